This design comes from an exercise in tuning for small area on the open sky130 flow, not from production work.
The RTL was checked by simulation tests, not by an equivalence proof against the original design.
The runs stand in the order in which they began. Some may have run side by side, so a run need not build on the results above it, and the first need not be the original design.
The series may have gaps, and a smaller design here may also do less where the tests do not look.
Power figures rest on the tool's default switching activity, not on a simulated workload.

==> flow/config.mk <==
export PLATFORM = sky130hd
export DESIGN_NAME = ITAGelu
export DESIGN_NICKNAME = ITAGelu
export VERILOG_FILES = /design/flow/design.v
export SDC_FILE = /design/flow/constraint.sdc
export NUM_CORES = 4
export LEC_CHECK = 0
export CAP_MARGIN = 20
export CORE_MARGIN = 2
export CORE_UTILIZATION = 40
export SLEW_MARGIN = 20
==> flow/constraint.sdc <==
create_clock -name core_clock -period 16.0 [get_ports {io_clk}]
set_input_delay 3.2000 -clock core_clock [delete_from_list [all_inputs] [get_ports {io_clk}]]
set_output_delay 3.2000 -clock core_clock [all_outputs]
set_load 0.01 [all_outputs]
==> flow/design.v <==
`timescale 1ns/1ps
module ITAGelu (
  input  wire          io_clk,
  input  wire          io_rst_ni,
  input  wire [15:0]   io_b_i,
  input  wire [15:0]   io_c_i,
  input  wire          io_calc_en_i,
  input  wire          io_calc_en_q_i,
  input  wire [7:0]    io_data_i,
  output wire [25:0]   io_data_o
);
  wire       [15:0]   _zz_coreArea_erf_abs;
  wire       [15:0]   _zz_coreArea_erf_clipped;
  wire       [15:0]   _zz_coreArea_erf_clipped_1;
  wire       [25:0]   _zz_coreArea_poly_sq_d;
  wire       [31:0]   _zz_coreArea_poly_sq_d_1;
  wire       [25:0]   _zz_coreArea_erf_L_q1;
  wire       [25:0]   _zz_coreArea_gelu_erf_q1;
  wire       [25:0]   _zz_coreArea_gelu_sum_q1;
  wire       [25:0]   _zz_coreArea_gelu_out_q1;
  wire       [33:0]   _zz_coreArea_gelu_out_q1_1;
  reg        [15:0]   coreArea_c_q1;
  reg        [7:0]    coreArea_data_q1;
  reg                 coreArea_erf_sgn_q1;
  reg        [25:0]   coreArea_poly_sq_q1;
  reg        [25:0]   coreArea_gelu_out_q2;
  wire       [15:0]   coreArea_data_sign_ext;
  wire                coreArea_erf_sgn_d;
  wire       [15:0]   coreArea_erf_abs;
  wire       [15:0]   coreArea_erf_clipped;
  wire       [15:0]   coreArea_poly_d;
  wire       [25:0]   coreArea_poly_sq_d;
  wire       [25:0]   coreArea_erf_L_q1;
  wire       [25:0]   coreArea_gelu_erf_q1;
  wire       [25:0]   coreArea_gelu_sum_q1;
  wire       [25:0]   coreArea_gelu_out_q1;
  assign _zz_coreArea_erf_abs = (- coreArea_data_sign_ext);
  assign _zz_coreArea_erf_clipped = (- io_b_i);
  assign _zz_coreArea_erf_clipped_1 = (- io_b_i);
  assign _zz_coreArea_poly_sq_d_1 = ($signed(coreArea_poly_d) * $signed(coreArea_poly_d));
  assign _zz_coreArea_poly_sq_d = _zz_coreArea_poly_sq_d_1[25:0];
  assign _zz_coreArea_erf_L_q1 = {{10{coreArea_c_q1[15]}}, coreArea_c_q1};
  assign _zz_coreArea_gelu_erf_q1 = (- coreArea_erf_L_q1);
  assign _zz_coreArea_gelu_sum_q1 = {{10{coreArea_c_q1[15]}}, coreArea_c_q1};
  assign _zz_coreArea_gelu_out_q1_1 = ($signed(coreArea_data_q1) * $signed(coreArea_gelu_sum_q1));
  assign _zz_coreArea_gelu_out_q1 = _zz_coreArea_gelu_out_q1_1[25:0];
  assign coreArea_data_sign_ext = {{8{io_data_i[7]}}, io_data_i};
  assign coreArea_erf_sgn_d = ($signed(io_data_i) < $signed(8'h0));
  assign coreArea_erf_abs = (coreArea_erf_sgn_d ? _zz_coreArea_erf_abs : coreArea_data_sign_ext);
  assign coreArea_erf_clipped = (($signed(_zz_coreArea_erf_clipped) < $signed(coreArea_erf_abs)) ? _zz_coreArea_erf_clipped_1 : coreArea_erf_abs);
  assign coreArea_poly_d = ($signed(coreArea_erf_clipped) + $signed(io_b_i));
  assign coreArea_poly_sq_d = (io_calc_en_i ? _zz_coreArea_poly_sq_d : coreArea_poly_sq_q1);
  assign coreArea_erf_L_q1 = ($signed(coreArea_poly_sq_q1) + $signed(_zz_coreArea_erf_L_q1));
  assign coreArea_gelu_erf_q1 = (coreArea_erf_sgn_q1 ? _zz_coreArea_gelu_erf_q1 : coreArea_erf_L_q1);
  assign coreArea_gelu_sum_q1 = ($signed(coreArea_gelu_erf_q1) + $signed(_zz_coreArea_gelu_sum_q1));
  assign coreArea_gelu_out_q1 = (io_calc_en_q_i ? _zz_coreArea_gelu_out_q1 : coreArea_gelu_out_q2);
  assign io_data_o = coreArea_gelu_out_q2;
  always @(posedge io_clk or negedge io_rst_ni) begin
    if(!io_rst_ni) begin
      coreArea_c_q1 <= 16'h0;
      coreArea_data_q1 <= 8'h0;
      coreArea_erf_sgn_q1 <= 1'b0;
      coreArea_poly_sq_q1 <= 26'h0;
      coreArea_gelu_out_q2 <= 26'h0;
    end else begin
      coreArea_c_q1 <= io_c_i;
      coreArea_data_q1 <= io_data_i;
      coreArea_erf_sgn_q1 <= coreArea_erf_sgn_d;
      coreArea_poly_sq_q1 <= coreArea_poly_sq_d;
      coreArea_gelu_out_q2 <= coreArea_gelu_out_q1;
    end
  end
endmodule
==> flow/run.sh <==
#!/bin/bash
# synth_recipe.tcl (not shown) runs the flow's synth.tcl, then flattens the netlist and writes it again
# the make line also repeats each setting of config.mk as NAME=value (left out here)
make -C /OpenROAD-flow-scripts/flow DESIGN_CONFIG=/design/flow/config.mk WORK_HOME=/design/flow/orfs CLKGATE_MAP_FILE= SYNTH_SCRIPT=/design/flow/synth_recipe.tcl finish
==> summary.md, run 1 <==
| Metric | Value |
|---|---|
| Register bit count reported by yosys | 75 |
| Top Ports | 70 |
| Top library cells by usage in the layout, fill and taps aside | inv_1, fa_1, ha_1 |
| Number of DRC markers after the initial detailed-route iteration | 620 |
| Largest family of logic cells by synthesized area | adder cells |
| Worst r2r src | coreArea_c_q1[2] |
| Clk buf depth | 2 |
| Largest stage delay on the critical path | 0.66 ns |
| Final wirelength | roughly 44000 µm |
| Xor and xnor fraction of the mapped netlist area | between 7 and 8% |
| Avg Inst Size Synth | between 8 and 9 µm² |
| Clock network latency to the later pin of the worst-skew pair | roughly 0.38 ns |
| Clock H-tree levels | 3 |
| Register-to-Register Path Depth | 33 |
| Post-placement worst setup slack | between 0.2 and 0.3 ns |
| Total global routing track utilization | 18.7% |
| Final worst-path cycle share | 93.4% |
| Crit Path Max Fanout | 9 |
| Class of the tightest hold or removal check | flip-flop to flip-flop |
| Sink count of the clock tree | 75 |
| Via count of the first global-routing pass | 15.9k |
| Sequential cell area fraction in the yosys report | 9.58% |
| CTS clock-pin slew for the worst setup and hold paths | 0.06 ns |
| Hold Slack | 0.502 ns |
| Post-synthesis share of cell area spent on and, or, nand and nor gates | ~15% |
| Synth Cell Area | between 15000 and 20000 µm² |
| Length of the first detailed-routing pass in iterations | 5 |
| Slew headroom | around 36% |
| Final setup TNS | 0 ns |
| Antenna violations before repair | 0 |
| Hold Violations, Final | 0 |
| EDFF count, synth | 0 |
| Leading cell type in the layout, fill and taps excluded | inv_1 |
| Per-cell routed wire length | around 15 µm |
| X dimension of the die | 225 µm |
| Net total in the final layout | 2830 |
| Hpwl dp | 37000 µm |
| Max Clock Skew | 0.00547 ns |
| Placed cell count | 2874 |
| Count of vias placed by the detailed router | 14.6k |
| Critical setup path kind | primary input to flip-flop |
| Area fraction in compound gates after synthesis | 9.54% |
| Unrepaired setup endpoints after global routing | no |
| Adder-Cell Fraction of Synth Area | 45.2% |
| Critical path launch point type | primary input |
| Most used flip-flop cell after synthesis | dfrtp_1 |
| DRC violation count after routing | 0 |
| Layout cells sized above 1 | 4.36% |
| Data arrival time of the worst path | between 15 and 20 ns |
| Startpoint of the most critical hold path | coreArea_poly_sq_q1[16] |
| Required time of the critical path | 16.26 ns |
| Dominant cell type by count on the critical path | fa_1 |
| Count of input and output buffers | between 60 and 70 |
| Worst setup slack for register-to-register paths | 6.04 ns |
| Library cell contributing the largest single delay on the critical path | or4b_1 |
| Die boundary height | 225 µm |
| Highest clock frequency the design can meet | ~0.067 GHz |
| CP endpoint kind | flip-flop |
| Global route total overflow | 0 |
| Starting density of the core | 40.3% |
| Run status | timing/DRC/antenna clean |
| Inserted Clock Buffers | 9 |
| Fraction of synthesized area in multiplexers | 2.58% |
| Min setup slack post-route | ~1.1 ns |
| Routability-driven placement congestion ratio | 0.862 |
| End point of the worst hold path | coreArea_poly_sq_q1[16] |
| Growth of design area from synthesis to finish | 9.23% |
| Number of vias per cell after detailed routing | 5.06 |
| Distinct cells, synth | 78 |
| Crit path time final | 14.94 ns |
| Root cell of the clock tree | clkbuf_16 |
| Count of final max-slew check failures | 0 |
| CTS hold repair buffers | 0 |
| Hold Path Cell Cnt | 1 |
| Crit Reg-Reg Endpoint | coreArea_gelu_out_q2[25] |
| Yosys warnings | 1 |
| Die area | about 50000 µm² |
| Remaining antenna violation count after routing | 0 |
| Mapped Cells | 2205 |
| Final setup violation count | 0 |
| Global-route wire length before repair | approximately 76000 µm |
| Area of the core region | 48600 µm² |
| Max cap viols | 0 |
| Largest net degree at the start of global routing | 76 |
| Post-route insts no fill | about 2.9k |
| Worst Max-Slew Pin Slew | about 0.96 ns |
| Number of placement rows | 81 |
| TritonCTS clock tree | yes |
| Fraction of registers with async set/reset | 100% |
## final cells by class
class / count / area (µm²)
Multi-Input combinational cell: 1611 / 15800
Tap cell: 622 / 778
Sequential cell: 75 / 1880
Clock inverter: 7 / 87.6
Antenna cell: 1 / 2.50
Clock buffer: 9 / 225
Fill cell: 4755 / 27200
Timing Repair Buffer: 88 / 835
Inverter: 479 / 1800
## worst max-delay path: cells and delay by family
| family | cells | cell delay, ns |
|---|---|---|
| AOI/OAI and AO/OA | 17 | 3.73 |
| xor gates and xnor gates | 3 | 0.59 |
| adders and majority gates | 10 | 3.91 |
| buffers and inverters | 7 | 1.00 |
| muxes | 1 | 0.26 |
| and+or+nand+nor | 12 | 2.53 |
## per-layer routing
metal	wire length, µm	global-route usage, %	vias up
met5	0	0	-
met4	778	4.83	0
met3	1410	2.45	46
met2	22900	35.0	250
met1	18800	22.4	7315
li1	-	-	7029
## Yosys cell counts, types with 3 or more instances
cell type	number	area, µm²
a21oi_1	70	350
o41ai_1	3	26.3
xor2_1	46	403
nand2_1	173	649
dfrtp_1	75	1880
nor2b_1	35	219
o22ai_1	3	18.8
and3_1	11	68.8
nand4_1	7	43.8
a21boi_0	5	37.5
nand3b_1	3	22.5
mux2_2	40	450
nor4_1	5	31.3
clkbuf_1	45	169
xnor3_1	4	90.1
o211ai_1	5	37.5
a2111oi_0	6	52.6
fa_1	309	6190
o21ai_1	10	50.1
o21ai_0	58	290
a211oi_1	12	90.1
or2_2	6	37.5
o21a_1	12	90.1
a31oi_1	15	93.8
and4_1	3	26.3
mux2i_1	4	40.0
nor3_1	23	115
a21o_1	41	308
nand3_1	16	80.1
nor2_1	101	379
ha_1	213	2670
and2_1	114	713
o21bai_1	11	82.6
xnor2_1	118	1030
nand2b_1	54	338
o31ai_1	7	52.6
nand4b_1	3	26.3
inv_1	477	1790
or3_1	11	68.8
## sequential cells by signal, summed over array words and instances (netlist names)
register,cells
coreArea_poly_sq_q1,25
coreArea_c_q1,16
coreArea_gelu_out_q2,26
coreArea_data_q1,8
## cells by family (layout without fill, tap and decap cells)
group | count (synthesis) | after routing
and+or+nand+nor | 582 | 582
muxes | 45 | 45
xor gates and xnor gates | 168 | 168
other | 1 | 9
adders and majority gates | 522 | 522
buffers and inverters | 526 | 583
DFF | 75 | 75
AOI/OAI and AO/OA | 286 | 286
## per-stage QoR
step	cell area, µm²	utilization [%]
4_1_cts	21400	43.9
3_5_place_dp	21100	43.3
3_3_place_gp	21100	43.3
5_1_grt	21400	44.0
6_report	21400	44.0
2_1_floorplan	19600	-
## what timing repair did
action	in CTS	in global routing
setup endpoints to repair	0	7
endpoints found under the hold margin	0	0
setup buffers	0	1
gates resized for setup	0	4
## how the worst max path moves through the flow
| stage | slack, ns | cells past startpoint | end | start |
|---|---|---|---|---|
| finish | 1.06 | 50 | coreArea_poly_sq_q1[24] | io_b_i[2] |
| floorplan | 1.97 | 49 | coreArea_poly_sq_q1[24] | io_b_i[2] |
| global route | 0.06 | 50 | coreArea_poly_sq_q1[24] | io_b_i[2] |
| CTS | 0.67 | 50 | coreArea_poly_sq_q1[24] | io_b_i[2] |
| global placement | 0.64 | 50 | coreArea_poly_sq_q1[24] | io_b_i[2] |
| detailed placement | 0.30 | 50 | coreArea_poly_sq_q1[24] | io_b_i[2] |
Power of run 1 is left out: the tool's default activity adds up to more than one toggle a clock period on the data nets, which glitch-free logic cannot reach.
==> inputs of run 2 (changes only) <==
==> flow/design.v (replaced) <==
`timescale 1ns/1ps
module ITAGelu (
  input  wire          io_clk,
  input  wire          io_rst_ni,
  input  wire [15:0]   io_b_i,
  input  wire [15:0]   io_c_i,
  input  wire          io_calc_en_i,
  input  wire          io_calc_en_q_i,
  input  wire [7:0]    io_data_i,
  output wire [25:0]   io_data_o
);
  reg  [14:0] q_q1;      
  reg  [15:0] cg_q1;     
  reg  [7:0]  x_q1;      
  reg  [25:0] out_q2;
  wire [25:0] prod;
  wire nb1;
  wire nb2;
  wire nb3;
  wire nb4;
  wire nb5;
  wire nb6;
  wire nb7;
  wire nb8;
  wire nb9;
  wire nb10;
  wire nb11;
  wire nb12;
  wire nb13;
  wire nb14;
  wire nb15;
  wire nb16;
  wire z17;
  wire z18;
  wire z19;
  wire z20;
  wire z21;
  wire z22;
  wire z23;
  wire ns24;
  wire s25;
  wire k26;
  wire s27;
  wire k28;
  wire s29;
  wire k30;
  wire s31;
  wire k32;
  wire s33;
  wire k34;
  wire s35;
  wire k36;
  wire s37;
  wire k38;
  wire s39;
  wire k40;
  wire s41;
  wire k42;
  wire s43;
  wire k44;
  wire s45;
  wire k46;
  wire s47;
  wire k48;
  wire s49;
  wire k50;
  wire s51;
  wire k52;
  wire s53;
  wire k54;
  wire s55;
  wire k56;
  wire s57;
  wire k58;
  wire s59;
  wire k60;
  wire s61;
  wire k62;
  wire s63;
  wire k64;
  wire s65;
  wire k66;
  wire s67;
  wire k68;
  wire s69;
  wire k70;
  wire s71;
  wire k72;
  wire s73;
  wire k74;
  wire s75;
  wire k76;
  wire s77;
  wire k78;
  wire s79;
  wire k80;
  wire s81;
  wire k82;
  wire s83;
  wire k84;
  wire s85;
  wire k86;
  wire s87;
  wire k88;
  wire s89;
  wire k90;
  wire p91;
  wire p92;
  wire p93;
  wire p94;
  wire p95;
  wire p96;
  wire p97;
  wire p98;
  wire p99;
  wire p100;
  wire p101;
  wire p102;
  wire p103;
  wire p104;
  wire p105;
  wire p106;
  wire p107;
  wire p108;
  wire p109;
  wire p110;
  wire p111;
  wire p112;
  wire p113;
  wire p114;
  wire p115;
  wire p116;
  wire p117;
  wire p118;
  wire p119;
  wire p120;
  wire p121;
  wire p122;
  wire p123;
  wire p124;
  wire p125;
  wire p126;
  wire p127;
  wire p128;
  wire p129;
  wire p130;
  wire p131;
  wire p132;
  wire p133;
  wire p134;
  wire p135;
  wire p136;
  wire p137;
  wire p138;
  wire p139;
  wire p140;
  wire p141;
  wire p142;
  wire p143;
  wire p144;
  wire p145;
  wire p146;
  wire p147;
  wire p148;
  wire p149;
  wire p150;
  wire p151;
  wire p152;
  wire p153;
  wire p154;
  wire p155;
  wire p156;
  wire p157;
  wire p158;
  wire p159;
  wire p160;
  wire p161;
  wire p162;
  wire p163;
  wire p164;
  wire p165;
  wire p166;
  wire p167;
  wire p168;
  wire p169;
  wire p170;
  wire p171;
  wire p172;
  wire p173;
  wire p174;
  wire p175;
  wire p176;
  wire p177;
  wire p178;
  wire p179;
  wire p180;
  wire p181;
  wire p182;
  wire p183;
  wire p184;
  wire p185;
  wire p186;
  wire p187;
  wire p188;
  wire p189;
  wire p190;
  wire p191;
  wire p192;
  wire p193;
  wire p194;
  wire p195;
  wire p196;
  wire p197;
  wire p198;
  wire p199;
  wire p200;
  wire p201;
  wire p202;
  wire p203;
  wire s204;
  wire k205;
  wire s206;
  wire k207;
  wire s208;
  wire k209;
  wire s210;
  wire k211;
  wire s212;
  wire k213;
  wire s214;
  wire k215;
  wire s216;
  wire k217;
  wire s218;
  wire k219;
  wire s220;
  wire k221;
  wire s222;
  wire k223;
  wire s224;
  wire k225;
  wire s226;
  wire k227;
  wire s228;
  wire k229;
  wire s230;
  wire k231;
  wire s232;
  wire k233;
  wire s234;
  wire k235;
  wire s236;
  wire k237;
  wire s238;
  wire k239;
  wire s240;
  wire k241;
  wire s242;
  wire k243;
  wire s244;
  wire k245;
  wire s246;
  wire k247;
  wire s248;
  wire k249;
  wire s250;
  wire k251;
  wire s252;
  wire k253;
  wire s254;
  wire k255;
  wire s256;
  wire k257;
  wire s258;
  wire k259;
  wire s260;
  wire k261;
  wire s262;
  wire k263;
  wire s264;
  wire k265;
  wire s266;
  wire k267;
  wire s268;
  wire k269;
  wire s270;
  wire k271;
  wire s272;
  wire k273;
  wire s274;
  wire k275;
  wire s276;
  wire k277;
  wire s278;
  wire k279;
  wire s280;
  wire k281;
  wire s282;
  wire k283;
  wire s284;
  wire k285;
  wire s286;
  wire k287;
  wire s288;
  wire k289;
  wire s290;
  wire k291;
  wire s292;
  wire k293;
  wire s294;
  wire k295;
  wire s296;
  wire k297;
  wire s298;
  wire k299;
  wire s300;
  wire k301;
  wire s302;
  wire k303;
  wire s304;
  wire k305;
  wire s306;
  wire k307;
  wire s308;
  wire k309;
  wire s310;
  wire k311;
  wire s312;
  wire k313;
  wire s314;
  wire k315;
  wire s316;
  wire k317;
  wire s318;
  wire k319;
  wire s320;
  wire k321;
  wire s322;
  wire k323;
  wire s324;
  wire k325;
  wire s326;
  wire k327;
  wire s328;
  wire k329;
  wire s330;
  wire k331;
  wire s332;
  wire k333;
  wire s334;
  wire k335;
  wire s336;
  wire k337;
  wire s338;
  wire k339;
  wire s340;
  wire k341;
  wire s342;
  wire k343;
  wire s344;
  wire k345;
  wire s346;
  wire k347;
  wire s348;
  wire k349;
  wire s350;
  wire k351;
  wire s352;
  wire k353;
  wire s354;
  wire k355;
  wire s356;
  wire k357;
  wire s358;
  wire k359;
  wire s360;
  wire k361;
  wire s362;
  wire k363;
  wire s364;
  wire k365;
  wire s366;
  wire k367;
  wire s368;
  wire k369;
  wire s370;
  wire k371;
  wire s372;
  wire k373;
  wire s374;
  wire k375;
  wire s376;
  wire k377;
  wire s378;
  wire k379;
  wire s380;
  wire k381;
  wire s382;
  wire k383;
  wire s384;
  wire k385;
  wire s386;
  wire k387;
  wire s388;
  wire k389;
  wire s390;
  wire k391;
  wire s392;
  wire k393;
  wire s394;
  wire k395;
  wire s396;
  wire k397;
  wire s398;
  wire k399;
  wire s400;
  wire k401;
  wire s402;
  wire k403;
  wire s404;
  wire k405;
  wire s406;
  wire k407;
  wire s408;
  wire k409;
  wire s410;
  wire k411;
  wire s412;
  wire k413;
  wire s414;
  wire k415;
  wire s416;
  wire k417;
  wire s418;
  wire k419;
  wire s420;
  wire k421;
  wire s422;
  wire k423;
  wire s424;
  wire k425;
  wire s426;
  wire k427;
  wire s428;
  wire k429;
  wire s430;
  wire k431;
  wire s432;
  wire k433;
  wire s434;
  wire k435;
  wire s436;
  wire k437;
  wire s438;
  wire k439;
  wire s440;
  wire k441;
  wire s442;
  wire k443;
  wire s444;
  wire k445;
  wire s446;
  wire k447;
  wire s448;
  wire k449;
  wire b1_450;
  wire b2_451;
  wire bn_452;
  wire p453;
  wire p454;
  wire p455;
  wire p456;
  wire p457;
  wire p458;
  wire p459;
  wire p460;
  wire p461;
  wire p462;
  wire p463;
  wire p464;
  wire p465;
  wire p466;
  wire p467;
  wire p468;
  wire p469;
  wire p470;
  wire p471;
  wire p472;
  wire p473;
  wire p474;
  wire p475;
  wire p476;
  wire p477;
  wire p478;
  wire p479;
  wire b1_480;
  wire b2_481;
  wire bn_482;
  wire p483;
  wire p484;
  wire p485;
  wire p486;
  wire p487;
  wire p488;
  wire p489;
  wire p490;
  wire p491;
  wire p492;
  wire p493;
  wire p494;
  wire p495;
  wire p496;
  wire p497;
  wire p498;
  wire p499;
  wire p500;
  wire p501;
  wire p502;
  wire p503;
  wire p504;
  wire p505;
  wire p506;
  wire p507;
  wire b1_508;
  wire b2_509;
  wire bn_510;
  wire p511;
  wire p512;
  wire p513;
  wire p514;
  wire p515;
  wire p516;
  wire p517;
  wire p518;
  wire p519;
  wire p520;
  wire p521;
  wire p522;
  wire p523;
  wire p524;
  wire p525;
  wire p526;
  wire p527;
  wire p528;
  wire p529;
  wire p530;
  wire p531;
  wire p532;
  wire p533;
  wire b1_534;
  wire b2_535;
  wire p536;
  wire p537;
  wire p538;
  wire p539;
  wire p540;
  wire p541;
  wire p542;
  wire p543;
  wire p544;
  wire p545;
  wire p546;
  wire p547;
  wire p548;
  wire p549;
  wire p550;
  wire p551;
  wire p552;
  wire p553;
  wire p554;
  wire p555;
  wire s556;
  wire k557;
  wire s558;
  wire k559;
  wire s560;
  wire k561;
  wire s562;
  wire k563;
  wire s564;
  wire k565;
  wire s566;
  wire k567;
  wire s568;
  wire k569;
  wire s570;
  wire k571;
  wire s572;
  wire k573;
  wire s574;
  wire k575;
  wire s576;
  wire k577;
  wire s578;
  wire k579;
  wire s580;
  wire k581;
  wire s582;
  wire k583;
  wire s584;
  wire k585;
  wire s586;
  wire k587;
  wire s588;
  wire k589;
  wire s590;
  wire k591;
  wire s592;
  wire k593;
  wire s594;
  wire k595;
  wire s596;
  wire k597;
  wire s598;
  wire k599;
  wire s600;
  wire k601;
  wire s602;
  wire k603;
  wire s604;
  wire k605;
  wire s606;
  wire k607;
  wire s608;
  wire k609;
  wire s610;
  wire k611;
  wire s612;
  wire k613;
  wire s614;
  wire k615;
  wire s616;
  wire k617;
  wire s618;
  wire k619;
  wire s620;
  wire k621;
  wire s622;
  wire k623;
  wire s624;
  wire k625;
  wire s626;
  wire k627;
  wire s628;
  wire k629;
  wire s630;
  wire k631;
  wire s632;
  wire k633;
  wire s634;
  wire k635;
  wire s636;
  wire k637;
  wire s638;
  wire k639;
  wire s640;
  wire k641;
  wire s642;
  wire k643;
  wire s644;
  wire k645;
  wire s646;
  wire k647;
  wire s648;
  wire k649;
  wire s650;
  wire k651;
  wire s652;
  wire k653;
  wire s654;
  wire k655;
  wire s656;
  wire k657;
  wire s658;
  wire k659;
  wire s660;
  wire k661;
  wire s662;
  wire k663;
  wire s664;
  wire k665;
  wire s666;
  wire k667;
  wire s668;
  wire k669;
  wire s670;
  wire k671;
  wire s672;
  wire k673;
  wire s674;
  wire k675;
  wire s676;
  wire k677;
  wire s678;
  wire k679;
  wire s680;
  wire k681;
  wire s682;
  wire k683;
  wire s684;
  wire k685;
  wire s686;
  wire k687;
  wire s688;
  wire k689;
  wire s690;
  wire k691;
  wire s692;
  wire k693;
  assign nb1 = ~io_b_i[0];
  assign nb2 = ~io_b_i[1];
  assign nb3 = ~io_b_i[2];
  assign nb4 = ~io_b_i[3];
  assign nb5 = ~io_b_i[4];
  assign nb6 = ~io_b_i[5];
  assign nb7 = ~io_b_i[6];
  assign nb8 = ~io_b_i[7];
  assign nb9 = ~io_b_i[8];
  assign nb10 = ~io_b_i[9];
  assign nb11 = ~io_b_i[10];
  assign nb12 = ~io_b_i[11];
  assign nb13 = ~io_b_i[12];
  assign nb14 = ~io_b_i[13];
  assign nb15 = ~io_b_i[14];
  assign nb16 = ~io_b_i[15];
  assign z17 = io_data_i[0] ^ ~io_data_i[7];
  assign z18 = io_data_i[1] ^ ~io_data_i[7];
  assign z19 = io_data_i[2] ^ ~io_data_i[7];
  assign z20 = io_data_i[3] ^ ~io_data_i[7];
  assign z21 = io_data_i[4] ^ ~io_data_i[7];
  assign z22 = io_data_i[5] ^ ~io_data_i[7];
  assign z23 = io_data_i[6] ^ ~io_data_i[7];
  assign ns24 = ~io_data_i[7];
  gelu_fa u_s25 (.a(io_data_i[7]), .b(nb1), .c(z17), .s(s25), .co(k26));
  gelu_fa u_s27 (.a(nb2), .b(ns24), .c(z18), .s(s27), .co(k28));
  gelu_ha u_s29 (.a(k26), .b(s27), .s(s29), .co(k30));
  gelu_fa u_s31 (.a(nb3), .b(z19), .c(k28), .s(s31), .co(k32));
  gelu_ha u_s33 (.a(k30), .b(s31), .s(s33), .co(k34));
  gelu_fa u_s35 (.a(nb4), .b(z20), .c(k32), .s(s35), .co(k36));
  gelu_ha u_s37 (.a(k34), .b(s35), .s(s37), .co(k38));
  gelu_fa u_s39 (.a(nb5), .b(z21), .c(k36), .s(s39), .co(k40));
  gelu_ha u_s41 (.a(k38), .b(s39), .s(s41), .co(k42));
  gelu_fa u_s43 (.a(nb6), .b(z22), .c(k40), .s(s43), .co(k44));
  gelu_ha u_s45 (.a(k42), .b(s43), .s(s45), .co(k46));
  gelu_fa u_s47 (.a(nb7), .b(z23), .c(k44), .s(s47), .co(k48));
  gelu_ha u_s49 (.a(k46), .b(s47), .s(s49), .co(k50));
  assign s51 = ~(nb8 ^ k48);
  assign k52 = nb8 | k48;
  gelu_ha u_s53 (.a(k50), .b(s51), .s(s53), .co(k54));
  assign s55 = ~(nb9 ^ k52);
  assign k56 = nb9 | k52;
  gelu_ha u_s57 (.a(k54), .b(s55), .s(s57), .co(k58));
  assign s59 = ~(nb10 ^ k56);
  assign k60 = nb10 | k56;
  gelu_ha u_s61 (.a(k58), .b(s59), .s(s61), .co(k62));
  assign s63 = ~(nb11 ^ k60);
  assign k64 = nb11 | k60;
  gelu_ha u_s65 (.a(k62), .b(s63), .s(s65), .co(k66));
  assign s67 = ~(nb12 ^ k64);
  assign k68 = nb12 | k64;
  gelu_ha u_s69 (.a(k66), .b(s67), .s(s69), .co(k70));
  assign s71 = ~(nb13 ^ k68);
  assign k72 = nb13 | k68;
  gelu_ha u_s73 (.a(k70), .b(s71), .s(s73), .co(k74));
  assign s75 = ~(nb14 ^ k72);
  assign k76 = nb14 | k72;
  gelu_ha u_s77 (.a(k74), .b(s75), .s(s77), .co(k78));
  assign s79 = ~(nb15 ^ k76);
  assign k80 = nb15 | k76;
  gelu_ha u_s81 (.a(k78), .b(s79), .s(s81), .co(k82));
  assign s83 = ~(nb16 ^ k80);
  assign k84 = nb16 | k80;
  gelu_ha u_s85 (.a(k82), .b(s83), .s(s85), .co(k86));
  assign s87 = ~(nb16 ^ k84);
  assign k88 = nb16 | k84;
  gelu_ha u_s89 (.a(k86), .b(s87), .s(s89), .co(k90));
  wire [16:0] q = {s89, s85, s81, s77, s73, s69, s65, s61, s57, s53, s49, s45, s41, s37, s33, s29, s25};
  wire        bmin = io_b_i[15] & ~(|io_b_i[14:0]);
  wire        take = ~q[16] & ~bmin;
  assign p91 = q_q1[0] & q_q1[2];
  assign p92 = q_q1[0] & q_q1[3];
  assign p93 = q_q1[0] & q_q1[4];
  assign p94 = q_q1[0] & q_q1[5];
  assign p95 = q_q1[0] & q_q1[6];
  assign p96 = q_q1[0] & q_q1[7];
  assign p97 = q_q1[0] & q_q1[8];
  assign p98 = q_q1[0] & q_q1[9];
  assign p99 = q_q1[0] & q_q1[10];
  assign p100 = q_q1[0] & q_q1[11];
  assign p101 = q_q1[0] & q_q1[12];
  assign p102 = q_q1[0] & q_q1[13];
  assign p103 = q_q1[0] & q_q1[14];
  assign p104 = q_q1[1] & q_q1[3];
  assign p105 = q_q1[1] & q_q1[4];
  assign p106 = q_q1[1] & q_q1[5];
  assign p107 = q_q1[1] & q_q1[6];
  assign p108 = q_q1[1] & q_q1[7];
  assign p109 = q_q1[1] & q_q1[8];
  assign p110 = q_q1[1] & q_q1[9];
  assign p111 = q_q1[1] & q_q1[10];
  assign p112 = q_q1[1] & q_q1[11];
  assign p113 = q_q1[1] & q_q1[12];
  assign p114 = q_q1[1] & q_q1[13];
  assign p115 = q_q1[1] & q_q1[14];
  assign p116 = q_q1[2] & q_q1[4];
  assign p117 = q_q1[2] & q_q1[5];
  assign p118 = q_q1[2] & q_q1[6];
  assign p119 = q_q1[2] & q_q1[7];
  assign p120 = q_q1[2] & q_q1[8];
  assign p121 = q_q1[2] & q_q1[9];
  assign p122 = q_q1[2] & q_q1[10];
  assign p123 = q_q1[2] & q_q1[11];
  assign p124 = q_q1[2] & q_q1[12];
  assign p125 = q_q1[2] & q_q1[13];
  assign p126 = q_q1[2] & q_q1[14];
  assign p127 = q_q1[3] & q_q1[5];
  assign p128 = q_q1[3] & q_q1[6];
  assign p129 = q_q1[3] & q_q1[7];
  assign p130 = q_q1[3] & q_q1[8];
  assign p131 = q_q1[3] & q_q1[9];
  assign p132 = q_q1[3] & q_q1[10];
  assign p133 = q_q1[3] & q_q1[11];
  assign p134 = q_q1[3] & q_q1[12];
  assign p135 = q_q1[3] & q_q1[13];
  assign p136 = q_q1[3] & q_q1[14];
  assign p137 = q_q1[4] & q_q1[6];
  assign p138 = q_q1[4] & q_q1[7];
  assign p139 = q_q1[4] & q_q1[8];
  assign p140 = q_q1[4] & q_q1[9];
  assign p141 = q_q1[4] & q_q1[10];
  assign p142 = q_q1[4] & q_q1[11];
  assign p143 = q_q1[4] & q_q1[12];
  assign p144 = q_q1[4] & q_q1[13];
  assign p145 = q_q1[4] & q_q1[14];
  assign p146 = q_q1[5] & q_q1[7];
  assign p147 = q_q1[5] & q_q1[8];
  assign p148 = q_q1[5] & q_q1[9];
  assign p149 = q_q1[5] & q_q1[10];
  assign p150 = q_q1[5] & q_q1[11];
  assign p151 = q_q1[5] & q_q1[12];
  assign p152 = q_q1[5] & q_q1[13];
  assign p153 = q_q1[5] & q_q1[14];
  assign p154 = q_q1[6] & q_q1[8];
  assign p155 = q_q1[6] & q_q1[9];
  assign p156 = q_q1[6] & q_q1[10];
  assign p157 = q_q1[6] & q_q1[11];
  assign p158 = q_q1[6] & q_q1[12];
  assign p159 = q_q1[6] & q_q1[13];
  assign p160 = q_q1[6] & q_q1[14];
  assign p161 = q_q1[7] & q_q1[9];
  assign p162 = q_q1[7] & q_q1[10];
  assign p163 = q_q1[7] & q_q1[11];
  assign p164 = q_q1[7] & q_q1[12];
  assign p165 = q_q1[7] & q_q1[13];
  assign p166 = q_q1[7] & q_q1[14];
  assign p167 = q_q1[8] & q_q1[10];
  assign p168 = q_q1[8] & q_q1[11];
  assign p169 = q_q1[8] & q_q1[12];
  assign p170 = q_q1[8] & q_q1[13];
  assign p171 = q_q1[8] & q_q1[14];
  assign p172 = q_q1[9] & q_q1[11];
  assign p173 = q_q1[9] & q_q1[12];
  assign p174 = q_q1[9] & q_q1[13];
  assign p175 = q_q1[9] & q_q1[14];
  assign p176 = q_q1[10] & q_q1[12];
  assign p177 = q_q1[10] & q_q1[13];
  assign p178 = q_q1[10] & q_q1[14];
  assign p179 = q_q1[11] & q_q1[13];
  assign p180 = q_q1[1] & ~q_q1[0];
  assign p181 = q_q1[1] & q_q1[0];
  assign p182 = q_q1[2] & ~q_q1[1];
  assign p183 = q_q1[2] & q_q1[1];
  assign p184 = q_q1[3] & ~q_q1[2];
  assign p185 = q_q1[3] & q_q1[2];
  assign p186 = q_q1[4] & ~q_q1[3];
  assign p187 = q_q1[4] & q_q1[3];
  assign p188 = q_q1[5] & ~q_q1[4];
  assign p189 = q_q1[5] & q_q1[4];
  assign p190 = q_q1[6] & ~q_q1[5];
  assign p191 = q_q1[6] & q_q1[5];
  assign p192 = q_q1[7] & ~q_q1[6];
  assign p193 = q_q1[7] & q_q1[6];
  assign p194 = q_q1[8] & ~q_q1[7];
  assign p195 = q_q1[8] & q_q1[7];
  assign p196 = q_q1[9] & ~q_q1[8];
  assign p197 = q_q1[9] & q_q1[8];
  assign p198 = q_q1[10] & ~q_q1[9];
  assign p199 = q_q1[10] & q_q1[9];
  assign p200 = q_q1[11] & ~q_q1[10];
  assign p201 = q_q1[11] & q_q1[10];
  assign p202 = q_q1[12] & ~q_q1[11];
  assign p203 = q_q1[12] & q_q1[11];
  gelu_ha u_s204 (.a(p180), .b(cg_q1[1]), .s(s204), .co(k205));
  gelu_fa u_s206 (.a(cg_q1[2]), .b(p91), .c(p181), .s(s206), .co(k207));
  gelu_ha u_s208 (.a(k205), .b(s206), .s(s208), .co(k209));
  gelu_fa u_s210 (.a(cg_q1[3]), .b(p92), .c(p182), .s(s210), .co(k211));
  gelu_fa u_s212 (.a(k207), .b(s210), .c(k209), .s(s212), .co(k213));
  gelu_fa u_s214 (.a(cg_q1[4]), .b(p93), .c(p104), .s(s214), .co(k215));
  gelu_fa u_s216 (.a(p183), .b(k211), .c(s214), .s(s216), .co(k217));
  gelu_ha u_s218 (.a(k213), .b(s216), .s(s218), .co(k219));
  gelu_fa u_s220 (.a(cg_q1[5]), .b(p94), .c(p105), .s(s220), .co(k221));
  gelu_fa u_s222 (.a(p184), .b(k215), .c(s220), .s(s222), .co(k223));
  gelu_fa u_s224 (.a(k217), .b(s222), .c(k219), .s(s224), .co(k225));
  gelu_fa u_s226 (.a(cg_q1[6]), .b(p95), .c(p106), .s(s226), .co(k227));
  gelu_fa u_s228 (.a(p116), .b(p185), .c(k221), .s(s228), .co(k229));
  gelu_fa u_s230 (.a(s226), .b(k223), .c(s228), .s(s230), .co(k231));
  gelu_ha u_s232 (.a(k225), .b(s230), .s(s232), .co(k233));
  gelu_fa u_s234 (.a(cg_q1[7]), .b(p96), .c(p107), .s(s234), .co(k235));
  gelu_fa u_s236 (.a(p117), .b(p186), .c(k227), .s(s236), .co(k237));
  gelu_fa u_s238 (.a(s234), .b(k229), .c(s236), .s(s238), .co(k239));
  gelu_fa u_s240 (.a(k231), .b(s238), .c(k233), .s(s240), .co(k241));
  gelu_fa u_s242 (.a(cg_q1[8]), .b(p97), .c(p108), .s(s242), .co(k243));
  gelu_fa u_s244 (.a(p118), .b(p127), .c(p187), .s(s244), .co(k245));
  gelu_fa u_s246 (.a(k235), .b(s242), .c(s244), .s(s246), .co(k247));
  gelu_fa u_s248 (.a(k237), .b(s246), .c(k239), .s(s248), .co(k249));
  gelu_ha u_s250 (.a(k241), .b(s248), .s(s250), .co(k251));
  gelu_fa u_s252 (.a(cg_q1[9]), .b(p98), .c(p109), .s(s252), .co(k253));
  gelu_fa u_s254 (.a(p119), .b(p128), .c(p188), .s(s254), .co(k255));
  gelu_fa u_s256 (.a(k243), .b(k245), .c(s252), .s(s256), .co(k257));
  gelu_fa u_s258 (.a(s254), .b(k247), .c(s256), .s(s258), .co(k259));
  gelu_fa u_s260 (.a(s258), .b(k249), .c(k251), .s(s260), .co(k261));
  gelu_fa u_s262 (.a(cg_q1[10]), .b(p99), .c(p110), .s(s262), .co(k263));
  gelu_fa u_s264 (.a(p120), .b(p129), .c(p137), .s(s264), .co(k265));
  gelu_fa u_s266 (.a(p189), .b(k253), .c(k255), .s(s266), .co(k267));
  gelu_fa u_s268 (.a(s262), .b(s264), .c(k257), .s(s268), .co(k269));
  gelu_fa u_s270 (.a(s266), .b(k259), .c(s268), .s(s270), .co(k271));
  gelu_ha u_s272 (.a(k261), .b(s270), .s(s272), .co(k273));
  gelu_fa u_s274 (.a(cg_q1[11]), .b(p100), .c(p111), .s(s274), .co(k275));
  gelu_fa u_s276 (.a(p121), .b(p130), .c(p138), .s(s276), .co(k277));
  gelu_fa u_s278 (.a(p190), .b(k263), .c(k265), .s(s278), .co(k279));
  gelu_fa u_s280 (.a(s274), .b(s276), .c(k267), .s(s280), .co(k281));
  gelu_fa u_s282 (.a(s278), .b(s280), .c(k269), .s(s282), .co(k283));
  gelu_fa u_s284 (.a(k271), .b(s282), .c(k273), .s(s284), .co(k285));
  gelu_fa u_s286 (.a(cg_q1[12]), .b(p101), .c(p112), .s(s286), .co(k287));
  gelu_fa u_s288 (.a(p122), .b(p131), .c(p139), .s(s288), .co(k289));
  gelu_fa u_s290 (.a(p146), .b(p191), .c(k275), .s(s290), .co(k291));
  gelu_fa u_s292 (.a(k277), .b(s286), .c(s288), .s(s292), .co(k293));
  gelu_fa u_s294 (.a(k279), .b(s290), .c(s292), .s(s294), .co(k295));
  gelu_fa u_s296 (.a(k281), .b(s294), .c(k283), .s(s296), .co(k297));
  gelu_ha u_s298 (.a(k285), .b(s296), .s(s298), .co(k299));
  gelu_fa u_s300 (.a(cg_q1[13]), .b(p102), .c(p113), .s(s300), .co(k301));
  gelu_fa u_s302 (.a(p123), .b(p132), .c(p140), .s(s302), .co(k303));
  gelu_fa u_s304 (.a(p147), .b(p192), .c(k287), .s(s304), .co(k305));
  gelu_fa u_s306 (.a(k289), .b(s300), .c(s302), .s(s306), .co(k307));
  gelu_fa u_s308 (.a(k291), .b(k293), .c(s304), .s(s308), .co(k309));
  gelu_fa u_s310 (.a(s306), .b(k295), .c(s308), .s(s310), .co(k311));
  gelu_fa u_s312 (.a(s310), .b(k297), .c(k299), .s(s312), .co(k313));
  gelu_fa u_s314 (.a(cg_q1[14]), .b(p103), .c(p114), .s(s314), .co(k315));
  gelu_fa u_s316 (.a(p124), .b(p133), .c(p141), .s(s316), .co(k317));
  gelu_fa u_s318 (.a(p148), .b(p154), .c(p193), .s(s318), .co(k319));
  gelu_fa u_s320 (.a(k301), .b(k303), .c(s314), .s(s320), .co(k321));
  gelu_fa u_s322 (.a(s316), .b(s318), .c(k305), .s(s322), .co(k323));
  gelu_fa u_s324 (.a(k307), .b(s320), .c(s322), .s(s324), .co(k325));
  gelu_fa u_s326 (.a(k309), .b(k311), .c(s324), .s(s326), .co(k327));
  gelu_ha u_s328 (.a(k313), .b(s326), .s(s328), .co(k329));
  gelu_fa u_s330 (.a(cg_q1[15]), .b(p115), .c(p125), .s(s330), .co(k331));
  gelu_fa u_s332 (.a(p134), .b(p142), .c(p149), .s(s332), .co(k333));
  gelu_fa u_s334 (.a(p155), .b(p194), .c(k315), .s(s334), .co(k335));
  gelu_fa u_s336 (.a(k317), .b(k319), .c(s330), .s(s336), .co(k337));
  gelu_fa u_s338 (.a(s332), .b(k321), .c(s334), .s(s338), .co(k339));
  gelu_fa u_s340 (.a(s336), .b(k323), .c(s338), .s(s340), .co(k341));
  gelu_fa u_s342 (.a(k325), .b(s340), .c(k327), .s(s342), .co(k343));
  gelu_ha u_s344 (.a(k329), .b(s342), .s(s344), .co(k345));
  gelu_fa u_s346 (.a(cg_q1[15]), .b(p126), .c(p135), .s(s346), .co(k347));
  gelu_fa u_s348 (.a(p143), .b(p150), .c(p156), .s(s348), .co(k349));
  gelu_fa u_s350 (.a(p161), .b(p195), .c(k331), .s(s350), .co(k351));
  gelu_fa u_s352 (.a(k333), .b(s346), .c(s348), .s(s352), .co(k353));
  gelu_fa u_s354 (.a(k335), .b(k337), .c(s350), .s(s354), .co(k355));
  gelu_fa u_s356 (.a(s352), .b(k339), .c(s354), .s(s356), .co(k357));
  gelu_fa u_s358 (.a(k341), .b(s356), .c(k343), .s(s358), .co(k359));
  gelu_ha u_s360 (.a(k345), .b(s358), .s(s360), .co(k361));
  gelu_fa u_s362 (.a(cg_q1[15]), .b(p136), .c(p144), .s(s362), .co(k363));
  gelu_fa u_s364 (.a(p151), .b(p157), .c(p162), .s(s364), .co(k365));
  gelu_fa u_s366 (.a(p196), .b(k347), .c(k349), .s(s366), .co(k367));
  gelu_fa u_s368 (.a(s362), .b(s364), .c(k351), .s(s368), .co(k369));
  gelu_fa u_s370 (.a(k353), .b(s366), .c(s368), .s(s370), .co(k371));
  gelu_fa u_s372 (.a(k355), .b(k357), .c(s370), .s(s372), .co(k373));
  gelu_fa u_s374 (.a(s372), .b(k359), .c(k361), .s(s374), .co(k375));
  gelu_fa u_s376 (.a(cg_q1[15]), .b(p145), .c(p152), .s(s376), .co(k377));
  gelu_fa u_s378 (.a(p158), .b(p163), .c(p167), .s(s378), .co(k379));
  gelu_fa u_s380 (.a(p197), .b(k363), .c(k365), .s(s380), .co(k381));
  gelu_fa u_s382 (.a(s376), .b(s378), .c(k367), .s(s382), .co(k383));
  gelu_fa u_s384 (.a(s380), .b(k369), .c(s382), .s(s384), .co(k385));
  gelu_fa u_s386 (.a(k371), .b(s384), .c(k373), .s(s386), .co(k387));
  gelu_ha u_s388 (.a(k375), .b(s386), .s(s388), .co(k389));
  gelu_fa u_s390 (.a(cg_q1[15]), .b(p153), .c(p159), .s(s390), .co(k391));
  gelu_fa u_s392 (.a(p164), .b(p168), .c(p198), .s(s392), .co(k393));
  gelu_fa u_s394 (.a(k377), .b(k379), .c(s390), .s(s394), .co(k395));
  gelu_fa u_s396 (.a(s392), .b(k381), .c(s394), .s(s396), .co(k397));
  gelu_fa u_s398 (.a(k383), .b(s396), .c(k385), .s(s398), .co(k399));
  gelu_fa u_s400 (.a(s398), .b(k387), .c(k389), .s(s400), .co(k401));
  gelu_fa u_s402 (.a(cg_q1[15]), .b(p160), .c(p165), .s(s402), .co(k403));
  gelu_fa u_s404 (.a(p169), .b(p172), .c(p199), .s(s404), .co(k405));
  gelu_fa u_s406 (.a(k391), .b(k393), .c(s402), .s(s406), .co(k407));
  gelu_fa u_s408 (.a(s404), .b(k395), .c(s406), .s(s408), .co(k409));
  gelu_fa u_s410 (.a(k397), .b(s408), .c(k399), .s(s410), .co(k411));
  gelu_ha u_s412 (.a(k401), .b(s410), .s(s412), .co(k413));
  gelu_fa u_s414 (.a(cg_q1[15]), .b(p166), .c(p170), .s(s414), .co(k415));
  gelu_fa u_s416 (.a(p173), .b(p200), .c(k403), .s(s416), .co(k417));
  gelu_fa u_s418 (.a(k405), .b(s414), .c(k407), .s(s418), .co(k419));
  gelu_fa u_s420 (.a(s416), .b(k409), .c(s418), .s(s420), .co(k421));
  gelu_fa u_s422 (.a(s420), .b(k411), .c(k413), .s(s422), .co(k423));
  gelu_fa u_s424 (.a(cg_q1[15]), .b(p171), .c(p174), .s(s424), .co(k425));
  gelu_fa u_s426 (.a(p176), .b(p201), .c(k415), .s(s426), .co(k427));
  gelu_fa u_s428 (.a(s424), .b(k417), .c(s426), .s(s428), .co(k429));
  gelu_fa u_s430 (.a(k419), .b(s428), .c(k421), .s(s430), .co(k431));
  gelu_ha u_s432 (.a(k423), .b(s430), .s(s432), .co(k433));
  gelu_fa u_s434 (.a(cg_q1[15]), .b(p175), .c(p177), .s(s434), .co(k435));
  gelu_fa u_s436 (.a(p202), .b(k425), .c(s434), .s(s436), .co(k437));
  gelu_fa u_s438 (.a(k427), .b(s436), .c(k429), .s(s438), .co(k439));
  gelu_fa u_s440 (.a(s438), .b(k431), .c(k433), .s(s440), .co(k441));
  gelu_fa u_s442 (.a(cg_q1[15]), .b(p178), .c(p179), .s(s442), .co(k443));
  gelu_fa u_s444 (.a(p203), .b(k435), .c(s442), .s(s444), .co(k445));
  gelu_fa u_s446 (.a(k437), .b(s444), .c(k439), .s(s446), .co(k447));
  gelu_ha u_s448 (.a(k441), .b(s446), .s(s448), .co(k449));
  assign b1_450 = x_q1[0] ^ 1'b0;
  assign b2_451 = (x_q1[1] & ~x_q1[0] & ~1'b0) | (~x_q1[1] & x_q1[0] & 1'b0);
  assign bn_452 = x_q1[1] ^ x_q1[7];
  assign p453 = (b1_450 & q_q1[0]);
  assign p454 = bn_452 & ~p453;
  assign p455 = ((b1_450 & cg_q1[0]) | (b2_451 & q_q1[0])) ^ bn_452;
  assign p456 = ((b1_450 & s204) | (b2_451 & cg_q1[0])) ^ bn_452;
  assign p457 = ((b1_450 & s208) | (b2_451 & s204)) ^ bn_452;
  assign p458 = ((b1_450 & s212) | (b2_451 & s208)) ^ bn_452;
  assign p459 = ((b1_450 & s218) | (b2_451 & s212)) ^ bn_452;
  assign p460 = ((b1_450 & s224) | (b2_451 & s218)) ^ bn_452;
  assign p461 = ((b1_450 & s232) | (b2_451 & s224)) ^ bn_452;
  assign p462 = ((b1_450 & s240) | (b2_451 & s232)) ^ bn_452;
  assign p463 = ((b1_450 & s250) | (b2_451 & s240)) ^ bn_452;
  assign p464 = ((b1_450 & s260) | (b2_451 & s250)) ^ bn_452;
  assign p465 = ((b1_450 & s272) | (b2_451 & s260)) ^ bn_452;
  assign p466 = ((b1_450 & s284) | (b2_451 & s272)) ^ bn_452;
  assign p467 = ((b1_450 & s298) | (b2_451 & s284)) ^ bn_452;
  assign p468 = ((b1_450 & s312) | (b2_451 & s298)) ^ bn_452;
  assign p469 = ((b1_450 & s328) | (b2_451 & s312)) ^ bn_452;
  assign p470 = ((b1_450 & s344) | (b2_451 & s328)) ^ bn_452;
  assign p471 = ((b1_450 & s360) | (b2_451 & s344)) ^ bn_452;
  assign p472 = ((b1_450 & s374) | (b2_451 & s360)) ^ bn_452;
  assign p473 = ((b1_450 & s388) | (b2_451 & s374)) ^ bn_452;
  assign p474 = ((b1_450 & s400) | (b2_451 & s388)) ^ bn_452;
  assign p475 = ((b1_450 & s412) | (b2_451 & s400)) ^ bn_452;
  assign p476 = ((b1_450 & s422) | (b2_451 & s412)) ^ bn_452;
  assign p477 = ((b1_450 & s432) | (b2_451 & s422)) ^ bn_452;
  assign p478 = ((b1_450 & s440) | (b2_451 & s432)) ^ bn_452;
  assign p479 = ((b1_450 & s448) | (b2_451 & s440)) ^ bn_452;
  assign b1_480 = x_q1[2] ^ x_q1[1];
  assign b2_481 = (x_q1[3] & ~x_q1[2] & ~x_q1[1]) | (~x_q1[3] & x_q1[2] & x_q1[1]);
  assign bn_482 = x_q1[3] ^ x_q1[7];
  assign p483 = (b1_480 & q_q1[0]);
  assign p484 = bn_482 & ~p483;
  assign p485 = ((b1_480 & cg_q1[0]) | (b2_481 & q_q1[0])) ^ bn_482;
  assign p486 = ((b1_480 & s204) | (b2_481 & cg_q1[0])) ^ bn_482;
  assign p487 = ((b1_480 & s208) | (b2_481 & s204)) ^ bn_482;
  assign p488 = ((b1_480 & s212) | (b2_481 & s208)) ^ bn_482;
  assign p489 = ((b1_480 & s218) | (b2_481 & s212)) ^ bn_482;
  assign p490 = ((b1_480 & s224) | (b2_481 & s218)) ^ bn_482;
  assign p491 = ((b1_480 & s232) | (b2_481 & s224)) ^ bn_482;
  assign p492 = ((b1_480 & s240) | (b2_481 & s232)) ^ bn_482;
  assign p493 = ((b1_480 & s250) | (b2_481 & s240)) ^ bn_482;
  assign p494 = ((b1_480 & s260) | (b2_481 & s250)) ^ bn_482;
  assign p495 = ((b1_480 & s272) | (b2_481 & s260)) ^ bn_482;
  assign p496 = ((b1_480 & s284) | (b2_481 & s272)) ^ bn_482;
  assign p497 = ((b1_480 & s298) | (b2_481 & s284)) ^ bn_482;
  assign p498 = ((b1_480 & s312) | (b2_481 & s298)) ^ bn_482;
  assign p499 = ((b1_480 & s328) | (b2_481 & s312)) ^ bn_482;
  assign p500 = ((b1_480 & s344) | (b2_481 & s328)) ^ bn_482;
  assign p501 = ((b1_480 & s360) | (b2_481 & s344)) ^ bn_482;
  assign p502 = ((b1_480 & s374) | (b2_481 & s360)) ^ bn_482;
  assign p503 = ((b1_480 & s388) | (b2_481 & s374)) ^ bn_482;
  assign p504 = ((b1_480 & s400) | (b2_481 & s388)) ^ bn_482;
  assign p505 = ((b1_480 & s412) | (b2_481 & s400)) ^ bn_482;
  assign p506 = ((b1_480 & s422) | (b2_481 & s412)) ^ bn_482;
  assign p507 = ((b1_480 & s432) | (b2_481 & s422)) ^ bn_482;
  assign b1_508 = x_q1[4] ^ x_q1[3];
  assign b2_509 = (x_q1[5] & ~x_q1[4] & ~x_q1[3]) | (~x_q1[5] & x_q1[4] & x_q1[3]);
  assign bn_510 = x_q1[5] ^ x_q1[7];
  assign p511 = (b1_508 & q_q1[0]);
  assign p512 = bn_510 & ~p511;
  assign p513 = ((b1_508 & cg_q1[0]) | (b2_509 & q_q1[0])) ^ bn_510;
  assign p514 = ((b1_508 & s204) | (b2_509 & cg_q1[0])) ^ bn_510;
  assign p515 = ((b1_508 & s208) | (b2_509 & s204)) ^ bn_510;
  assign p516 = ((b1_508 & s212) | (b2_509 & s208)) ^ bn_510;
  assign p517 = ((b1_508 & s218) | (b2_509 & s212)) ^ bn_510;
  assign p518 = ((b1_508 & s224) | (b2_509 & s218)) ^ bn_510;
  assign p519 = ((b1_508 & s232) | (b2_509 & s224)) ^ bn_510;
  assign p520 = ((b1_508 & s240) | (b2_509 & s232)) ^ bn_510;
  assign p521 = ((b1_508 & s250) | (b2_509 & s240)) ^ bn_510;
  assign p522 = ((b1_508 & s260) | (b2_509 & s250)) ^ bn_510;
  assign p523 = ((b1_508 & s272) | (b2_509 & s260)) ^ bn_510;
  assign p524 = ((b1_508 & s284) | (b2_509 & s272)) ^ bn_510;
  assign p525 = ((b1_508 & s298) | (b2_509 & s284)) ^ bn_510;
  assign p526 = ((b1_508 & s312) | (b2_509 & s298)) ^ bn_510;
  assign p527 = ((b1_508 & s328) | (b2_509 & s312)) ^ bn_510;
  assign p528 = ((b1_508 & s344) | (b2_509 & s328)) ^ bn_510;
  assign p529 = ((b1_508 & s360) | (b2_509 & s344)) ^ bn_510;
  assign p530 = ((b1_508 & s374) | (b2_509 & s360)) ^ bn_510;
  assign p531 = ((b1_508 & s388) | (b2_509 & s374)) ^ bn_510;
  assign p532 = ((b1_508 & s400) | (b2_509 & s388)) ^ bn_510;
  assign p533 = ((b1_508 & s412) | (b2_509 & s400)) ^ bn_510;
  assign b1_534 = x_q1[6] ^ x_q1[5];
  assign b2_535 = (x_q1[7] & ~x_q1[6] & ~x_q1[5]) | (~x_q1[7] & x_q1[6] & x_q1[5]);
  assign p536 = (b1_534 & q_q1[0]);
  assign p537 = ((b1_534 & cg_q1[0]) | (b2_535 & q_q1[0]));
  assign p538 = ((b1_534 & s204) | (b2_535 & cg_q1[0]));
  assign p539 = ((b1_534 & s208) | (b2_535 & s204));
  assign p540 = ((b1_534 & s212) | (b2_535 & s208));
  assign p541 = ((b1_534 & s218) | (b2_535 & s212));
  assign p542 = ((b1_534 & s224) | (b2_535 & s218));
  assign p543 = ((b1_534 & s232) | (b2_535 & s224));
  assign p544 = ((b1_534 & s240) | (b2_535 & s232));
  assign p545 = ((b1_534 & s250) | (b2_535 & s240));
  assign p546 = ((b1_534 & s260) | (b2_535 & s250));
  assign p547 = ((b1_534 & s272) | (b2_535 & s260));
  assign p548 = ((b1_534 & s284) | (b2_535 & s272));
  assign p549 = ((b1_534 & s298) | (b2_535 & s284));
  assign p550 = ((b1_534 & s312) | (b2_535 & s298));
  assign p551 = ((b1_534 & s328) | (b2_535 & s312));
  assign p552 = ((b1_534 & s344) | (b2_535 & s328));
  assign p553 = ((b1_534 & s360) | (b2_535 & s344));
  assign p554 = ((b1_534 & s374) | (b2_535 & s360));
  assign p555 = ((b1_534 & s388) | (b2_535 & s374));
  gelu_ha u_s556 (.a(p454), .b(p455), .s(s556), .co(k557));
  gelu_fa u_s558 (.a(p483), .b(k557), .c(p456), .s(s558), .co(k559));
  gelu_fa u_s560 (.a(p484), .b(p485), .c(k559), .s(s560), .co(k561));
  gelu_ha u_s562 (.a(p457), .b(s560), .s(s562), .co(k563));
  gelu_fa u_s564 (.a(p511), .b(p486), .c(k561), .s(s564), .co(k565));
  gelu_fa u_s566 (.a(p458), .b(k563), .c(s564), .s(s566), .co(k567));
  gelu_fa u_s568 (.a(p512), .b(p513), .c(p487), .s(s568), .co(k569));
  gelu_fa u_s570 (.a(s568), .b(p459), .c(k565), .s(s570), .co(k571));
  gelu_ha u_s572 (.a(k567), .b(s570), .s(s572), .co(k573));
  gelu_fa u_s574 (.a(p536), .b(p514), .c(p488), .s(s574), .co(k575));
  gelu_fa u_s576 (.a(k569), .b(s574), .c(p460), .s(s576), .co(k577));
  gelu_fa u_s578 (.a(k571), .b(k573), .c(s576), .s(s578), .co(k579));
  gelu_fa u_s580 (.a(p537), .b(p515), .c(p489), .s(s580), .co(k581));
  gelu_fa u_s582 (.a(k575), .b(s580), .c(p461), .s(s582), .co(k583));
  gelu_fa u_s584 (.a(k577), .b(s582), .c(k579), .s(s584), .co(k585));
  gelu_fa u_s586 (.a(p538), .b(p516), .c(p490), .s(s586), .co(k587));
  gelu_fa u_s588 (.a(k581), .b(s586), .c(k583), .s(s588), .co(k589));
  gelu_fa u_s590 (.a(p462), .b(s588), .c(k585), .s(s590), .co(k591));
  gelu_fa u_s592 (.a(p539), .b(p517), .c(p491), .s(s592), .co(k593));
  gelu_fa u_s594 (.a(k587), .b(s592), .c(p463), .s(s594), .co(k595));
  gelu_fa u_s596 (.a(k589), .b(s594), .c(k591), .s(s596), .co(k597));
  gelu_fa u_s598 (.a(p540), .b(p518), .c(k593), .s(s598), .co(k599));
  gelu_fa u_s600 (.a(p492), .b(s598), .c(k595), .s(s600), .co(k601));
  gelu_fa u_s602 (.a(p464), .b(s600), .c(k597), .s(s602), .co(k603));
  gelu_fa u_s604 (.a(p541), .b(p519), .c(p493), .s(s604), .co(k605));
  gelu_fa u_s606 (.a(k599), .b(s604), .c(p465), .s(s606), .co(k607));
  gelu_fa u_s608 (.a(k601), .b(s606), .c(k603), .s(s608), .co(k609));
  gelu_fa u_s610 (.a(p542), .b(p520), .c(k605), .s(s610), .co(k611));
  gelu_fa u_s612 (.a(p494), .b(s610), .c(p466), .s(s612), .co(k613));
  gelu_fa u_s614 (.a(k607), .b(s612), .c(k609), .s(s614), .co(k615));
  gelu_fa u_s616 (.a(p543), .b(p521), .c(p495), .s(s616), .co(k617));
  gelu_fa u_s618 (.a(k611), .b(s616), .c(p467), .s(s618), .co(k619));
  gelu_fa u_s620 (.a(k613), .b(s618), .c(k615), .s(s620), .co(k621));
  gelu_fa u_s622 (.a(p544), .b(p522), .c(p496), .s(s622), .co(k623));
  gelu_fa u_s624 (.a(k617), .b(s622), .c(p468), .s(s624), .co(k625));
  gelu_fa u_s626 (.a(k619), .b(s624), .c(k621), .s(s626), .co(k627));
  gelu_fa u_s628 (.a(p545), .b(p523), .c(p497), .s(s628), .co(k629));
  gelu_fa u_s630 (.a(k623), .b(s628), .c(p469), .s(s630), .co(k631));
  gelu_fa u_s632 (.a(k625), .b(s630), .c(k627), .s(s632), .co(k633));
  gelu_fa u_s634 (.a(p546), .b(p524), .c(p498), .s(s634), .co(k635));
  gelu_fa u_s636 (.a(k629), .b(p470), .c(s634), .s(s636), .co(k637));
  gelu_fa u_s638 (.a(k631), .b(s636), .c(k633), .s(s638), .co(k639));
  gelu_fa u_s640 (.a(p547), .b(p525), .c(p499), .s(s640), .co(k641));
  gelu_fa u_s642 (.a(k635), .b(p471), .c(s640), .s(s642), .co(k643));
  gelu_fa u_s644 (.a(k637), .b(s642), .c(k639), .s(s644), .co(k645));
  gelu_fa u_s646 (.a(p548), .b(p526), .c(p500), .s(s646), .co(k647));
  gelu_fa u_s648 (.a(k641), .b(s646), .c(p472), .s(s648), .co(k649));
  gelu_fa u_s650 (.a(k643), .b(s648), .c(k645), .s(s650), .co(k651));
  gelu_fa u_s652 (.a(p549), .b(p527), .c(p501), .s(s652), .co(k653));
  gelu_fa u_s654 (.a(k647), .b(s652), .c(p473), .s(s654), .co(k655));
  gelu_fa u_s656 (.a(k649), .b(s654), .c(k651), .s(s656), .co(k657));
  gelu_fa u_s658 (.a(p550), .b(p528), .c(p502), .s(s658), .co(k659));
  gelu_fa u_s660 (.a(k653), .b(s658), .c(p474), .s(s660), .co(k661));
  gelu_fa u_s662 (.a(k655), .b(s660), .c(k657), .s(s662), .co(k663));
  gelu_fa u_s664 (.a(p551), .b(p529), .c(p503), .s(s664), .co(k665));
  gelu_fa u_s666 (.a(k659), .b(s664), .c(p475), .s(s666), .co(k667));
  gelu_fa u_s668 (.a(k661), .b(s666), .c(k663), .s(s668), .co(k669));
  gelu_fa u_s670 (.a(p552), .b(p530), .c(p504), .s(s670), .co(k671));
  gelu_fa u_s672 (.a(k665), .b(s670), .c(p476), .s(s672), .co(k673));
  gelu_fa u_s674 (.a(k667), .b(s672), .c(k669), .s(s674), .co(k675));
  gelu_fa u_s676 (.a(p553), .b(p531), .c(p505), .s(s676), .co(k677));
  gelu_fa u_s678 (.a(k671), .b(s676), .c(p477), .s(s678), .co(k679));
  gelu_fa u_s680 (.a(k673), .b(s678), .c(k675), .s(s680), .co(k681));
  gelu_fa u_s682 (.a(p554), .b(p532), .c(p506), .s(s682), .co(k683));
  gelu_fa u_s684 (.a(k677), .b(s682), .c(p478), .s(s684), .co(k685));
  gelu_fa u_s686 (.a(k679), .b(s684), .c(k681), .s(s686), .co(k687));
  gelu_fa u_s688 (.a(p555), .b(p533), .c(p507), .s(s688), .co(k689));
  gelu_fa u_s690 (.a(k683), .b(s688), .c(p479), .s(s690), .co(k691));
  gelu_fa u_s692 (.a(k685), .b(s690), .c(k687), .s(s692), .co(k693));
  assign prod = {s692, s686, s680, s674, s668, s662, s656, s650, s644, s638, s632, s626, s620, s614, s608, s602, s596, s590, s584, s578, s572, s566, s562, s558, s556, p453};
  assign io_data_o = out_q2;
  always @(posedge io_clk or negedge io_rst_ni) begin
    if (!io_rst_ni) begin
      q_q1   <= 15'd0;
      cg_q1  <= 16'd0;
      x_q1   <= 8'd0;
      out_q2 <= 26'd0;
    end else begin
      if (io_calc_en_i) q_q1 <= take ? q[14:0] : 15'd0;
      cg_q1  <= io_data_i[7] ? 16'd0 : io_c_i;
      x_q1   <= io_data_i;
      if (io_calc_en_q_i) out_q2 <= prod;
    end
  end
endmodule
module gelu_fa (input wire a, input wire b, input wire c, output wire s, output wire co);
  assign s  = a ^ b ^ c;
  assign co = (a & b) | (a & c) | (b & c);
endmodule
module gelu_ha (input wire a, input wire b, output wire s, output wire co);
  assign s  = a ^ b;
  assign co = a & b;
endmodule
--- a/flow/config.mk
+++ b/flow/config.mk
@@ -6,6 +6,9 @@
 export NUM_CORES = 4
 export LEC_CHECK = 0
+export ABC_AREA = 1
 export CAP_MARGIN = 20
 export CORE_MARGIN = 2
 export CORE_UTILIZATION = 40
 export SLEW_MARGIN = 20
+export SYNTH_HIERARCHICAL = 1
+export SYNTH_MINIMUM_KEEP_SIZE = 0
==> summary.md, run 2 <==
| Metric | Value |
|---|---|
| Layout cells sized above 1 | 4.49% (was 4.36%) |
| Slew headroom | 34.7% (was 36.0%) |
| Peak supply drop | 0.122 mV |
| Post-placement worst setup slack | 3.79 ns (was 0.298 ns) |
| Hold Slack | 0.504 ns (was 0.502 ns) |
| Reg with most FFs | out_q2 (was coreArea_gelu_out_q2) |
| Class of the tightest hold or removal check | flip-flop to flip-flop (unchanged) |
| Net total in the final layout | 1466 (was 2830) |
| Global-route wire length before repair | 38200 µm (was 76400 µm) |
| Dominant cell type by count on the critical path | fa_1 (unchanged) |
| Length of the first detailed-routing pass in iterations | 5 (unchanged) |
| Total global routing track utilization | 18.4% (was 18.7%) |
| Mapped Cells | 1180 (was 2205) |
| Number of placement rows | 57 (was 81) |
| Power per unit of standard cell area | 213 nW/µm² |
| Final core area utilization | 45.2% (was 44.0%) |
| Largest net degree at the start of global routing | 66 (was 76) |
| DRC violation count after routing | 0 (unchanged) |
| Buffers inserted by post-CTS timing repair | 0 (unchanged) |
| Hpwl dp | 17600 µm (was 37000 µm) |
| Global route total overflow | 0 (unchanged) |
| Per-cell routed wire length | 14.6 µm (was 15.2 µm) |
| Root cell of the clock tree | clkbuf_16 (unchanged) |
| Count of vias placed by the detailed router | 7438 (was 14.6k) |
| Flip-flop count of the largest register after layout | 26 (unchanged) |
| Distinct cells, synth | 25 (was 78) |
| Starting density of the core | 40.6% (was 40.3%) |
| Data arrival time of the worst path | 12.48 ns (was 15.20 ns) |
| Count of final max-slew check failures | 0 (unchanged) |
| Top library cells by usage in the layout, fill and taps aside | nand2_1, inv_1, fa_1 (was inv_1, fa_1, ha_1) |
| Number of vias per cell after detailed routing | 4.87 (was 5.06) |
| Sequential cell area fraction in the yosys report | 16.6% (was 9.58%) |
| Leading cell type in the layout, fill and taps excluded | nand2_1 (was inv_1) |
| Die area | 25800 µm² (was 50800 µm²) |
| Final wirelength | 22300 µm (was 43900 µm) |
| Library cell contributing the largest single delay on the critical path | nand2_1 (was or4b_1) |
| Register bit count reported by yosys | 65 (was 75) |
| Number of inserted diodes | 0 (was 1) |
| Clock H-tree levels | 3 (unchanged) |
| Most used flip-flop cell after synthesis | dfrtp_1 (unchanged) |
| Min setup slack post-route | 3.75 ns (was 1.06 ns) |
| CP endpoint kind | flip-flop (unchanged) |
| Number of instances resized during post-cts repair | 0 (unchanged) |
| Routability-driven placement congestion ratio | 0.841 (was 0.862) |
| Synth Cell Area | 9810 µm² (was 19600 µm²) |
| Area contributors post-synth | fa_1, dfrtp_1, nand2_1 (was fa_1, ha_1, dfrtp_1) |
| EDFF count, synth | 0 (unchanged) |
| Busiest layer in global routing | met2 (unchanged) |
| Count of input and output buffers | 69 (unchanged) |
| Inserted Clock Buffers | 9 (unchanged) |
| Unrepaired setup endpoints after global routing | no (unchanged) |
| Critical path launch point type | flip-flop (was primary input) |
| TritonCTS clock tree | yes (unchanged) |
| Avg Inst Size Synth | 8.31 µm² (was 8.89 µm²) |
| Final worst-path cycle share | 76.6% (was 93.4%) |
| Antenna violations before repair | 0 (unchanged) |
| Max cap viols | 0 (unchanged) |
| CP Buf/Inv Count | 1 (was 7) |
| Met3 track utilization from global routing | 2.87% (was 2.45%) |
| CTS clock-pin slew for the worst setup and hold paths | 0.07 ns (was 0.06 ns) |
| Share of Yosys cell area claimed by the top area cell type | 37.1% (was 31.6%) |
| Clk buf depth | 2 (unchanged) |
| Highest clock frequency the design can meet | 0.0816 GHz (was 0.0669 GHz) |
| Dominant delay contributor by cell family on the critical path | adder cells (unchanged) |
| Final setup violation count | 0 (unchanged) |
| CTS hold repair buffers | 0 (unchanged) |
| Reported leakage power | 0.00632 µW |
| Largest stage delay on the critical path | 0.58 ns (was 0.66 ns) |
| Most numerous cell in the Yosys netlist | nand2_1 (was inv_1) |
| Max Clock Skew | 0.0127 ns (was 0.00547 ns) |
| Yosys warnings | 7 (was 1) |
| Via count of the first global-routing pass | 7685 (was 15.9k) |
| Final setup TNS | 0 ns (unchanged) |
| Required time of the critical path | 16.23 ns (was 16.26 ns) |
| Post-synth top cells | nand2_1, inv_1, fa_1 (was inv_1, fa_1, ha_1) |
| Critical setup path kind | flip-flop to flip-flop (was primary input to flip-flop) |
| Remaining antenna violation count after routing | 0 (unchanged) |
| Hold Violations, Final | 0 (unchanged) |
| Cell type with the highest aggregate area in the netlist | fa_1 (unchanged) |
| Run status | timing/DRC/antenna clean (unchanged) |
| Clock network latency to the later pin of the worst-skew pair | 0.35 ns (was 0.38 ns) |
| Fraction of registers with async set/reset | 100% (unchanged) |
| Global routing met2 resource utilization | 31.0% (was 35.0%) |
| Crit Path Max Fanout | 25 (was 9) |
| Crit path time final | 12.25 ns (was 14.94 ns) |
| Growth of design area from synthesis to finish | 11.5% (was 9.23%) |
| Worst Max-Slew Pin Slew | 0.978 ns (was 0.960 ns) |
| Number of DRC markers after the initial detailed-route iteration | 666 (was 620) |
| X dimension of the die | 161 µm (was 225 µm) |
| Sink count of the clock tree | 65 (was 75) |
| Area of the core region | 24200 µm² (was 48600 µm²) |
| Die boundary height | 161 µm (was 225 µm) |
| Registers with the highest flip-flop counts | out_q2 (26), cg_q1 (16), q_q1 (15) (was coreArea_gelu_out_q2 (26), coreArea_poly_sq_q1 (25), coreArea_c_q1 (16)) |
| Top Ports | 70 (unchanged) |
| GR met1 Demand/Resource | 25.1% (was 22.4%) |
## run 2: cell types whose count changed after synthesis, moves of 54 or more
cell / before / now
nand2b_1: 54 / 0
a21oi_1: 70 / 1
fa_1: 309 / 182
inv_1: 477 / 201
nand2_1: 173 / 364
ha_1: 213 / 42
nand3_1: 16 / 104
and2_1: 114 / 1
nor2_1: 101 / 42
xnor2_1: 118 / 7
## run 2: stage by stage
step,cells,cell area [µm²],power (µW)
floorplan,1180,9810,1710
global placement,1511,10600,2100
detailed placement,1511,10600,2160
CTS,1527,10900,2380
global route,1527,10900,2680
finish,1527,10900,2330
## run 2: final cells by class
class                   count  area, µm²
fillers                  2385      13200
multi-input cells         843       7110
flip-flops and latches     65       1630
inverters                 204        766
repair buffers             75        731
well taps                 324        405
clock buffers               9        225
clock inverters             7       77.6
## run 2: worst register-to-register path: cells and delay by family, from the launching register on
family | cells | cell delay, ns
buffers and inverters | 1 | 0.33
XOR/XNOR | 1 | 0.11
multiplexers | 1 | 0.27
adder cells (fa/ha/maj) | 26 | 10.09
AND/OR/NAND/NOR | 1 | 0.59
flip-flops | 1 | 0.41
AO/OA/AOI/OAI | 1 | 0.34
## run 2: cell families (layout without fill, tap and decap cells)
family | count (synthesis) | in the layout | share of synthesized area (%)
adders and majority gates | 224 | 224 | 42.5
buffers and inverters | 272 | 295 | 11.0
DFF | 65 | 65 | 16.6
muxes | 25 | 25 | 2.87
AOI/OAI and AO/OA | 48 | 48 | 2.79
and+or+nand+nor | 512 | 512 | 21.0
xor gates and xnor gates | 34 | 34 | 3.30
## run 2: final timing paths
kind                             from          to  slack, ns  cells past startpoint
max                           x_q1[0]  out_q2[25]       3.75                     31
min reg2reg                out_q2[10]  out_q2[10]       0.50                      1
max reg2reg                   x_q1[0]  out_q2[25]       3.75                     31
min                        out_q2[10]  out_q2[10]       0.50                      1
min in group asynchronous   io_rst_ni   out_q2[7]       3.03                      2
max in group asynchronous   io_rst_ni     q_q1[8]      12.41                      2
## run 2: metal layers
metal / share of wire [%] / vias up
li1: - / 3568
met1: 47 / 3653
met2: 47 / 192
met3: 4.9 / 25
met4: 1.4 / 0
met5: 0 / -
## run 2: report_power, final
group / total [µW] / internal, µW / switching, µW
sequential: 280 / 232 / 48.9
combinational: 1840 / 909 / 935
clock: 203 / 122 / 81.0
total: 2330 / 1260 / 1070
## run 2: per-module statistics from Yosys, one instance, submodules excluded
module | copies in the design | flops+latches | cells | cell area [µm²]
gelu_ha | 33 | 0 | 1 | 12.5
gelu_fa | 182 | 0 | 1 | 20.0
ITAGelu | 1 | 65 | 965 | 5750
==> inputs of run 3 (changes only) <==
==> flow/design.v (replaced) <==
`timescale 1ns/1ps
module ITAGelu (
  input  wire          io_clk,
  input  wire          io_rst_ni,
  input  wire [15:0]   io_b_i,
  input  wire [15:0]   io_c_i,
  input  wire          io_calc_en_i,
  input  wire          io_calc_en_q_i,
  input  wire [7:0]    io_data_i,
  output wire [25:0]   io_data_o
);
  reg  [14:0] p_q1;
  reg  [15:0] cgx_q1;
  reg  [7:0]  x_q1;
  reg  [25:0] out_q2;
  wire n1;
  wire n2;
  wire n3;
  wire n4;
  wire n5;
  wire n6;
  wire n7;
  wire s8;
  wire k9;
  wire s10;
  wire k11;
  wire s12;
  wire k13;
  wire s14;
  wire k15;
  wire s16;
  wire k17;
  wire s18;
  wire k19;
  wire s20;
  wire k21;
  wire s22;
  wire k23;
  wire s24;
  wire k25;
  wire s26;
  wire k27;
  wire s28;
  wire k29;
  wire s30;
  wire k31;
  wire s32;
  wire k33;
  wire s34;
  wire k35;
  wire s36;
  wire k37;
  wire s38;
  wire k39;
  wire pd40;
  wire pd41;
  wire pd42;
  wire pd43;
  wire pd44;
  wire pd45;
  wire pd46;
  wire pd47;
  wire pd48;
  wire pd49;
  wire pd50;
  wire pd51;
  wire pd52;
  wire pd53;
  wire pd54;
  wire n55;
  wire cd56;
  wire cd57;
  wire cd58;
  wire cd59;
  wire cd60;
  wire cd61;
  wire cd62;
  wire cd63;
  wire cd64;
  wire cd65;
  wire cd66;
  wire cd67;
  wire cd68;
  wire cd69;
  wire cd70;
  wire cd71;
  wire n72;
  wire p73;
  wire p74;
  wire p75;
  wire p76;
  wire p77;
  wire p78;
  wire p79;
  wire p80;
  wire p81;
  wire p82;
  wire p83;
  wire p84;
  wire p85;
  wire p86;
  wire n87;
  wire p88;
  wire p89;
  wire p90;
  wire p91;
  wire p92;
  wire p93;
  wire p94;
  wire p95;
  wire p96;
  wire p97;
  wire p98;
  wire p99;
  wire p100;
  wire n101;
  wire p102;
  wire p103;
  wire p104;
  wire p105;
  wire p106;
  wire p107;
  wire p108;
  wire p109;
  wire p110;
  wire p111;
  wire p112;
  wire p113;
  wire n114;
  wire p115;
  wire p116;
  wire p117;
  wire p118;
  wire p119;
  wire p120;
  wire p121;
  wire p122;
  wire p123;
  wire p124;
  wire p125;
  wire n126;
  wire p127;
  wire p128;
  wire p129;
  wire p130;
  wire p131;
  wire p132;
  wire p133;
  wire p134;
  wire p135;
  wire p136;
  wire n137;
  wire p138;
  wire p139;
  wire p140;
  wire p141;
  wire p142;
  wire p143;
  wire p144;
  wire p145;
  wire p146;
  wire n147;
  wire p148;
  wire p149;
  wire p150;
  wire p151;
  wire p152;
  wire p153;
  wire p154;
  wire p155;
  wire n156;
  wire p157;
  wire p158;
  wire p159;
  wire p160;
  wire p161;
  wire p162;
  wire p163;
  wire n164;
  wire p165;
  wire p166;
  wire p167;
  wire p168;
  wire p169;
  wire p170;
  wire n171;
  wire p172;
  wire p173;
  wire p174;
  wire p175;
  wire p176;
  wire n177;
  wire p178;
  wire p179;
  wire p180;
  wire p181;
  wire n182;
  wire p183;
  wire p184;
  wire n185;
  wire s186;
  wire k187;
  wire s188;
  wire k189;
  wire s190;
  wire k191;
  wire s192;
  wire k193;
  wire s194;
  wire k195;
  wire s196;
  wire k197;
  wire s198;
  wire k199;
  wire s200;
  wire k201;
  wire s202;
  wire k203;
  wire s204;
  wire k205;
  wire s206;
  wire k207;
  wire s208;
  wire k209;
  wire s210;
  wire k211;
  wire s212;
  wire k213;
  wire s214;
  wire k215;
  wire s216;
  wire k217;
  wire s218;
  wire k219;
  wire s220;
  wire k221;
  wire s222;
  wire k223;
  wire s224;
  wire k225;
  wire s226;
  wire k227;
  wire s228;
  wire k229;
  wire s230;
  wire k231;
  wire s232;
  wire k233;
  wire s234;
  wire k235;
  wire s236;
  wire k237;
  wire s238;
  wire k239;
  wire s240;
  wire k241;
  wire s242;
  wire k243;
  wire s244;
  wire k245;
  wire s246;
  wire k247;
  wire s248;
  wire k249;
  wire s250;
  wire k251;
  wire s252;
  wire k253;
  wire s254;
  wire k255;
  wire s256;
  wire k257;
  wire s258;
  wire k259;
  wire s260;
  wire k261;
  wire s262;
  wire k263;
  wire s264;
  wire k265;
  wire s266;
  wire k267;
  wire s268;
  wire k269;
  wire s270;
  wire k271;
  wire s272;
  wire k273;
  wire s274;
  wire k275;
  wire s276;
  wire k277;
  wire s278;
  wire k279;
  wire s280;
  wire k281;
  wire s282;
  wire k283;
  wire s284;
  wire k285;
  wire s286;
  wire k287;
  wire s288;
  wire k289;
  wire s290;
  wire k291;
  wire s292;
  wire k293;
  wire s294;
  wire k295;
  wire s296;
  wire k297;
  wire s298;
  wire k299;
  wire s300;
  wire k301;
  wire s302;
  wire k303;
  wire s304;
  wire k305;
  wire s306;
  wire k307;
  wire s308;
  wire k309;
  wire s310;
  wire k311;
  wire s312;
  wire k313;
  wire s314;
  wire k315;
  wire s316;
  wire k317;
  wire s318;
  wire k319;
  wire s320;
  wire k321;
  wire s322;
  wire k323;
  wire s324;
  wire k325;
  wire s326;
  wire k327;
  wire s328;
  wire k329;
  wire s330;
  wire k331;
  wire s332;
  wire k333;
  wire s334;
  wire k335;
  wire s336;
  wire k337;
  wire s338;
  wire k339;
  wire s340;
  wire k341;
  wire s342;
  wire k343;
  wire s344;
  wire k345;
  wire s346;
  wire k347;
  wire s348;
  wire k349;
  wire s350;
  wire k351;
  wire s352;
  wire k353;
  wire s354;
  wire k355;
  wire s356;
  wire k357;
  wire s358;
  wire k359;
  wire s360;
  wire k361;
  wire s362;
  wire k363;
  wire s364;
  wire k365;
  wire s366;
  wire k367;
  wire s368;
  wire k369;
  wire s370;
  wire k371;
  wire s372;
  wire k373;
  wire s374;
  wire k375;
  wire s376;
  wire k377;
  wire s378;
  wire k379;
  wire s380;
  wire k381;
  wire s382;
  wire k383;
  wire s384;
  wire k385;
  wire s386;
  wire k387;
  wire s388;
  wire k389;
  wire s390;
  wire k391;
  wire s392;
  wire k393;
  wire s394;
  wire k395;
  wire s396;
  wire k397;
  wire s398;
  wire k399;
  wire s400;
  wire k401;
  wire n402;
  wire n403;
  wire n404;
  wire n405;
  wire n406;
  wire n407;
  wire m408;
  wire p409;
  wire m410;
  wire p411;
  wire m412;
  wire p413;
  wire m414;
  wire p415;
  wire m416;
  wire p417;
  wire m418;
  wire p419;
  wire m420;
  wire p421;
  wire m422;
  wire p423;
  wire m424;
  wire p425;
  wire m426;
  wire p427;
  wire m428;
  wire p429;
  wire m430;
  wire p431;
  wire m432;
  wire p433;
  wire m434;
  wire p435;
  wire m436;
  wire p437;
  wire m438;
  wire p439;
  wire m440;
  wire p441;
  wire m442;
  wire p443;
  wire m444;
  wire p445;
  wire m446;
  wire p447;
  wire m448;
  wire p449;
  wire m450;
  wire p451;
  wire m452;
  wire p453;
  wire m454;
  wire p455;
  wire m456;
  wire p457;
  wire m458;
  wire p459;
  wire m460;
  wire p461;
  wire m462;
  wire p463;
  wire m464;
  wire p465;
  wire m466;
  wire p467;
  wire m468;
  wire p469;
  wire m470;
  wire p471;
  wire m472;
  wire p473;
  wire m474;
  wire p475;
  wire m476;
  wire p477;
  wire m478;
  wire p479;
  wire m480;
  wire p481;
  wire m482;
  wire p483;
  wire m484;
  wire p485;
  wire m486;
  wire p487;
  wire m488;
  wire p489;
  wire m490;
  wire p491;
  wire m492;
  wire p493;
  wire m494;
  wire p495;
  wire m496;
  wire p497;
  wire m498;
  wire p499;
  wire m500;
  wire p501;
  wire m502;
  wire p503;
  wire m504;
  wire p505;
  wire m506;
  wire p507;
  wire m508;
  wire p509;
  wire m510;
  wire p511;
  wire m512;
  wire p513;
  wire m514;
  wire p515;
  wire m516;
  wire p517;
  wire m518;
  wire p519;
  wire m520;
  wire p521;
  wire m522;
  wire p523;
  wire m524;
  wire p525;
  wire m526;
  wire p527;
  wire m528;
  wire p529;
  wire m530;
  wire p531;
  wire m532;
  wire p533;
  wire m534;
  wire p535;
  wire m536;
  wire p537;
  wire m538;
  wire p539;
  wire m540;
  wire p541;
  wire m542;
  wire p543;
  wire m544;
  wire p545;
  wire m546;
  wire p547;
  wire m548;
  wire p549;
  wire m550;
  wire p551;
  wire m552;
  wire m553;
  wire m554;
  wire m555;
  wire m556;
  wire m557;
  wire m558;
  wire m559;
  wire m560;
  wire m561;
  wire m562;
  wire m563;
  wire m564;
  wire m565;
  wire m566;
  wire m567;
  wire m568;
  wire m569;
  wire m570;
  wire m571;
  wire s572;
  wire k573;
  wire s574;
  wire k575;
  wire s576;
  wire k577;
  wire s578;
  wire k579;
  wire s580;
  wire k581;
  wire s582;
  wire k583;
  wire s584;
  wire k585;
  wire s586;
  wire k587;
  wire s588;
  wire k589;
  wire s590;
  wire k591;
  wire s592;
  wire k593;
  wire s594;
  wire k595;
  wire s596;
  wire k597;
  wire s598;
  wire k599;
  wire s600;
  wire k601;
  wire s602;
  wire k603;
  wire s604;
  wire k605;
  wire s606;
  wire k607;
  wire s608;
  wire k609;
  wire s610;
  wire k611;
  wire s612;
  wire k613;
  wire s614;
  wire k615;
  wire s616;
  wire k617;
  wire s618;
  wire k619;
  wire s620;
  wire k621;
  wire s622;
  wire k623;
  wire s624;
  wire k625;
  wire s626;
  wire k627;
  wire s628;
  wire k629;
  wire s630;
  wire k631;
  wire s632;
  wire k633;
  wire s634;
  wire k635;
  wire s636;
  wire k637;
  wire s638;
  wire k639;
  wire s640;
  wire k641;
  wire s642;
  wire k643;
  wire s644;
  wire k645;
  wire s646;
  wire k647;
  wire s648;
  wire k649;
  wire s650;
  wire k651;
  wire s652;
  wire k653;
  wire s654;
  wire k655;
  wire s656;
  wire k657;
  wire s658;
  wire k659;
  wire s660;
  wire k661;
  wire s662;
  wire k663;
  wire s664;
  wire k665;
  wire s666;
  wire k667;
  wire s668;
  wire k669;
  wire s670;
  wire k671;
  wire s672;
  wire k673;
  wire s674;
  wire k675;
  wire s676;
  wire k677;
  wire s678;
  wire k679;
  wire s680;
  wire k681;
  wire s682;
  wire k683;
  wire s684;
  wire k685;
  wire s686;
  wire k687;
  wire s688;
  wire k689;
  wire s690;
  wire k691;
  wire s692;
  wire k693;
  wire s694;
  wire k695;
  wire s696;
  wire k697;
  wire s698;
  wire k699;
  wire s700;
  wire k701;
  wire s702;
  wire k703;
  wire n704;
  wire n705;
  wire n706;
  wire n707;
  wire n708;
  wire n709;
  wire od710;
  wire od711;
  wire od712;
  wire od713;
  wire od714;
  wire od715;
  wire od716;
  wire od717;
  wire od718;
  wire od719;
  wire od720;
  wire od721;
  wire od722;
  wire od723;
  wire od724;
  wire od725;
  wire od726;
  wire od727;
  wire od728;
  wire od729;
  wire od730;
  wire od731;
  wire od732;
  wire od733;
  wire od734;
  wire od735;
  gelu_xor2 u1 (.a(io_data_i[0]), .b(io_data_i[7]), .y(n1));
  gelu_xor2 u2 (.a(io_data_i[1]), .b(io_data_i[7]), .y(n2));
  gelu_xor2 u3 (.a(io_data_i[2]), .b(io_data_i[7]), .y(n3));
  gelu_xor2 u4 (.a(io_data_i[3]), .b(io_data_i[7]), .y(n4));
  gelu_xor2 u5 (.a(io_data_i[4]), .b(io_data_i[7]), .y(n5));
  gelu_xor2 u6 (.a(io_data_i[5]), .b(io_data_i[7]), .y(n6));
  gelu_xor2 u7 (.a(io_data_i[6]), .b(io_data_i[7]), .y(n7));
  gelu_fa u9 (.a(io_b_i[0]), .b(io_data_i[7]), .c(n1), .s(s8), .co(k9));
  gelu_fa u11 (.a(io_b_i[1]), .b(n2), .c(k9), .s(s10), .co(k11));
  gelu_fa u13 (.a(io_b_i[2]), .b(n3), .c(k11), .s(s12), .co(k13));
  gelu_fa u15 (.a(io_b_i[3]), .b(n4), .c(k13), .s(s14), .co(k15));
  gelu_fa u17 (.a(io_b_i[4]), .b(n5), .c(k15), .s(s16), .co(k17));
  gelu_fa u19 (.a(io_b_i[5]), .b(n6), .c(k17), .s(s18), .co(k19));
  gelu_fa u21 (.a(io_b_i[6]), .b(n7), .c(k19), .s(s20), .co(k21));
  gelu_ha u23 (.a(io_b_i[7]), .b(k21), .s(s22), .co(k23));
  gelu_ha u25 (.a(io_b_i[8]), .b(k23), .s(s24), .co(k25));
  gelu_ha u27 (.a(io_b_i[9]), .b(k25), .s(s26), .co(k27));
  gelu_ha u29 (.a(io_b_i[10]), .b(k27), .s(s28), .co(k29));
  gelu_ha u31 (.a(io_b_i[11]), .b(k29), .s(s30), .co(k31));
  gelu_ha u33 (.a(io_b_i[12]), .b(k31), .s(s32), .co(k33));
  gelu_ha u35 (.a(io_b_i[13]), .b(k33), .s(s34), .co(k35));
  gelu_ha u37 (.a(io_b_i[14]), .b(k35), .s(s36), .co(k37));
  gelu_ha u39 (.a(io_b_i[15]), .b(k37), .s(s38), .co(k39));
  wire ld = io_calc_en_i & io_b_i[15] & ~k39 & (|io_b_i[14:0]);
  wire nen1 = ~io_calc_en_i;
  gelu_a22o u40 (.a1(ld), .a2(s8), .b1(nen1), .b2(p_q1[0]), .y(pd40));
  gelu_a22o u41 (.a1(ld), .a2(s10), .b1(nen1), .b2(p_q1[1]), .y(pd41));
  gelu_a22o u42 (.a1(ld), .a2(s12), .b1(nen1), .b2(p_q1[2]), .y(pd42));
  gelu_a22o u43 (.a1(ld), .a2(s14), .b1(nen1), .b2(p_q1[3]), .y(pd43));
  gelu_a22o u44 (.a1(ld), .a2(s16), .b1(nen1), .b2(p_q1[4]), .y(pd44));
  gelu_a22o u45 (.a1(ld), .a2(s18), .b1(nen1), .b2(p_q1[5]), .y(pd45));
  gelu_a22o u46 (.a1(ld), .a2(s20), .b1(nen1), .b2(p_q1[6]), .y(pd46));
  gelu_a22o u47 (.a1(ld), .a2(s22), .b1(nen1), .b2(p_q1[7]), .y(pd47));
  gelu_a22o u48 (.a1(ld), .a2(s24), .b1(nen1), .b2(p_q1[8]), .y(pd48));
  gelu_a22o u49 (.a1(ld), .a2(s26), .b1(nen1), .b2(p_q1[9]), .y(pd49));
  gelu_a22o u50 (.a1(ld), .a2(s28), .b1(nen1), .b2(p_q1[10]), .y(pd50));
  gelu_a22o u51 (.a1(ld), .a2(s30), .b1(nen1), .b2(p_q1[11]), .y(pd51));
  gelu_a22o u52 (.a1(ld), .a2(s32), .b1(nen1), .b2(p_q1[12]), .y(pd52));
  gelu_a22o u53 (.a1(ld), .a2(s34), .b1(nen1), .b2(p_q1[13]), .y(pd53));
  gelu_a22o u54 (.a1(ld), .a2(s36), .b1(nen1), .b2(p_q1[14]), .y(pd54));
  gelu_inv u55 (.a(io_data_i[7]), .y(n55));
  gelu_nand2 u56 (.a(n55), .b(io_c_i[0]), .y(cd56));
  gelu_nand2 u57 (.a(n55), .b(io_c_i[1]), .y(cd57));
  gelu_nand2 u58 (.a(n55), .b(io_c_i[2]), .y(cd58));
  gelu_nand2 u59 (.a(n55), .b(io_c_i[3]), .y(cd59));
  gelu_nand2 u60 (.a(n55), .b(io_c_i[4]), .y(cd60));
  gelu_nand2 u61 (.a(n55), .b(io_c_i[5]), .y(cd61));
  gelu_nand2 u62 (.a(n55), .b(io_c_i[6]), .y(cd62));
  gelu_nand2 u63 (.a(n55), .b(io_c_i[7]), .y(cd63));
  gelu_nand2 u64 (.a(n55), .b(io_c_i[8]), .y(cd64));
  gelu_nand2 u65 (.a(n55), .b(io_c_i[9]), .y(cd65));
  gelu_nand2 u66 (.a(n55), .b(io_c_i[10]), .y(cd66));
  gelu_nand2 u67 (.a(n55), .b(io_c_i[11]), .y(cd67));
  gelu_nand2 u68 (.a(n55), .b(io_c_i[12]), .y(cd68));
  gelu_nand2 u69 (.a(n55), .b(io_c_i[13]), .y(cd69));
  gelu_nand2 u70 (.a(n55), .b(io_c_i[14]), .y(cd70));
  gelu_and2 u71 (.a(n55), .b(io_c_i[15]), .y(cd71));
  gelu_inv u72 (.a(p_q1[0]), .y(n72));
  gelu_nand2 u73 (.a(p_q1[0]), .b(p_q1[1]), .y(p73));
  gelu_nand2 u74 (.a(p_q1[0]), .b(p_q1[2]), .y(p74));
  gelu_nand2 u75 (.a(p_q1[0]), .b(p_q1[3]), .y(p75));
  gelu_nand2 u76 (.a(p_q1[0]), .b(p_q1[4]), .y(p76));
  gelu_nand2 u77 (.a(p_q1[0]), .b(p_q1[5]), .y(p77));
  gelu_nand2 u78 (.a(p_q1[0]), .b(p_q1[6]), .y(p78));
  gelu_nand2 u79 (.a(p_q1[0]), .b(p_q1[7]), .y(p79));
  gelu_nand2 u80 (.a(p_q1[0]), .b(p_q1[8]), .y(p80));
  gelu_nand2 u81 (.a(p_q1[0]), .b(p_q1[9]), .y(p81));
  gelu_nand2 u82 (.a(p_q1[0]), .b(p_q1[10]), .y(p82));
  gelu_nand2 u83 (.a(p_q1[0]), .b(p_q1[11]), .y(p83));
  gelu_nand2 u84 (.a(p_q1[0]), .b(p_q1[12]), .y(p84));
  gelu_nand2 u85 (.a(p_q1[0]), .b(p_q1[13]), .y(p85));
  gelu_nand2 u86 (.a(p_q1[0]), .b(p_q1[14]), .y(p86));
  gelu_inv u87 (.a(p_q1[1]), .y(n87));
  gelu_nand2 u88 (.a(p_q1[1]), .b(p_q1[2]), .y(p88));
  gelu_nand2 u89 (.a(p_q1[1]), .b(p_q1[3]), .y(p89));
  gelu_nand2 u90 (.a(p_q1[1]), .b(p_q1[4]), .y(p90));
  gelu_nand2 u91 (.a(p_q1[1]), .b(p_q1[5]), .y(p91));
  gelu_nand2 u92 (.a(p_q1[1]), .b(p_q1[6]), .y(p92));
  gelu_nand2 u93 (.a(p_q1[1]), .b(p_q1[7]), .y(p93));
  gelu_nand2 u94 (.a(p_q1[1]), .b(p_q1[8]), .y(p94));
  gelu_nand2 u95 (.a(p_q1[1]), .b(p_q1[9]), .y(p95));
  gelu_nand2 u96 (.a(p_q1[1]), .b(p_q1[10]), .y(p96));
  gelu_nand2 u97 (.a(p_q1[1]), .b(p_q1[11]), .y(p97));
  gelu_nand2 u98 (.a(p_q1[1]), .b(p_q1[12]), .y(p98));
  gelu_nand2 u99 (.a(p_q1[1]), .b(p_q1[13]), .y(p99));
  gelu_nand2 u100 (.a(p_q1[1]), .b(p_q1[14]), .y(p100));
  gelu_inv u101 (.a(p_q1[2]), .y(n101));
  gelu_nand2 u102 (.a(p_q1[2]), .b(p_q1[3]), .y(p102));
  gelu_nand2 u103 (.a(p_q1[2]), .b(p_q1[4]), .y(p103));
  gelu_nand2 u104 (.a(p_q1[2]), .b(p_q1[5]), .y(p104));
  gelu_nand2 u105 (.a(p_q1[2]), .b(p_q1[6]), .y(p105));
  gelu_nand2 u106 (.a(p_q1[2]), .b(p_q1[7]), .y(p106));
  gelu_nand2 u107 (.a(p_q1[2]), .b(p_q1[8]), .y(p107));
  gelu_nand2 u108 (.a(p_q1[2]), .b(p_q1[9]), .y(p108));
  gelu_nand2 u109 (.a(p_q1[2]), .b(p_q1[10]), .y(p109));
  gelu_nand2 u110 (.a(p_q1[2]), .b(p_q1[11]), .y(p110));
  gelu_nand2 u111 (.a(p_q1[2]), .b(p_q1[12]), .y(p111));
  gelu_nand2 u112 (.a(p_q1[2]), .b(p_q1[13]), .y(p112));
  gelu_nand2 u113 (.a(p_q1[2]), .b(p_q1[14]), .y(p113));
  gelu_inv u114 (.a(p_q1[3]), .y(n114));
  gelu_nand2 u115 (.a(p_q1[3]), .b(p_q1[4]), .y(p115));
  gelu_nand2 u116 (.a(p_q1[3]), .b(p_q1[5]), .y(p116));
  gelu_nand2 u117 (.a(p_q1[3]), .b(p_q1[6]), .y(p117));
  gelu_nand2 u118 (.a(p_q1[3]), .b(p_q1[7]), .y(p118));
  gelu_nand2 u119 (.a(p_q1[3]), .b(p_q1[8]), .y(p119));
  gelu_nand2 u120 (.a(p_q1[3]), .b(p_q1[9]), .y(p120));
  gelu_nand2 u121 (.a(p_q1[3]), .b(p_q1[10]), .y(p121));
  gelu_nand2 u122 (.a(p_q1[3]), .b(p_q1[11]), .y(p122));
  gelu_nand2 u123 (.a(p_q1[3]), .b(p_q1[12]), .y(p123));
  gelu_nand2 u124 (.a(p_q1[3]), .b(p_q1[13]), .y(p124));
  gelu_nand2 u125 (.a(p_q1[3]), .b(p_q1[14]), .y(p125));
  gelu_inv u126 (.a(p_q1[4]), .y(n126));
  gelu_nand2 u127 (.a(p_q1[4]), .b(p_q1[5]), .y(p127));
  gelu_nand2 u128 (.a(p_q1[4]), .b(p_q1[6]), .y(p128));
  gelu_nand2 u129 (.a(p_q1[4]), .b(p_q1[7]), .y(p129));
  gelu_nand2 u130 (.a(p_q1[4]), .b(p_q1[8]), .y(p130));
  gelu_nand2 u131 (.a(p_q1[4]), .b(p_q1[9]), .y(p131));
  gelu_nand2 u132 (.a(p_q1[4]), .b(p_q1[10]), .y(p132));
  gelu_nand2 u133 (.a(p_q1[4]), .b(p_q1[11]), .y(p133));
  gelu_nand2 u134 (.a(p_q1[4]), .b(p_q1[12]), .y(p134));
  gelu_nand2 u135 (.a(p_q1[4]), .b(p_q1[13]), .y(p135));
  gelu_nand2 u136 (.a(p_q1[4]), .b(p_q1[14]), .y(p136));
  gelu_inv u137 (.a(p_q1[5]), .y(n137));
  gelu_nand2 u138 (.a(p_q1[5]), .b(p_q1[6]), .y(p138));
  gelu_nand2 u139 (.a(p_q1[5]), .b(p_q1[7]), .y(p139));
  gelu_nand2 u140 (.a(p_q1[5]), .b(p_q1[8]), .y(p140));
  gelu_nand2 u141 (.a(p_q1[5]), .b(p_q1[9]), .y(p141));
  gelu_nand2 u142 (.a(p_q1[5]), .b(p_q1[10]), .y(p142));
  gelu_nand2 u143 (.a(p_q1[5]), .b(p_q1[11]), .y(p143));
  gelu_nand2 u144 (.a(p_q1[5]), .b(p_q1[12]), .y(p144));
  gelu_nand2 u145 (.a(p_q1[5]), .b(p_q1[13]), .y(p145));
  gelu_nand2 u146 (.a(p_q1[5]), .b(p_q1[14]), .y(p146));
  gelu_inv u147 (.a(p_q1[6]), .y(n147));
  gelu_nand2 u148 (.a(p_q1[6]), .b(p_q1[7]), .y(p148));
  gelu_nand2 u149 (.a(p_q1[6]), .b(p_q1[8]), .y(p149));
  gelu_nand2 u150 (.a(p_q1[6]), .b(p_q1[9]), .y(p150));
  gelu_nand2 u151 (.a(p_q1[6]), .b(p_q1[10]), .y(p151));
  gelu_nand2 u152 (.a(p_q1[6]), .b(p_q1[11]), .y(p152));
  gelu_nand2 u153 (.a(p_q1[6]), .b(p_q1[12]), .y(p153));
  gelu_nand2 u154 (.a(p_q1[6]), .b(p_q1[13]), .y(p154));
  gelu_nand2 u155 (.a(p_q1[6]), .b(p_q1[14]), .y(p155));
  gelu_inv u156 (.a(p_q1[7]), .y(n156));
  gelu_nand2 u157 (.a(p_q1[7]), .b(p_q1[8]), .y(p157));
  gelu_nand2 u158 (.a(p_q1[7]), .b(p_q1[9]), .y(p158));
  gelu_nand2 u159 (.a(p_q1[7]), .b(p_q1[10]), .y(p159));
  gelu_nand2 u160 (.a(p_q1[7]), .b(p_q1[11]), .y(p160));
  gelu_nand2 u161 (.a(p_q1[7]), .b(p_q1[12]), .y(p161));
  gelu_nand2 u162 (.a(p_q1[7]), .b(p_q1[13]), .y(p162));
  gelu_nand2 u163 (.a(p_q1[7]), .b(p_q1[14]), .y(p163));
  gelu_inv u164 (.a(p_q1[8]), .y(n164));
  gelu_nand2 u165 (.a(p_q1[8]), .b(p_q1[9]), .y(p165));
  gelu_nand2 u166 (.a(p_q1[8]), .b(p_q1[10]), .y(p166));
  gelu_nand2 u167 (.a(p_q1[8]), .b(p_q1[11]), .y(p167));
  gelu_nand2 u168 (.a(p_q1[8]), .b(p_q1[12]), .y(p168));
  gelu_nand2 u169 (.a(p_q1[8]), .b(p_q1[13]), .y(p169));
  gelu_nand2 u170 (.a(p_q1[8]), .b(p_q1[14]), .y(p170));
  gelu_inv u171 (.a(p_q1[9]), .y(n171));
  gelu_nand2 u172 (.a(p_q1[9]), .b(p_q1[10]), .y(p172));
  gelu_nand2 u173 (.a(p_q1[9]), .b(p_q1[11]), .y(p173));
  gelu_nand2 u174 (.a(p_q1[9]), .b(p_q1[12]), .y(p174));
  gelu_nand2 u175 (.a(p_q1[9]), .b(p_q1[13]), .y(p175));
  gelu_nand2 u176 (.a(p_q1[9]), .b(p_q1[14]), .y(p176));
  gelu_inv u177 (.a(p_q1[10]), .y(n177));
  gelu_nand2 u178 (.a(p_q1[10]), .b(p_q1[11]), .y(p178));
  gelu_nand2 u179 (.a(p_q1[10]), .b(p_q1[12]), .y(p179));
  gelu_nand2 u180 (.a(p_q1[10]), .b(p_q1[13]), .y(p180));
  gelu_nand2 u181 (.a(p_q1[10]), .b(p_q1[14]), .y(p181));
  gelu_inv u182 (.a(p_q1[11]), .y(n182));
  gelu_nand2 u183 (.a(p_q1[11]), .b(p_q1[12]), .y(p183));
  gelu_nand2 u184 (.a(p_q1[11]), .b(p_q1[13]), .y(p184));
  gelu_inv u185 (.a(p_q1[12]), .y(n185));
  gelu_fa u187 (.a(cgx_q1[1]), .b(n87), .c(p73), .s(s186), .co(k187));
  gelu_fa u189 (.a(cgx_q1[2]), .b(p74), .c(k187), .s(s188), .co(k189));
  gelu_fa u191 (.a(cgx_q1[3]), .b(n101), .c(p75), .s(s190), .co(k191));
  gelu_fa u193 (.a(p88), .b(s190), .c(k189), .s(s192), .co(k193));
  gelu_fa u195 (.a(cgx_q1[4]), .b(p76), .c(p89), .s(s194), .co(k195));
  gelu_fa u197 (.a(k191), .b(s194), .c(k193), .s(s196), .co(k197));
  gelu_fa u199 (.a(cgx_q1[5]), .b(n114), .c(p77), .s(s198), .co(k199));
  gelu_fa u201 (.a(p90), .b(p102), .c(k195), .s(s200), .co(k201));
  gelu_fa u203 (.a(s198), .b(s200), .c(k197), .s(s202), .co(k203));
  gelu_fa u205 (.a(cgx_q1[6]), .b(p78), .c(p91), .s(s204), .co(k205));
  gelu_fa u207 (.a(p103), .b(k199), .c(s204), .s(s206), .co(k207));
  gelu_fa u209 (.a(k201), .b(s206), .c(k203), .s(s208), .co(k209));
  gelu_fa u211 (.a(cgx_q1[7]), .b(n126), .c(p79), .s(s210), .co(k211));
  gelu_fa u213 (.a(p92), .b(p104), .c(p115), .s(s212), .co(k213));
  gelu_fa u215 (.a(k205), .b(s210), .c(s212), .s(s214), .co(k215));
  gelu_fa u217 (.a(k207), .b(s214), .c(k209), .s(s216), .co(k217));
  gelu_fa u219 (.a(cgx_q1[8]), .b(p80), .c(p93), .s(s218), .co(k219));
  gelu_fa u221 (.a(p105), .b(p116), .c(k211), .s(s220), .co(k221));
  gelu_fa u223 (.a(k213), .b(s218), .c(s220), .s(s222), .co(k223));
  gelu_fa u225 (.a(k215), .b(s222), .c(k217), .s(s224), .co(k225));
  gelu_fa u227 (.a(cgx_q1[9]), .b(n137), .c(p81), .s(s226), .co(k227));
  gelu_fa u229 (.a(p94), .b(p106), .c(p117), .s(s228), .co(k229));
  gelu_fa u231 (.a(p127), .b(k219), .c(s226), .s(s230), .co(k231));
  gelu_fa u233 (.a(s228), .b(k221), .c(s230), .s(s232), .co(k233));
  gelu_fa u235 (.a(k223), .b(s232), .c(k225), .s(s234), .co(k235));
  gelu_fa u237 (.a(cgx_q1[10]), .b(p82), .c(p95), .s(s236), .co(k237));
  gelu_fa u239 (.a(p107), .b(p118), .c(p128), .s(s238), .co(k239));
  gelu_fa u241 (.a(k227), .b(k229), .c(s236), .s(s240), .co(k241));
  gelu_fa u243 (.a(s238), .b(k231), .c(s240), .s(s242), .co(k243));
  gelu_fa u245 (.a(k233), .b(s242), .c(k235), .s(s244), .co(k245));
  gelu_fa u247 (.a(cgx_q1[11]), .b(n147), .c(p83), .s(s246), .co(k247));
  gelu_fa u249 (.a(p96), .b(p108), .c(p119), .s(s248), .co(k249));
  gelu_fa u251 (.a(p129), .b(p138), .c(k237), .s(s250), .co(k251));
  gelu_fa u253 (.a(k239), .b(s246), .c(s248), .s(s252), .co(k253));
  gelu_fa u255 (.a(s250), .b(k241), .c(s252), .s(s254), .co(k255));
  gelu_fa u257 (.a(k243), .b(s254), .c(k245), .s(s256), .co(k257));
  gelu_fa u259 (.a(cgx_q1[12]), .b(p84), .c(p97), .s(s258), .co(k259));
  gelu_fa u261 (.a(p109), .b(p120), .c(p130), .s(s260), .co(k261));
  gelu_fa u263 (.a(p139), .b(k247), .c(k249), .s(s262), .co(k263));
  gelu_fa u265 (.a(s258), .b(s260), .c(k251), .s(s264), .co(k265));
  gelu_fa u267 (.a(s262), .b(k253), .c(s264), .s(s266), .co(k267));
  gelu_fa u269 (.a(k255), .b(s266), .c(k257), .s(s268), .co(k269));
  gelu_fa u271 (.a(cgx_q1[13]), .b(n156), .c(p85), .s(s270), .co(k271));
  gelu_fa u273 (.a(p98), .b(p110), .c(p121), .s(s272), .co(k273));
  gelu_fa u275 (.a(p131), .b(p140), .c(p148), .s(s274), .co(k275));
  gelu_fa u277 (.a(k259), .b(k261), .c(s270), .s(s276), .co(k277));
  gelu_fa u279 (.a(s272), .b(s274), .c(k263), .s(s278), .co(k279));
  gelu_fa u281 (.a(s276), .b(k265), .c(s278), .s(s280), .co(k281));
  gelu_fa u283 (.a(k267), .b(s280), .c(k269), .s(s282), .co(k283));
  gelu_fa u285 (.a(cgx_q1[14]), .b(p86), .c(p99), .s(s284), .co(k285));
  gelu_fa u287 (.a(p111), .b(p122), .c(p132), .s(s286), .co(k287));
  gelu_fa u289 (.a(p141), .b(p149), .c(k271), .s(s288), .co(k289));
  gelu_fa u291 (.a(k273), .b(k275), .c(s284), .s(s290), .co(k291));
  gelu_fa u293 (.a(s286), .b(s288), .c(k277), .s(s292), .co(k293));
  gelu_fa u295 (.a(s290), .b(k279), .c(s292), .s(s294), .co(k295));
  gelu_fa u297 (.a(k281), .b(s294), .c(k283), .s(s296), .co(k297));
  gelu_fa u299 (.a(p_q1[0]), .b(cgx_q1[15]), .c(n164), .s(s298), .co(k299));
  gelu_fa u301 (.a(p100), .b(p112), .c(p123), .s(s300), .co(k301));
  gelu_fa u303 (.a(p133), .b(p142), .c(p150), .s(s302), .co(k303));
  gelu_fa u305 (.a(p157), .b(k285), .c(k287), .s(s304), .co(k305));
  gelu_fa u307 (.a(s298), .b(s300), .c(s302), .s(s306), .co(k307));
  gelu_fa u309 (.a(k289), .b(s304), .c(k291), .s(s308), .co(k309));
  gelu_fa u311 (.a(s306), .b(k293), .c(s308), .s(s310), .co(k311));
  gelu_fa u313 (.a(k295), .b(s310), .c(k297), .s(s312), .co(k313));
  gelu_fa u315 (.a(p_q1[1]), .b(p113), .c(p124), .s(s314), .co(k315));
  gelu_fa u317 (.a(p134), .b(p143), .c(p151), .s(s316), .co(k317));
  gelu_fa u319 (.a(p158), .b(k299), .c(k301), .s(s318), .co(k319));
  gelu_fa u321 (.a(k303), .b(s314), .c(s316), .s(s320), .co(k321));
  gelu_fa u323 (.a(k305), .b(s318), .c(k307), .s(s322), .co(k323));
  gelu_fa u325 (.a(s320), .b(k309), .c(s322), .s(s324), .co(k325));
  gelu_fa u327 (.a(k311), .b(s324), .c(k313), .s(s326), .co(k327));
  gelu_fa u329 (.a(p_q1[2]), .b(n171), .c(p125), .s(s328), .co(k329));
  gelu_fa u331 (.a(p135), .b(p144), .c(p152), .s(s330), .co(k331));
  gelu_fa u333 (.a(p159), .b(p165), .c(k315), .s(s332), .co(k333));
  gelu_fa u335 (.a(k317), .b(s328), .c(s330), .s(s334), .co(k335));
  gelu_fa u337 (.a(k319), .b(s332), .c(k321), .s(s336), .co(k337));
  gelu_fa u339 (.a(s334), .b(k323), .c(s336), .s(s338), .co(k339));
  gelu_fa u341 (.a(k325), .b(s338), .c(k327), .s(s340), .co(k341));
  gelu_fa u343 (.a(p_q1[3]), .b(p136), .c(p145), .s(s342), .co(k343));
  gelu_fa u345 (.a(p153), .b(p160), .c(p166), .s(s344), .co(k345));
  gelu_fa u347 (.a(k329), .b(k331), .c(s342), .s(s346), .co(k347));
  gelu_fa u349 (.a(s344), .b(k333), .c(k335), .s(s348), .co(k349));
  gelu_fa u351 (.a(s346), .b(k337), .c(s348), .s(s350), .co(k351));
  gelu_fa u353 (.a(k339), .b(s350), .c(k341), .s(s352), .co(k353));
  gelu_fa u355 (.a(p_q1[4]), .b(n177), .c(p146), .s(s354), .co(k355));
  gelu_fa u357 (.a(p154), .b(p161), .c(p167), .s(s356), .co(k357));
  gelu_fa u359 (.a(p172), .b(k343), .c(k345), .s(s358), .co(k359));
  gelu_fa u361 (.a(s354), .b(s356), .c(s358), .s(s360), .co(k361));
  gelu_fa u363 (.a(k347), .b(k349), .c(s360), .s(s362), .co(k363));
  gelu_fa u365 (.a(k351), .b(s362), .c(k353), .s(s364), .co(k365));
  gelu_fa u367 (.a(p_q1[5]), .b(p155), .c(p162), .s(s366), .co(k367));
  gelu_fa u369 (.a(p168), .b(p173), .c(k355), .s(s368), .co(k369));
  gelu_fa u371 (.a(k357), .b(s366), .c(k359), .s(s370), .co(k371));
  gelu_fa u373 (.a(s368), .b(k361), .c(s370), .s(s372), .co(k373));
  gelu_fa u375 (.a(k363), .b(s372), .c(k365), .s(s374), .co(k375));
  gelu_fa u377 (.a(p_q1[6]), .b(n182), .c(p163), .s(s376), .co(k377));
  gelu_fa u379 (.a(p169), .b(p174), .c(p178), .s(s378), .co(k379));
  gelu_fa u381 (.a(k367), .b(s376), .c(s378), .s(s380), .co(k381));
  gelu_fa u383 (.a(k369), .b(s380), .c(k371), .s(s382), .co(k383));
  gelu_fa u385 (.a(k373), .b(s382), .c(k375), .s(s384), .co(k385));
  gelu_fa u387 (.a(p_q1[7]), .b(p170), .c(p175), .s(s386), .co(k387));
  gelu_fa u389 (.a(p179), .b(k377), .c(k379), .s(s388), .co(k389));
  gelu_fa u391 (.a(s386), .b(s388), .c(k381), .s(s390), .co(k391));
  gelu_fa u393 (.a(s390), .b(k383), .c(k385), .s(s392), .co(k393));
  gelu_fa u395 (.a(p_q1[8]), .b(n185), .c(p176), .s(s394), .co(k395));
  gelu_fa u397 (.a(p180), .b(p183), .c(k387), .s(s396), .co(k397));
  gelu_fa u399 (.a(s394), .b(k389), .c(s396), .s(s398), .co(k399));
  gelu_fa u401 (.a(k391), .b(s398), .c(k393), .s(s400), .co(k401));
  gelu_xor2 u402 (.a(p_q1[9]), .b(p181), .y(n402));
  gelu_xor2 u403 (.a(p184), .b(n402), .y(n403));
  gelu_xor2 u404 (.a(k395), .b(n403), .y(n404));
  gelu_xor2 u405 (.a(n404), .b(k397), .y(n405));
  gelu_xor2 u406 (.a(n405), .b(k399), .y(n406));
  gelu_xor2 u407 (.a(n406), .b(k401), .y(n407));
  wire [3:0] none, ntwo, neg, nneg;
  assign none[0] = ~(x_q1[0] ^ 1'b0);
  assign ntwo[0] = ~((x_q1[1] & ~x_q1[0] & ~1'b0) | (~x_q1[1] & x_q1[0] & 1'b0));
  assign neg[0] = x_q1[1] ^ x_q1[7];
  assign nneg[0] = ~(x_q1[1] ^ x_q1[7]);
  assign none[1] = ~(x_q1[2] ^ x_q1[1]);
  assign ntwo[1] = ~((x_q1[3] & ~x_q1[2] & ~x_q1[1]) | (~x_q1[3] & x_q1[2] & x_q1[1]));
  assign neg[1] = x_q1[3] ^ x_q1[7];
  assign nneg[1] = ~(x_q1[3] ^ x_q1[7]);
  assign none[2] = ~(x_q1[4] ^ x_q1[3]);
  assign ntwo[2] = ~((x_q1[5] & ~x_q1[4] & ~x_q1[3]) | (~x_q1[5] & x_q1[4] & x_q1[3]));
  assign neg[2] = x_q1[5] ^ x_q1[7];
  assign nneg[2] = ~(x_q1[5] ^ x_q1[7]);
  assign none[3] = ~(x_q1[6] ^ x_q1[5]);
  assign ntwo[3] = ~((x_q1[7] & ~x_q1[6] & ~x_q1[5]) | (~x_q1[7] & x_q1[6] & x_q1[5]));
  assign neg[3] = x_q1[7] ^ x_q1[7];
  assign nneg[3] = ~(x_q1[7] ^ x_q1[7]);
  gelu_nor2 u408 (.a(none[0]), .b(n72), .y(m408));
  gelu_nor2 u409 (.a(m408), .b(nneg[0]), .y(p409));
  gelu_o22ai u410 (.a1(none[0]), .a2(cgx_q1[0]), .b1(ntwo[0]), .b2(n72), .y(m410));
  gelu_xor2 u411 (.a(m410), .b(neg[0]), .y(p411));
  gelu_o22ai u412 (.a1(none[0]), .a2(s186), .b1(ntwo[0]), .b2(cgx_q1[0]), .y(m412));
  gelu_xor2 u413 (.a(m412), .b(neg[0]), .y(p413));
  gelu_o22ai u414 (.a1(none[0]), .a2(s188), .b1(ntwo[0]), .b2(s186), .y(m414));
  gelu_xor2 u415 (.a(m414), .b(neg[0]), .y(p415));
  gelu_o22ai u416 (.a1(none[0]), .a2(s192), .b1(ntwo[0]), .b2(s188), .y(m416));
  gelu_xor2 u417 (.a(m416), .b(neg[0]), .y(p417));
  gelu_o22ai u418 (.a1(none[0]), .a2(s196), .b1(ntwo[0]), .b2(s192), .y(m418));
  gelu_xor2 u419 (.a(m418), .b(neg[0]), .y(p419));
  gelu_o22ai u420 (.a1(none[0]), .a2(s202), .b1(ntwo[0]), .b2(s196), .y(m420));
  gelu_xor2 u421 (.a(m420), .b(neg[0]), .y(p421));
  gelu_o22ai u422 (.a1(none[0]), .a2(s208), .b1(ntwo[0]), .b2(s202), .y(m422));
  gelu_xor2 u423 (.a(m422), .b(neg[0]), .y(p423));
  gelu_o22ai u424 (.a1(none[0]), .a2(s216), .b1(ntwo[0]), .b2(s208), .y(m424));
  gelu_xor2 u425 (.a(m424), .b(neg[0]), .y(p425));
  gelu_o22ai u426 (.a1(none[0]), .a2(s224), .b1(ntwo[0]), .b2(s216), .y(m426));
  gelu_xor2 u427 (.a(m426), .b(neg[0]), .y(p427));
  gelu_o22ai u428 (.a1(none[0]), .a2(s234), .b1(ntwo[0]), .b2(s224), .y(m428));
  gelu_xor2 u429 (.a(m428), .b(neg[0]), .y(p429));
  gelu_o22ai u430 (.a1(none[0]), .a2(s244), .b1(ntwo[0]), .b2(s234), .y(m430));
  gelu_xor2 u431 (.a(m430), .b(neg[0]), .y(p431));
  gelu_o22ai u432 (.a1(none[0]), .a2(s256), .b1(ntwo[0]), .b2(s244), .y(m432));
  gelu_xor2 u433 (.a(m432), .b(neg[0]), .y(p433));
  gelu_o22ai u434 (.a1(none[0]), .a2(s268), .b1(ntwo[0]), .b2(s256), .y(m434));
  gelu_xor2 u435 (.a(m434), .b(neg[0]), .y(p435));
  gelu_o22ai u436 (.a1(none[0]), .a2(s282), .b1(ntwo[0]), .b2(s268), .y(m436));
  gelu_xor2 u437 (.a(m436), .b(neg[0]), .y(p437));
  gelu_o22ai u438 (.a1(none[0]), .a2(s296), .b1(ntwo[0]), .b2(s282), .y(m438));
  gelu_xor2 u439 (.a(m438), .b(neg[0]), .y(p439));
  gelu_o22ai u440 (.a1(none[0]), .a2(s312), .b1(ntwo[0]), .b2(s296), .y(m440));
  gelu_xor2 u441 (.a(m440), .b(neg[0]), .y(p441));
  gelu_o22ai u442 (.a1(none[0]), .a2(s326), .b1(ntwo[0]), .b2(s312), .y(m442));
  gelu_xor2 u443 (.a(m442), .b(neg[0]), .y(p443));
  gelu_o22ai u444 (.a1(none[0]), .a2(s340), .b1(ntwo[0]), .b2(s326), .y(m444));
  gelu_xor2 u445 (.a(m444), .b(neg[0]), .y(p445));
  gelu_o22ai u446 (.a1(none[0]), .a2(s352), .b1(ntwo[0]), .b2(s340), .y(m446));
  gelu_xor2 u447 (.a(m446), .b(neg[0]), .y(p447));
  gelu_o22ai u448 (.a1(none[0]), .a2(s364), .b1(ntwo[0]), .b2(s352), .y(m448));
  gelu_xor2 u449 (.a(m448), .b(neg[0]), .y(p449));
  gelu_o22ai u450 (.a1(none[0]), .a2(s374), .b1(ntwo[0]), .b2(s364), .y(m450));
  gelu_xor2 u451 (.a(m450), .b(neg[0]), .y(p451));
  gelu_o22ai u452 (.a1(none[0]), .a2(s384), .b1(ntwo[0]), .b2(s374), .y(m452));
  gelu_xor2 u453 (.a(m452), .b(neg[0]), .y(p453));
  gelu_o22ai u454 (.a1(none[0]), .a2(s392), .b1(ntwo[0]), .b2(s384), .y(m454));
  gelu_xor2 u455 (.a(m454), .b(neg[0]), .y(p455));
  gelu_o22ai u456 (.a1(none[0]), .a2(s400), .b1(ntwo[0]), .b2(s392), .y(m456));
  gelu_xor2 u457 (.a(m456), .b(neg[0]), .y(p457));
  gelu_o22ai u458 (.a1(none[0]), .a2(n407), .b1(ntwo[0]), .b2(s400), .y(m458));
  gelu_xor2 u459 (.a(m458), .b(neg[0]), .y(p459));
  gelu_nor2 u460 (.a(none[1]), .b(n72), .y(m460));
  gelu_nor2 u461 (.a(m460), .b(nneg[1]), .y(p461));
  gelu_o22ai u462 (.a1(none[1]), .a2(cgx_q1[0]), .b1(ntwo[1]), .b2(n72), .y(m462));
  gelu_xor2 u463 (.a(m462), .b(neg[1]), .y(p463));
  gelu_o22ai u464 (.a1(none[1]), .a2(s186), .b1(ntwo[1]), .b2(cgx_q1[0]), .y(m464));
  gelu_xor2 u465 (.a(m464), .b(neg[1]), .y(p465));
  gelu_o22ai u466 (.a1(none[1]), .a2(s188), .b1(ntwo[1]), .b2(s186), .y(m466));
  gelu_xor2 u467 (.a(m466), .b(neg[1]), .y(p467));
  gelu_o22ai u468 (.a1(none[1]), .a2(s192), .b1(ntwo[1]), .b2(s188), .y(m468));
  gelu_xor2 u469 (.a(m468), .b(neg[1]), .y(p469));
  gelu_o22ai u470 (.a1(none[1]), .a2(s196), .b1(ntwo[1]), .b2(s192), .y(m470));
  gelu_xor2 u471 (.a(m470), .b(neg[1]), .y(p471));
  gelu_o22ai u472 (.a1(none[1]), .a2(s202), .b1(ntwo[1]), .b2(s196), .y(m472));
  gelu_xor2 u473 (.a(m472), .b(neg[1]), .y(p473));
  gelu_o22ai u474 (.a1(none[1]), .a2(s208), .b1(ntwo[1]), .b2(s202), .y(m474));
  gelu_xor2 u475 (.a(m474), .b(neg[1]), .y(p475));
  gelu_o22ai u476 (.a1(none[1]), .a2(s216), .b1(ntwo[1]), .b2(s208), .y(m476));
  gelu_xor2 u477 (.a(m476), .b(neg[1]), .y(p477));
  gelu_o22ai u478 (.a1(none[1]), .a2(s224), .b1(ntwo[1]), .b2(s216), .y(m478));
  gelu_xor2 u479 (.a(m478), .b(neg[1]), .y(p479));
  gelu_o22ai u480 (.a1(none[1]), .a2(s234), .b1(ntwo[1]), .b2(s224), .y(m480));
  gelu_xor2 u481 (.a(m480), .b(neg[1]), .y(p481));
  gelu_o22ai u482 (.a1(none[1]), .a2(s244), .b1(ntwo[1]), .b2(s234), .y(m482));
  gelu_xor2 u483 (.a(m482), .b(neg[1]), .y(p483));
  gelu_o22ai u484 (.a1(none[1]), .a2(s256), .b1(ntwo[1]), .b2(s244), .y(m484));
  gelu_xor2 u485 (.a(m484), .b(neg[1]), .y(p485));
  gelu_o22ai u486 (.a1(none[1]), .a2(s268), .b1(ntwo[1]), .b2(s256), .y(m486));
  gelu_xor2 u487 (.a(m486), .b(neg[1]), .y(p487));
  gelu_o22ai u488 (.a1(none[1]), .a2(s282), .b1(ntwo[1]), .b2(s268), .y(m488));
  gelu_xor2 u489 (.a(m488), .b(neg[1]), .y(p489));
  gelu_o22ai u490 (.a1(none[1]), .a2(s296), .b1(ntwo[1]), .b2(s282), .y(m490));
  gelu_xor2 u491 (.a(m490), .b(neg[1]), .y(p491));
  gelu_o22ai u492 (.a1(none[1]), .a2(s312), .b1(ntwo[1]), .b2(s296), .y(m492));
  gelu_xor2 u493 (.a(m492), .b(neg[1]), .y(p493));
  gelu_o22ai u494 (.a1(none[1]), .a2(s326), .b1(ntwo[1]), .b2(s312), .y(m494));
  gelu_xor2 u495 (.a(m494), .b(neg[1]), .y(p495));
  gelu_o22ai u496 (.a1(none[1]), .a2(s340), .b1(ntwo[1]), .b2(s326), .y(m496));
  gelu_xor2 u497 (.a(m496), .b(neg[1]), .y(p497));
  gelu_o22ai u498 (.a1(none[1]), .a2(s352), .b1(ntwo[1]), .b2(s340), .y(m498));
  gelu_xor2 u499 (.a(m498), .b(neg[1]), .y(p499));
  gelu_o22ai u500 (.a1(none[1]), .a2(s364), .b1(ntwo[1]), .b2(s352), .y(m500));
  gelu_xor2 u501 (.a(m500), .b(neg[1]), .y(p501));
  gelu_o22ai u502 (.a1(none[1]), .a2(s374), .b1(ntwo[1]), .b2(s364), .y(m502));
  gelu_xor2 u503 (.a(m502), .b(neg[1]), .y(p503));
  gelu_o22ai u504 (.a1(none[1]), .a2(s384), .b1(ntwo[1]), .b2(s374), .y(m504));
  gelu_xor2 u505 (.a(m504), .b(neg[1]), .y(p505));
  gelu_o22ai u506 (.a1(none[1]), .a2(s392), .b1(ntwo[1]), .b2(s384), .y(m506));
  gelu_xor2 u507 (.a(m506), .b(neg[1]), .y(p507));
  gelu_nor2 u508 (.a(none[2]), .b(n72), .y(m508));
  gelu_nor2 u509 (.a(m508), .b(nneg[2]), .y(p509));
  gelu_o22ai u510 (.a1(none[2]), .a2(cgx_q1[0]), .b1(ntwo[2]), .b2(n72), .y(m510));
  gelu_xor2 u511 (.a(m510), .b(neg[2]), .y(p511));
  gelu_o22ai u512 (.a1(none[2]), .a2(s186), .b1(ntwo[2]), .b2(cgx_q1[0]), .y(m512));
  gelu_xor2 u513 (.a(m512), .b(neg[2]), .y(p513));
  gelu_o22ai u514 (.a1(none[2]), .a2(s188), .b1(ntwo[2]), .b2(s186), .y(m514));
  gelu_xor2 u515 (.a(m514), .b(neg[2]), .y(p515));
  gelu_o22ai u516 (.a1(none[2]), .a2(s192), .b1(ntwo[2]), .b2(s188), .y(m516));
  gelu_xor2 u517 (.a(m516), .b(neg[2]), .y(p517));
  gelu_o22ai u518 (.a1(none[2]), .a2(s196), .b1(ntwo[2]), .b2(s192), .y(m518));
  gelu_xor2 u519 (.a(m518), .b(neg[2]), .y(p519));
  gelu_o22ai u520 (.a1(none[2]), .a2(s202), .b1(ntwo[2]), .b2(s196), .y(m520));
  gelu_xor2 u521 (.a(m520), .b(neg[2]), .y(p521));
  gelu_o22ai u522 (.a1(none[2]), .a2(s208), .b1(ntwo[2]), .b2(s202), .y(m522));
  gelu_xor2 u523 (.a(m522), .b(neg[2]), .y(p523));
  gelu_o22ai u524 (.a1(none[2]), .a2(s216), .b1(ntwo[2]), .b2(s208), .y(m524));
  gelu_xor2 u525 (.a(m524), .b(neg[2]), .y(p525));
  gelu_o22ai u526 (.a1(none[2]), .a2(s224), .b1(ntwo[2]), .b2(s216), .y(m526));
  gelu_xor2 u527 (.a(m526), .b(neg[2]), .y(p527));
  gelu_o22ai u528 (.a1(none[2]), .a2(s234), .b1(ntwo[2]), .b2(s224), .y(m528));
  gelu_xor2 u529 (.a(m528), .b(neg[2]), .y(p529));
  gelu_o22ai u530 (.a1(none[2]), .a2(s244), .b1(ntwo[2]), .b2(s234), .y(m530));
  gelu_xor2 u531 (.a(m530), .b(neg[2]), .y(p531));
  gelu_o22ai u532 (.a1(none[2]), .a2(s256), .b1(ntwo[2]), .b2(s244), .y(m532));
  gelu_xor2 u533 (.a(m532), .b(neg[2]), .y(p533));
  gelu_o22ai u534 (.a1(none[2]), .a2(s268), .b1(ntwo[2]), .b2(s256), .y(m534));
  gelu_xor2 u535 (.a(m534), .b(neg[2]), .y(p535));
  gelu_o22ai u536 (.a1(none[2]), .a2(s282), .b1(ntwo[2]), .b2(s268), .y(m536));
  gelu_xor2 u537 (.a(m536), .b(neg[2]), .y(p537));
  gelu_o22ai u538 (.a1(none[2]), .a2(s296), .b1(ntwo[2]), .b2(s282), .y(m538));
  gelu_xor2 u539 (.a(m538), .b(neg[2]), .y(p539));
  gelu_o22ai u540 (.a1(none[2]), .a2(s312), .b1(ntwo[2]), .b2(s296), .y(m540));
  gelu_xor2 u541 (.a(m540), .b(neg[2]), .y(p541));
  gelu_o22ai u542 (.a1(none[2]), .a2(s326), .b1(ntwo[2]), .b2(s312), .y(m542));
  gelu_xor2 u543 (.a(m542), .b(neg[2]), .y(p543));
  gelu_o22ai u544 (.a1(none[2]), .a2(s340), .b1(ntwo[2]), .b2(s326), .y(m544));
  gelu_xor2 u545 (.a(m544), .b(neg[2]), .y(p545));
  gelu_o22ai u546 (.a1(none[2]), .a2(s352), .b1(ntwo[2]), .b2(s340), .y(m546));
  gelu_xor2 u547 (.a(m546), .b(neg[2]), .y(p547));
  gelu_o22ai u548 (.a1(none[2]), .a2(s364), .b1(ntwo[2]), .b2(s352), .y(m548));
  gelu_xor2 u549 (.a(m548), .b(neg[2]), .y(p549));
  gelu_o22ai u550 (.a1(none[2]), .a2(s374), .b1(ntwo[2]), .b2(s364), .y(m550));
  gelu_xor2 u551 (.a(m550), .b(neg[2]), .y(p551));
  gelu_nor2 u552 (.a(none[3]), .b(n72), .y(m552));
  gelu_o22ai u553 (.a1(none[3]), .a2(cgx_q1[0]), .b1(ntwo[3]), .b2(n72), .y(m553));
  gelu_o22ai u554 (.a1(none[3]), .a2(s186), .b1(ntwo[3]), .b2(cgx_q1[0]), .y(m554));
  gelu_o22ai u555 (.a1(none[3]), .a2(s188), .b1(ntwo[3]), .b2(s186), .y(m555));
  gelu_o22ai u556 (.a1(none[3]), .a2(s192), .b1(ntwo[3]), .b2(s188), .y(m556));
  gelu_o22ai u557 (.a1(none[3]), .a2(s196), .b1(ntwo[3]), .b2(s192), .y(m557));
  gelu_o22ai u558 (.a1(none[3]), .a2(s202), .b1(ntwo[3]), .b2(s196), .y(m558));
  gelu_o22ai u559 (.a1(none[3]), .a2(s208), .b1(ntwo[3]), .b2(s202), .y(m559));
  gelu_o22ai u560 (.a1(none[3]), .a2(s216), .b1(ntwo[3]), .b2(s208), .y(m560));
  gelu_o22ai u561 (.a1(none[3]), .a2(s224), .b1(ntwo[3]), .b2(s216), .y(m561));
  gelu_o22ai u562 (.a1(none[3]), .a2(s234), .b1(ntwo[3]), .b2(s224), .y(m562));
  gelu_o22ai u563 (.a1(none[3]), .a2(s244), .b1(ntwo[3]), .b2(s234), .y(m563));
  gelu_o22ai u564 (.a1(none[3]), .a2(s256), .b1(ntwo[3]), .b2(s244), .y(m564));
  gelu_o22ai u565 (.a1(none[3]), .a2(s268), .b1(ntwo[3]), .b2(s256), .y(m565));
  gelu_o22ai u566 (.a1(none[3]), .a2(s282), .b1(ntwo[3]), .b2(s268), .y(m566));
  gelu_o22ai u567 (.a1(none[3]), .a2(s296), .b1(ntwo[3]), .b2(s282), .y(m567));
  gelu_o22ai u568 (.a1(none[3]), .a2(s312), .b1(ntwo[3]), .b2(s296), .y(m568));
  gelu_o22ai u569 (.a1(none[3]), .a2(s326), .b1(ntwo[3]), .b2(s312), .y(m569));
  gelu_o22ai u570 (.a1(none[3]), .a2(s340), .b1(ntwo[3]), .b2(s326), .y(m570));
  gelu_o22ai u571 (.a1(none[3]), .a2(s352), .b1(ntwo[3]), .b2(s340), .y(m571));
  gelu_ha u573 (.a(p409), .b(p411), .s(s572), .co(k573));
  gelu_fa u575 (.a(m460), .b(p413), .c(k573), .s(s574), .co(k575));
  gelu_fa u577 (.a(p461), .b(p463), .c(p415), .s(s576), .co(k577));
  gelu_ha u579 (.a(k575), .b(s576), .s(s578), .co(k579));
  gelu_fa u581 (.a(m508), .b(p465), .c(p417), .s(s580), .co(k581));
  gelu_fa u583 (.a(k577), .b(k579), .c(s580), .s(s582), .co(k583));
  gelu_fa u585 (.a(p509), .b(p511), .c(p467), .s(s584), .co(k585));
  gelu_fa u587 (.a(s584), .b(p419), .c(k581), .s(s586), .co(k587));
  gelu_ha u589 (.a(k583), .b(s586), .s(s588), .co(k589));
  gelu_fa u591 (.a(m552), .b(p513), .c(p469), .s(s590), .co(k591));
  gelu_fa u593 (.a(k585), .b(s590), .c(k587), .s(s592), .co(k593));
  gelu_fa u595 (.a(p421), .b(k589), .c(s592), .s(s594), .co(k595));
  gelu_fa u597 (.a(m553), .b(p515), .c(p471), .s(s596), .co(k597));
  gelu_fa u599 (.a(k591), .b(s596), .c(k593), .s(s598), .co(k599));
  gelu_fa u601 (.a(p423), .b(k595), .c(s598), .s(s600), .co(k601));
  gelu_fa u603 (.a(m554), .b(p517), .c(k597), .s(s602), .co(k603));
  gelu_fa u605 (.a(p473), .b(s602), .c(k599), .s(s604), .co(k605));
  gelu_fa u607 (.a(p425), .b(k601), .c(s604), .s(s606), .co(k607));
  gelu_fa u609 (.a(m555), .b(p519), .c(k603), .s(s608), .co(k609));
  gelu_fa u611 (.a(p475), .b(s608), .c(k605), .s(s610), .co(k611));
  gelu_fa u613 (.a(p427), .b(s610), .c(k607), .s(s612), .co(k613));
  gelu_fa u615 (.a(m556), .b(p521), .c(k609), .s(s614), .co(k615));
  gelu_fa u617 (.a(p477), .b(s614), .c(k611), .s(s616), .co(k617));
  gelu_fa u619 (.a(p429), .b(s616), .c(k613), .s(s618), .co(k619));
  gelu_fa u621 (.a(m557), .b(p523), .c(k615), .s(s620), .co(k621));
  gelu_fa u623 (.a(p479), .b(s620), .c(p431), .s(s622), .co(k623));
  gelu_fa u625 (.a(k617), .b(s622), .c(k619), .s(s624), .co(k625));
  gelu_fa u627 (.a(m558), .b(p525), .c(k621), .s(s626), .co(k627));
  gelu_fa u629 (.a(p481), .b(s626), .c(p433), .s(s628), .co(k629));
  gelu_fa u631 (.a(k623), .b(s628), .c(k625), .s(s630), .co(k631));
  gelu_fa u633 (.a(m559), .b(p527), .c(p483), .s(s632), .co(k633));
  gelu_fa u635 (.a(k627), .b(s632), .c(p435), .s(s634), .co(k635));
  gelu_fa u637 (.a(k629), .b(s634), .c(k631), .s(s636), .co(k637));
  gelu_fa u639 (.a(m560), .b(p529), .c(p485), .s(s638), .co(k639));
  gelu_fa u641 (.a(k633), .b(s638), .c(p437), .s(s640), .co(k641));
  gelu_fa u643 (.a(k635), .b(s640), .c(k637), .s(s642), .co(k643));
  gelu_fa u645 (.a(m561), .b(p531), .c(p487), .s(s644), .co(k645));
  gelu_fa u647 (.a(k639), .b(s644), .c(p439), .s(s646), .co(k647));
  gelu_fa u649 (.a(k641), .b(s646), .c(k643), .s(s648), .co(k649));
  gelu_fa u651 (.a(m562), .b(p533), .c(p489), .s(s650), .co(k651));
  gelu_fa u653 (.a(k645), .b(s650), .c(p441), .s(s652), .co(k653));
  gelu_fa u655 (.a(k647), .b(s652), .c(k649), .s(s654), .co(k655));
  gelu_fa u657 (.a(m563), .b(p535), .c(p491), .s(s656), .co(k657));
  gelu_fa u659 (.a(k651), .b(s656), .c(p443), .s(s658), .co(k659));
  gelu_fa u661 (.a(k653), .b(s658), .c(k655), .s(s660), .co(k661));
  gelu_fa u663 (.a(m564), .b(p537), .c(p493), .s(s662), .co(k663));
  gelu_fa u665 (.a(k657), .b(s662), .c(p445), .s(s664), .co(k665));
  gelu_fa u667 (.a(k659), .b(s664), .c(k661), .s(s666), .co(k667));
  gelu_fa u669 (.a(m565), .b(p539), .c(p495), .s(s668), .co(k669));
  gelu_fa u671 (.a(k663), .b(s668), .c(p447), .s(s670), .co(k671));
  gelu_fa u673 (.a(k665), .b(k667), .c(s670), .s(s672), .co(k673));
  gelu_fa u675 (.a(m566), .b(p541), .c(p497), .s(s674), .co(k675));
  gelu_fa u677 (.a(k669), .b(s674), .c(p449), .s(s676), .co(k677));
  gelu_fa u679 (.a(k671), .b(s676), .c(k673), .s(s678), .co(k679));
  gelu_fa u681 (.a(m567), .b(p543), .c(p499), .s(s680), .co(k681));
  gelu_fa u683 (.a(k675), .b(s680), .c(p451), .s(s682), .co(k683));
  gelu_fa u685 (.a(k677), .b(s682), .c(k679), .s(s684), .co(k685));
  gelu_fa u687 (.a(m568), .b(p545), .c(p501), .s(s686), .co(k687));
  gelu_fa u689 (.a(k681), .b(s686), .c(p453), .s(s688), .co(k689));
  gelu_fa u691 (.a(k683), .b(s688), .c(k685), .s(s690), .co(k691));
  gelu_fa u693 (.a(m569), .b(p547), .c(p503), .s(s692), .co(k693));
  gelu_fa u695 (.a(k687), .b(s692), .c(p455), .s(s694), .co(k695));
  gelu_fa u697 (.a(k689), .b(s694), .c(k691), .s(s696), .co(k697));
  gelu_fa u699 (.a(m570), .b(p549), .c(p505), .s(s698), .co(k699));
  gelu_fa u701 (.a(k693), .b(s698), .c(p457), .s(s700), .co(k701));
  gelu_fa u703 (.a(k695), .b(s700), .c(k697), .s(s702), .co(k703));
  gelu_xor2 u704 (.a(m571), .b(p551), .y(n704));
  gelu_xor2 u705 (.a(n704), .b(p507), .y(n705));
  gelu_xor2 u706 (.a(k699), .b(n705), .y(n706));
  gelu_xor2 u707 (.a(n706), .b(p459), .y(n707));
  gelu_xor2 u708 (.a(n707), .b(k701), .y(n708));
  gelu_xor2 u709 (.a(n708), .b(k703), .y(n709));
  wire nen2 = ~io_calc_en_q_i;
  gelu_a22o u710 (.a1(io_calc_en_q_i), .a2(m408), .b1(nen2), .b2(out_q2[0]), .y(od710));
  gelu_a22o u711 (.a1(io_calc_en_q_i), .a2(s572), .b1(nen2), .b2(out_q2[1]), .y(od711));
  gelu_a22o u712 (.a1(io_calc_en_q_i), .a2(s574), .b1(nen2), .b2(out_q2[2]), .y(od712));
  gelu_a22o u713 (.a1(io_calc_en_q_i), .a2(s578), .b1(nen2), .b2(out_q2[3]), .y(od713));
  gelu_a22o u714 (.a1(io_calc_en_q_i), .a2(s582), .b1(nen2), .b2(out_q2[4]), .y(od714));
  gelu_a22o u715 (.a1(io_calc_en_q_i), .a2(s588), .b1(nen2), .b2(out_q2[5]), .y(od715));
  gelu_a22o u716 (.a1(io_calc_en_q_i), .a2(s594), .b1(nen2), .b2(out_q2[6]), .y(od716));
  gelu_a22o u717 (.a1(io_calc_en_q_i), .a2(s600), .b1(nen2), .b2(out_q2[7]), .y(od717));
  gelu_a22o u718 (.a1(io_calc_en_q_i), .a2(s606), .b1(nen2), .b2(out_q2[8]), .y(od718));
  gelu_a22o u719 (.a1(io_calc_en_q_i), .a2(s612), .b1(nen2), .b2(out_q2[9]), .y(od719));
  gelu_a22o u720 (.a1(io_calc_en_q_i), .a2(s618), .b1(nen2), .b2(out_q2[10]), .y(od720));
  gelu_a22o u721 (.a1(io_calc_en_q_i), .a2(s624), .b1(nen2), .b2(out_q2[11]), .y(od721));
  gelu_a22o u722 (.a1(io_calc_en_q_i), .a2(s630), .b1(nen2), .b2(out_q2[12]), .y(od722));
  gelu_a22o u723 (.a1(io_calc_en_q_i), .a2(s636), .b1(nen2), .b2(out_q2[13]), .y(od723));
  gelu_a22o u724 (.a1(io_calc_en_q_i), .a2(s642), .b1(nen2), .b2(out_q2[14]), .y(od724));
  gelu_a22o u725 (.a1(io_calc_en_q_i), .a2(s648), .b1(nen2), .b2(out_q2[15]), .y(od725));
  gelu_a22o u726 (.a1(io_calc_en_q_i), .a2(s654), .b1(nen2), .b2(out_q2[16]), .y(od726));
  gelu_a22o u727 (.a1(io_calc_en_q_i), .a2(s660), .b1(nen2), .b2(out_q2[17]), .y(od727));
  gelu_a22o u728 (.a1(io_calc_en_q_i), .a2(s666), .b1(nen2), .b2(out_q2[18]), .y(od728));
  gelu_a22o u729 (.a1(io_calc_en_q_i), .a2(s672), .b1(nen2), .b2(out_q2[19]), .y(od729));
  gelu_a22o u730 (.a1(io_calc_en_q_i), .a2(s678), .b1(nen2), .b2(out_q2[20]), .y(od730));
  gelu_a22o u731 (.a1(io_calc_en_q_i), .a2(s684), .b1(nen2), .b2(out_q2[21]), .y(od731));
  gelu_a22o u732 (.a1(io_calc_en_q_i), .a2(s690), .b1(nen2), .b2(out_q2[22]), .y(od732));
  gelu_a22o u733 (.a1(io_calc_en_q_i), .a2(s696), .b1(nen2), .b2(out_q2[23]), .y(od733));
  gelu_a22o u734 (.a1(io_calc_en_q_i), .a2(s702), .b1(nen2), .b2(out_q2[24]), .y(od734));
  gelu_a22o u735 (.a1(io_calc_en_q_i), .a2(n709), .b1(nen2), .b2(out_q2[25]), .y(od735));
  assign io_data_o = out_q2;
  always @(posedge io_clk) begin
    cgx_q1 <= {cd71, cd70, cd69, cd68, cd67, cd66, cd65, cd64, cd63, cd62, cd61, cd60, cd59, cd58, cd57, cd56};
  end
  always @(posedge io_clk or negedge io_rst_ni) begin
    if (!io_rst_ni) begin
      p_q1   <= 15'd0;
      x_q1   <= 8'd0;
      out_q2 <= 26'd0;
    end else begin
      p_q1   <= {pd54, pd53, pd52, pd51, pd50, pd49, pd48, pd47, pd46, pd45, pd44, pd43, pd42, pd41, pd40};
      x_q1   <= io_data_i;
      out_q2 <= {od735, od734, od733, od732, od731, od730, od729, od728, od727, od726, od725, od724, od723, od722, od721, od720, od719, od718, od717, od716, od715, od714, od713, od712, od711, od710};
    end
  end
endmodule
module gelu_a22o (input wire a1, input wire a2, input wire b1, input wire b2, output wire y);
  assign y = (a1 & a2) | (b1 & b2);
endmodule
module gelu_and2 (input wire a, input wire b, output wire y);
  assign y = a & b;
endmodule
module gelu_fa (input wire a, input wire b, input wire c, output wire s, output wire co);
  assign s  = a ^ b ^ c;
  assign co = (a & b) | (a & c) | (b & c);
endmodule
module gelu_ha (input wire a, input wire b, output wire s, output wire co);
  assign s  = a ^ b;
  assign co = a & b;
endmodule
module gelu_inv (input wire a, output wire y);
  assign y = ~a;
endmodule
module gelu_nand2 (input wire a, input wire b, output wire y);
  assign y = ~(a & b);
endmodule
module gelu_nor2 (input wire a, input wire b, output wire y);
  assign y = ~(a | b);
endmodule
module gelu_o22ai (input wire a1, input wire a2, input wire b1, input wire b2, output wire y);
  assign y = ~((a1 | a2) & (b1 | b2));
endmodule
module gelu_xor2 (input wire a, input wire b, output wire y);
  assign y = a ^ b;
endmodule
==> flow/flow/run.sh (new file) <==
#!/bin/bash
# Layout flow: the standard ORFS flow (standard.sh, unchanged synthesis)
# with two knobs changed:
#  - the port buffers that global placement inserts are sky130_fd_sc_hd__buf_1
#    instead of the default clkdlybuf4s50_1;
#  - clock tree synthesis uses clkbuf_8 buffers and no dummy loads.
# The full output of the ORFS run goes to flow_standard.log in this folder;
# each ORFS step also keeps its own log under orfs/logs/.
set -euo pipefail
bash standard.sh \
  "BUFFER_PORTS_ARGS=-buffer_cell sky130_fd_sc_hd__buf_1" \
  "CTS_ARGS=-sink_clustering_enable -repair_clock_nets -buf_list sky130_fd_sc_hd__clkbuf_8 -dont_use_dummy_load" \
  finish > flow_standard.log 2>&1
==> flow/standard.sh (new file) <==
#!/bin/bash
# synth_recipe.tcl (not shown) runs the flow's synth.tcl, then flattens the netlist and writes it again
# the make line also repeats each setting of config.mk as NAME=value (left out here)
make -C /OpenROAD-flow-scripts/flow DESIGN_CONFIG=/design/flow/config.mk WORK_HOME=/design/flow/orfs CLKGATE_MAP_FILE= SYNTH_SCRIPT=/design/flow/synth_recipe.tcl "${@:-finish}"
--- a/flow/config.mk
+++ b/flow/config.mk
@@ -6,5 +6,4 @@
 export NUM_CORES = 4
 export LEC_CHECK = 0
-export ABC_AREA = 1
 export CAP_MARGIN = 20
 export CORE_MARGIN = 2
removed: flow/run.sh
==> summary.md, run 3 <==
| Metric | Value |
|---|---|
| Cell type with the highest aggregate area in the netlist | fa_1 (unchanged) |
| Dominant delay contributor by cell family on the critical path | adder cells (unchanged) |
| Startpoint of the most critical hold path | out_q2[9] (was out_q2[10]) |
| Run status | timing/DRC/antenna clean (unchanged) |
| Count of vias placed by the detailed router | 5527 (was 7438) |
| Final setup violation count | 0 (unchanged) |
| Busiest layer in global routing | met2 (unchanged) |
| Largest stage delay on the critical path | 0.76 ns (was 0.58 ns) |
| Register bit count reported by yosys | 65 (unchanged) |
| Class of the tightest hold or removal check | flip-flop to flip-flop (unchanged) |
| Sequential cell area fraction in the yosys report | 20.2% (was 16.6%) |
| Avg Inst Size Synth | 11.9 µm² (was 8.31 µm²) |
| Routability-driven placement congestion ratio | 0.881 (was 0.841) |
| Number of placement rows | 50 (was 57) |
| CP Buf/Inv Count | 0 (was 1) |
| Global routing met2 resource utilization | 34.9% (was 31.0%) |
| Per-cell routed wire length | 19.0 µm (was 14.6 µm) |
| Clock H-tree levels | 3 (unchanged) |
| Via count of the first global-routing pass | 6359 (was 7685) |
| Critical setup path kind | flip-flop to flip-flop (unchanged) |
| Library cell contributing the largest single delay on the critical path | dfrtp_1 (was nand2_1) |
| Distinct cells, synth | 19 (was 25) |
| Remaining antenna violation count after routing | 0 (unchanged) |
| Max Clock Skew | 0.00824 ns (was 0.0127 ns) |
| Unrepaired setup endpoints after global routing | no (unchanged) |
| Share of Yosys cell area claimed by the top area cell type | 46.6% (was 37.1%) |
| Hpwl dp | 14000 µm (was 17600 µm) |
| Inserted Clock Buffers | 9 (unchanged) |
| Data arrival time of the worst path | 12.37 ns (was 12.48 ns) |
| Sink count of the clock tree | 65 (unchanged) |
| Reg with most FFs | out_q2 (unchanged) |
| Flip-flop count of the largest register after layout | 26 (unchanged) |
| Area contributors post-synth | fa_1, dfrtp_1, xor2_1 (was fa_1, dfrtp_1, nand2_1) |
| Number of instances resized during post-cts repair | 0 (unchanged) |
| Die area | 20200 µm² (was 25800 µm²) |
| DRC violation count after routing | 0 (unchanged) |
| GR met1 Demand/Resource | 24.6% (was 25.1%) |
| Critical Path Source | p_q1[0] (was x_q1[0]) |
| Dominant cell type by count on the critical path | fa_1 (unchanged) |
| Count of final max-slew check failures | 0 (unchanged) |
| Critical path launch point type | flip-flop (unchanged) |
| CTS hold repair buffers | 0 (unchanged) |
| Die boundary height | 142 µm (was 161 µm) |
| Yosys warnings | 7 (unchanged) |
| Mapped Cells | 644 (was 1180) |
| Worst r2r src | p_q1[0] (was x_q1[0]) |
| Clock network latency to the later pin of the worst-skew pair | 0.37 ns (was 0.35 ns) |
| Crit path time final | 12.10 ns (was 12.25 ns) |
| Global route total overflow | 0 (unchanged) |
| Most used flip-flop cell after synthesis | dfrtp_1 (unchanged) |
| Final worst-path cycle share | 75.6% (was 76.6%) |
| Post-route insts no fill | 967 (was 1527) |
| Root cell of the clock tree | clkbuf_8 (was clkbuf_16) |
| Number of fill cells | 1754 (was 2385) |
| Number of DRC markers after the initial detailed-route iteration | 407 (was 666) |
| Area of the core region | 18700 µm² (was 24200 µm²) |
| Max cap viols | 0 (unchanged) |
| Top library cells by usage in the layout, fill and taps aside | fa_1, nand2_1, xor2_1, o22ai_1, buf_1 (was nand2_1, inv_1, fa_1) |
| CTS clock-pin slew for the worst setup and hold paths | 0.06 ns (was 0.07 ns) |
| Hold Violations, Final | 0 (unchanged) |
| Buffers inserted by post-CTS timing repair | 0 (unchanged) |
| CP endpoint kind | flip-flop (unchanged) |
| Count of input and output buffers | 69 (unchanged) |
| Post-placement worst setup slack | 3.86 ns (was 3.79 ns) |
| Slew headroom | 47.3% (was 34.7%) |
| Hold Slack | 0.494 ns (was 0.504 ns) |
| Synth Cell Area | 7650 µm² (was 9810 µm²) |
| Top Ports | 70 (unchanged) |
| Starting density of the core | 40.9% (was 40.6%) |
| Worst Max-Slew Pin Slew | 0.790 ns (was 0.978 ns) |
| TritonCTS clock tree | yes (unchanged) |
| Crit Path Max Fanout | 17 (was 25) |
| Final setup TNS | 0 ns (unchanged) |
| Number of inserted diodes | 0 (unchanged) |
| Most numerous cell in the Yosys netlist | fa_1 (was nand2_1) |
| Highest clock frequency the design can meet | 0.0826 GHz (was 0.0816 GHz) |
| Clk buf depth | 2 (unchanged) |
| X dimension of the die | 142 µm (was 161 µm) |
| Min setup slack post-route | 3.90 ns (was 3.75 ns) |
| Growth of design area from synthesis to finish | 10.3% (was 11.5%) |
| Required time of the critical path | 16.26 ns (was 16.23 ns) |
| Layout cells sized above 1 | 3.82% (was 4.49%) |
| Number of vias per cell after detailed routing | 5.72 (was 4.87) |
| Post-synth top cells | fa_1, nand2_1, xor2_1 (was nand2_1, inv_1, fa_1) |
| Antenna violations before repair | 0 (unchanged) |
| Largest net degree at the start of global routing | 44 (was 66) |
| Leading cell type in the layout, fill and taps excluded | fa_1 (was nand2_1) |
| Placed cell count | 958 (was 1511) |
| Global-route wire length before repair | 31400 µm (was 38200 µm) |
| Fraction of registers with async set/reset | 75.4% (was 100%) |
| EDFF count, synth | 0 (unchanged) |
| Met3 track utilization from global routing | 4.74% (was 2.87%) |
| Net total in the final layout | 969 (was 1466) |
| Registers with the highest flip-flop counts | out_q2 (26), cgx_q1 (16), p_q1 (15) (was out_q2 (26), cg_q1 (16), q_q1 (15)) |
| Length of the first detailed-routing pass in iterations | 5 (unchanged) |
| Total global routing track utilization | 19.9% (was 18.4%) |
| Final wirelength | 18300 µm (was 22300 µm) |
## run 3: changes by cell type in the layout (fill, tap and decap cells not counted), sizes merged, moves of 64 or more
cell,change
buf,+75
clkdlybuf4s50,-68
inv,-186
nand2,-244
nand3,-104
o22ai,+64
xor2,+65
## run 3: modules after synthesis (local to each module, per instance), a selection
module	cells	flops+latches	times used	cell area, µm²
ITAGelu	99	65	1	1740
gelu_inv	1	0	14	3.75
gelu_ha	1	0	12	12.5
gelu_and2	1	0	1	6.26
gelu_o22ai	1	0	88	6.26
gelu_nor2	1	0	7	3.75
gelu_xor2	1	0	88	8.76
## run 3: final timing paths
path	end	depth (start not counted)	slack, ns
setup reg to reg	out_q2[25]	30	3.90
hold / removal	out_q2[9]	1	0.49
max in group asynchronous	p_q1[10]	2	12.56
setup / recovery	out_q2[25]	30	3.90
min in group asynchronous	out_q2[1]	1	2.65
hold reg to reg	out_q2[9]	1	0.49
## run 3: cell type report
| class | instances | area [µm²] | share of cell area (%) |
|---|---|---|---|
| Clock buffer | 9 | 124 | 1.47 |
| Inverter | 20 | 75.1 | 0.890 |
| Multi-Input combinational cell | 556 | 6040 | 71.5 |
| Sequential cell | 65 | 1550 | 18.3 |
| Tap cell | 234 | 293 | 3.47 |
| Timing Repair Buffer | 83 | 365 | 4.33 |
## run 3: worst reg2reg max path, delay by kind of cell, from the launching register on
family	cells	cell delay [ns]
compound gates	2	0.39
xor+xnor	2	0.36
fa+ha+maj	25	10.31
flops	1	0.76
simple gates	1	0.17
## run 3: metal layers
layer  routed length, µm  share of wire (%)  up-vias
li1                    -                  -     2388
met1                7310                 40     2879
met2                9530                 52      214
met3                1090                5.9       46
met4                 415                2.3        0
met5                   0                  0        -
## run 3: cells by family after synthesis
kind of cell	Yosys count	synth area share, %
xor+xnor	94	10.8
buf+inv	23	1.18
flops	65	20.2
simple gates	140	7.21
compound gates	132	12.1
fa+ha+maj	190	48.5
## run 3: stage by stage
step / area (µm²) / utilization (%)
after floorplan: 7650 / -
after global placement: 8320 / 44.5
after detailed placement: 8320 / 44.5
after CTS: 8440 / 45.1
after global routing: 8440 / 45.1
final: 8440 / 45.1
Power of run 3 is not shown: the default activity estimate is doubtful for this run.
==> inputs of run 4 (changes only) <==
--- a/flow/design.v
+++ b/flow/design.v
@@ -421,16 +421,16 @@
   wire n406;
   wire n407;
-  wire m408;
-  wire p409;
-  wire m410;
-  wire p411;
-  wire m412;
-  wire p413;
-  wire m414;
-  wire p415;
-  wire m416;
-  wire p417;
-  wire m418;
-  wire p419;
+  wire n408;
+  wire n409;
+  wire n410;
+  wire n411;
+  wire n412;
+  wire n413;
+  wire n414;
+  wire n415;
+  wire n416;
+  wire n417;
+  wire n418;
+  wire n419;
   wire m420;
   wire p421;
@@ -566,15 +566,15 @@
   wire p551;
   wire m552;
-  wire m553;
+  wire p553;
   wire m554;
-  wire m555;
+  wire p555;
   wire m556;
-  wire m557;
+  wire p557;
   wire m558;
-  wire m559;
+  wire p559;
   wire m560;
-  wire m561;
+  wire p561;
   wire m562;
-  wire m563;
+  wire p563;
   wire m564;
   wire m565;
@@ -585,16 +585,16 @@
   wire m570;
   wire m571;
-  wire s572;
-  wire k573;
-  wire s574;
-  wire k575;
-  wire s576;
-  wire k577;
-  wire s578;
-  wire k579;
-  wire s580;
-  wire k581;
-  wire s582;
-  wire k583;
+  wire m572;
+  wire m573;
+  wire m574;
+  wire m575;
+  wire m576;
+  wire m577;
+  wire m578;
+  wire m579;
+  wire m580;
+  wire m581;
+  wire m582;
+  wire m583;
   wire s584;
   wire k585;
@@ -717,22 +717,22 @@
   wire s702;
   wire k703;
-  wire n704;
-  wire n705;
-  wire n706;
-  wire n707;
-  wire n708;
-  wire n709;
-  wire od710;
-  wire od711;
-  wire od712;
-  wire od713;
-  wire od714;
-  wire od715;
-  wire od716;
-  wire od717;
-  wire od718;
-  wire od719;
-  wire od720;
-  wire od721;
+  wire s704;
+  wire k705;
+  wire s706;
+  wire k707;
+  wire s708;
+  wire k709;
+  wire s710;
+  wire k711;
+  wire s712;
+  wire k713;
+  wire s714;
+  wire k715;
+  wire n716;
+  wire n717;
+  wire n718;
+  wire n719;
+  wire n720;
+  wire n721;
   wire od722;
   wire od723;
@@ -749,4 +749,16 @@
   wire od734;
   wire od735;
+  wire od736;
+  wire od737;
+  wire od738;
+  wire od739;
+  wire od740;
+  wire od741;
+  wire od742;
+  wire od743;
+  wire od744;
+  wire od745;
+  wire od746;
+  wire od747;
   gelu_xor2 u1 (.a(io_data_i[0]), .b(io_data_i[7]), .y(n1));
   gelu_xor2 u2 (.a(io_data_i[1]), .b(io_data_i[7]), .y(n2));
@@ -1035,283 +1047,303 @@
   gelu_xor2 u407 (.a(n406), .b(k401), .y(n407));
   wire [3:0] none, ntwo, neg, nneg;
-  assign none[0] = ~(x_q1[0] ^ 1'b0);
-  assign ntwo[0] = ~((x_q1[1] & ~x_q1[0] & ~1'b0) | (~x_q1[1] & x_q1[0] & 1'b0));
-  assign neg[0] = x_q1[1] ^ x_q1[7];
+  wire one0 = x_q1[0] ^ 1'b0;
+  wire two0 = (x_q1[1] & ~x_q1[0] & ~1'b0) | (~x_q1[1] & x_q1[0] & 1'b0);
   assign nneg[0] = ~(x_q1[1] ^ x_q1[7]);
-  assign none[1] = ~(x_q1[2] ^ x_q1[1]);
-  assign ntwo[1] = ~((x_q1[3] & ~x_q1[2] & ~x_q1[1]) | (~x_q1[3] & x_q1[2] & x_q1[1]));
-  assign neg[1] = x_q1[3] ^ x_q1[7];
+  gelu_inv u408 (.a(one0), .y(n408));
+  assign none[0] = n408;
+  gelu_inv u409 (.a(two0), .y(n409));
+  assign ntwo[0] = n409;
+  gelu_inv u410 (.a(nneg[0]), .y(n410));
+  assign neg[0] = n410;
+  wire one1 = x_q1[2] ^ x_q1[1];
+  wire two1 = (x_q1[3] & ~x_q1[2] & ~x_q1[1]) | (~x_q1[3] & x_q1[2] & x_q1[1]);
   assign nneg[1] = ~(x_q1[3] ^ x_q1[7]);
-  assign none[2] = ~(x_q1[4] ^ x_q1[3]);
-  assign ntwo[2] = ~((x_q1[5] & ~x_q1[4] & ~x_q1[3]) | (~x_q1[5] & x_q1[4] & x_q1[3]));
-  assign neg[2] = x_q1[5] ^ x_q1[7];
+  gelu_inv u411 (.a(one1), .y(n411));
+  assign none[1] = n411;
+  gelu_inv u412 (.a(two1), .y(n412));
+  assign ntwo[1] = n412;
+  gelu_inv u413 (.a(nneg[1]), .y(n413));
+  assign neg[1] = n413;
+  wire one2 = x_q1[4] ^ x_q1[3];
+  wire two2 = (x_q1[5] & ~x_q1[4] & ~x_q1[3]) | (~x_q1[5] & x_q1[4] & x_q1[3]);
   assign nneg[2] = ~(x_q1[5] ^ x_q1[7]);
-  assign none[3] = ~(x_q1[6] ^ x_q1[5]);
-  assign ntwo[3] = ~((x_q1[7] & ~x_q1[6] & ~x_q1[5]) | (~x_q1[7] & x_q1[6] & x_q1[5]));
-  assign neg[3] = x_q1[7] ^ x_q1[7];
+  gelu_inv u414 (.a(one2), .y(n414));
+  assign none[2] = n414;
+  gelu_inv u415 (.a(two2), .y(n415));
+  assign ntwo[2] = n415;
+  gelu_inv u416 (.a(nneg[2]), .y(n416));
+  assign neg[2] = n416;
+  wire one3 = x_q1[6] ^ x_q1[5];
+  wire two3 = (x_q1[7] & ~x_q1[6] & ~x_q1[5]) | (~x_q1[7] & x_q1[6] & x_q1[5]);
   assign nneg[3] = ~(x_q1[7] ^ x_q1[7]);
-  gelu_nor2 u408 (.a(none[0]), .b(n72), .y(m408));
-  gelu_nor2 u409 (.a(m408), .b(nneg[0]), .y(p409));
-  gelu_o22ai u410 (.a1(none[0]), .a2(cgx_q1[0]), .b1(ntwo[0]), .b2(n72), .y(m410));
-  gelu_xor2 u411 (.a(m410), .b(neg[0]), .y(p411));
-  gelu_o22ai u412 (.a1(none[0]), .a2(s186), .b1(ntwo[0]), .b2(cgx_q1[0]), .y(m412));
-  gelu_xor2 u413 (.a(m412), .b(neg[0]), .y(p413));
-  gelu_o22ai u414 (.a1(none[0]), .a2(s188), .b1(ntwo[0]), .b2(s186), .y(m414));
-  gelu_xor2 u415 (.a(m414), .b(neg[0]), .y(p415));
-  gelu_o22ai u416 (.a1(none[0]), .a2(s192), .b1(ntwo[0]), .b2(s188), .y(m416));
-  gelu_xor2 u417 (.a(m416), .b(neg[0]), .y(p417));
-  gelu_o22ai u418 (.a1(none[0]), .a2(s196), .b1(ntwo[0]), .b2(s192), .y(m418));
-  gelu_xor2 u419 (.a(m418), .b(neg[0]), .y(p419));
-  gelu_o22ai u420 (.a1(none[0]), .a2(s202), .b1(ntwo[0]), .b2(s196), .y(m420));
-  gelu_xor2 u421 (.a(m420), .b(neg[0]), .y(p421));
-  gelu_o22ai u422 (.a1(none[0]), .a2(s208), .b1(ntwo[0]), .b2(s202), .y(m422));
+  gelu_inv u417 (.a(one3), .y(n417));
+  assign none[3] = n417;
+  gelu_inv u418 (.a(two3), .y(n418));
+  assign ntwo[3] = n418;
+  gelu_inv u419 (.a(nneg[3]), .y(n419));
+  assign neg[3] = n419;
+  gelu_nor2 u420 (.a(none[0]), .b(n72), .y(m420));
+  gelu_nor2 u421 (.a(m420), .b(nneg[0]), .y(p421));
+  gelu_o22ai u422 (.a1(none[0]), .a2(cgx_q1[0]), .b1(ntwo[0]), .b2(n72), .y(m422));
   gelu_xor2 u423 (.a(m422), .b(neg[0]), .y(p423));
-  gelu_o22ai u424 (.a1(none[0]), .a2(s216), .b1(ntwo[0]), .b2(s208), .y(m424));
+  gelu_o22ai u424 (.a1(none[0]), .a2(s186), .b1(ntwo[0]), .b2(cgx_q1[0]), .y(m424));
   gelu_xor2 u425 (.a(m424), .b(neg[0]), .y(p425));
-  gelu_o22ai u426 (.a1(none[0]), .a2(s224), .b1(ntwo[0]), .b2(s216), .y(m426));
+  gelu_o22ai u426 (.a1(none[0]), .a2(s188), .b1(ntwo[0]), .b2(s186), .y(m426));
   gelu_xor2 u427 (.a(m426), .b(neg[0]), .y(p427));
-  gelu_o22ai u428 (.a1(none[0]), .a2(s234), .b1(ntwo[0]), .b2(s224), .y(m428));
+  gelu_o22ai u428 (.a1(none[0]), .a2(s192), .b1(ntwo[0]), .b2(s188), .y(m428));
   gelu_xor2 u429 (.a(m428), .b(neg[0]), .y(p429));
-  gelu_o22ai u430 (.a1(none[0]), .a2(s244), .b1(ntwo[0]), .b2(s234), .y(m430));
+  gelu_o22ai u430 (.a1(none[0]), .a2(s196), .b1(ntwo[0]), .b2(s192), .y(m430));
   gelu_xor2 u431 (.a(m430), .b(neg[0]), .y(p431));
-  gelu_o22ai u432 (.a1(none[0]), .a2(s256), .b1(ntwo[0]), .b2(s244), .y(m432));
+  gelu_o22ai u432 (.a1(none[0]), .a2(s202), .b1(ntwo[0]), .b2(s196), .y(m432));
   gelu_xor2 u433 (.a(m432), .b(neg[0]), .y(p433));
-  gelu_o22ai u434 (.a1(none[0]), .a2(s268), .b1(ntwo[0]), .b2(s256), .y(m434));
+  gelu_o22ai u434 (.a1(none[0]), .a2(s208), .b1(ntwo[0]), .b2(s202), .y(m434));
   gelu_xor2 u435 (.a(m434), .b(neg[0]), .y(p435));
-  gelu_o22ai u436 (.a1(none[0]), .a2(s282), .b1(ntwo[0]), .b2(s268), .y(m436));
+  gelu_o22ai u436 (.a1(none[0]), .a2(s216), .b1(ntwo[0]), .b2(s208), .y(m436));
   gelu_xor2 u437 (.a(m436), .b(neg[0]), .y(p437));
-  gelu_o22ai u438 (.a1(none[0]), .a2(s296), .b1(ntwo[0]), .b2(s282), .y(m438));
+  gelu_o22ai u438 (.a1(none[0]), .a2(s224), .b1(ntwo[0]), .b2(s216), .y(m438));
   gelu_xor2 u439 (.a(m438), .b(neg[0]), .y(p439));
-  gelu_o22ai u440 (.a1(none[0]), .a2(s312), .b1(ntwo[0]), .b2(s296), .y(m440));
+  gelu_o22ai u440 (.a1(none[0]), .a2(s234), .b1(ntwo[0]), .b2(s224), .y(m440));
   gelu_xor2 u441 (.a(m440), .b(neg[0]), .y(p441));
-  gelu_o22ai u442 (.a1(none[0]), .a2(s326), .b1(ntwo[0]), .b2(s312), .y(m442));
+  gelu_o22ai u442 (.a1(none[0]), .a2(s244), .b1(ntwo[0]), .b2(s234), .y(m442));
   gelu_xor2 u443 (.a(m442), .b(neg[0]), .y(p443));
-  gelu_o22ai u444 (.a1(none[0]), .a2(s340), .b1(ntwo[0]), .b2(s326), .y(m444));
+  gelu_o22ai u444 (.a1(none[0]), .a2(s256), .b1(ntwo[0]), .b2(s244), .y(m444));
   gelu_xor2 u445 (.a(m444), .b(neg[0]), .y(p445));
-  gelu_o22ai u446 (.a1(none[0]), .a2(s352), .b1(ntwo[0]), .b2(s340), .y(m446));
+  gelu_o22ai u446 (.a1(none[0]), .a2(s268), .b1(ntwo[0]), .b2(s256), .y(m446));
   gelu_xor2 u447 (.a(m446), .b(neg[0]), .y(p447));
-  gelu_o22ai u448 (.a1(none[0]), .a2(s364), .b1(ntwo[0]), .b2(s352), .y(m448));
+  gelu_o22ai u448 (.a1(none[0]), .a2(s282), .b1(ntwo[0]), .b2(s268), .y(m448));
   gelu_xor2 u449 (.a(m448), .b(neg[0]), .y(p449));
-  gelu_o22ai u450 (.a1(none[0]), .a2(s374), .b1(ntwo[0]), .b2(s364), .y(m450));
+  gelu_o22ai u450 (.a1(none[0]), .a2(s296), .b1(ntwo[0]), .b2(s282), .y(m450));
   gelu_xor2 u451 (.a(m450), .b(neg[0]), .y(p451));
-  gelu_o22ai u452 (.a1(none[0]), .a2(s384), .b1(ntwo[0]), .b2(s374), .y(m452));
+  gelu_o22ai u452 (.a1(none[0]), .a2(s312), .b1(ntwo[0]), .b2(s296), .y(m452));
   gelu_xor2 u453 (.a(m452), .b(neg[0]), .y(p453));
-  gelu_o22ai u454 (.a1(none[0]), .a2(s392), .b1(ntwo[0]), .b2(s384), .y(m454));
+  gelu_o22ai u454 (.a1(none[0]), .a2(s326), .b1(ntwo[0]), .b2(s312), .y(m454));
   gelu_xor2 u455 (.a(m454), .b(neg[0]), .y(p455));
-  gelu_o22ai u456 (.a1(none[0]), .a2(s400), .b1(ntwo[0]), .b2(s392), .y(m456));
+  gelu_o22ai u456 (.a1(none[0]), .a2(s340), .b1(ntwo[0]), .b2(s326), .y(m456));
   gelu_xor2 u457 (.a(m456), .b(neg[0]), .y(p457));
-  gelu_o22ai u458 (.a1(none[0]), .a2(n407), .b1(ntwo[0]), .b2(s400), .y(m458));
+  gelu_o22ai u458 (.a1(none[0]), .a2(s352), .b1(ntwo[0]), .b2(s340), .y(m458));
   gelu_xor2 u459 (.a(m458), .b(neg[0]), .y(p459));
-  gelu_nor2 u460 (.a(none[1]), .b(n72), .y(m460));
-  gelu_nor2 u461 (.a(m460), .b(nneg[1]), .y(p461));
-  gelu_o22ai u462 (.a1(none[1]), .a2(cgx_q1[0]), .b1(ntwo[1]), .b2(n72), .y(m462));
-  gelu_xor2 u463 (.a(m462), .b(neg[1]), .y(p463));
-  gelu_o22ai u464 (.a1(none[1]), .a2(s186), .b1(ntwo[1]), .b2(cgx_q1[0]), .y(m464));
-  gelu_xor2 u465 (.a(m464), .b(neg[1]), .y(p465));
-  gelu_o22ai u466 (.a1(none[1]), .a2(s188), .b1(ntwo[1]), .b2(s186), .y(m466));
-  gelu_xor2 u467 (.a(m466), .b(neg[1]), .y(p467));
-  gelu_o22ai u468 (.a1(none[1]), .a2(s192), .b1(ntwo[1]), .b2(s188), .y(m468));
-  gelu_xor2 u469 (.a(m468), .b(neg[1]), .y(p469));
-  gelu_o22ai u470 (.a1(none[1]), .a2(s196), .b1(ntwo[1]), .b2(s192), .y(m470));
-  gelu_xor2 u471 (.a(m470), .b(neg[1]), .y(p471));
-  gelu_o22ai u472 (.a1(none[1]), .a2(s202), .b1(ntwo[1]), .b2(s196), .y(m472));
-  gelu_xor2 u473 (.a(m472), .b(neg[1]), .y(p473));
-  gelu_o22ai u474 (.a1(none[1]), .a2(s208), .b1(ntwo[1]), .b2(s202), .y(m474));
+  gelu_o22ai u460 (.a1(none[0]), .a2(s364), .b1(ntwo[0]), .b2(s352), .y(m460));
+  gelu_xor2 u461 (.a(m460), .b(neg[0]), .y(p461));
+  gelu_o22ai u462 (.a1(none[0]), .a2(s374), .b1(ntwo[0]), .b2(s364), .y(m462));
+  gelu_xor2 u463 (.a(m462), .b(neg[0]), .y(p463));
+  gelu_o22ai u464 (.a1(none[0]), .a2(s384), .b1(ntwo[0]), .b2(s374), .y(m464));
+  gelu_xor2 u465 (.a(m464), .b(neg[0]), .y(p465));
+  gelu_o22ai u466 (.a1(none[0]), .a2(s392), .b1(ntwo[0]), .b2(s384), .y(m466));
+  gelu_xor2 u467 (.a(m466), .b(neg[0]), .y(p467));
+  gelu_o22ai u468 (.a1(none[0]), .a2(s400), .b1(ntwo[0]), .b2(s392), .y(m468));
+  gelu_xor2 u469 (.a(m468), .b(neg[0]), .y(p469));
+  gelu_o22ai u470 (.a1(none[0]), .a2(n407), .b1(ntwo[0]), .b2(s400), .y(m470));
+  gelu_xor2 u471 (.a(m470), .b(neg[0]), .y(p471));
+  gelu_nor2 u472 (.a(none[1]), .b(n72), .y(m472));
+  gelu_nor2 u473 (.a(m472), .b(nneg[1]), .y(p473));
+  gelu_o22ai u474 (.a1(none[1]), .a2(cgx_q1[0]), .b1(ntwo[1]), .b2(n72), .y(m474));
   gelu_xor2 u475 (.a(m474), .b(neg[1]), .y(p475));
-  gelu_o22ai u476 (.a1(none[1]), .a2(s216), .b1(ntwo[1]), .b2(s208), .y(m476));
+  gelu_o22ai u476 (.a1(none[1]), .a2(s186), .b1(ntwo[1]), .b2(cgx_q1[0]), .y(m476));
   gelu_xor2 u477 (.a(m476), .b(neg[1]), .y(p477));
-  gelu_o22ai u478 (.a1(none[1]), .a2(s224), .b1(ntwo[1]), .b2(s216), .y(m478));
+  gelu_o22ai u478 (.a1(none[1]), .a2(s188), .b1(ntwo[1]), .b2(s186), .y(m478));
   gelu_xor2 u479 (.a(m478), .b(neg[1]), .y(p479));
-  gelu_o22ai u480 (.a1(none[1]), .a2(s234), .b1(ntwo[1]), .b2(s224), .y(m480));
+  gelu_o22ai u480 (.a1(none[1]), .a2(s192), .b1(ntwo[1]), .b2(s188), .y(m480));
   gelu_xor2 u481 (.a(m480), .b(neg[1]), .y(p481));
-  gelu_o22ai u482 (.a1(none[1]), .a2(s244), .b1(ntwo[1]), .b2(s234), .y(m482));
+  gelu_o22ai u482 (.a1(none[1]), .a2(s196), .b1(ntwo[1]), .b2(s192), .y(m482));
   gelu_xor2 u483 (.a(m482), .b(neg[1]), .y(p483));
-  gelu_o22ai u484 (.a1(none[1]), .a2(s256), .b1(ntwo[1]), .b2(s244), .y(m484));
+  gelu_o22ai u484 (.a1(none[1]), .a2(s202), .b1(ntwo[1]), .b2(s196), .y(m484));
   gelu_xor2 u485 (.a(m484), .b(neg[1]), .y(p485));
-  gelu_o22ai u486 (.a1(none[1]), .a2(s268), .b1(ntwo[1]), .b2(s256), .y(m486));
+  gelu_o22ai u486 (.a1(none[1]), .a2(s208), .b1(ntwo[1]), .b2(s202), .y(m486));
   gelu_xor2 u487 (.a(m486), .b(neg[1]), .y(p487));
-  gelu_o22ai u488 (.a1(none[1]), .a2(s282), .b1(ntwo[1]), .b2(s268), .y(m488));
+  gelu_o22ai u488 (.a1(none[1]), .a2(s216), .b1(ntwo[1]), .b2(s208), .y(m488));
   gelu_xor2 u489 (.a(m488), .b(neg[1]), .y(p489));
-  gelu_o22ai u490 (.a1(none[1]), .a2(s296), .b1(ntwo[1]), .b2(s282), .y(m490));
+  gelu_o22ai u490 (.a1(none[1]), .a2(s224), .b1(ntwo[1]), .b2(s216), .y(m490));
   gelu_xor2 u491 (.a(m490), .b(neg[1]), .y(p491));
-  gelu_o22ai u492 (.a1(none[1]), .a2(s312), .b1(ntwo[1]), .b2(s296), .y(m492));
+  gelu_o22ai u492 (.a1(none[1]), .a2(s234), .b1(ntwo[1]), .b2(s224), .y(m492));
   gelu_xor2 u493 (.a(m492), .b(neg[1]), .y(p493));
-  gelu_o22ai u494 (.a1(none[1]), .a2(s326), .b1(ntwo[1]), .b2(s312), .y(m494));
+  gelu_o22ai u494 (.a1(none[1]), .a2(s244), .b1(ntwo[1]), .b2(s234), .y(m494));
   gelu_xor2 u495 (.a(m494), .b(neg[1]), .y(p495));
-  gelu_o22ai u496 (.a1(none[1]), .a2(s340), .b1(ntwo[1]), .b2(s326), .y(m496));
+  gelu_o22ai u496 (.a1(none[1]), .a2(s256), .b1(ntwo[1]), .b2(s244), .y(m496));
   gelu_xor2 u497 (.a(m496), .b(neg[1]), .y(p497));
-  gelu_o22ai u498 (.a1(none[1]), .a2(s352), .b1(ntwo[1]), .b2(s340), .y(m498));
+  gelu_o22ai u498 (.a1(none[1]), .a2(s268), .b1(ntwo[1]), .b2(s256), .y(m498));
   gelu_xor2 u499 (.a(m498), .b(neg[1]), .y(p499));
-  gelu_o22ai u500 (.a1(none[1]), .a2(s364), .b1(ntwo[1]), .b2(s352), .y(m500));
+  gelu_o22ai u500 (.a1(none[1]), .a2(s282), .b1(ntwo[1]), .b2(s268), .y(m500));
   gelu_xor2 u501 (.a(m500), .b(neg[1]), .y(p501));
-  gelu_o22ai u502 (.a1(none[1]), .a2(s374), .b1(ntwo[1]), .b2(s364), .y(m502));
+  gelu_o22ai u502 (.a1(none[1]), .a2(s296), .b1(ntwo[1]), .b2(s282), .y(m502));
   gelu_xor2 u503 (.a(m502), .b(neg[1]), .y(p503));
-  gelu_o22ai u504 (.a1(none[1]), .a2(s384), .b1(ntwo[1]), .b2(s374), .y(m504));
+  gelu_o22ai u504 (.a1(none[1]), .a2(s312), .b1(ntwo[1]), .b2(s296), .y(m504));
   gelu_xor2 u505 (.a(m504), .b(neg[1]), .y(p505));
-  gelu_o22ai u506 (.a1(none[1]), .a2(s392), .b1(ntwo[1]), .b2(s384), .y(m506));
+  gelu_o22ai u506 (.a1(none[1]), .a2(s326), .b1(ntwo[1]), .b2(s312), .y(m506));
   gelu_xor2 u507 (.a(m506), .b(neg[1]), .y(p507));
-  gelu_nor2 u508 (.a(none[2]), .b(n72), .y(m508));
-  gelu_nor2 u509 (.a(m508), .b(nneg[2]), .y(p509));
-  gelu_o22ai u510 (.a1(none[2]), .a2(cgx_q1[0]), .b1(ntwo[2]), .b2(n72), .y(m510));
-  gelu_xor2 u511 (.a(m510), .b(neg[2]), .y(p511));
-  gelu_o22ai u512 (.a1(none[2]), .a2(s186), .b1(ntwo[2]), .b2(cgx_q1[0]), .y(m512));
-  gelu_xor2 u513 (.a(m512), .b(neg[2]), .y(p513));
-  gelu_o22ai u514 (.a1(none[2]), .a2(s188), .b1(ntwo[2]), .b2(s186), .y(m514));
-  gelu_xor2 u515 (.a(m514), .b(neg[2]), .y(p515));
-  gelu_o22ai u516 (.a1(none[2]), .a2(s192), .b1(ntwo[2]), .b2(s188), .y(m516));
-  gelu_xor2 u517 (.a(m516), .b(neg[2]), .y(p517));
-  gelu_o22ai u518 (.a1(none[2]), .a2(s196), .b1(ntwo[2]), .b2(s192), .y(m518));
-  gelu_xor2 u519 (.a(m518), .b(neg[2]), .y(p519));
-  gelu_o22ai u520 (.a1(none[2]), .a2(s202), .b1(ntwo[2]), .b2(s196), .y(m520));
-  gelu_xor2 u521 (.a(m520), .b(neg[2]), .y(p521));
-  gelu_o22ai u522 (.a1(none[2]), .a2(s208), .b1(ntwo[2]), .b2(s202), .y(m522));
+  gelu_o22ai u508 (.a1(none[1]), .a2(s340), .b1(ntwo[1]), .b2(s326), .y(m508));
+  gelu_xor2 u509 (.a(m508), .b(neg[1]), .y(p509));
+  gelu_o22ai u510 (.a1(none[1]), .a2(s352), .b1(ntwo[1]), .b2(s340), .y(m510));
+  gelu_xor2 u511 (.a(m510), .b(neg[1]), .y(p511));
+  gelu_o22ai u512 (.a1(none[1]), .a2(s364), .b1(ntwo[1]), .b2(s352), .y(m512));
+  gelu_xor2 u513 (.a(m512), .b(neg[1]), .y(p513));
+  gelu_o22ai u514 (.a1(none[1]), .a2(s374), .b1(ntwo[1]), .b2(s364), .y(m514));
+  gelu_xor2 u515 (.a(m514), .b(neg[1]), .y(p515));
+  gelu_o22ai u516 (.a1(none[1]), .a2(s384), .b1(ntwo[1]), .b2(s374), .y(m516));
+  gelu_xor2 u517 (.a(m516), .b(neg[1]), .y(p517));
+  gelu_o22ai u518 (.a1(none[1]), .a2(s392), .b1(ntwo[1]), .b2(s384), .y(m518));
+  gelu_xor2 u519 (.a(m518), .b(neg[1]), .y(p519));
+  gelu_nor2 u520 (.a(none[2]), .b(n72), .y(m520));
+  gelu_nor2 u521 (.a(m520), .b(nneg[2]), .y(p521));
+  gelu_o22ai u522 (.a1(none[2]), .a2(cgx_q1[0]), .b1(ntwo[2]), .b2(n72), .y(m522));
   gelu_xor2 u523 (.a(m522), .b(neg[2]), .y(p523));
-  gelu_o22ai u524 (.a1(none[2]), .a2(s216), .b1(ntwo[2]), .b2(s208), .y(m524));
+  gelu_o22ai u524 (.a1(none[2]), .a2(s186), .b1(ntwo[2]), .b2(cgx_q1[0]), .y(m524));
   gelu_xor2 u525 (.a(m524), .b(neg[2]), .y(p525));
-  gelu_o22ai u526 (.a1(none[2]), .a2(s224), .b1(ntwo[2]), .b2(s216), .y(m526));
+  gelu_o22ai u526 (.a1(none[2]), .a2(s188), .b1(ntwo[2]), .b2(s186), .y(m526));
   gelu_xor2 u527 (.a(m526), .b(neg[2]), .y(p527));
-  gelu_o22ai u528 (.a1(none[2]), .a2(s234), .b1(ntwo[2]), .b2(s224), .y(m528));
+  gelu_o22ai u528 (.a1(none[2]), .a2(s192), .b1(ntwo[2]), .b2(s188), .y(m528));
   gelu_xor2 u529 (.a(m528), .b(neg[2]), .y(p529));
-  gelu_o22ai u530 (.a1(none[2]), .a2(s244), .b1(ntwo[2]), .b2(s234), .y(m530));
+  gelu_o22ai u530 (.a1(none[2]), .a2(s196), .b1(ntwo[2]), .b2(s192), .y(m530));
   gelu_xor2 u531 (.a(m530), .b(neg[2]), .y(p531));
-  gelu_o22ai u532 (.a1(none[2]), .a2(s256), .b1(ntwo[2]), .b2(s244), .y(m532));
+  gelu_o22ai u532 (.a1(none[2]), .a2(s202), .b1(ntwo[2]), .b2(s196), .y(m532));
   gelu_xor2 u533 (.a(m532), .b(neg[2]), .y(p533));
-  gelu_o22ai u534 (.a1(none[2]), .a2(s268), .b1(ntwo[2]), .b2(s256), .y(m534));
+  gelu_o22ai u534 (.a1(none[2]), .a2(s208), .b1(ntwo[2]), .b2(s202), .y(m534));
   gelu_xor2 u535 (.a(m534), .b(neg[2]), .y(p535));
-  gelu_o22ai u536 (.a1(none[2]), .a2(s282), .b1(ntwo[2]), .b2(s268), .y(m536));
+  gelu_o22ai u536 (.a1(none[2]), .a2(s216), .b1(ntwo[2]), .b2(s208), .y(m536));
   gelu_xor2 u537 (.a(m536), .b(neg[2]), .y(p537));
-  gelu_o22ai u538 (.a1(none[2]), .a2(s296), .b1(ntwo[2]), .b2(s282), .y(m538));
+  gelu_o22ai u538 (.a1(none[2]), .a2(s224), .b1(ntwo[2]), .b2(s216), .y(m538));
   gelu_xor2 u539 (.a(m538), .b(neg[2]), .y(p539));
-  gelu_o22ai u540 (.a1(none[2]), .a2(s312), .b1(ntwo[2]), .b2(s296), .y(m540));
+  gelu_o22ai u540 (.a1(none[2]), .a2(s234), .b1(ntwo[2]), .b2(s224), .y(m540));
   gelu_xor2 u541 (.a(m540), .b(neg[2]), .y(p541));
-  gelu_o22ai u542 (.a1(none[2]), .a2(s326), .b1(ntwo[2]), .b2(s312), .y(m542));
+  gelu_o22ai u542 (.a1(none[2]), .a2(s244), .b1(ntwo[2]), .b2(s234), .y(m542));
   gelu_xor2 u543 (.a(m542), .b(neg[2]), .y(p543));
-  gelu_o22ai u544 (.a1(none[2]), .a2(s340), .b1(ntwo[2]), .b2(s326), .y(m544));
+  gelu_o22ai u544 (.a1(none[2]), .a2(s256), .b1(ntwo[2]), .b2(s244), .y(m544));
   gelu_xor2 u545 (.a(m544), .b(neg[2]), .y(p545));
-  gelu_o22ai u546 (.a1(none[2]), .a2(s352), .b1(ntwo[2]), .b2(s340), .y(m546));
+  gelu_o22ai u546 (.a1(none[2]), .a2(s268), .b1(ntwo[2]), .b2(s256), .y(m546));
   gelu_xor2 u547 (.a(m546), .b(neg[2]), .y(p547));
-  gelu_o22ai u548 (.a1(none[2]), .a2(s364), .b1(ntwo[2]), .b2(s352), .y(m548));
+  gelu_o22ai u548 (.a1(none[2]), .a2(s282), .b1(ntwo[2]), .b2(s268), .y(m548));
   gelu_xor2 u549 (.a(m548), .b(neg[2]), .y(p549));
-  gelu_o22ai u550 (.a1(none[2]), .a2(s374), .b1(ntwo[2]), .b2(s364), .y(m550));
+  gelu_o22ai u550 (.a1(none[2]), .a2(s296), .b1(ntwo[2]), .b2(s282), .y(m550));
   gelu_xor2 u551 (.a(m550), .b(neg[2]), .y(p551));
-  gelu_nor2 u552 (.a(none[3]), .b(n72), .y(m552));
-  gelu_o22ai u553 (.a1(none[3]), .a2(cgx_q1[0]), .b1(ntwo[3]), .b2(n72), .y(m553));
-  gelu_o22ai u554 (.a1(none[3]), .a2(s186), .b1(ntwo[3]), .b2(cgx_q1[0]), .y(m554));
-  gelu_o22ai u555 (.a1(none[3]), .a2(s188), .b1(ntwo[3]), .b2(s186), .y(m555));
-  gelu_o22ai u556 (.a1(none[3]), .a2(s192), .b1(ntwo[3]), .b2(s188), .y(m556));
-  gelu_o22ai u557 (.a1(none[3]), .a2(s196), .b1(ntwo[3]), .b2(s192), .y(m557));
-  gelu_o22ai u558 (.a1(none[3]), .a2(s202), .b1(ntwo[3]), .b2(s196), .y(m558));
-  gelu_o22ai u559 (.a1(none[3]), .a2(s208), .b1(ntwo[3]), .b2(s202), .y(m559));
-  gelu_o22ai u560 (.a1(none[3]), .a2(s216), .b1(ntwo[3]), .b2(s208), .y(m560));
-  gelu_o22ai u561 (.a1(none[3]), .a2(s224), .b1(ntwo[3]), .b2(s216), .y(m561));
-  gelu_o22ai u562 (.a1(none[3]), .a2(s234), .b1(ntwo[3]), .b2(s224), .y(m562));
-  gelu_o22ai u563 (.a1(none[3]), .a2(s244), .b1(ntwo[3]), .b2(s234), .y(m563));
-  gelu_o22ai u564 (.a1(none[3]), .a2(s256), .b1(ntwo[3]), .b2(s244), .y(m564));
-  gelu_o22ai u565 (.a1(none[3]), .a2(s268), .b1(ntwo[3]), .b2(s256), .y(m565));
-  gelu_o22ai u566 (.a1(none[3]), .a2(s282), .b1(ntwo[3]), .b2(s268), .y(m566));
-  gelu_o22ai u567 (.a1(none[3]), .a2(s296), .b1(ntwo[3]), .b2(s282), .y(m567));
-  gelu_o22ai u568 (.a1(none[3]), .a2(s312), .b1(ntwo[3]), .b2(s296), .y(m568));
-  gelu_o22ai u569 (.a1(none[3]), .a2(s326), .b1(ntwo[3]), .b2(s312), .y(m569));
-  gelu_o22ai u570 (.a1(none[3]), .a2(s340), .b1(ntwo[3]), .b2(s326), .y(m570));
-  gelu_o22ai u571 (.a1(none[3]), .a2(s352), .b1(ntwo[3]), .b2(s340), .y(m571));
-  gelu_ha u573 (.a(p409), .b(p411), .s(s572), .co(k573));
-  gelu_fa u575 (.a(m460), .b(p413), .c(k573), .s(s574), .co(k575));
-  gelu_fa u577 (.a(p461), .b(p463), .c(p415), .s(s576), .co(k577));
-  gelu_ha u579 (.a(k575), .b(s576), .s(s578), .co(k579));
-  gelu_fa u581 (.a(m508), .b(p465), .c(p417), .s(s580), .co(k581));
-  gelu_fa u583 (.a(k577), .b(k579), .c(s580), .s(s582), .co(k583));
-  gelu_fa u585 (.a(p509), .b(p511), .c(p467), .s(s584), .co(k585));
-  gelu_fa u587 (.a(s584), .b(p419), .c(k581), .s(s586), .co(k587));
-  gelu_ha u589 (.a(k583), .b(s586), .s(s588), .co(k589));
-  gelu_fa u591 (.a(m552), .b(p513), .c(p469), .s(s590), .co(k591));
-  gelu_fa u593 (.a(k585), .b(s590), .c(k587), .s(s592), .co(k593));
-  gelu_fa u595 (.a(p421), .b(k589), .c(s592), .s(s594), .co(k595));
-  gelu_fa u597 (.a(m553), .b(p515), .c(p471), .s(s596), .co(k597));
-  gelu_fa u599 (.a(k591), .b(s596), .c(k593), .s(s598), .co(k599));
-  gelu_fa u601 (.a(p423), .b(k595), .c(s598), .s(s600), .co(k601));
-  gelu_fa u603 (.a(m554), .b(p517), .c(k597), .s(s602), .co(k603));
-  gelu_fa u605 (.a(p473), .b(s602), .c(k599), .s(s604), .co(k605));
-  gelu_fa u607 (.a(p425), .b(k601), .c(s604), .s(s606), .co(k607));
-  gelu_fa u609 (.a(m555), .b(p519), .c(k603), .s(s608), .co(k609));
-  gelu_fa u611 (.a(p475), .b(s608), .c(k605), .s(s610), .co(k611));
-  gelu_fa u613 (.a(p427), .b(s610), .c(k607), .s(s612), .co(k613));
-  gelu_fa u615 (.a(m556), .b(p521), .c(k609), .s(s614), .co(k615));
-  gelu_fa u617 (.a(p477), .b(s614), .c(k611), .s(s616), .co(k617));
-  gelu_fa u619 (.a(p429), .b(s616), .c(k613), .s(s618), .co(k619));
-  gelu_fa u621 (.a(m557), .b(p523), .c(k615), .s(s620), .co(k621));
-  gelu_fa u623 (.a(p479), .b(s620), .c(p431), .s(s622), .co(k623));
-  gelu_fa u625 (.a(k617), .b(s622), .c(k619), .s(s624), .co(k625));
-  gelu_fa u627 (.a(m558), .b(p525), .c(k621), .s(s626), .co(k627));
-  gelu_fa u629 (.a(p481), .b(s626), .c(p433), .s(s628), .co(k629));
-  gelu_fa u631 (.a(k623), .b(s628), .c(k625), .s(s630), .co(k631));
-  gelu_fa u633 (.a(m559), .b(p527), .c(p483), .s(s632), .co(k633));
-  gelu_fa u635 (.a(k627), .b(s632), .c(p435), .s(s634), .co(k635));
+  gelu_o22ai u552 (.a1(none[2]), .a2(s312), .b1(ntwo[2]), .b2(s296), .y(m552));
+  gelu_xor2 u553 (.a(m552), .b(neg[2]), .y(p553));
+  gelu_o22ai u554 (.a1(none[2]), .a2(s326), .b1(ntwo[2]), .b2(s312), .y(m554));
+  gelu_xor2 u555 (.a(m554), .b(neg[2]), .y(p555));
+  gelu_o22ai u556 (.a1(none[2]), .a2(s340), .b1(ntwo[2]), .b2(s326), .y(m556));
+  gelu_xor2 u557 (.a(m556), .b(neg[2]), .y(p557));
+  gelu_o22ai u558 (.a1(none[2]), .a2(s352), .b1(ntwo[2]), .b2(s340), .y(m558));
+  gelu_xor2 u559 (.a(m558), .b(neg[2]), .y(p559));
+  gelu_o22ai u560 (.a1(none[2]), .a2(s364), .b1(ntwo[2]), .b2(s352), .y(m560));
+  gelu_xor2 u561 (.a(m560), .b(neg[2]), .y(p561));
+  gelu_o22ai u562 (.a1(none[2]), .a2(s374), .b1(ntwo[2]), .b2(s364), .y(m562));
+  gelu_xor2 u563 (.a(m562), .b(neg[2]), .y(p563));
+  gelu_nor2 u564 (.a(none[3]), .b(n72), .y(m564));
+  gelu_o22ai u565 (.a1(none[3]), .a2(cgx_q1[0]), .b1(ntwo[3]), .b2(n72), .y(m565));
+  gelu_o22ai u566 (.a1(none[3]), .a2(s186), .b1(ntwo[3]), .b2(cgx_q1[0]), .y(m566));
+  gelu_o22ai u567 (.a1(none[3]), .a2(s188), .b1(ntwo[3]), .b2(s186), .y(m567));
+  gelu_o22ai u568 (.a1(none[3]), .a2(s192), .b1(ntwo[3]), .b2(s188), .y(m568));
+  gelu_o22ai u569 (.a1(none[3]), .a2(s196), .b1(ntwo[3]), .b2(s192), .y(m569));
+  gelu_o22ai u570 (.a1(none[3]), .a2(s202), .b1(ntwo[3]), .b2(s196), .y(m570));
+  gelu_o22ai u571 (.a1(none[3]), .a2(s208), .b1(ntwo[3]), .b2(s202), .y(m571));
+  gelu_o22ai u572 (.a1(none[3]), .a2(s216), .b1(ntwo[3]), .b2(s208), .y(m572));
+  gelu_o22ai u573 (.a1(none[3]), .a2(s224), .b1(ntwo[3]), .b2(s216), .y(m573));
+  gelu_o22ai u574 (.a1(none[3]), .a2(s234), .b1(ntwo[3]), .b2(s224), .y(m574));
+  gelu_o22ai u575 (.a1(none[3]), .a2(s244), .b1(ntwo[3]), .b2(s234), .y(m575));
+  gelu_o22ai u576 (.a1(none[3]), .a2(s256), .b1(ntwo[3]), .b2(s244), .y(m576));
+  gelu_o22ai u577 (.a1(none[3]), .a2(s268), .b1(ntwo[3]), .b2(s256), .y(m577));
+  gelu_o22ai u578 (.a1(none[3]), .a2(s282), .b1(ntwo[3]), .b2(s268), .y(m578));
+  gelu_o22ai u579 (.a1(none[3]), .a2(s296), .b1(ntwo[3]), .b2(s282), .y(m579));
+  gelu_o22ai u580 (.a1(none[3]), .a2(s312), .b1(ntwo[3]), .b2(s296), .y(m580));
+  gelu_o22ai u581 (.a1(none[3]), .a2(s326), .b1(ntwo[3]), .b2(s312), .y(m581));
+  gelu_o22ai u582 (.a1(none[3]), .a2(s340), .b1(ntwo[3]), .b2(s326), .y(m582));
+  gelu_o22ai u583 (.a1(none[3]), .a2(s352), .b1(ntwo[3]), .b2(s340), .y(m583));
+  gelu_ha u585 (.a(p421), .b(p423), .s(s584), .co(k585));
+  gelu_fa u587 (.a(m472), .b(p425), .c(k585), .s(s586), .co(k587));
+  gelu_fa u589 (.a(p473), .b(p475), .c(p427), .s(s588), .co(k589));
+  gelu_ha u591 (.a(k587), .b(s588), .s(s590), .co(k591));
+  gelu_fa u593 (.a(m520), .b(p477), .c(p429), .s(s592), .co(k593));
+  gelu_fa u595 (.a(k589), .b(k591), .c(s592), .s(s594), .co(k595));
+  gelu_fa u597 (.a(p521), .b(p523), .c(p479), .s(s596), .co(k597));
+  gelu_fa u599 (.a(s596), .b(p431), .c(k593), .s(s598), .co(k599));
+  gelu_ha u601 (.a(k595), .b(s598), .s(s600), .co(k601));
+  gelu_fa u603 (.a(m564), .b(p525), .c(p481), .s(s602), .co(k603));
+  gelu_fa u605 (.a(k597), .b(s602), .c(k599), .s(s604), .co(k605));
+  gelu_fa u607 (.a(p433), .b(k601), .c(s604), .s(s606), .co(k607));
+  gelu_fa u609 (.a(m565), .b(p527), .c(p483), .s(s608), .co(k609));
+  gelu_fa u611 (.a(k603), .b(s608), .c(k605), .s(s610), .co(k611));
+  gelu_fa u613 (.a(p435), .b(k607), .c(s610), .s(s612), .co(k613));
+  gelu_fa u615 (.a(m566), .b(p529), .c(k609), .s(s614), .co(k615));
+  gelu_fa u617 (.a(p485), .b(s614), .c(k611), .s(s616), .co(k617));
+  gelu_fa u619 (.a(p437), .b(k613), .c(s616), .s(s618), .co(k619));
+  gelu_fa u621 (.a(m567), .b(p531), .c(k615), .s(s620), .co(k621));
+  gelu_fa u623 (.a(p487), .b(s620), .c(k617), .s(s622), .co(k623));
+  gelu_fa u625 (.a(p439), .b(s622), .c(k619), .s(s624), .co(k625));
+  gelu_fa u627 (.a(m568), .b(p533), .c(k621), .s(s626), .co(k627));
+  gelu_fa u629 (.a(p489), .b(s626), .c(k623), .s(s628), .co(k629));
+  gelu_fa u631 (.a(p441), .b(s628), .c(k625), .s(s630), .co(k631));
+  gelu_fa u633 (.a(m569), .b(p535), .c(k627), .s(s632), .co(k633));
+  gelu_fa u635 (.a(p491), .b(s632), .c(p443), .s(s634), .co(k635));
   gelu_fa u637 (.a(k629), .b(s634), .c(k631), .s(s636), .co(k637));
-  gelu_fa u639 (.a(m560), .b(p529), .c(p485), .s(s638), .co(k639));
-  gelu_fa u641 (.a(k633), .b(s638), .c(p437), .s(s640), .co(k641));
+  gelu_fa u639 (.a(m570), .b(p537), .c(k633), .s(s638), .co(k639));
+  gelu_fa u641 (.a(p493), .b(s638), .c(p445), .s(s640), .co(k641));
   gelu_fa u643 (.a(k635), .b(s640), .c(k637), .s(s642), .co(k643));
-  gelu_fa u645 (.a(m561), .b(p531), .c(p487), .s(s644), .co(k645));
-  gelu_fa u647 (.a(k639), .b(s644), .c(p439), .s(s646), .co(k647));
+  gelu_fa u645 (.a(m571), .b(p539), .c(p495), .s(s644), .co(k645));
+  gelu_fa u647 (.a(k639), .b(s644), .c(p447), .s(s646), .co(k647));
   gelu_fa u649 (.a(k641), .b(s646), .c(k643), .s(s648), .co(k649));
-  gelu_fa u651 (.a(m562), .b(p533), .c(p489), .s(s650), .co(k651));
-  gelu_fa u653 (.a(k645), .b(s650), .c(p441), .s(s652), .co(k653));
+  gelu_fa u651 (.a(m572), .b(p541), .c(p497), .s(s650), .co(k651));
+  gelu_fa u653 (.a(k645), .b(s650), .c(p449), .s(s652), .co(k653));
   gelu_fa u655 (.a(k647), .b(s652), .c(k649), .s(s654), .co(k655));
-  gelu_fa u657 (.a(m563), .b(p535), .c(p491), .s(s656), .co(k657));
-  gelu_fa u659 (.a(k651), .b(s656), .c(p443), .s(s658), .co(k659));
+  gelu_fa u657 (.a(m573), .b(p543), .c(p499), .s(s656), .co(k657));
+  gelu_fa u659 (.a(k651), .b(s656), .c(p451), .s(s658), .co(k659));
   gelu_fa u661 (.a(k653), .b(s658), .c(k655), .s(s660), .co(k661));
-  gelu_fa u663 (.a(m564), .b(p537), .c(p493), .s(s662), .co(k663));
-  gelu_fa u665 (.a(k657), .b(s662), .c(p445), .s(s664), .co(k665));
+  gelu_fa u663 (.a(m574), .b(p545), .c(p501), .s(s662), .co(k663));
+  gelu_fa u665 (.a(k657), .b(s662), .c(p453), .s(s664), .co(k665));
   gelu_fa u667 (.a(k659), .b(s664), .c(k661), .s(s666), .co(k667));
-  gelu_fa u669 (.a(m565), .b(p539), .c(p495), .s(s668), .co(k669));
-  gelu_fa u671 (.a(k663), .b(s668), .c(p447), .s(s670), .co(k671));
-  gelu_fa u673 (.a(k665), .b(k667), .c(s670), .s(s672), .co(k673));
-  gelu_fa u675 (.a(m566), .b(p541), .c(p497), .s(s674), .co(k675));
-  gelu_fa u677 (.a(k669), .b(s674), .c(p449), .s(s676), .co(k677));
+  gelu_fa u669 (.a(m575), .b(p547), .c(p503), .s(s668), .co(k669));
+  gelu_fa u671 (.a(k663), .b(s668), .c(p455), .s(s670), .co(k671));
+  gelu_fa u673 (.a(k665), .b(s670), .c(k667), .s(s672), .co(k673));
+  gelu_fa u675 (.a(m576), .b(p549), .c(p505), .s(s674), .co(k675));
+  gelu_fa u677 (.a(k669), .b(s674), .c(p457), .s(s676), .co(k677));
   gelu_fa u679 (.a(k671), .b(s676), .c(k673), .s(s678), .co(k679));
-  gelu_fa u681 (.a(m567), .b(p543), .c(p499), .s(s680), .co(k681));
-  gelu_fa u683 (.a(k675), .b(s680), .c(p451), .s(s682), .co(k683));
-  gelu_fa u685 (.a(k677), .b(s682), .c(k679), .s(s684), .co(k685));
-  gelu_fa u687 (.a(m568), .b(p545), .c(p501), .s(s686), .co(k687));
-  gelu_fa u689 (.a(k681), .b(s686), .c(p453), .s(s688), .co(k689));
+  gelu_fa u681 (.a(m577), .b(p551), .c(p507), .s(s680), .co(k681));
+  gelu_fa u683 (.a(k675), .b(s680), .c(p459), .s(s682), .co(k683));
+  gelu_fa u685 (.a(k677), .b(k679), .c(s682), .s(s684), .co(k685));
+  gelu_fa u687 (.a(m578), .b(p553), .c(p509), .s(s686), .co(k687));
+  gelu_fa u689 (.a(k681), .b(s686), .c(p461), .s(s688), .co(k689));
   gelu_fa u691 (.a(k683), .b(s688), .c(k685), .s(s690), .co(k691));
-  gelu_fa u693 (.a(m569), .b(p547), .c(p503), .s(s692), .co(k693));
-  gelu_fa u695 (.a(k687), .b(s692), .c(p455), .s(s694), .co(k695));
+  gelu_fa u693 (.a(m579), .b(p555), .c(p511), .s(s692), .co(k693));
+  gelu_fa u695 (.a(k687), .b(s692), .c(p463), .s(s694), .co(k695));
   gelu_fa u697 (.a(k689), .b(s694), .c(k691), .s(s696), .co(k697));
-  gelu_fa u699 (.a(m570), .b(p549), .c(p505), .s(s698), .co(k699));
-  gelu_fa u701 (.a(k693), .b(s698), .c(p457), .s(s700), .co(k701));
+  gelu_fa u699 (.a(m580), .b(p557), .c(p513), .s(s698), .co(k699));
+  gelu_fa u701 (.a(k693), .b(s698), .c(p465), .s(s700), .co(k701));
   gelu_fa u703 (.a(k695), .b(s700), .c(k697), .s(s702), .co(k703));
-  gelu_xor2 u704 (.a(m571), .b(p551), .y(n704));
-  gelu_xor2 u705 (.a(n704), .b(p507), .y(n705));
-  gelu_xor2 u706 (.a(k699), .b(n705), .y(n706));
-  gelu_xor2 u707 (.a(n706), .b(p459), .y(n707));
-  gelu_xor2 u708 (.a(n707), .b(k701), .y(n708));
-  gelu_xor2 u709 (.a(n708), .b(k703), .y(n709));
+  gelu_fa u705 (.a(m581), .b(p559), .c(p515), .s(s704), .co(k705));
+  gelu_fa u707 (.a(k699), .b(s704), .c(p467), .s(s706), .co(k707));
+  gelu_fa u709 (.a(k701), .b(s706), .c(k703), .s(s708), .co(k709));
+  gelu_fa u711 (.a(m582), .b(p561), .c(p517), .s(s710), .co(k711));
+  gelu_fa u713 (.a(k705), .b(s710), .c(p469), .s(s712), .co(k713));
+  gelu_fa u715 (.a(k707), .b(s712), .c(k709), .s(s714), .co(k715));
+  gelu_xor2 u716 (.a(m583), .b(p563), .y(n716));
+  gelu_xor2 u717 (.a(n716), .b(p519), .y(n717));
+  gelu_xor2 u718 (.a(k711), .b(n717), .y(n718));
+  gelu_xor2 u719 (.a(n718), .b(p471), .y(n719));
+  gelu_xor2 u720 (.a(n719), .b(k713), .y(n720));
+  gelu_xor2 u721 (.a(n720), .b(k715), .y(n721));
   wire nen2 = ~io_calc_en_q_i;
-  gelu_a22o u710 (.a1(io_calc_en_q_i), .a2(m408), .b1(nen2), .b2(out_q2[0]), .y(od710));
-  gelu_a22o u711 (.a1(io_calc_en_q_i), .a2(s572), .b1(nen2), .b2(out_q2[1]), .y(od711));
-  gelu_a22o u712 (.a1(io_calc_en_q_i), .a2(s574), .b1(nen2), .b2(out_q2[2]), .y(od712));
-  gelu_a22o u713 (.a1(io_calc_en_q_i), .a2(s578), .b1(nen2), .b2(out_q2[3]), .y(od713));
-  gelu_a22o u714 (.a1(io_calc_en_q_i), .a2(s582), .b1(nen2), .b2(out_q2[4]), .y(od714));
-  gelu_a22o u715 (.a1(io_calc_en_q_i), .a2(s588), .b1(nen2), .b2(out_q2[5]), .y(od715));
-  gelu_a22o u716 (.a1(io_calc_en_q_i), .a2(s594), .b1(nen2), .b2(out_q2[6]), .y(od716));
-  gelu_a22o u717 (.a1(io_calc_en_q_i), .a2(s600), .b1(nen2), .b2(out_q2[7]), .y(od717));
-  gelu_a22o u718 (.a1(io_calc_en_q_i), .a2(s606), .b1(nen2), .b2(out_q2[8]), .y(od718));
-  gelu_a22o u719 (.a1(io_calc_en_q_i), .a2(s612), .b1(nen2), .b2(out_q2[9]), .y(od719));
-  gelu_a22o u720 (.a1(io_calc_en_q_i), .a2(s618), .b1(nen2), .b2(out_q2[10]), .y(od720));
-  gelu_a22o u721 (.a1(io_calc_en_q_i), .a2(s624), .b1(nen2), .b2(out_q2[11]), .y(od721));
-  gelu_a22o u722 (.a1(io_calc_en_q_i), .a2(s630), .b1(nen2), .b2(out_q2[12]), .y(od722));
-  gelu_a22o u723 (.a1(io_calc_en_q_i), .a2(s636), .b1(nen2), .b2(out_q2[13]), .y(od723));
-  gelu_a22o u724 (.a1(io_calc_en_q_i), .a2(s642), .b1(nen2), .b2(out_q2[14]), .y(od724));
-  gelu_a22o u725 (.a1(io_calc_en_q_i), .a2(s648), .b1(nen2), .b2(out_q2[15]), .y(od725));
-  gelu_a22o u726 (.a1(io_calc_en_q_i), .a2(s654), .b1(nen2), .b2(out_q2[16]), .y(od726));
-  gelu_a22o u727 (.a1(io_calc_en_q_i), .a2(s660), .b1(nen2), .b2(out_q2[17]), .y(od727));
-  gelu_a22o u728 (.a1(io_calc_en_q_i), .a2(s666), .b1(nen2), .b2(out_q2[18]), .y(od728));
-  gelu_a22o u729 (.a1(io_calc_en_q_i), .a2(s672), .b1(nen2), .b2(out_q2[19]), .y(od729));
-  gelu_a22o u730 (.a1(io_calc_en_q_i), .a2(s678), .b1(nen2), .b2(out_q2[20]), .y(od730));
-  gelu_a22o u731 (.a1(io_calc_en_q_i), .a2(s684), .b1(nen2), .b2(out_q2[21]), .y(od731));
-  gelu_a22o u732 (.a1(io_calc_en_q_i), .a2(s690), .b1(nen2), .b2(out_q2[22]), .y(od732));
-  gelu_a22o u733 (.a1(io_calc_en_q_i), .a2(s696), .b1(nen2), .b2(out_q2[23]), .y(od733));
-  gelu_a22o u734 (.a1(io_calc_en_q_i), .a2(s702), .b1(nen2), .b2(out_q2[24]), .y(od734));
-  gelu_a22o u735 (.a1(io_calc_en_q_i), .a2(n709), .b1(nen2), .b2(out_q2[25]), .y(od735));
+  gelu_a22o u722 (.a1(io_calc_en_q_i), .a2(m420), .b1(nen2), .b2(out_q2[0]), .y(od722));
+  gelu_a22o u723 (.a1(io_calc_en_q_i), .a2(s584), .b1(nen2), .b2(out_q2[1]), .y(od723));
+  gelu_a22o u724 (.a1(io_calc_en_q_i), .a2(s586), .b1(nen2), .b2(out_q2[2]), .y(od724));
+  gelu_a22o u725 (.a1(io_calc_en_q_i), .a2(s590), .b1(nen2), .b2(out_q2[3]), .y(od725));
+  gelu_a22o u726 (.a1(io_calc_en_q_i), .a2(s594), .b1(nen2), .b2(out_q2[4]), .y(od726));
+  gelu_a22o u727 (.a1(io_calc_en_q_i), .a2(s600), .b1(nen2), .b2(out_q2[5]), .y(od727));
+  gelu_a22o u728 (.a1(io_calc_en_q_i), .a2(s606), .b1(nen2), .b2(out_q2[6]), .y(od728));
+  gelu_a22o u729 (.a1(io_calc_en_q_i), .a2(s612), .b1(nen2), .b2(out_q2[7]), .y(od729));
+  gelu_a22o u730 (.a1(io_calc_en_q_i), .a2(s618), .b1(nen2), .b2(out_q2[8]), .y(od730));
+  gelu_a22o u731 (.a1(io_calc_en_q_i), .a2(s624), .b1(nen2), .b2(out_q2[9]), .y(od731));
+  gelu_a22o u732 (.a1(io_calc_en_q_i), .a2(s630), .b1(nen2), .b2(out_q2[10]), .y(od732));
+  gelu_a22o u733 (.a1(io_calc_en_q_i), .a2(s636), .b1(nen2), .b2(out_q2[11]), .y(od733));
+  gelu_a22o u734 (.a1(io_calc_en_q_i), .a2(s642), .b1(nen2), .b2(out_q2[12]), .y(od734));
+  gelu_a22o u735 (.a1(io_calc_en_q_i), .a2(s648), .b1(nen2), .b2(out_q2[13]), .y(od735));
+  gelu_a22o u736 (.a1(io_calc_en_q_i), .a2(s654), .b1(nen2), .b2(out_q2[14]), .y(od736));
+  gelu_a22o u737 (.a1(io_calc_en_q_i), .a2(s660), .b1(nen2), .b2(out_q2[15]), .y(od737));
+  gelu_a22o u738 (.a1(io_calc_en_q_i), .a2(s666), .b1(nen2), .b2(out_q2[16]), .y(od738));
+  gelu_a22o u739 (.a1(io_calc_en_q_i), .a2(s672), .b1(nen2), .b2(out_q2[17]), .y(od739));
+  gelu_a22o u740 (.a1(io_calc_en_q_i), .a2(s678), .b1(nen2), .b2(out_q2[18]), .y(od740));
+  gelu_a22o u741 (.a1(io_calc_en_q_i), .a2(s684), .b1(nen2), .b2(out_q2[19]), .y(od741));
+  gelu_a22o u742 (.a1(io_calc_en_q_i), .a2(s690), .b1(nen2), .b2(out_q2[20]), .y(od742));
+  gelu_a22o u743 (.a1(io_calc_en_q_i), .a2(s696), .b1(nen2), .b2(out_q2[21]), .y(od743));
+  gelu_a22o u744 (.a1(io_calc_en_q_i), .a2(s702), .b1(nen2), .b2(out_q2[22]), .y(od744));
+  gelu_a22o u745 (.a1(io_calc_en_q_i), .a2(s708), .b1(nen2), .b2(out_q2[23]), .y(od745));
+  gelu_a22o u746 (.a1(io_calc_en_q_i), .a2(s714), .b1(nen2), .b2(out_q2[24]), .y(od746));
+  gelu_a22o u747 (.a1(io_calc_en_q_i), .a2(n721), .b1(nen2), .b2(out_q2[25]), .y(od747));
   assign io_data_o = out_q2;
   always @(posedge io_clk) begin
@@ -1326,5 +1358,5 @@
       p_q1   <= {pd54, pd53, pd52, pd51, pd50, pd49, pd48, pd47, pd46, pd45, pd44, pd43, pd42, pd41, pd40};
       x_q1   <= io_data_i;
-      out_q2 <= {od735, od734, od733, od732, od731, od730, od729, od728, od727, od726, od725, od724, od723, od722, od721, od720, od719, od718, od717, od716, od715, od714, od713, od712, od711, od710};
+      out_q2 <= {od747, od746, od745, od744, od743, od742, od741, od740, od739, od738, od737, od736, od735, od734, od733, od732, od731, od730, od729, od728, od727, od726, od725, od724, od723, od722};
     end
   end
==> flow/flow/run.sh (replaced) <==
#!/bin/bash
# Layout flow: the standard ORFS flow (standard.sh, unchanged synthesis)
# with these knobs changed:
#  - the port buffers that global placement inserts are sky130_fd_sc_hd__buf_1
#    instead of the default clkdlybuf4s50_1;
#  - timing-driven global placement does not keep its trial buffering
#    (GPL_KEEP_OVERFLOW=0); the resizer step after placement still repairs
#    slew and capacitance as usual;
#  - clock tree synthesis uses clkbuf_8 buffers and no dummy loads.
# The full output of the ORFS run goes to flow_standard.log in this folder;
# each ORFS step also keeps its own log under orfs/logs/.
set -euo pipefail
bash standard.sh \
  "BUFFER_PORTS_ARGS=-buffer_cell sky130_fd_sc_hd__buf_1" \
  "GPL_KEEP_OVERFLOW=0" \
  "CTS_ARGS=-sink_clustering_enable -repair_clock_nets -buf_list sky130_fd_sc_hd__clkbuf_8 -dont_use_dummy_load" \
  finish > flow_standard.log 2>&1
==> summary.md, run 4 <==
| Metric | Value |
|---|---|
| Final worst-path cycle share | 76.5% (was 75.6%) |
| Busiest layer in global routing | met2 (unchanged) |
| Per-cell routed wire length | 19.7 µm (was 19.0 µm) |
| Post-synth top cells | fa_1, nand2_1, xor2_1 (unchanged) |
| Routability-driven placement congestion ratio | 0.886 (was 0.881) |
| Library cell contributing the largest single delay on the critical path | dfrtp_1 (unchanged) |
| Hpwl dp | 14300 µm (was 14000 µm) |
| Dominant cell type by count on the critical path | fa_1 (unchanged) |
| Net total in the final layout | 959 (was 969) |
| Leading cell type in the layout, fill and taps excluded | fa_1 (unchanged) |
| Buffers inserted by post-CTS timing repair | 0 (unchanged) |
| Unrepaired setup endpoints after global routing | no (unchanged) |
| Total global routing track utilization | 19.8% (was 19.9%) |
| Inserted Clock Buffers | 9 (unchanged) |
| Flip-flop count of the largest register after layout | 26 (unchanged) |
| Via count of the first global-routing pass | 6047 (was 6359) |
| Number of placement rows | 50 (unchanged) |
| Class of the tightest hold or removal check | flip-flop to flip-flop (unchanged) |
| Top Ports | 70 (unchanged) |
| Crit path time final | 12.25 ns (was 12.10 ns) |
| Yosys warnings | 7 (unchanged) |
| Met3 track utilization from global routing | 2.76% (was 4.74%) |
| Mapped Cells | 643 (was 644) |
| TritonCTS clock tree | yes (unchanged) |
| CTS hold repair buffers | 0 (unchanged) |
| Largest net degree at the start of global routing | 33 (was 44) |
| Area contributors post-synth | fa_1, dfrtp_1, xor2_1 (unchanged) |
| Clock network latency to the later pin of the worst-skew pair | 0.37 ns (about the same) |
| Sink count of the clock tree | 65 (unchanged) |
| Layout cells sized above 1 | 2.21% (was 3.82%) |
| Largest stage delay on the critical path | 0.82 ns (was 0.76 ns) |
| Growth of design area from synthesis to finish | 9.32% (was 10.3%) |
| Top library cells by usage in the layout, fill and taps aside | fa_1, nand2_1, xor2_1 (was fa_1, nand2_1, xor2_1, o22ai_1, buf_1) |
| Synth Cell Area | 7660 µm² (was 7650 µm²) |
| Avg Inst Size Synth | 11.9 µm² (about the same) |
| CTS clock-pin slew for the worst setup and hold paths | 0.08 ns (was 0.06 ns) |
| Cell type with the highest aggregate area in the netlist | fa_1 (unchanged) |
| Fraction of registers with async set/reset | 75.4% (unchanged) |
| Required time of the critical path | 16.25 ns (was 16.26 ns) |
| Distinct cells, synth | 21 (was 19) |
| Final wirelength | 18800 µm (was 18300 µm) |
| Die boundary height | 142 µm (about the same) |
| Min setup slack post-route | 3.75 ns (was 3.90 ns) |
| CP endpoint kind | flip-flop (unchanged) |
| Number of inserted diodes | 0 (unchanged) |
| Hold Violations, Final | 0 (unchanged) |
| Largest family of logic cells by synthesized area | adder cells (unchanged) |
| EDFF count, synth | 0 (unchanged) |
| Hold Path Cell Cnt | 1 (unchanged) |
| Final setup TNS | 0 ns (unchanged) |
| Register bit count reported by yosys | 65 (unchanged) |
| Die area | 20300 µm² (was 20200 µm²) |
| Number of instances resized during post-cts repair | 0 (unchanged) |
| Max Clock Skew | 0.0295 ns (was 0.00824 ns) |
| Antenna violations before repair | 0 (unchanged) |
| Number of DRC markers after the initial detailed-route iteration | 397 (was 407) |
| Xor and xnor fraction of the mapped netlist area | 10.8% (about the same) |
| Global route total overflow | 0 (unchanged) |
| Count of final max-slew check failures | 0 (unchanged) |
| Count of vias placed by the detailed router | 5504 (was 5527) |
| Fraction of synthesized area in multiplexers | 0% (unchanged) |
| Critical path launch point type | flip-flop (unchanged) |
| Register-to-Register Path Depth | 30 (unchanged) |
| Clock H-tree levels | 3 (unchanged) |
| DRC violation count after routing | 0 (unchanged) |
| Root cell of the clock tree | clkbuf_8 (unchanged) |
| Remaining antenna violation count after routing | 0 (unchanged) |
| Reg with most FFs | out_q2 (unchanged) |
| Count of input and output buffers | 69 (unchanged) |
| Post-placement worst setup slack | 3.79 ns (was 3.86 ns) |
| Registers with the highest flip-flop counts | out_q2 (26), cgx_q1 (16), p_q1 (15) (unchanged) |
| Share of Yosys cell area claimed by the top area cell type | 46.5% (was 46.6%) |
| Final setup violation count | 0 (unchanged) |
| Run status | timing/DRC/antenna clean (unchanged) |
| Crit Path Max Fanout | 17 (unchanged) |
| X dimension of the die | 142 µm (about the same) |
| Length of the first detailed-routing pass in iterations | 5 (unchanged) |
| Most numerous cell in the Yosys netlist | fa_1 (unchanged) |
| Global routing met2 resource utilization | 34.4% (was 34.9%) |
| Critical setup path kind | flip-flop to flip-flop (unchanged) |
| Most used flip-flop cell after synthesis | dfrtp_1 (unchanged) |
| Max cap viols | 0 (unchanged) |
| Post-synthesis share of cell area spent on and, or, nand and nor gates | 7.21% (about the same) |
| Clk buf depth | 2 (unchanged) |
| Global-route wire length before repair | 31000 µm (was 31400 µm) |
| Sequential cell area fraction in the yosys report | 20.2% (about the same) |
| Worst Max-Slew Pin Slew | 0.923 ns (was 0.790 ns) |
| GR met1 Demand/Resource | 25.2% (was 24.6%) |
| Number of vias per cell after detailed routing | 5.75 (was 5.72) |
| Area of the core region | 18800 µm² (was 18700 µm²) |
| Hold Slack | 0.490 ns (was 0.494 ns) |
| Data arrival time of the worst path | 12.50 ns (was 12.37 ns) |
| Area fraction in compound gates after synthesis | 12.0% (was 12.1%) |
| Starting density of the core | 40.8% (was 40.9%) |
| Slew headroom | 38.4% (was 47.3%) |
| Adder-Cell Fraction of Synth Area | 48.5% (about the same) |
| Highest clock frequency the design can meet | 0.0817 GHz (was 0.0826 GHz) |
run 4: changes by cell type after synthesis, sizes merged:
cell,before,now
nor2b,0,1
nand2b,0,2
o21ai,0,2
nand2,120,116
nand3b,0,2
nor2,13,8
a21oi,3,0
inv,20,27
clkbuf,3,0
run 4: routing by layer:
metal / vias to the layer above / wire, µm
li1: 2364 / -
met1: 2875 / 7610
met2: 225 / 9700
met3: 40 / 1050
met4: 0 / 462
met5: - / 0
run 4: modules after synthesis (local to each module, per instance), excerpt:
| module | cells inside | copies in the design | flip-flops and latches | area (µm²) |
|---|---|---|---|---|
| ITAGelu | 87 | 1 | 65 | 1700 |
| gelu_a22o | 1 | 41 | 0 | 8.76 |
| gelu_fa | 1 | 178 | 0 | 20.0 |
| gelu_ha | 1 | 12 | 0 | 12.5 |
| gelu_nand2 | 1 | 116 | 0 | 3.75 |
| gelu_nor2 | 1 | 7 | 0 | 3.75 |
run 4: kinds of logic after synthesis:
| group | Yosys count |
|---|---|
| xor gates and xnor gates | 94 |
| adders and majority gates | 190 |
| AOI/OAI and AO/OA | 131 |
| and+or+nand+nor | 136 |
| buffers and inverters | 27 |
| DFF | 65 |
run 4: worst paths after layout:
path                                    to  slack, ns       from
worst max register to register  out_q2[25]       3.75    p_q1[0]
min in group asynchronous       out_q2[23]       2.78  io_rst_ni
worst min-delay path             out_q2[9]       0.49  out_q2[9]
worst max-delay path            out_q2[25]       3.75    p_q1[0]
worst min register to register   out_q2[9]       0.49  out_q2[9]
max in group asynchronous          p_q1[4]      12.71  io_rst_ni
run 4: layout make-up:
type	count	area [µm²]
tap	234	293
clock buffer	9	124
sequential	65	1550
inverter	27	101
multi-input combinational	551	6010
fill	1793	10400
timing repair buffer	71	297
run 4: metrics by stage:
| stage | utilization (%) | std cells | cell area, µm² |
|---|---|---|---|
| final | 44.6 | 957 | 8370 |
| after detailed placement | 43.9 | 947 | 8230 |
| after floorplan | - | 643 | 7660 |
| after CTS | 44.5 | 956 | 8350 |
| after global placement | 43.7 | 946 | 8210 |
| after global routing | 44.6 | 957 | 8370 |
run 4: critical path, delay by kind of cell, from the launching register on:
kind / cells / cell delay (ns)
AO/OA/AOI/OAI: 2 / 0.37
XOR/XNOR: 2 / 0.37
adder cells (fa/ha/maj): 25 / 10.44
flip-flops: 1 / 0.82
AND/OR/NAND/NOR: 1 / 0.15
Power of run 4 is not shown: default switching activity piles up to over one toggle a cycle in this logic, so the estimate is an artifact.
==> inputs of run 5 (changes only) <==
--- a/flow/flow/run.sh
+++ b/flow/flow/run.sh
@@ -7,5 +7,5 @@
 #    (GPL_KEEP_OVERFLOW=0); the resizer step after placement still repairs
 #    slew and capacitance as usual;
-#  - clock tree synthesis uses clkbuf_8 buffers and no dummy loads.
+#  - clock tree synthesis uses clkbuf_4 buffers and no dummy loads.
 # The full output of the ORFS run goes to flow_standard.log in this folder;
 # each ORFS step also keeps its own log under orfs/logs/.
@@ -14,4 +14,4 @@
   "BUFFER_PORTS_ARGS=-buffer_cell sky130_fd_sc_hd__buf_1" \
   "GPL_KEEP_OVERFLOW=0" \
-  "CTS_ARGS=-sink_clustering_enable -repair_clock_nets -buf_list sky130_fd_sc_hd__clkbuf_8 -dont_use_dummy_load" \
+  "CTS_ARGS=-sink_clustering_enable -repair_clock_nets -buf_list sky130_fd_sc_hd__clkbuf_4 -dont_use_dummy_load" \
   finish > flow_standard.log 2>&1
--- a/flow/config.mk
+++ b/flow/config.mk
@@ -8,5 +8,6 @@
 export CAP_MARGIN = 20
 export CORE_MARGIN = 2
-export CORE_UTILIZATION = 40
+export CORE_UTILIZATION = 65
+export PLACE_DENSITY = 0.75
 export SLEW_MARGIN = 20
 export SYNTH_HIERARCHICAL = 1
==> summary.md, run 5 <==
| Metric | Value |
|---|---|
| Run status | timing/DRC/antenna clean (unchanged) |
| Synth Cell Area | 7660 µm² (unchanged) |
| Per-cell routed wire length | 21.0 µm (was 19.7 µm) |
| Crit Reg-Reg Endpoint | out_q2[25] (unchanged) |
| Number of placement rows | 39 (was 50) |
| Avg Inst Size Synth | 11.9 µm² (unchanged) |
| Cell type with the highest aggregate area in the netlist | fa_1 (unchanged) |
| Final worst-path cycle share | 75.8% (was 76.5%) |
| Crit Path Max Fanout | 17 (unchanged) |
| Top library cells by usage in the layout, fill and taps aside | fa_1, nand2_1, xor2_1 (unchanged) |
| Worst r2r src | p_q1[0] (unchanged) |
| Global route total overflow | 0 (unchanged) |
| Critical setup path kind | flip-flop to flip-flop (unchanged) |
| Slew headroom | 31.3% (was 38.4%) |
| Growth of design area from synthesis to finish | 6.93% (was 9.32%) |
| Count of vias placed by the detailed router | 5540 (was 5504) |
| Die area | 12700 µm² (was 20300 µm²) |
| Count of final max-slew check failures | 0 (unchanged) |
| Distinct cells, synth | 21 (unchanged) |
| Routability-driven placement congestion ratio | 0.886 (about the same) |
| Sequential cell area fraction in the yosys report | 20.2% (unchanged) |
| Final core area utilization | 71.4% (was 44.6%) |
| Mapped Cells | 643 (unchanged) |
| Required time of the critical path | 16.36 ns (was 16.25 ns) |
| Starting density of the core | 66.8% (was 40.8%) |
| Die boundary height | 113 µm (was 142 µm) |
| Length of the first detailed-routing pass in iterations | 4 (was 5) |
| DRC violation count after routing | 0 (unchanged) |
| Clk buf depth | 2 (unchanged) |
| CTS clock-pin slew for the worst setup and hold paths | 0.11 ns (was 0.08 ns) |
| Max cap viols | 0 (unchanged) |
| Fraction of registers with async set/reset | 75.4% (unchanged) |
| Highest clock frequency the design can meet | 0.0825 GHz (was 0.0817 GHz) |
| Crit path time final | 12.12 ns (was 12.25 ns) |
| Registers with the highest flip-flop counts | out_q2 (26), cgx_q1 (16), p_q1 (15) (unchanged) |
| Critical path launch point type | flip-flop (unchanged) |
| Clock network latency to the later pin of the worst-skew pair | 0.47 ns (was 0.37 ns) |
| Class of the tightest hold or removal check | flip-flop to flip-flop (unchanged) |
| Via count of the first global-routing pass | 6141 (was 6047) |
| Number of vias per cell after detailed routing | 6.40 (was 5.75) |
| Min setup slack post-route | 3.88 ns (was 3.75 ns) |
| Total global routing track utilization | 31.1% (was 19.8%) |
| End point of the worst hold path | out_q2[10] (was out_q2[9]) |
| Data arrival time of the worst path | 12.49 ns (was 12.50 ns) |
| Layout cells sized above 1 | 2.08% (was 2.21%) |
| Root cell of the clock tree | clkbuf_4 (was clkbuf_8) |
| CTS hold repair buffers | 0 (unchanged) |
| Area of the core region | 11500 µm² (was 18800 µm²) |
| Final wirelength | 18200 µm (was 18800 µm) |
| Area contributors post-synth | fa_1, dfrtp_1, xor2_1 (unchanged) |
| Post-synth top cells | fa_1, nand2_1, xor2_1 (unchanged) |
| Top Ports | 70 (unchanged) |
| Register-to-Register Path Depth | 30 (unchanged) |
| Hold Violations, Final | 0 (unchanged) |
| Global-route wire length before repair | 30200 µm (was 31000 µm) |
| Flip-flop count of the largest register after layout | 26 (unchanged) |
| Library cell contributing the largest single delay on the critical path | dfrtp_1 (unchanged) |
| Final Cell Area | 8190 µm² (was 8370 µm²) |
| Sink count of the clock tree | 65 (unchanged) |
| Buffers inserted by post-CTS timing repair | 0 (unchanged) |
| CP endpoint kind | flip-flop (unchanged) |
| Largest net degree at the start of global routing | 33 (unchanged) |
| Reg with most FFs | out_q2 (unchanged) |
| Inserted Clock Buffers | 9 (unchanged) |
| Clock H-tree levels | 3 (unchanged) |
| TritonCTS clock tree | yes (unchanged) |
| Most used flip-flop cell after synthesis | dfrtp_1 (unchanged) |
| Count of input and output buffers | 69 (unchanged) |
| Hpwl dp | 13500 µm (was 14300 µm) |
| Unrepaired setup endpoints after global routing | no (unchanged) |
| Dominant cell type by count on the critical path | fa_1 (unchanged) |
| Worst Max-Slew Pin Slew | 1.03 ns (was 0.923 ns) |
| Number of DRC markers after the initial detailed-route iteration | 473 (was 397) |
| Hold Path Cell Cnt | 1 (unchanged) |
| Final setup violation count | 0 (unchanged) |
| Remaining antenna violation count after routing | 0 (unchanged) |
| Number of instances resized during post-cts repair | 0 (unchanged) |
| Startpoint of the most critical hold path | out_q2[10] (was out_q2[9]) |
| Antenna violations before repair | 0 (unchanged) |
| Most numerous cell in the Yosys netlist | fa_1 (unchanged) |
| Max Clock Skew | 0.0201 ns (was 0.0295 ns) |
| Yosys warnings | 7 (unchanged) |
| Post-placement worst setup slack | 3.90 ns (was 3.79 ns) |
| Final setup TNS | 0 ns (unchanged) |
| Share of Yosys cell area claimed by the top area cell type | 46.5% (unchanged) |
| Worst setup slack for register-to-register paths | 3.88 ns (was 3.75 ns) |
| Largest stage delay on the critical path | 0.84 ns (was 0.82 ns) |
| Leading cell type in the layout, fill and taps excluded | fa_1 (unchanged) |
| Placed Instance Area | 8120 µm² (was 8230 µm²) |
| Net total in the final layout | 958 (was 959) |
| X dimension of the die | 113 µm (was 142 µm) |
| Register bit count reported by yosys | 65 (unchanged) |
| EDFF count, synth | 0 (unchanged) |
[run 5: final cells by class]
type | instances | area, µm²
well taps | 143 | 179
fillers | 876 | 3280
multi-input cells | 551 | 6010
flip-flops and latches | 65 | 1550
clock buffers | 9 | 67.6
diodes | 1 | 2.50
repair buffers | 70 | 282
inverters | 27 | 101
[run 5: cells by family (layout without fill, tap and decap cells)]
group	count (synthesis)	after routing	synth area share, %
buffers and inverters	27	106	1.32
AND/OR/NAND/NOR	136	136	7.21
adder cells (fa/ha/maj)	190	190	48.5
XOR/XNOR	94	94	10.8
flip-flops	65	65	20.2
AO/OA/AOI/OAI	131	131	12.0
other	0	1	0
[run 5: how the worst max path moves through the flow]
stage,depth (start not counted),start,to,slack (ns)
after global placement,30,p_q1[1],out_q2[25],4.05
after floorplan,30,p_q1[1],out_q2[25],4.54
final,30,p_q1[0],out_q2[25],3.88
after detailed placement,30,p_q1[0],out_q2[25],3.90
after global routing,30,p_q1[0],out_q2[25],3.46
after CTS,30,p_q1[1],out_q2[25],3.89
[run 5: per-stage QoR]
stage | std cells | hold WS, ns
6_report | 866 | 0.499
3_5_place_dp | 856 | 0.478
2_1_floorplan | 643 | 0.532
5_1_grt | 865 | 0.520
4_1_cts | 865 | 0.507
3_3_place_gp | 855 | 0.479
[run 5: critical path: cells and delay by family (launching register included)]
family,cells,cell delay [ns]
AO/OA/AOI/OAI,2,0.39
flip-flops,1,0.84
adder cells (fa/ha/maj),25,10.25
XOR/XNOR,2,0.38
AND/OR/NAND/NOR,1,0.16
[run 5: Yosys stat by module (local to each module, per instance), a selection]
module / cells / flops+latches / cell area, µm²
ITAGelu: 87 / 65 / 1700
gelu_a22o: 1 / 0 / 8.76
gelu_and2: 1 / 0 / 6.26
gelu_fa: 1 / 0 / 20.0
gelu_ha: 1 / 0 / 12.5
gelu_inv: 1 / 0 / 3.75
gelu_nand2: 1 / 0 / 3.75
gelu_nor2: 1 / 0 / 3.75
gelu_xor2: 1 / 0 / 8.76
[run 5: layer usage]
| layer | wire [µm] | vias up | share of wire (%) | GRT usage, % |
|---|---|---|---|---|
| met2 | 9570 | 275 | 53 | 54.3 |
| met5 | 0 | - | 0 | 0 |
| met4 | 607 | 0 | 3.3 | 13.3 |
| met3 | 1220 | 51 | 6.7 | 5.56 |
| met1 | 6820 | 2847 | 37 | 38.4 |
| li1 | - | 2367 | - | - |
Power of run 5 is left out for the same reason.

==> port drivers added, routing unchanged <==
The results above use ideal ports. As a check the final layouts listed here were re-extracted and re-timed, cells and wires unchanged. Step 1 (the two cells are an assumption about what drives the block):
set clk [get_ports {io_clk}]
set_driving_cell -lib_cell sky130_fd_sc_hd__clkbuf_16 $clk
set_driving_cell -lib_cell sky130_fd_sc_hd__buf_2 [delete_from_list [all_inputs] $clk]
Step 2, shift: input delay + t, output delay - t, t = (earliest + latest rising clock arrival at the registers) / 2. This alone moves slack from input paths to output paths. a / b / c = ideal ports / drivers / drivers and shift; a / b = the first two.
| run | shift t [ns] | slack for setup (ns) | latest minus earliest clock arrival (ns) | worst register clock-pin slew, ns |
|---|---|---|---|---|
| run 1 | 0.426 | 1.058 / 1.088 / 0.662 | 0.007 / 0.007 | 0.07 / 0.07 |
| run 2 | 0.393 | 3.749 / 3.749 / 3.749 | 0.013 / 0.013 | 0.07 / 0.07 |
| run 3 | 0.407 | 3.897 / 3.897 / 3.897 | 0.009 / 0.008 | 0.07 / 0.07 |
| run 4 | 0.392 | 3.753 / 3.753 / 3.753 | 0.029 / 0.029 | 0.08 / 0.08 |
| run 5 | 0.492 | 3.877 / 3.877 / 3.877 | 0.025 / 0.025 | 0.12 / 0.12 |
After both steps every run listed still meets setup and hold. For run 1, which loses most, drivers alone change the setup slack by +0.030 ns; drivers and shift together by -0.396 ns.
